Source: an optimization exercise on an open RTL-to-GDS flow (aim: small area). Production flows keep margins and buffers that such runs may drop. RTL that was checked went through simulation tests only; none was proved equivalent to the original. The runs stand in the order in which they began. Some may have run side by side, so a run need not build on the results above it, and the first need not be the original design. Some runs may be left out. An edit can pass the tests and still lose a function that they never use. The RTL of runs 8 and 9 was laid out without a check of its function. Power and IR drop assume default switching activity.

[flow/config.mk]
export PLATFORM = sky130hd
export DESIGN_NAME = pacman_top
export DESIGN_NICKNAME = pacman_top
export VERILOG_FILES = /design/flow/design.v
export SDC_FILE = /design/flow/constraint.sdc
export NUM_CORES = 8
export LEC_CHECK = 0
export CAP_MARGIN = 20
export CORE_MARGIN = 2
export CORE_UTILIZATION = 40
export SLEW_MARGIN = 20
[flow/run.sh]
#!/bin/bash
# synth_recipe.tcl (not shown) runs the flow's synth.tcl, then flattens the netlist and writes it again
# the make line also repeats each setting of config.mk as NAME=value (left out here)
make -C /OpenROAD-flow-scripts/flow DESIGN_CONFIG=/design/flow/config.mk WORK_HOME=/design/flow/orfs CLKGATE_MAP_FILE= SYNTH_SCRIPT=/design/flow/synth_recipe.tcl finish
[flow/design.v]
`timescale 1ns / 1ps
module vga_controller_640_480(
    input  wire        pixel_clk,
    input  wire        rst,
    output reg         hs,
    output reg         vs,
    output reg  [10:0] hcount,
    output reg  [10:0] vcount,
    output reg         blank
);
    localparam [10:0] HMAX   = 11'd800;
    localparam [10:0] HLINES = 11'd640;
    localparam [10:0] HFP    = 11'd648;
    localparam [10:0] HSP    = 11'd744;
    localparam [10:0] VMAX   = 11'd525;
    localparam [10:0] VLINES = 11'd480;
    localparam [10:0] VFP    = 11'd482;
    localparam [10:0] VSP    = 11'd484;
    localparam [10:0] HLAST = HMAX - 11'd1;
    localparam [10:0] VLAST = VMAX - 11'd1;
    always @(posedge pixel_clk) begin
        if (rst) begin
            hcount <= 11'd0;
        end else if (hcount == HLAST) begin
            hcount <= 11'd0;
        end else begin
            hcount <= hcount + 11'd1;
        end
    end
    always @(posedge pixel_clk) begin
        if (rst) hs <= 1'b1;
        else     hs <= (hcount >= HFP && hcount < HSP) ? 1'b0 : 1'b1;
    end
    always @(posedge pixel_clk) begin
        if (rst) begin
            vcount <= 11'd0;
        end else if (hcount == HLAST) begin
            if (vcount == VLAST) vcount <= 11'd0;
            else                 vcount <= vcount + 11'd1;
        end
    end
    always @(posedge pixel_clk) begin
        if (rst) begin
            vs <= 1'b1;
        end else if (hcount == HLAST) begin
            vs <= (vcount >= VFP && vcount < VSP) ? 1'b0 : 1'b1;
        end
    end
    always @(posedge pixel_clk) begin
        blank <= ((hcount < HLINES) && (vcount < VLINES)) ? 1'b0 : 1'b1;
    end
endmodule
`timescale 1ns/1ps
module move_control #(
    parameter [10:0] STEP_SIZE = 11'd4,
    parameter [10:0] START_X   = 11'd320,
    parameter [10:0] START_Y   = 11'd240,
    parameter [10:0] MIN_X     = 11'd30,
    parameter [10:0] MAX_X     = 11'd610,
    parameter [10:0] MIN_Y     = 11'd30,
    parameter [10:0] MAX_Y     = 11'd450
)(
    input  wire       pixel_clk,
    input  wire       rst,
    input  wire       vs,
    input  wire       btn_up,
    input  wire       btn_down,
    input  wire       btn_left,
    input  wire       btn_right,
    output reg [10:0] cx,
    output reg [10:0] cy
);
    reg up_d1, up_d2;
    reg dn_d1, dn_d2;
    reg lf_d1, lf_d2;
    reg rt_d1, rt_d2;
    always @(posedge pixel_clk) begin
        up_d1 <= btn_up;    up_d2 <= up_d1;
        dn_d1 <= btn_down;  dn_d2 <= dn_d1;
        lf_d1 <= btn_left;  lf_d2 <= lf_d1;
        rt_d1 <= btn_right; rt_d2 <= rt_d1;
    end
    wire up    = up_d2;
    wire down  = dn_d2;
    wire left  = lf_d2;
    wire right = rt_d2;
    reg vs_d;
    always @(posedge pixel_clk) begin
        if (rst) vs_d <= 1'b1;
        else     vs_d <= vs;
    end
    wire vs_rise = vs & ~vs_d;
    always @(posedge pixel_clk) begin
        if (rst) begin
            cx <= START_X;
            cy <= START_Y;
        end else if (vs_rise) begin
            if (up) begin
                if (cy >= (MIN_Y + STEP_SIZE)) cy <= cy - STEP_SIZE;
                else                           cy <= MIN_Y;
            end
            if (down) begin
                if ((cy + STEP_SIZE) <= MAX_Y) cy <= cy + STEP_SIZE;
                else                           cy <= MAX_Y;
            end
            if (left) begin
                if (cx >= (MIN_X + STEP_SIZE)) cx <= cx - STEP_SIZE;
                else                           cx <= MIN_X;
            end
            if (right) begin
                if ((cx + STEP_SIZE) <= MAX_X) cx <= cx + STEP_SIZE;
                else                           cx <= MAX_X;
            end
        end
    end
endmodule
`timescale 1ns / 1ps
module pacman_top (
    input  wire        clk,
    input  wire        rst,
    input  wire        btn_up,
    input  wire        btn_down,
    input  wire        btn_left,
    input  wire        btn_right,
    output wire        hs,
    output wire        vs,
    output reg  [11:0] rgb
);
    localparam BALL_RADIUS    = 10;
    localparam PELLET_RADIUS  = 4;
    localparam ENEMY_RADIUS   = 10;
    localparam WALL_THICKNESS = 20;
    localparam SCREEN_W       = 640;
    localparam SCREEN_H       = 480;
    wire pixel_clk = clk;
    wire [10:0] hcount, vcount;
    wire        blank;
    vga_controller_640_480 vga_ctrl (
        .pixel_clk (pixel_clk),
        .rst       (rst),
        .hs        (hs),
        .vs        (vs),
        .hcount    (hcount),
        .vcount    (vcount),
        .blank     (blank)
    );
    reg vs_d;
    always @(posedge pixel_clk) begin
        if (rst) vs_d <= 1'b1;
        else     vs_d <= vs;
    end
    wire vs_rise = vs & ~vs_d;
    wire [10:0] mover_cx, mover_cy;
    wire game_reset;
    move_control #(4) mover (
        .pixel_clk (pixel_clk),
        .rst       (game_reset),
        .vs        (vs),
        .btn_up    (btn_up),
        .btn_down  (btn_down),
        .btn_left  (btn_left),
        .btn_right (btn_right),
        .cx        (mover_cx),
        .cy        (mover_cy)
    );
    reg [10:0] cx, cy;
    reg        pacman_reset;
    reg [164:0] pellet_bits;
    reg [10:0] ex0, ey0;  reg dir0_h;
    reg [10:0] ex1, ey1;  reg dir1_h;
    reg [10:0] ex2, ey2;  reg dir2_h;
    reg [10:0] ex3, ey3;  reg dir3_h;
    reg [10:0] ex4, ey4;  reg dir4_h;
    reg [10:0] ex5, ey5;  reg dir5_h;
    reg [10:0] ex6, ey6;  reg dir6_h;
    reg [10:0] ex7, ey7;  reg dir7_h;
    reg [10:0] ex8, ey8;  reg dir8_h;
    reg [10:0] ex9, ey9;  reg dir9_h;
    reg [10:0] ex10, ey10;  reg dir10_v;
    reg [10:0] ex11, ey11;  reg dir11_v;
    reg [10:0] ex12, ey12;  reg dir12_v;
    reg [10:0] ex13, ey13;  reg dir13_v;
    reg [10:0] ex14, ey14;  reg dir14_v;
    reg [10:0] ex15, ey15;  reg dir15_v;
    reg [10:0] ex16, ey16;  reg dir16_v;
    reg [10:0] ex17, ey17;  reg dir17_v;
    reg [10:0] ex18, ey18;  reg dir18_v;
    reg [10:0] ex19, ey19;  reg dir19_v;
    reg  [4:0]  check_idx;
    reg  [10:0] target_ex, target_ey;
    reg         collide_latch;
    always @(*) begin
        case (check_idx)
            5'd0:  begin target_ex = ex0;  target_ey = ey0;  end
            5'd1:  begin target_ex = ex1;  target_ey = ey1;  end
            5'd2:  begin target_ex = ex2;  target_ey = ey2;  end
            5'd3:  begin target_ex = ex3;  target_ey = ey3;  end
            5'd4:  begin target_ex = ex4;  target_ey = ey4;  end
            5'd5:  begin target_ex = ex5;  target_ey = ey5;  end
            5'd6:  begin target_ex = ex6;  target_ey = ey6;  end
            5'd7:  begin target_ex = ex7;  target_ey = ey7;  end
            5'd8:  begin target_ex = ex8;  target_ey = ey8;  end
            5'd9:  begin target_ex = ex9;  target_ey = ey9;  end
            5'd10: begin target_ex = ex10; target_ey = ey10; end
            5'd11: begin target_ex = ex11; target_ey = ey11; end
            5'd12: begin target_ex = ex12; target_ey = ey12; end
            5'd13: begin target_ex = ex13; target_ey = ey13; end
            5'd14: begin target_ex = ex14; target_ey = ey14; end
            5'd15: begin target_ex = ex15; target_ey = ey15; end
            5'd16: begin target_ex = ex16; target_ey = ey16; end
            5'd17: begin target_ex = ex17; target_ey = ey17; end
            5'd18: begin target_ex = ex18; target_ey = ey18; end
            5'd19: begin target_ex = ex19; target_ey = ey19; end
            default: begin target_ex = ex0; target_ey = ey0; end
        endcase
    end
    wire [10:0] t_dx = (cx > target_ex) ? (cx - target_ex) : (target_ex - cx);
    wire [10:0] t_dy = (cy > target_ey) ? (cy - target_ey) : (target_ey - cy);
    wire [21:0] t_dist_sq = (t_dx * t_dx) + (t_dy * t_dy);
    wire [21:0] hit_enemy_sq = (BALL_RADIUS + ENEMY_RADIUS) * (BALL_RADIUS + ENEMY_RADIUS);
    wire        current_hit  = (t_dist_sq < hit_enemy_sq);
    always @(posedge pixel_clk) begin
        if (rst) begin
            check_idx     <= 0;
            collide_latch <= 1'b0;
        end else begin
            check_idx <= (check_idx == 5'd19) ? 5'd0 : (check_idx + 5'd1);
            if (vs_rise) begin
                collide_latch <= 1'b0;
            end else if (current_hit) begin
                collide_latch <= 1'b1;
            end
        end
    end
    reg collide_d;
    always @(posedge pixel_clk) begin
        if (rst) collide_d <= 1'b0;
        else     collide_d <= collide_latch;
    end
    wire collide_pulse = collide_latch & ~collide_d;
    assign game_reset = rst | collide_pulse;
    wire [10:0] pm_rel_x = (cx >= WALL_THICKNESS) ? (cx - WALL_THICKNESS) : 11'd0;
    wire [10:0] pm_rel_y = (cy >= WALL_THICKNESS) ? (cy - WALL_THICKNESS) : 11'd0;
    wire [3:0] pm_grid_x = pm_rel_x / 40;   
    wire [3:0] pm_grid_y = pm_rel_y / 40;   
    wire [7:0] pm_idx = (pm_grid_y * 8'd15) + pm_grid_x;
    wire [10:0] pellet_cx = 11'd40 + (pm_grid_x * 11'd40);
    wire [10:0] pellet_cy = 11'd40 + (pm_grid_y * 11'd40);
    wire [10:0] pm_dx = (cx > pellet_cx) ? (cx - pellet_cx) : (pellet_cx - cx);
    wire [10:0] pm_dy = (cy > pellet_cy) ? (cy - pellet_cy) : (pellet_cy - cy);
    wire [21:0] pm_dist_sq = (pm_dx * pm_dx) + (pm_dy * pm_dy);
    wire [21:0] eat_sq = (BALL_RADIUS + PELLET_RADIUS) * (BALL_RADIUS + PELLET_RADIUS);
    wire eat_signal =
        (pm_grid_x < 4'd15) && (pm_grid_y < 4'd11) &&
        (pellet_bits[pm_idx] == 1'b1) &&
        (pm_dist_sq < eat_sq);
    always @(posedge pixel_clk) begin
        if (game_reset) begin
            pellet_bits   <= {165{1'b1}};
            cx            <= 320;
            cy            <= 240;
            pacman_reset  <= 1'b1;
            ex0  <=  40;  ey0  <=  80;  dir0_h  <= 1'b1;
            ex1  <= 120;  ey1  <= 120;  dir1_h  <= 1'b0;
            ex2  <= 200;  ey2  <= 160;  dir2_h  <= 1'b1;
            ex3  <= 280;  ey3  <= 200;  dir3_h  <= 1'b0;
            ex4  <= 360;  ey4  <= 240;  dir4_h  <= 1'b1;
            ex5  <=  80;  ey5  <= 280;  dir5_h  <= 1'b0;
            ex6  <= 160;  ey6  <= 320;  dir6_h  <= 1'b1;
            ex7  <= 240;  ey7  <= 360;  dir7_h  <= 1'b0;
            ex8  <= 320;  ey8  <= 400;  dir8_h  <= 1'b1;
            ex9  <= 400;  ey9  <= 440;  dir9_h  <= 1'b0;
            ex10 <=  60;  ey10 <=  60;  dir10_v <= 1'b1;
            ex11 <= 140;  ey11 <= 140;  dir11_v <= 1'b0;
            ex12 <= 220;  ey12 <= 220;  dir12_v <= 1'b1;
            ex13 <= 300;  ey13 <= 300;  dir13_v <= 1'b0;
            ex14 <= 380;  ey14 <= 380;  dir14_v <= 1'b1;
            ex15 <=  60;  ey15 <= 440;  dir15_v <= 1'b0;
            ex16 <= 220;  ey16 <=  60;  dir16_v <= 1'b1;
            ex17 <= 380;  ey17 <= 140;  dir17_v <= 1'b0;
            ex18 <=  60;  ey18 <= 220;  dir18_v <= 1'b1;
            ex19 <= 140;  ey19 <= 300;  dir19_v <= 1'b0;
        end else if (vs_rise) begin
            if (eat_signal) pellet_bits[pm_idx] <= 1'b0;
            if (pacman_reset) begin
                cx <= 320;
                cy <= 240;
                if (btn_up || btn_down || btn_left || btn_right)
                    pacman_reset <= 1'b0;
            end else begin
                cx <= mover_cx;
                cy <= mover_cy;
            end
            if (dir0_h)  begin if (ex0  + 2 <= SCREEN_W - WALL_THICKNESS - ENEMY_RADIUS) ex0  <= ex0  + 2; else begin ex0  <= SCREEN_W - WALL_THICKNESS - ENEMY_RADIUS; dir0_h  <= 1'b0; end end
            else         begin if (ex0  >= WALL_THICKNESS + ENEMY_RADIUS + 2)           ex0  <= ex0  - 2; else begin ex0  <= WALL_THICKNESS + ENEMY_RADIUS;           dir0_h  <= 1'b1; end end
            if (dir1_h)  begin if (ex1  + 2 <= SCREEN_W - WALL_THICKNESS - ENEMY_RADIUS) ex1  <= ex1  + 2; else begin ex1  <= SCREEN_W - WALL_THICKNESS - ENEMY_RADIUS; dir1_h  <= 1'b0; end end
            else         begin if (ex1  >= WALL_THICKNESS + ENEMY_RADIUS + 2)           ex1  <= ex1  - 2; else begin ex1  <= WALL_THICKNESS + ENEMY_RADIUS;           dir1_h  <= 1'b1; end end
            if (dir2_h)  begin if (ex2  + 2 <= SCREEN_W - WALL_THICKNESS - ENEMY_RADIUS) ex2  <= ex2  + 2; else begin ex2  <= SCREEN_W - WALL_THICKNESS - ENEMY_RADIUS; dir2_h  <= 1'b0; end end
            else         begin if (ex2  >= WALL_THICKNESS + ENEMY_RADIUS + 2)           ex2  <= ex2  - 2; else begin ex2  <= WALL_THICKNESS + ENEMY_RADIUS;           dir2_h  <= 1'b1; end end
            if (dir3_h)  begin if (ex3  + 2 <= SCREEN_W - WALL_THICKNESS - ENEMY_RADIUS) ex3  <= ex3  + 2; else begin ex3  <= SCREEN_W - WALL_THICKNESS - ENEMY_RADIUS; dir3_h  <= 1'b0; end end
            else         begin if (ex3  >= WALL_THICKNESS + ENEMY_RADIUS + 2)           ex3  <= ex3  - 2; else begin ex3  <= WALL_THICKNESS + ENEMY_RADIUS;           dir3_h  <= 1'b1; end end
            if (dir4_h)  begin if (ex4  + 2 <= SCREEN_W - WALL_THICKNESS - ENEMY_RADIUS) ex4  <= ex4  + 2; else begin ex4  <= SCREEN_W - WALL_THICKNESS - ENEMY_RADIUS; dir4_h  <= 1'b0; end end
            else         begin if (ex4  >= WALL_THICKNESS + ENEMY_RADIUS + 2)           ex4  <= ex4  - 2; else begin ex4  <= WALL_THICKNESS + ENEMY_RADIUS;           dir4_h  <= 1'b1; end end
            if (dir5_h)  begin if (ex5  + 2 <= SCREEN_W - WALL_THICKNESS - ENEMY_RADIUS) ex5  <= ex5  + 2; else begin ex5  <= SCREEN_W - WALL_THICKNESS - ENEMY_RADIUS; dir5_h  <= 1'b0; end end
            else         begin if (ex5  >= WALL_THICKNESS + ENEMY_RADIUS + 2)           ex5  <= ex5  - 2; else begin ex5  <= WALL_THICKNESS + ENEMY_RADIUS;           dir5_h  <= 1'b1; end end
            if (dir6_h)  begin if (ex6  + 2 <= SCREEN_W - WALL_THICKNESS - ENEMY_RADIUS) ex6  <= ex6  + 2; else begin ex6  <= SCREEN_W - WALL_THICKNESS - ENEMY_RADIUS; dir6_h  <= 1'b0; end end
            else         begin if (ex6  >= WALL_THICKNESS + ENEMY_RADIUS + 2)           ex6  <= ex6  - 2; else begin ex6  <= WALL_THICKNESS + ENEMY_RADIUS;           dir6_h  <= 1'b1; end end
            if (dir7_h)  begin if (ex7  + 2 <= SCREEN_W - WALL_THICKNESS - ENEMY_RADIUS) ex7  <= ex7  + 2; else begin ex7  <= SCREEN_W - WALL_THICKNESS - ENEMY_RADIUS; dir7_h  <= 1'b0; end end
            else         begin if (ex7  >= WALL_THICKNESS + ENEMY_RADIUS + 2)           ex7  <= ex7  - 2; else begin ex7  <= WALL_THICKNESS + ENEMY_RADIUS;           dir7_h  <= 1'b1; end end
            if (dir8_h)  begin if (ex8  + 2 <= SCREEN_W - WALL_THICKNESS - ENEMY_RADIUS) ex8  <= ex8  + 2; else begin ex8  <= SCREEN_W - WALL_THICKNESS - ENEMY_RADIUS; dir8_h  <= 1'b0; end end
            else         begin if (ex8  >= WALL_THICKNESS + ENEMY_RADIUS + 2)           ex8  <= ex8  - 2; else begin ex8  <= WALL_THICKNESS + ENEMY_RADIUS;           dir8_h  <= 1'b1; end end
            if (dir9_h)  begin if (ex9  + 2 <= SCREEN_W - WALL_THICKNESS - ENEMY_RADIUS) ex9  <= ex9  + 2; else begin ex9  <= SCREEN_W - WALL_THICKNESS - ENEMY_RADIUS; dir9_h  <= 1'b0; end end
            else         begin if (ex9  >= WALL_THICKNESS + ENEMY_RADIUS + 2)           ex9  <= ex9  - 2; else begin ex9  <= WALL_THICKNESS + ENEMY_RADIUS;           dir9_h  <= 1'b1; end end
            if (dir10_v) begin if (ey10 + 2 <= SCREEN_H - WALL_THICKNESS - ENEMY_RADIUS) ey10 <= ey10 + 2; else begin ey10 <= SCREEN_H - WALL_THICKNESS - ENEMY_RADIUS; dir10_v <= 1'b0; end end
            else         begin if (ey10 >= WALL_THICKNESS + ENEMY_RADIUS + 2)           ey10 <= ey10 - 2; else begin ey10 <= WALL_THICKNESS + ENEMY_RADIUS;           dir10_v <= 1'b1; end end
            if (dir11_v) begin if (ey11 + 2 <= SCREEN_H - WALL_THICKNESS - ENEMY_RADIUS) ey11 <= ey11 + 2; else begin ey11 <= SCREEN_H - WALL_THICKNESS - ENEMY_RADIUS; dir11_v <= 1'b0; end end
            else         begin if (ey11 >= WALL_THICKNESS + ENEMY_RADIUS + 2)           ey11 <= ey11 - 2; else begin ey11 <= WALL_THICKNESS + ENEMY_RADIUS;           dir11_v <= 1'b1; end end
            if (dir12_v) begin if (ey12 + 2 <= SCREEN_H - WALL_THICKNESS - ENEMY_RADIUS) ey12 <= ey12 + 2; else begin ey12 <= SCREEN_H - WALL_THICKNESS - ENEMY_RADIUS; dir12_v <= 1'b0; end end
            else         begin if (ey12 >= WALL_THICKNESS + ENEMY_RADIUS + 2)           ey12 <= ey12 - 2; else begin ey12 <= WALL_THICKNESS + ENEMY_RADIUS;           dir12_v <= 1'b1; end end
            if (dir13_v) begin if (ey13 + 2 <= SCREEN_H - WALL_THICKNESS - ENEMY_RADIUS) ey13 <= ey13 + 2; else begin ey13 <= SCREEN_H - WALL_THICKNESS - ENEMY_RADIUS; dir13_v <= 1'b0; end end
            else         begin if (ey13 >= WALL_THICKNESS + ENEMY_RADIUS + 2)           ey13 <= ey13 - 2; else begin ey13 <= WALL_THICKNESS + ENEMY_RADIUS;           dir13_v <= 1'b1; end end
            if (dir14_v) begin if (ey14 + 2 <= SCREEN_H - WALL_THICKNESS - ENEMY_RADIUS) ey14 <= ey14 + 2; else begin ey14 <= SCREEN_H - WALL_THICKNESS - ENEMY_RADIUS; dir14_v <= 1'b0; end end
            else         begin if (ey14 >= WALL_THICKNESS + ENEMY_RADIUS + 2)           ey14 <= ey14 - 2; else begin ey14 <= WALL_THICKNESS + ENEMY_RADIUS;           dir14_v <= 1'b1; end end
            if (dir15_v) begin if (ey15 + 2 <= SCREEN_H - WALL_THICKNESS - ENEMY_RADIUS) ey15 <= ey15 + 2; else begin ey15 <= SCREEN_H - WALL_THICKNESS - ENEMY_RADIUS; dir15_v <= 1'b0; end end
            else         begin if (ey15 >= WALL_THICKNESS + ENEMY_RADIUS + 2)           ey15 <= ey15 - 2; else begin ey15 <= WALL_THICKNESS + ENEMY_RADIUS;           dir15_v <= 1'b1; end end
            if (dir16_v) begin if (ey16 + 2 <= SCREEN_H - WALL_THICKNESS - ENEMY_RADIUS) ey16 <= ey16 + 2; else begin ey16 <= SCREEN_H - WALL_THICKNESS - ENEMY_RADIUS; dir16_v <= 1'b0; end end
            else         begin if (ey16 >= WALL_THICKNESS + ENEMY_RADIUS + 2)           ey16 <= ey16 - 2; else begin ey16 <= WALL_THICKNESS + ENEMY_RADIUS;           dir16_v <= 1'b1; end end
            if (dir17_v) begin if (ey17 + 2 <= SCREEN_H - WALL_THICKNESS - ENEMY_RADIUS) ey17 <= ey17 + 2; else begin ey17 <= SCREEN_H - WALL_THICKNESS - ENEMY_RADIUS; dir17_v <= 1'b0; end end
            else         begin if (ey17 >= WALL_THICKNESS + ENEMY_RADIUS + 2)           ey17 <= ey17 - 2; else begin ey17 <= WALL_THICKNESS + ENEMY_RADIUS;           dir17_v <= 1'b1; end end
            if (dir18_v) begin if (ey18 + 2 <= SCREEN_H - WALL_THICKNESS - ENEMY_RADIUS) ey18 <= ey18 + 2; else begin ey18 <= SCREEN_H - WALL_THICKNESS - ENEMY_RADIUS; dir18_v <= 1'b0; end end
            else         begin if (ey18 >= WALL_THICKNESS + ENEMY_RADIUS + 2)           ey18 <= ey18 - 2; else begin ey18 <= WALL_THICKNESS + ENEMY_RADIUS;           dir18_v <= 1'b1; end end
            if (dir19_v) begin if (ey19 + 2 <= SCREEN_H - WALL_THICKNESS - ENEMY_RADIUS) ey19 <= ey19 + 2; else begin ey19 <= SCREEN_H - WALL_THICKNESS - ENEMY_RADIUS; dir19_v <= 1'b0; end end
            else         begin if (ey19 >= WALL_THICKNESS + ENEMY_RADIUS + 2)           ey19 <= ey19 - 2; else begin ey19 <= WALL_THICKNESS + ENEMY_RADIUS;           dir19_v <= 1'b1; end end
        end
    end
    function [21:0] dist_sq;
        input [10:0] x1, y1, x2, y2;
        reg   [10:0] dx, dy;
        begin
            dx = (x1 > x2) ? (x1 - x2) : (x2 - x1);
            dy = (y1 > y2) ? (y1 - y2) : (y2 - y1);
            dist_sq = (dx * dx) + (dy * dy);
        end
    endfunction
    wire [21:0] enemy_r_sq = ENEMY_RADIUS * ENEMY_RADIUS;
    wire [21:0] ball_r_sq  = BALL_RADIUS  * BALL_RADIUS;
    wire [21:0] pellet_r_sq = PELLET_RADIUS * PELLET_RADIUS;
    wire [10:0] rr_x = (hcount >= WALL_THICKNESS) ? (hcount - WALL_THICKNESS) : 11'd0;
    wire [10:0] rr_y = (vcount >= WALL_THICKNESS) ? (vcount - WALL_THICKNESS) : 11'd0;
    wire [3:0] rg_x = rr_x / 40;
    wire [3:0] rg_y = rr_y / 40;
    wire [7:0] render_idx = (rg_y * 8'd15) + rg_x;
    wire [10:0] p_cx = 11'd40 + (rg_x * 11'd40);
    wire [10:0] p_cy = 11'd40 + (rg_y * 11'd40);
    wire is_pellet_pixel =
        (hcount >= WALL_THICKNESS) && (vcount >= WALL_THICKNESS) &&
        (rg_x < 4'd15) && (rg_y < 4'd11) &&
        (pellet_bits[render_idx] == 1'b1) &&
        (dist_sq(hcount, vcount, p_cx, p_cy) < pellet_r_sq);
    always @(*) begin
        if (blank) begin
            rgb = 12'h000;
        end else if ((hcount < WALL_THICKNESS) ||
                     (hcount >= SCREEN_W - WALL_THICKNESS) ||
                     (vcount < WALL_THICKNESS) ||
                     (vcount >= SCREEN_H - WALL_THICKNESS)) begin
            rgb = 12'h00F;
        end else if (is_pellet_pixel) begin
            rgb = 12'hFFF;
        end else begin
            if      (dist_sq(hcount, vcount, ex0,  ey0)  < enemy_r_sq) rgb = 12'hF00;
            else if (dist_sq(hcount, vcount, ex1,  ey1)  < enemy_r_sq) rgb = 12'h0F0;
            else if (dist_sq(hcount, vcount, ex2,  ey2)  < enemy_r_sq) rgb = 12'h00F;
            else if (dist_sq(hcount, vcount, ex3,  ey3)  < enemy_r_sq) rgb = 12'h0FF;
            else if (dist_sq(hcount, vcount, ex4,  ey4)  < enemy_r_sq) rgb = 12'hF0F;
            else if (dist_sq(hcount, vcount, ex5,  ey5)  < enemy_r_sq) rgb = 12'hFF0;
            else if (dist_sq(hcount, vcount, ex6,  ey6)  < enemy_r_sq) rgb = 12'hF80;
            else if (dist_sq(hcount, vcount, ex7,  ey7)  < enemy_r_sq) rgb = 12'hF8F;
            else if (dist_sq(hcount, vcount, ex8,  ey8)  < enemy_r_sq) rgb = 12'h08F;
            else if (dist_sq(hcount, vcount, ex9,  ey9)  < enemy_r_sq) rgb = 12'h8F0;
            else if (dist_sq(hcount, vcount, ex10, ey10) < enemy_r_sq) rgb = 12'hF44;
            else if (dist_sq(hcount, vcount, ex11, ey11) < enemy_r_sq) rgb = 12'h4F4;
            else if (dist_sq(hcount, vcount, ex12, ey12) < enemy_r_sq) rgb = 12'h44F;
            else if (dist_sq(hcount, vcount, ex13, ey13) < enemy_r_sq) rgb = 12'hA50;
            else if (dist_sq(hcount, vcount, ex14, ey14) < enemy_r_sq) rgb = 12'hA0A;
            else if (dist_sq(hcount, vcount, ex15, ey15) < enemy_r_sq) rgb = 12'h0AF;
            else if (dist_sq(hcount, vcount, ex16, ey16) < enemy_r_sq) rgb = 12'h8A0;
            else if (dist_sq(hcount, vcount, ex17, ey17) < enemy_r_sq) rgb = 12'h00A;
            else if (dist_sq(hcount, vcount, ex18, ey18) < enemy_r_sq) rgb = 12'hA00;
            else if (dist_sq(hcount, vcount, ex19, ey19) < enemy_r_sq) rgb = 12'h888;
            else if (dist_sq(hcount, vcount, cx,   cy)   < ball_r_sq)  rgb = 12'hFF0;
            else rgb = 12'h000;
        end
    end
endmodule
[flow/constraint.sdc]
create_clock -name core_clock -period 40.0 [get_ports {clk}]
set_input_delay 8.0000 -clock core_clock [delete_from_list [all_inputs] [get_ports {clk}]]
set_output_delay 8.0000 -clock core_clock [all_outputs]
set_load 0.01 [all_outputs]
==> results of run 1 <==
## worst paths after layout
check                         end  slack, ns          startpoint  depth (start not counted)
setup reg to reg  pellet_bits[15]      19.46               cy[0]                         74
hold reg to reg       mover.lf_d2       0.33         mover.lf_d1                          0
hold / removal        mover.lf_d2       0.33         mover.lf_d1                          0
setup / recovery           rgb[4]      10.98  vga_ctrl.hcount[3]                         64
## layout by cell type (no fill, tap or decap), types with 71 or more instances in the layout
cell type,instances
sky130_fd_sc_hd__o21a_1,143
sky130_fd_sc_hd__o31ai_1,133
sky130_fd_sc_hd__a22oi_1,94
sky130_fd_sc_hd__o22ai_1,79
sky130_fd_sc_hd__buf_4,501
sky130_fd_sc_hd__nand3_1,339
sky130_fd_sc_hd__a21o_1,355
sky130_fd_sc_hd__nor2_1,2734
sky130_fd_sc_hd__a221oi_1,74
sky130_fd_sc_hd__o211ai_1,99
sky130_fd_sc_hd__xor2_1,242
sky130_fd_sc_hd__mux2_2,84
sky130_fd_sc_hd__or2_2,255
sky130_fd_sc_hd__mux2i_1,223
sky130_fd_sc_hd__fa_1,3524
sky130_fd_sc_hd__a211oi_1,120
sky130_fd_sc_hd__and2_1,71
sky130_fd_sc_hd__a31oi_1,208
sky130_fd_sc_hd__o21bai_1,121
sky130_fd_sc_hd__mux4_2,99
sky130_fd_sc_hd__xnor2_1,755
sky130_fd_sc_hd__a21boi_0,73
sky130_fd_sc_hd__nor2b_1,160
sky130_fd_sc_hd__or3_1,96
sky130_fd_sc_hd__nor4_1,115
sky130_fd_sc_hd__and3_1,120
sky130_fd_sc_hd__a21oi_1,1205
sky130_fd_sc_hd__nand4_1,147
sky130_fd_sc_hd__ha_1,2782
sky130_fd_sc_hd__nor3_1,320
sky130_fd_sc_hd__o21ai_0,957
sky130_fd_sc_hd__nand2b_1,300
sky130_fd_sc_hd__inv_1,5273
sky130_fd_sc_hd__dfxtp_1,447
sky130_fd_sc_hd__nand2_1,1486
## per-layer routing
| layer | track usage, % | vias up | wire (µm) |
|---|---|---|---|
| met3 | 4.04 | 1134 | 47700 |
| li1 | - | 80226 | - |
| met4 | 9.53 | 10 | 30200 |
| met2 | 40.5 | 5609 | 300000 |
| met5 | 0 | - | 70 |
| met1 | 34.1 | 86108 | 289000 |
## metrics by stage
step,cells,total power [mW],area [µm²]
finish,31886,15.7,222000
global route,31871,18.0,222000
CTS,31866,15.8,222000
detailed placement,31751,15.0,219000
global placement,31751,14.9,219000
floorplan,25073,11.8,209000
## layout make-up
type	count	share of cell area [%]
clock inverters	24	0.190
clock buffers	91	0.833
flip-flops and latches	469	4.26
diodes	17	0.0192
well taps	6942	3.92
inverters	5361	9.08
multi-input cells	18457	79.9
repair buffers	525	1.84
## cell usage after synthesis (255+ instances only)
cell type,count,area share (%)
sky130_fd_sc_hd__dfxtp_1,469,4.5
sky130_fd_sc_hd__clkbuf_1,713,1.3
sky130_fd_sc_hd__a21o_1,355,1.3
sky130_fd_sc_hd__nor2_1,2736,4.9
sky130_fd_sc_hd__nor3_1,326,0.78
sky130_fd_sc_hd__xnor2_1,781,3.3
sky130_fd_sc_hd__nand2b_1,302,0.90
sky130_fd_sc_hd__inv_1,5283,9.5
sky130_fd_sc_hd__a21oi_1,1208,2.9
sky130_fd_sc_hd__fa_1,3525,34
sky130_fd_sc_hd__or2_2,255,0.76
sky130_fd_sc_hd__ha_1,2787,17
sky130_fd_sc_hd__nand2_1,1486,2.7
sky130_fd_sc_hd__o21ai_0,963,2.3
sky130_fd_sc_hd__nand3_1,339,0.81
## power groups by stage
stage / Sequential [mW] / Combinational, mW / Clock [mW]
after CTS: 0.472 / 14.7 / 0.651
after detailed placement: 0.482 / 14.6 / 0
after global routing: 0.472 / 16.8 / 0.668
after floorplan: 0.480 / 11.4 / 0
after global placement: 0.482 / 14.4 / 0
final: 0.472 / 14.6 / 0.644
## flip-flops by register name, indices dropped and copies added (netlist names), 11 cells and up
| signal | flops |
|---|---|
| pellet_bits | 165 |
| vga_ctrl.vcount | 11 |
| vga_ctrl.hcount | 11 |
| cy | 11 |
## critical path: cells and delay by family, from the launching register on
kind | cells | cell delay [ns]
xor+xnor | 1 | 0.75
compound gates | 15 | 4.29
mux | 1 | 0.28
simple gates | 19 | 5.85
flops | 1 | 0.31
buf+inv | 14 | 3.03
fa+ha+maj | 14 | 5.68
## cells by family after synthesis
logic type / share of synthesized area, %
AOI/OAI and AO/OA: 13.2
adders and majority gates: 50.4
muxes: 2.61
xor gates and xnor gates: 4.39
other: 0.00359
buffers and inverters: 11.1
and+or+nand+nor: 13.8
DFF: 4.49
==> key figures, run 1 <==
Final layout
  – Filler cells: about 52k
  – Proportion of layout cells with a drive suffix above 1: between 5 and 6%
  – Area of combinational cells with multiple inputs: between 150000 and 200000 µm²
  – Nets: 31.2k
  – Area growth from synthesis to layout: 6.06%
  – Area occupied by registers: roughly 9400 µm²
  – Final core utilization: between 40% and 50%

Placement
  – Worst slack after detailed placement: 11.95 ns
  – Detailed placer's ending HPWL: 557000 µm
  – Number of input and output port buffers inserted: 19
  – Final RePlAce weighted congestion: between 1 and 1.5

Pwr
  – Relative contribution of combinational cells to total power: between 90 and 100%
  – Sequential cell fraction of total power: 3.0%
  – Proportion of total power due to net switching: 55.8%
  – LEAKAGE: between 100 and 150 nW
  – Power density of the placed cells: about 71 nW/µm²
  – Peak VDD IR: 0.000891 V
  – Total net switching power: a little under 9 mW
  – Internal cell power: between 6 and 7 mW
  – Power share of the clock group: 4.1%

Die
  – Die footprint: ~530000 µm²
  – Total I/O pin count: 20
  – Horiz. Die Dim: approximately 730 µm
  – Cell Rows: 265
  – Core region area: between 500000 and 600000 µm²
  – Die Span Y: a little over 700 µm
  – Initial core utilization: ~40%

Synth
  – Total of warnings raised by yosys: 3
  – Avg Inst Size Synth: about 8.4 µm²
  – Post-synthesis sequential element count: 469
  – Library cells used by synthesis: between 100 and 150
  – Flip-flop cell with the highest count after synthesis: sky130_fd_sc_hd__dfxtp_1
  – Portion of the post-synthesis area used by sequential elements: 4.49%
  – Post-synth EDFFs: 0
  – Post-synthesis instance total: 25.0k
  – Fraction of registers with async set or reset after synthesis: 0%
  – Post-synthesis instance area: between 200000 and 250000 µm²

STA
  – Crit share post-route: between 70% and 80%
  – Highest achievable clock rate: around 34 MHz
  – Fin crit period: between 20 and 30 ns
  – Transition time at the pin with the least slew margin: ~1.2 ns
  – Worst hold slack after final layout: about 0.33 ns
  – Hold Vio Cnt, Final: 0
  – Final setup viols: 0
  – Number of slew-limit violations in the final report: 0
  – RSZ-0062 raised after global routing: false
  – Slew HR: approximately 19%
  – Worst setup slack after layout: about 11 ns
  – Sum Neg Setup Slack: 0 ns
  – Worst clock skew: around 0.087 ns

Critical path
  – Classification of the worst setup path: reg -> out
  – Dominant cell type by count on the critical path: sky130_fd_sc_hd__inv_1
  – Crit path required time: 32.00 ns
  – Arr. time, crit path: around 21 ns
  – Library cell contributing the largest single delay on the critical path: sky130_fd_sc_hd__xnor2_1
  – Kind of start point of the critical path: register
  – Max FO, Critical Path: 19
  – Delay of the slowest cell on the worst path: about 0.75 ns
  – Element type at the critical path end: output port

Drt
  – Vias/cell: approximately 5.4
  – Via total after detailed routing: around 170k
  – Number of detailed-route iterations in the first pass: 9
  – Iteration-0 DRC Markers: about 14k
  – Detailed-route DRC error count: 0
  – Final wirelength: about 670000 µm
  – Post-route antenna net violation count: 0
  – Routed wirelength normalized by instance count: 20.9 µm

Clocking
  – Maximum root-to-sink buffer count: 3
  – CTS tree: done
  – CTS HTree Levels: 3
  – Quantity of hold-fixing buffers added after cts: 0
  – Clk sink count: roughly 470
  – Latest clock arrival within the worst-skew pair: between 0.7 and 0.8 ns
  – Number of cells upsized or downsized after cts: 0
  – Number of buffers created by CTS: between 60 and 70
  – Clock slew seen by the registers of the worst setup and hold paths: around 0.060 ns
  – Cell chosen for the clock root: sky130_fd_sc_hd__clkbuf_16
  – Number of buffers inserted by post-CTS setup repair: 0

Min path
  – Path type of the worst min-delay path: reg -> reg

Global route
  – GRT overflow: 0
  – Antenna violations before repair: 28
  – First-pass GRT wire length: around 1000000 µm
  – Vias in the first global route: 177k
  – Largest net degree at the start of global routing: 95
  – Global-route usage over all layers: roughly 25%

Flow run
  – Max capacitance violation total: 0

Run status
  – Outcome: finished clean
==> run 2: changes to the inputs <==
==> flow/design.v (replaced) <==
`timescale 1ns / 1ps
module pacman_top (
    input  wire        clk,
    input  wire        rst,
    input  wire        btn_up,
    input  wire        btn_down,
    input  wire        btn_left,
    input  wire        btn_right,
    output wire        hs,
    output wire        vs,
    output reg  [11:0] rgb
);
    function [10:0] add11;
        input [10:0] a, b;
        input        ci;
        reg c;
        integer i;
        begin
            c = ci;
            for (i = 0; i < 11; i = i + 1) begin
                add11[i] = a[i] ^ b[i] ^ c;
                c = (a[i] & b[i]) | (a[i] & c) | (b[i] & c);
            end
        end
    endfunction
    function [9:0] inc10;
        input [9:0] a;
        reg c;
        integer i;
        begin
            c = 1'b1;
            for (i = 0; i < 10; i = i + 1) begin
                inc10[i] = a[i] ^ c;
                c = c & a[i];
            end
        end
    endfunction
    function [8:0] dec9;
        input [8:0] a;
        reg b;
        integer i;
        begin
            b = 1'b1;
            for (i = 0; i < 9; i = i + 1) begin
                dec9[i] = a[i] ^ b;
                b = b & ~a[i];
            end
        end
    endfunction
    function [3:0] dstep;
        input [2:0] r;
        input       b;
        begin
            case ({r, b})
                4'd0: dstep = 4'b0_000;  4'd1: dstep = 4'b0_001;
                4'd2: dstep = 4'b0_010;  4'd3: dstep = 4'b0_011;
                4'd4: dstep = 4'b0_100;  4'd5: dstep = 4'b1_000;
                4'd6: dstep = 4'b1_001;  4'd7: dstep = 4'b1_010;
                4'd8: dstep = 4'b1_011;  4'd9: dstep = 4'b1_100;
                default: dstep = 4'bxxxx;
            endcase
        end
    endfunction
    function [7:0] dm5;
        input [6:0] x;
        reg [2:0] r;
        reg [6:0] q;
        reg [3:0] t;
        integer i;
        begin
            r = 3'd0;
            for (i = 6; i >= 0; i = i - 1) begin
                t = dstep(r, x[i]);
                q[i] = t[3];
                r = t[2:0];
            end
            dm5 = {q[4:0], r};
        end
    endfunction
    function [2:0] wcode;
        input [4:0] a;
        begin
            case (a)
                5'd0, 5'd1, 5'd2, 5'd3, 5'd4: wcode = 3'd5;
                5'd5:       wcode = 3'd4;
                5'd6, 5'd7: wcode = 3'd3;
                5'd8:       wcode = 3'd2;
                5'd9:       wcode = 3'd1;
                default:    wcode = 3'd0;
            endcase
        end
    endfunction
    function covers;
        input [2:0] c;
        input [4:0] a;
        begin
            case (c)
                3'd1: covers = (a <= 5'd4);
                3'd2: covers = (a <= 5'd5);
                3'd3: covers = (a <= 5'd7);
                3'd4: covers = (a <= 5'd8);
                3'd5: covers = (a <= 5'd9);
                default: covers = 1'b0;
            endcase
        end
    endfunction
    function [4:0] abs5;
        input [9:0] d;
        reg [4:0] n;
        reg c;
        integer i;
        begin
            c = 1'b1;
            for (i = 0; i < 5; i = i + 1) begin
                n[i] = ~d[i] ^ c;
                c = c & ~d[i];
            end
            if (d[9:5] == 5'b00000)                   abs5 = d[4:0];
            else if ((d[9:5] == 5'b11111) & ~c)       abs5 = n;
            else                                      abs5 = 5'd31;
        end
    endfunction
    function [4:0] ad20;
        input [5:0] a;
        begin
            ad20 = (a >= 6'd20) ? (a - 6'd20) : (6'd20 - a);
        end
    endfunction
    reg  [9:0] hb;             
    reg  [9:0] vb;             
    reg        blank;
    wire       hend = hb[9] & hb[8] & hb[5] & hb[4] & hb[1] & hb[0];    
    wire       vend = vb[9] & vb[5];                                    
    always @(posedge clk) begin
        if (rst) begin
            hb <= 10'd20;
            vb <= 10'd20;
        end else begin
            hb <= hend ? 10'd20 : inc10(hb);
            if (hend) vb <= vend ? 10'd20 : inc10(vb);
        end
    end
    always @(posedge clk)
        blank <= ~((hb < 10'd660) & (vb < 10'd500));
    assign hs = ~((hb >= 10'd669) & (hb <= 10'd764));
    assign vs = ~((vb == 10'd503) | (vb == 10'd504));
    wire pretick = hend & (vb == 10'd504);            
    wire tick    = (hb == 10'd20) & (vb == 10'd505);  
    wire colmode = (vb == 10'd506);                   
    wire line0e  = hend & (vb == 10'd20);
    reg  [3:0] d1;             
    reg  [3:0] step;           
    reg  [8:0] Rx;             
    reg  [7:0] Ry;
    reg        PR;             
    reg        T;              
    reg  [9:0] P;              
    reg  [8:0] Q;              
    reg        F;              
    reg        eatp;           
    wire       C320 = PR | T;
    wire [8:0] CXe  = C320 ? 9'd170 : Rx;
    wire [7:0] CYe  = C320 ? 8'd130 : Ry;
    wire       collide;
    wire       greset = rst | collide;
    wire [3:0] smv = PR ? d1 : (T ? 4'd0 : step);
    wire       anyb = btn_up | btn_down | btn_left | btn_right;
    wire [8:0] Rxp = {inc10({2'b0, Rx[8:1]}), Rx[0]};
    wire [8:0] Rxm = {dec9({1'b0, Rx[8:1]}), Rx[0]};
    wire [7:0] Ryp = {inc10({3'b0, Ry[7:1]}), Ry[0]};
    wire [7:0] Rym = {dec9({2'b0, Ry[7:1]}), Ry[0]};
    always @(posedge clk) d1 <= {btn_up, btn_down, btn_left, btn_right};
    always @(posedge clk) begin
        if (greset) begin
            Rx <= 9'd170;
            Ry <= 8'd130;
            PR <= 1'b1;
            T  <= 1'b0;
            P  <= 10'd0;
            Q  <= 9'd0;
        end else begin
            if (pretick) begin
                step <= d1;
                if (smv[2])      Ry <= (Ry <= 8'd233) ? Ryp : 8'd235;
                else if (smv[3]) Ry <= (Ry >= 8'd27)  ? Rym : 8'd25;
                if (smv[0])      Rx <= (Rx <= 9'd313) ? Rxp : 9'd315;
                else if (smv[1]) Rx <= (Rx >= 9'd27)  ? Rxm : 9'd25;
            end
            if (tick) begin
                T  <= PR & anyb;
                PR <= PR & ~anyb;
                P  <= (P == 10'd581) ? 10'd0 : inc10(P);
                Q  <= (Q == 9'd421)  ? 9'd0  : inc10({1'b0, Q});
            end
        end
    end
    wire [9:0] vbe = colmode ? {1'b0, CYe, 1'b0} : vb;
    wire [7:0] hdm = dm5(hb[9:3]);
    wire [7:0] vdm = dm5(vbe[9:3]);
    wire [4:0] hq  = hdm[7:3];
    wire [5:0] hr  = {hdm[2:0], hb[2:0]};
    wire [4:0] vq  = vdm[7:3];
    wire [5:0] vr  = {vdm[2:0], vbe[2:0]};
    wire op_slot = (hq[4:1] <= 4'd4) & ~hq[0] & (hr >= 6'd20) & (hr <= 6'd22);
    wire op_pdy  = (hq == 5'd0) & (hr == 6'd23);
    wire op_hx   = (hq == 5'd0) & (hr == 6'd24);
    wire [2:0] cj = hq[3:1];
    wire [1:0] cs = hr[1:0];           
    wire [3:0] hk = vq[3:0] - 4'd2;    
    reg  [9:0] off;
    reg        slot_ok;
    always @(*) begin
        off = 10'd0;
        slot_ok = 1'b0;
        if (op_hx) begin
            case (hk)
                4'd0: off = 10'd5;
                4'd1: off = 10'd536;
                4'd2: off = 10'd85;
                4'd3: off = 10'd456;
                4'd4: off = 10'd165;
                4'd5: off = 10'd556;
                4'd6: off = 10'd65;
                4'd7: off = 10'd476;
                4'd8: off = 10'd145;
                4'd9: off = 10'd396;
                default: off = 10'd0;
            endcase
        end else begin
            case ({cj, cs})
                {3'd0, 2'd0}: begin off = 10'd15; slot_ok = 1'b1; end
                {3'd0, 2'd1}: begin off = 10'd216; slot_ok = 1'b1; end
                {3'd0, 2'd2}: begin off = 10'd95; slot_ok = 1'b1; end
                {3'd1, 2'd0}: begin off = 10'd366; slot_ok = 1'b1; end
                {3'd1, 2'd1}: begin off = 10'd286; slot_ok = 1'b1; end
                {3'd2, 2'd0}: begin off = 10'd95; slot_ok = 1'b1; end
                {3'd2, 2'd1}: begin off = 10'd15; slot_ok = 1'b1; end
                {3'd3, 2'd0}: begin off = 10'd286; slot_ok = 1'b1; end
                {3'd4, 2'd0}: begin off = 10'd175; slot_ok = 1'b1; end
                {3'd4, 2'd1}: begin off = 10'd366; slot_ok = 1'b1; end
                default: ;
            endcase
        end
    end
    wire        isH = op_hx;
    wire [10:0] t   = add11(isH ? {1'b0, P} : {2'b0, Q}, {1'b0, off}, 1'b0);
    wire c1 = isH ? (t >= 11'd291) : (t >= 11'd211);
    wire c2 = isH ? (t >= 11'd582) : (t >= 11'd422);
    wire c3 = isH ? (t >= 11'd873) : (t >= 11'd633);
    wire neg = c1 ^ c2 ^ c3;
    reg [10:0] K;
    always @(*) begin
        case ({isH, c2, c3, c1})
            4'b1000: K = 11'd25;
            4'b1001: K = 11'd607;
            4'b1100: K = 11'd1491;
            4'b1101: K = 11'd1491;
            4'b1110: K = 11'd1189;
            4'b1111: K = 11'd1189;
            4'b0000: K = 11'd25;
            4'b0001: K = 11'd447;
            4'b0100: K = 11'd1651;
            4'b0101: K = 11'd1651;
            4'b0110: K = 11'd869;
            4'b0111: K = 11'd869;
            default: K = 11'd0;
        endcase
    end
    wire [10:0] tx   = add11(t ^ {11{neg}}, K, 1'b0);
    wire [8:0]  E    = tx[8:0];
    wire [8:0]  Ysel = op_pdy ? {1'b0, CYe} : E;
    wire [10:0] Dx   = add11({1'b0, vbe}, {1'b1, ~Ysel, 1'b1}, 1'b1);
    wire [9:0]  D    = Dx[9:0];
    wire [4:0]  Da   = abs5(D);
    wire [4:0]  Dah  = colmode ? {1'b0, Da[4:1]} : Da;
    wire [2:0]  Dw   = wcode(Dah);
    reg  [8:0] HX;
    reg  [2:0] PYw;
    reg        PYc;
    reg  [2:0] sl0, sl1, sl2;
    always @(posedge clk) begin
        if (op_hx)  HX <= E;
        if (op_pdy) begin PYw <= Dw; PYc <= (D == 10'd0); end
        if (op_slot & (cs == 2'd0)) sl0 <= slot_ok ? Dw : 3'd0;
        if (op_slot & (cs == 2'd1)) sl1 <= slot_ok ? Dw : 3'd0;
        if (op_slot & (cs == 2'd2)) sl2 <= slot_ok ? Dw : 3'd0;
    end
    wire [10:0] dxpx = add11({1'b0, hb}, {1'b1, ~CXe, 1'b1}, 1'b1);
    wire [10:0] dxhx = add11({1'b0, hb}, {1'b1, ~HX, 1'b1}, 1'b1);
    wire [9:0] dxp  = dxpx[9:0];
    wire [9:0] dxh  = dxhx[9:0];
    wire [4:0] axp  = abs5(dxp);
    wire [4:0] axh  = abs5(dxh);
    wire [4:0] axhh = colmode ? {1'b0, axh[4:1]} : axh;
    wire [4:0] ayr  = ad20(vr);
    wire [4:0] ayrh = colmode ? {1'b0, ayr[4:1]} : ayr;
    wire       hrow = (vq >= 5'd2) & (vq <= 5'd11);
    wire       hen  = hrow & covers(wcode(ayrh), axhh);
    wire       cwin = (hq >= 5'd1) & (hq <= 5'd10) & (hq[0] ? (hr >= 6'd20) : (hr <= 6'd19));
    wire [4:0] axc  = (hr <= 6'd19) ? hr[4:0] : (5'd8 - hr[4:0]);    
    wire [4:0] axch = colmode ? {1'b0, axc[4:1]} : axc;
    wire [2:0] wj   = hq[3:1] - {2'b0, ~hq[0]};                    
    wire       v0   = cwin & covers(sl0, axch);
    wire       v1   = cwin & covers(sl1, axch);
    wire       v2   = cwin & covers(sl2, axch);
    wire       ven  = v0 | v1 | v2;
    wire       ply  = covers(PYw, axp);
    assign collide = colmode & (dxp == 10'd0) & (hen | ven);
    reg  [199:0] ring;
    reg          cur;
    wire         load = (hr == {1'b0, vq});
    wire [1:0]   grp  = (hq <= 5'd5) ? 2'd0 : (hq <= 5'd10) ? 2'd1 : 2'd2;
    wire         tap  = (grp == 2'd0) ? ring[199] : (grp == 2'd1) ? ring[188] : ring[177];
    wire         cellm = (dxp[9:5] == 5'b11111) | (dxp[9:3] == 7'd0);
    wire         clr  = eatp & load & cellm & (vr >= 6'd23) & (vr <= 6'd39);
    wire         clr0 = clr & (grp == 2'd0);
    wire         clr1 = clr & (grp == 2'd1);
    wire         clr2 = clr & (grp == 2'd2);
    reg        ein;
    always @(*) begin
        case (ayr)
            5'd0, 5'd2, 5'd4, 5'd6: ein = (axp <= 5'd13);
            5'd8:                   ein = (axp <= 5'd11);
            5'd10:                  ein = (axp <= 5'd9);
            5'd12:                  ein = (axp <= 5'd7);
            default:                ein = 1'b0;
        endcase
    end
    wire eset = ~colmode & PYc & (hr == 6'd20) & ein;
    always @(posedge clk) begin
        ring <= {ring[198:189], ring[188] & ~clr1, ring[187:178], ring[177] & ~clr2,
                 ring[176:0], F | (ring[199] & ~clr0)};
        if (load) cur <= tap;
    end
    always @(posedge clk) begin
        if (greset) begin
            F    <= 1'b1;
            eatp <= 1'b0;
        end else begin
            if (line0e) F <= 1'b0;
            if (eset) eatp <= 1'b1;
            else if (clr) eatp <= 1'b0;
        end
    end
    wire [4:0] pax = ad20(hr);
    wire       pel = cur & ((ayr <= 5'd2) ? (pax <= 5'd3) : (ayr == 5'd3) ? (pax <= 5'd2) : 1'b0);
    wire wall = (hq == 5'd0) | (hq >= 5'd16) | (vq == 5'd0) | (vq >= 5'd12);
    reg [11:0] hcol, vcol;
    always @(*) begin
        case (hk)
            4'd0: hcol = 12'hF00;
            4'd1: hcol = 12'h0F0;
            4'd2: hcol = 12'h00F;
            4'd3: hcol = 12'h0FF;
            4'd4: hcol = 12'hF0F;
            4'd5: hcol = 12'hFF0;
            4'd6: hcol = 12'hF80;
            4'd7: hcol = 12'hF8F;
            4'd8: hcol = 12'h08F;
            4'd9: hcol = 12'h8F0;
            default: hcol = 12'h000;
        endcase
        vcol = 12'h000;
        case ({wj, v0 ? 2'd0 : v1 ? 2'd1 : 2'd2})
            {3'd0, 2'd0}: vcol = 12'hF44;
            {3'd0, 2'd1}: vcol = 12'h0AF;
            {3'd0, 2'd2}: vcol = 12'hA00;
            {3'd1, 2'd0}: vcol = 12'h4F4;
            {3'd1, 2'd1}: vcol = 12'h888;
            {3'd2, 2'd0}: vcol = 12'h44F;
            {3'd2, 2'd1}: vcol = 12'h8A0;
            {3'd3, 2'd0}: vcol = 12'hA50;
            {3'd4, 2'd0}: vcol = 12'hA0A;
            {3'd4, 2'd1}: vcol = 12'h00A;
            default: ;
        endcase
    end
    always @(*) begin
        if (blank)      rgb = 12'h000;
        else if (wall)  rgb = 12'h00F;
        else if (pel)   rgb = 12'hFFF;
        else if (hen)   rgb = hcol;
        else if (ven)   rgb = vcol;
        else if (ply)   rgb = 12'hFF0;
        else            rgb = 12'h000;
    end
endmodule
==> flow/flow/run.sh (new file) <==
#!/bin/bash
# Layout flow: the standard synthesis, then its combinational logic mapped
# again by ABC for area (registers untouched), then the standard layout.
set -eo pipefail
R=orfs/results/$FLOW_PLATFORM/pacman_top/base
LIB=$FLOW_HOME/platforms/$FLOW_PLATFORM/lib/sky130_fd_sc_hd__tt_025C_1v80.lib
PCFG=$FLOW_HOME/platforms/$FLOW_PLATFORM/config.mk
if [ -z "$YOSYS_EXE" ]; then
  if command -v yosys > /dev/null; then export YOSYS_EXE=$(command -v yosys);
  else export YOSYS_EXE=$FLOW_HOME/../tools/install/yosys/bin/yosys; fi
fi
bash standard.sh synth > std_synth.log 2>&1
cp $R/1_2_yosys.v synth_std.v
mkdir -p reopt
python3 flow/reopt.py $LIB $PCFG synth_std.v reopt/reopt.v reopt > reopt.log 2>&1
cp reopt/reopt.v $R/1_2_yosys.v
touch $R/1_2_yosys.v
bash standard.sh > std_layout.log 2>&1
==> flow/flow/mkcells.py (new file) <==
#!/usr/bin/env python3
"""Write Verilog models of the combinational sky130hd cells from the liberty file."""
import re, sys
lib = open(sys.argv[1]).read()
out = []
# split into cells
for m in re.finditer(r'\n\s*cell\s*\(\s*"?(\w+)"?\s*\)\s*\{', lib):
    name = m.group(1)
    start = m.end()
    depth = 1; i = start
    while depth:
        c = lib[i]
        if c == '{': depth += 1
        elif c == '}': depth -= 1
        i += 1
    body = lib[start:i]
    if re.search(r'\b(ff|latch|statetable)\s*\(', body):
        continue
    pins = []
    for pm in re.finditer(r'\n\s*pin\s*\(\s*"?(\w+)"?\s*\)\s*\{', body):
        pn = pm.group(1)
        s = pm.end(); d = 1; j = s
        while d:
            c = body[j]
            if c == '{': d += 1
            elif c == '}': d -= 1
            j += 1
        pb = body[s:j]
        dirm = re.search(r'direction\s*:\s*"?(\w+)"?', pb)
        fm = re.search(r'\n\s*function\s*:\s*"([^"]*)"', pb)
        pins.append((pn, dirm.group(1) if dirm else None, fm.group(1) if fm else None))
    ins = [p for p in pins if p[1] == 'input']
    outs = [p for p in pins if p[1] == 'output']
    if not outs or any(f is None for _, _, f in outs):
        continue
    def conv(f):
        f = f.replace('!', '~').replace('+', '|').replace('*', '&')
        # implicit AND by space between operands: "A B" -> "A & B"
        f = re.sub(r'(?<=[\w\)])\s+(?=[\w\(~])', ' & ', f)
        return f
    ports = [p[0] for p in ins] + [p[0] for p in outs]
    s = "module %s(%s);\n" % (name, ", ".join(ports))
    for p in ins: s += "  input %s;\n" % p[0]
    for p in outs: s += "  output %s;\n  assign %s = %s;\n" % (p[0], p[0], conv(p[2]))
    s += "endmodule\n"
    out.append(s)
print("".join(out))
==> flow/flow/reopt.py (new file) <==
#!/usr/bin/env python3
"""Maps the combinational logic of the standard synthesis netlist again with
ABC for area.  Registers (and their names and cell types) are left as they are.

usage: reopt.py LIB PLATFORM_CONFIG IN.v OUT.v WORKDIR
"""
import os, re, subprocess, sys

lib, pcfg, vin, vout, wd = sys.argv[1:6]
here = os.path.dirname(os.path.abspath(__file__))
yosys = os.environ.get("YOSYS_EXE") or "yosys"

# dont-use cells of the platform
cfg = open(pcfg).read()
m = re.search(r"DONT_USE_CELLS\s*\+?=((?:[^\n]*\\\n)*[^\n]*)", cfg)
du = re.findall(r"sky130_fd_sc_hd__\w+", m.group(1)) if m else []
duargs = " ".join("-dont_use " + c for c in du)

cells = os.path.join(wd, "cells.v")
with open(cells, "w") as f:
    subprocess.run([sys.executable, os.path.join(here, "mkcells.py"), lib], stdout=f, check=True)

abc = os.path.join(wd, "area.abc")
open(abc, "w").write(
    "strash; &get -n; &fraig -x; &put; dc2; strash; &get -n; &deepsyn -T 30; "
    "&dch -f; &nf -R 1000 -F 10 -A 10 -E 100; &put\n")

ys = os.path.join(wd, "reopt.ys")
open(ys, "w").write(f"""
read_verilog {cells}
read_liberty -lib -ignore_redef {lib}
read_verilog {vin}
hierarchy -top {os.environ.get('FLOW_TOP', 'pacman_top')}
flatten
opt -purge
techmap
opt -purge
abc -liberty {lib} {duargs} -script {abc}
opt_clean -purge
read_liberty -lib -ignore_redef {lib}
hilomap -singleton -hicell sky130_fd_sc_hd__conb_1 HI -locell sky130_fd_sc_hd__conb_1 LO
insbuf -buf sky130_fd_sc_hd__buf_4 A X
opt_clean -purge
tee -o {os.path.join(wd, 'reopt_stat.txt')} stat -liberty {lib}
check -assert -mapped
write_verilog -noattr -nohex -nodec {vout}
""")
subprocess.run([yosys, "-q", "-l", os.path.join(wd, "reopt_yosys.log"), ys], check=True)

# registers must be the same instances, names and cell types
def regs(path):
    txt = open(path).read()
    return sorted(re.findall(r"^\s*(sky130_fd_sc_hd__\w*df\w*)\s+(\S+)\s*\(", txt, re.M))
a, b = regs(vin), regs(vout)
if a != b:
    sys.exit("register mismatch: %d vs %d" % (len(a), len(b)))
print("registers kept:", len(a))
==> flow/standard.sh (new file) <==
#!/bin/bash
# synth_recipe.tcl (not shown) runs the flow's synth.tcl, then flattens the netlist and writes it again
# the make line also repeats each setting of config.mk as NAME=value (left out here)
make -C /OpenROAD-flow-scripts/flow DESIGN_CONFIG=/design/flow/config.mk WORK_HOME=/design/flow/orfs CLKGATE_MAP_FILE= SYNTH_SCRIPT=/design/flow/synth_recipe.tcl "${@:-finish}"
removed: flow/run.sh
==> run 2 against run 1 <==
Net effect:
- cell count down 95%
- count of clock-buffer cells in the layout down 47
- register-to-register slack better by 5.8 ns
- critical path depth down 33
- critical endpoint is now rgb[5]
- highest routed layer is now met4
==> key figures, run 2 <==
Critical path
  – Arr. time, crit path: 8.34 ns
  – Dominant cell type by count on the critical path: sky130_fd_sc_hd__nor2_1
  – Max FO, Critical Path: 11
  – Kind of start point of the critical path: register
  – Element type at the critical path end: output port
  – Delay of the slowest cell on the worst path: 0.59 ns
  – Critical register-to-register path endpoint: sl0[1]
  – Critical register-to-register path startpoint: vb[9]
  – Library cell contributing the largest single delay on the critical path: sky130_fd_sc_hd__clkdlybuf4s50_1
  – Number of cell instances on the worst register-to-register path: 63
  – Classification of the worst setup path: reg -> out
  – Reg2reg setup slack: roughly 25 ns
  – Crit path required time: between 30 and 40 ns

Drt
  – Number of detailed-route iterations in the first pass: 5
  – Iteration-0 DRC Markers: 642
  – Met3 wirelength from detailed routing: around 1700 µm
  – Routed metal-1 wirelength: ~13000 µm
  – Via total after detailed routing: 9343
  – Post-route antenna net violation count: 0
  – Highest metal used: met4
  – Final wirelength: 28900 µm
  – Length of routed met2 wiring: about 13000 µm
  – Detailed-route DRC error count: 0
  – Routed wirelength normalized by instance count: 16.8 µm
  – Vias/cell: about 5.4

STA
  – Final setup viols: 0
  – Fin crit period: 16.34 ns
  – Transition time at the pin with the least slew margin: approximately 0.91 ns
  – Worst hold slack after final layout: around 0.3 ns
  – Sum Neg Setup Slack: 0 ns
  – RSZ-0062 raised after global routing: false
  – Crit share post-route: between 40% and 50%
  – Number of slew-limit violations in the final report: 0
  – Hold Vio Cnt, Final: 0
  – Worst clock skew: between 0.02 and 0.03 ns
  – Slew HR: about two fifths
  – Highest achievable clock rate: around 60 MHz

Die
  – Initial core utilization: 40.6%
  – Total I/O pin count: 20
  – Horiz. Die Dim: 174 µm
  – Core region area: between 20000 and 30000 µm²
  – Die footprint: about 30000 µm²
  – Die Span Y: around 170 µm
  – Cell Rows: between 60 and 70

Clocking
  – Number of buffers created by CTS: 29
  – Clock slew seen by the registers of the worst setup and hold paths: 0.07 ns
  – Latest clock arrival within the worst-skew pair: roughly 0.57 ns
  – Clk sink count: about 300
  – CTS HTree Levels: 1
  – Number of cells upsized or downsized after cts: 0
  – Number of buffers inserted by post-CTS setup repair: 0
  – Quantity of hold-fixing buffers added after cts: 0
  – Maximum root-to-sink buffer count: 3
  – CTS tree: done
  – Cell chosen for the clock root: sky130_fd_sc_hd__clkbuf_16

Final layout
  – Proportion of layout cells with a drive suffix above 1: roughly 4.5%
  – Final Instance Area: 13400 µm²
  – Inserted Diodes: 0
  – Number of flip-flops in the largest register: 200
  – Nets: 1319
  – Leading cell types in the layout, fill and taps excluded: 265 x sky130_fd_sc_hd__dfxtp_1, 137 x sky130_fd_sc_hd__nor2_1, 132 x sky130_fd_sc_hd__nand2_1
  – Most common cell after layout, fill and taps aside: sky130_fd_sc_hd__dfxtp_1
  – Non-filler instance count after layout: around 1.7k
  – Register with the most flip-flops: ring
  – Area growth from synthesis to layout: 15.4%

Global route
  – Largest net degree at the start of global routing: 27
  – Vias in the first global route: between 8k and 9k
  – First-pass GRT wire length: between 40000 and 50000 µm
  – GRT overflow: 0
  – Global-route usage over all layers: between 10% and 20%
  – Antenna violations before repair: 0

Synth
  – Post-synthesis instance area: 11600 µm²
  – Avg Inst Size Synth: a little over 9 µm²
  – Total of warnings raised by yosys: 1
  – Post-synthesis instance total: roughly 1.3k

Min path
  – Min-Delay Path Depth: 0
  – Path type of the worst min-delay path: reg -> reg
  – Hold path endpoint: ring[188]
  – Hold Path Origin: ring[187]

Pwr
  – Peak VDD IR: ~0.000035 V
  – Final Total Pwr: ~0.67 mW
  – Total net switching power: between 0.15 and 0.2 mW
  – Relative contribution of combinational cells to total power: a little over an eighth
  – Power density of the placed cells: about 50 nW/µm²
  – Proportion of total power due to net switching: between 20% and 30%
  – Sequential cell fraction of total power: 44.6%
  – Power share of the clock group: 41.6%
  – LEAKAGE: slightly below 5 nW
  – Internal cell power: approximately 0.5 mW

Flow run
  – Max capacitance violation total: 0

Run status
  – Outcome: finished clean

Placement
  – Detailed placer's ending HPWL: between 20000 and 25000 µm
  – Number of cells after detailed placement: ~1.7k
  – Final RePlAce weighted congestion: just over 0.9
  – Cell area after placement: 12400 µm²
  – Number of input and output port buffers inserted: 19
## run 2: layer usage
layer | track usage [%] | up-vias
met4 | 6.55 | 0
met5 | 0 | -
met1 | 25.9 | 4377
met2 | 30.6 | 303
li1 | - | 4591
met3 | 3.22 | 72
## run 2: worst max path at each step
stage	from	slack, ns	endpoint	cells past startpoint
floorplan	vb[9]	26.09	rgb[5]	30
CTS	vb[9]	23.81	rgb[5]	31
detailed placement	vb[9]	24.46	rgb[5]	31
global placement	vb[9]	24.46	rgb[11]	32
global route	vb[9]	22.99	rgb[5]	31
finish	vb[9]	23.66	rgb[5]	31
## run 2: metrics by stage
| stage | util [%] | setup WS, ns |
|---|---|---|
| after floorplan | - | 26.09 |
| after global placement | 43.3 | 24.46 |
| after detailed placement | 43.3 | 24.46 |
| after CTS | 46.8 | 23.81 |
| after global routing | 46.8 | 22.99 |
| final | 46.8 | 23.66 |
## run 2: layout make-up
| type | instances | area [µm²] |
|---|---|---|
| clock buffers | 44 | 896 |
| clock inverters | 9 | 116 |
| fillers | 2727 | 15200 |
| inverters | 38 | 143 |
| multi-input cells | 921 | 5360 |
| flip-flops and latches | 292 | 6120 |
| well taps | 384 | 480 |
| repair buffers | 31 | 280 |
## run 2: critical path: cells and delay by family (launching register included)
kind,cells,cell delay [ns]
and+or+nand+nor,13,2.44
DFF,1,0.45
buffers and inverters,5,1.15
AOI/OAI and AO/OA,13,3.74
## run 2: power groups by stage
stage	sequential, mW	clock, mW	combinational, mW
after detailed placement	0.307	0	0.0906
after CTS	0.300	0.288	0.0911
after global placement	0.307	0	0.0896
after floorplan	0.306	0	0.0685
final	0.300	0.280	0.0923
after global routing	0.300	0.298	0.102
==> run 3: changes to the inputs <==
==> flow/run.sh (new file) <==
#!/bin/bash
# synth_recipe.tcl (not shown) runs the flow's synth.tcl, then flattens the netlist and writes it again
# the make line also repeats each setting of config.mk as NAME=value (left out here)
make -C /OpenROAD-flow-scripts/flow DESIGN_CONFIG=/design/flow/config.mk WORK_HOME=/design/flow/orfs CLKGATE_MAP_FILE= SYNTH_SCRIPT=/design/flow/synth_recipe.tcl finish
--- a/flow/config.mk
+++ b/flow/config.mk
@@ -10,2 +10,3 @@
 export CORE_UTILIZATION = 40
+export CTS_BUF_LIST = sky130_fd_sc_hd__clkbuf_2 sky130_fd_sc_hd__clkbuf_4
 export SLEW_MARGIN = 20
removed: flow/flow/run.sh
removed: flow/flow/mkcells.py
removed: flow/flow/reopt.py
removed: flow/standard.sh
==> run 3 against run 2 <==
Net effect:
- power fell by 8.5%
- critical endpoint is now rgb[9]
- cell count up 25%
- area after synthesis rose by 28%
- worst setup slack worse by 0.41 ns
- utilization is 1.8 points lower
- die area increased by 27%
- still clean
==> key figures, run 3 <==
Min path
  – Min-Delay Path Depth: 0
  – Path type of the worst min-delay path: reg -> reg
  – Hold path endpoint: ring[185]
  – Hold Path Origin: ring[184]

Critical path
  – Classification of the worst setup path: reg -> out
  – Critical register-to-register path startpoint: vb[0]
  – Reg2reg setup slack: between 20 and 25 ns
  – Max FO, Critical Path: 13
  – Delay of the slowest cell on the worst path: 0.63 ns
  – Number of cell instances on the worst register-to-register path: 54
  – CP Cell Sequence: inv_1, ha_1, inv_1, fa_1, fa_1, fa_1, fa_1, fa_1, fa_1, fa_1, xnor2_1, xnor2_1, or4b_2, o31ai_1, o21ai_0, or3_1, nand4_1, o211ai_1, a2111oi_2, nor3_1, or2_4, o311a_4, a221oi_1, clkdlybuf4s50_1
  – Kind of start point of the critical path: register
  – Critical register-to-register path endpoint: sl2[1]
  – Element type at the critical path end: output port
  – Arr. time, crit path: about 9 ns
  – Dominant cell type by count on the critical path: sky130_fd_sc_hd__fa_1
  – Crit path required time: around 32 ns
  – Library cell contributing the largest single delay on the critical path: sky130_fd_sc_hd__or4b_2

STA
  – Slew HR: around 25%
  – Fin crit period: between 15 and 20 ns
  – Sum Neg Setup Slack: 0 ns
  – Crit share post-route: a little over two fifths
  – Number of slew-limit violations in the final report: 0
  – Worst clock skew: between 0.06 and 0.07 ns
  – Final setup viols: 0
  – Transition time at the pin with the least slew margin: between 1 and 1.5 ns
  – Hold Vio Cnt, Final: 0
  – Highest achievable clock rate: 59.7 MHz
  – RSZ-0062 raised after global routing: false

Clocking
  – Maximum root-to-sink buffer count: 3
  – CTS HTree Levels: 3
  – Clock slew seen by the registers of the worst setup and hold paths: approximately 0.080 ns
  – Number of cells upsized or downsized after cts: 0
  – Cell chosen for the clock root: sky130_fd_sc_hd__clkbuf_4
  – Quantity of hold-fixing buffers added after cts: 0
  – CTS tree: done
  – Latest clock arrival within the worst-skew pair: a little over 0.7 ns
  – Number of buffers created by CTS: 74
  – Number of buffers inserted by post-CTS setup repair: 0
  – Clk sink count: approximately 290

Run status
  – Outcome: finished clean

Synth
  – Cell with the most instances after synthesis: sky130_fd_sc_hd__dfxtp_1
  – Post-synthesis instance total: between 1.5k and 2k
  – Portion of the post-synthesis area used by sequential elements: around two fifths
  – Library cells used by synthesis: between 100 and 150
  – Library cell occupying the most area in the post-synthesis netlist: sky130_fd_sc_hd__dfxtp_1
  – Flip-flop cell with the highest count after synthesis: sky130_fd_sc_hd__dfxtp_1
  – Fraction of registers with async set or reset after synthesis: 0%
  – Total of warnings raised by yosys: 1
  – Post-synthesis instance area: between 10000 and 15000 µm²
  – Avg Inst Size Synth: 9.39 µm²
  – Share of the synthesized area in the top cell type: a little over a third
  – Post-synthesis sequential element count: between 200 and 300
  – Cell types occupying the most area after synthesis: sky130_fd_sc_hd__dfxtp_1 36%, sky130_fd_sc_hd__ha_1 9.0%, sky130_fd_sc_hd__edfxtp_1 5.5%, sky130_fd_sc_hd__fa_1 4.8%, sky130_fd_sc_hd__a21oi_1 3.6%
  – Synth top cells by count: 265 x sky130_fd_sc_hd__dfxtp_1, 125 x sky130_fd_sc_hd__nand2_1, 108 x sky130_fd_sc_hd__nor2_1
  – Post-synth EDFFs: 27

Placement
  – Detailed placer's ending HPWL: roughly 26000 µm
  – Number of cells after detailed placement: around 2.0k
  – Cell area after placement: 15500 µm²
  – Number of input and output port buffers inserted: 19
  – Final RePlAce weighted congestion: ~0.92

Final layout
  – Final Instance Area: around 16000 µm²
  – Leading cell types in the layout, fill and taps excluded: 264 x sky130_fd_sc_hd__dfxtp_1, 125 x sky130_fd_sc_hd__nand2_1, 109 x sky130_fd_sc_hd__clkbuf_4
  – Number of flip-flops in the largest register: 200
  – Proportion of layout cells with a drive suffix above 1: 11.4%
  – Register with the most flip-flops: ring
  – Filler cells: about 3.6k
  – Non-filler instance count after layout: about 2.1k
  – Most common cell after layout, fill and taps aside: sky130_fd_sc_hd__dfxtp_1
  – Area growth from synthesis to layout: 10.7%
  – Nets: 1773

Die
  – Cell Rows: 70
  – Initial core utilization: 40.6%
  – Core region area: ~37000 µm²
  – Die Span Y: between 150 and 200 µm
  – Die footprint: 38700 µm²
  – Horiz. Die Dim: between 150 and 200 µm
  – Total I/O pin count: 20

Drt
  – Routed wirelength normalized by instance count: approximately 17 µm
  – Number of detailed-route iterations in the first pass: 5
  – Final wirelength: between 30000 and 40000 µm
  – Detailed-route DRC error count: 0
  – Via total after detailed routing: 12.0k
  – Vias/cell: roughly 5.6
  – Iteration-0 DRC Markers: 824
  – Post-route antenna net violation count: 0

Pwr
  – Final Total Pwr: about 0.62 mW
  – Peak VDD IR: approximately 0.000038 V
  – Power density of the placed cells: between 30 and 40 nW/µm²
  – LEAKAGE: approximately 6.5 nW

Global route
  – First-pass GRT wire length: between 60000 and 70000 µm
  – Global-route usage over all layers: between 10% and 20%
  – Antenna violations before repair: 2
  – Vias in the first global route: ~12k
  – Largest net degree at the start of global routing: 39
  – GRT overflow: 0

Flow run
  – Max capacitance violation total: 0
-- run 3: final cells by class --
cell class / instances / area [µm²] / area share (%)
inverters: 102 / 389 / 2.37
flip-flops and latches: 292 / 6120 / 37.2
well taps: 468 / 586 / 3.56
diodes: 1 / 2.50 / 0.0152
clock inverters: 23 / 145 / 0.882
repair buffers: 36 / 318 / 1.93
clock buffers: 109 / 818 / 4.97
multi-input cells: 1118 / 8080 / 49.1
-- run 3: worst max-delay path by stage --
stage              to  slack, ns  cells past startpoint  startpoint
3_3_place_gp   rgb[7]      24.06                     24       hb[1]
3_5_place_dp   sl0[1]      23.71                     54       vb[0]
5_1_grt        sl1[0]      22.38                     54       vb[0]
6_report       rgb[9]      23.25                     24       hb[1]
4_1_cts        rgb[9]      23.26                     24       hb[1]
2_1_floorplan  rgb[7]      25.19                     24       hb[1]
-- run 3: report_power, final --
part	switching (mW)	total [mW]	internal [mW]	leakage, nW
sequential	0.00206	0.300	0.297	2.38
clock	0.120	0.253	0.133	0.556
combinational	0.0383	0.0631	0.0248	3.59
-- run 3: kinds of logic (layout without fill, tap and decap cells) --
logic type	Yosys count	in the layout	synth area share, %
other	1	2	0.0252
adder cells (fa/ha/maj)	146	146	14.1
buffers and inverters	173	270	4.65
AND/OR/NAND/NOR	494	494	17.0
multiplexers	21	21	1.50
AO/OA/AOI/OAI	422	422	19.6
flip-flops	292	292	41.1
XOR/XNOR	34	34	2.00
-- run 3: metal layers --
metal  up-vias  global-route usage, %  part of all wire (%)
met1      5709                   26.4                    46
li1       5813                      -                     -
met3        74                   4.35                   6.7
met2       355                   30.2                    44
met5         -                      0                 0.035
met4         2                   6.63                   2.5
-- run 3: stage by stage --
step | worst slack [ns] | utilization [%] | hold slack, ns
CTS | 23.26 | 44.9 | 0.283
floorplan | 25.19 | - | 0.310
global placement | 24.06 | 42.3 | 0.310
global route | 22.38 | 44.9 | 0.288
detailed placement | 23.71 | 42.3 | 0.312
finish | 23.25 | 44.9 | 0.291
-- run 3: worst max-delay path: cells and delay by family, from the launching register on --
kind	cells	cell delay (ns)
buf+inv	3	1.04
xor+xnor	2	0.66
compound gates	6	1.35
flops	1	0.47
fa+ha+maj	8	2.99
simple gates	5	1.54
==> run 4: changes to the inputs <==
==> flow/flow/run.sh (new file) <==
#!/bin/bash
# Layout flow: the standard synthesis, then its combinational logic mapped
# again by ABC for area (registers untouched), then the standard layout.
set -eo pipefail
R=orfs/results/$FLOW_PLATFORM/pacman_top/base
LIB=$FLOW_HOME/platforms/$FLOW_PLATFORM/lib/sky130_fd_sc_hd__tt_025C_1v80.lib
PCFG=$FLOW_HOME/platforms/$FLOW_PLATFORM/config.mk
if [ -z "$YOSYS_EXE" ]; then
  if command -v yosys > /dev/null; then export YOSYS_EXE=$(command -v yosys);
  else export YOSYS_EXE=$FLOW_HOME/../tools/install/yosys/bin/yosys; fi
fi
bash standard.sh synth > std_synth.log 2>&1
cp $R/1_2_yosys.v synth_std.v
mkdir -p reopt
python3 flow/reopt.py $LIB $PCFG synth_std.v reopt/reopt.v reopt > reopt.log 2>&1
cp reopt/reopt.v $R/1_2_yosys.v
touch $R/1_2_yosys.v
bash standard.sh > std_layout.log 2>&1
==> flow/flow/mkcells.py (new file) <==
#!/usr/bin/env python3
"""Write Verilog models of the combinational sky130hd cells from the liberty file."""
import re, sys
lib = open(sys.argv[1]).read()
out = []
# split into cells
for m in re.finditer(r'\n\s*cell\s*\(\s*"?(\w+)"?\s*\)\s*\{', lib):
    name = m.group(1)
    start = m.end()
    depth = 1; i = start
    while depth:
        c = lib[i]
        if c == '{': depth += 1
        elif c == '}': depth -= 1
        i += 1
    body = lib[start:i]
    if re.search(r'\b(ff|latch|statetable)\s*\(', body):
        continue
    pins = []
    for pm in re.finditer(r'\n\s*pin\s*\(\s*"?(\w+)"?\s*\)\s*\{', body):
        pn = pm.group(1)
        s = pm.end(); d = 1; j = s
        while d:
            c = body[j]
            if c == '{': d += 1
            elif c == '}': d -= 1
            j += 1
        pb = body[s:j]
        dirm = re.search(r'direction\s*:\s*"?(\w+)"?', pb)
        fm = re.search(r'\n\s*function\s*:\s*"([^"]*)"', pb)
        pins.append((pn, dirm.group(1) if dirm else None, fm.group(1) if fm else None))
    ins = [p for p in pins if p[1] == 'input']
    outs = [p for p in pins if p[1] == 'output']
    if not outs or any(f is None for _, _, f in outs):
        continue
    def conv(f):
        f = f.replace('!', '~').replace('+', '|').replace('*', '&')
        # implicit AND by space between operands: "A B" -> "A & B"
        f = re.sub(r'(?<=[\w\)])\s+(?=[\w\(~])', ' & ', f)
        return f
    ports = [p[0] for p in ins] + [p[0] for p in outs]
    s = "module %s(%s);\n" % (name, ", ".join(ports))
    for p in ins: s += "  input %s;\n" % p[0]
    for p in outs: s += "  output %s;\n  assign %s = %s;\n" % (p[0], p[0], conv(p[2]))
    s += "endmodule\n"
    out.append(s)
print("".join(out))
==> flow/flow/reopt.py (new file) <==
#!/usr/bin/env python3
"""Maps the combinational logic of the standard synthesis netlist again with
ABC for area.  Registers (and their names and cell types) are left as they are.

usage: reopt.py LIB PLATFORM_CONFIG IN.v OUT.v WORKDIR
"""
import os, re, subprocess, sys

lib, pcfg, vin, vout, wd = sys.argv[1:6]
here = os.path.dirname(os.path.abspath(__file__))
yosys = os.environ.get("YOSYS_EXE") or "yosys"

# dont-use cells of the platform
cfg = open(pcfg).read()
m = re.search(r"DONT_USE_CELLS\s*\+?=((?:[^\n]*\\\n)*[^\n]*)", cfg)
du = re.findall(r"sky130_fd_sc_hd__\w+", m.group(1)) if m else []
duargs = " ".join("-dont_use " + c for c in du)

cells = os.path.join(wd, "cells.v")
with open(cells, "w") as f:
    subprocess.run([sys.executable, os.path.join(here, "mkcells.py"), lib], stdout=f, check=True)

abc = os.path.join(wd, "area.abc")
open(abc, "w").write(
    "strash; &get -n; &fraig -x; &put; dc2; strash; &get -n; &deepsyn -T 30; "
    "&dch -f; &nf -R 1000 -F 10 -A 10 -E 100; &put\n")

ys = os.path.join(wd, "reopt.ys")
open(ys, "w").write(f"""
read_verilog {cells}
read_liberty -lib -ignore_redef {lib}
read_verilog {vin}
hierarchy -top {os.environ.get('FLOW_TOP', 'pacman_top')}
flatten
opt -purge
techmap
opt -purge
abc -liberty {lib} {duargs} -script {abc}
opt_clean -purge
read_liberty -lib -ignore_redef {lib}
hilomap -singleton -hicell sky130_fd_sc_hd__conb_1 HI -locell sky130_fd_sc_hd__conb_1 LO
insbuf -buf sky130_fd_sc_hd__buf_4 A X
opt_clean -purge
tee -o {os.path.join(wd, 'reopt_stat.txt')} stat -liberty {lib}
check -assert -mapped
write_verilog -noattr -nohex -nodec {vout}
""")
subprocess.run([yosys, "-q", "-l", os.path.join(wd, "reopt_yosys.log"), ys], check=True)

# registers must be the same instances, names and cell types
def regs(path):
    txt = open(path).read()
    return sorted(re.findall(r"^\s*(sky130_fd_sc_hd__\w*df\w*)\s+(\S+)\s*\(", txt, re.M))
a, b = regs(vin), regs(vout)
if a != b:
    sys.exit("register mismatch: %d vs %d" % (len(a), len(b)))
print("registers kept:", len(a))
==> flow/standard.sh (new file) <==
#!/bin/bash
# synth_recipe.tcl (not shown) runs the flow's synth.tcl, then flattens the netlist and writes it again
# the make line also repeats each setting of config.mk as NAME=value (left out here)
make -C /OpenROAD-flow-scripts/flow DESIGN_CONFIG=/design/flow/config.mk WORK_HOME=/design/flow/orfs CLKGATE_MAP_FILE= SYNTH_SCRIPT=/design/flow/synth_recipe.tcl "${@:-finish}"
--- a/flow/config.mk
+++ b/flow/config.mk
@@ -9,4 +9,6 @@
 export CORE_MARGIN = 2
-export CORE_UTILIZATION = 40
-export CTS_BUF_LIST = sky130_fd_sc_hd__clkbuf_2 sky130_fd_sc_hd__clkbuf_4
+export CORE_UTILIZATION = 60
+export CTS_BUF_LIST = sky130_fd_sc_hd__clkbuf_4 sky130_fd_sc_hd__clkbuf_8
+export CTS_CLUSTER_DIAMETER = 80
+export CTS_CLUSTER_SIZE = 20
 export SLEW_MARGIN = 20
removed: flow/run.sh
==> run 4 against run 3 <==
Net effect:
- worst setup slack better by 0.50 ns
- non-clock buffer count fell by 6
- clock skew decreased by 0.028 ns
- hold slack improved by 0.016 ns
- area after synthesis shrank 22%
==> key figures, run 4 <==
Critical path
  – Element type at the critical path end: output port
  – Kind of start point of the critical path: register
  – Delay of the slowest cell on the worst path: between 0.9 and 1 ns
  – Max FO, Critical Path: 11
  – Crit path required time: around 32 ns
  – Classification of the worst setup path: reg -> out
  – Arr. time, crit path: approximately 8.3 ns
  – Critical Path Start: vb[9]
  – Library cell contributing the largest single delay on the critical path: sky130_fd_sc_hd__o31ai_1
  – Critical register-to-register path startpoint: vb[9]

Placement
  – Number of input and output port buffers inserted: 19
  – Final RePlAce weighted congestion: 0.996
  – Number of cells after detailed placement: 1541
  – Detailed placer's ending HPWL: a little under 20000 µm
  – Cell area after placement: between 10000 and 15000 µm²

STA
  – Transition time at the pin with the least slew margin: 1.11 ns
  – Worst hold slack after final layout: roughly 0.31 ns
  – Fin crit period: about 16 ns
  – Worst clock skew: roughly 0.033 ns
  – Number of slew-limit violations in the final report: 0
  – Highest achievable clock rate: 61.5 MHz
  – Crit share post-route: 40.6%
  – Final setup viols: 0
  – Hold Vio Cnt, Final: 0
  – Slew HR: between 20% and 30%
  – RSZ-0062 raised after global routing: false
  – Sum Neg Setup Slack: 0 ns

Global route
  – Global-route usage over all layers: approximately a quarter
  – First-pass GRT wire length: between 40000 and 50000 µm
  – Vias in the first global route: approximately 8.4k
  – GRT overflow: 0
  – Largest net degree at the start of global routing: 26
  – Antenna violations before repair: 0

Die
  – Die footprint: slightly above 20000 µm²
  – Core region area: roughly 19000 µm²
  – Horiz. Die Dim: 143 µm
  – Total I/O pin count: 20
  – Initial core utilization: about three fifths
  – Die Span Y: approximately 140 µm
  – Cell Rows: 50

Final layout
  – Final core utilization: about two thirds
  – Number of flip-flops in the largest register: 200
  – Inserted Diodes: 0
  – Proportion of layout cells with a drive suffix above 1: under 10%
  – Area growth from synthesis to layout: 8.23%
  – Leading cell types in the layout, fill and taps excluded: 265 x sky130_fd_sc_hd__dfxtp_1, 137 x sky130_fd_sc_hd__nor2_1, 132 x sky130_fd_sc_hd__nand2_1
  – Non-filler instance count after layout: ~1.6k
  – Most common cell after layout, fill and taps aside: sky130_fd_sc_hd__dfxtp_1
  – Nets: roughly 1.3k
  – Filler cells: 1560
  – Final Instance Area: roughly 13000 µm²
  – Register with the most flip-flops: ring

Flow run
  – Max capacitance violation total: 0

Pwr
  – Relative contribution of combinational cells to total power: 17.2%
  – Internal cell power: slightly below 0.4 mW
  – Power share of the clock group: 26.5%
  – Sequential cell fraction of total power: a little under three fifths
  – Power density of the placed cells: between 40 and 50 nW/µm²
  – Total net switching power: ~0.15 mW
  – LEAKAGE: between 4 and 5 nW
  – Peak VDD IR: about 0.000043 V
  – Proportion of total power due to net switching: 27.7%

Synth
  – Post-synthesis instance area: 11600 µm²
  – Avg Inst Size Synth: between 9 and 10 µm²
  – Total of warnings raised by yosys: 1
  – Post-synthesis instance total: ~1.3k

Clocking
  – Number of buffers created by CTS: 19
  – Number of buffers inserted by post-CTS setup repair: 0
  – Latest clock arrival within the worst-skew pair: ~0.56 ns
  – CTS tree: done
  – Clk sink count: ~290
  – Cell chosen for the clock root: sky130_fd_sc_hd__clkbuf_8
  – Number of cells upsized or downsized after cts: 0
  – Maximum root-to-sink buffer count: 3
  – Quantity of hold-fixing buffers added after cts: 0
  – CTS HTree Levels: 1
  – Clock slew seen by the registers of the worst setup and hold paths: 0.12 ns

Drt
  – Number of detailed-route iterations in the first pass: 6
  – Detailed-route DRC error count: 0
  – Post-route antenna net violation count: 0
  – Final wirelength: between 20000 and 30000 µm
  – Iteration-0 DRC Markers: 669
  – Vias/cell: 5.91
  – Routed wirelength normalized by instance count: approximately 17 µm
  – Via total after detailed routing: ~9.3k

Min path
  – Path type of the worst min-delay path: reg -> reg
  – Hold Path Origin: ring[173]

Run status
  – Outcome: finished clean
run 4: worst max-delay path, delay by kind of cell (launching register included):
family / cells / cell delay (ns)
buffers and inverters: 4 / 0.91
DFF: 1 / 0.45
muxes: 1 / 0.39
AOI/OAI and AO/OA: 12 / 3.58
and+or+nand+nor: 14 / 2.37
run 4: area by class of cell:
class | count | area [µm²] | share of cell area [%]
Tap cell | 260 | 325 | 2.59
Clock inverter | 5 | 70.1 | 0.558
Sequential cell | 292 | 6120 | 48.7
Clock buffer | 21 | 277 | 2.20
Timing Repair Buffer | 30 | 273 | 2.17
Inverter | 38 | 143 | 1.14
Multi-Input combinational cell | 921 | 5360 | 42.7
run 4: per-stage QoR:
step	power, mW	setup slack [ns]
after global routing	0.557	22.91
after detailed placement	0.395	24.62
after CTS	0.535	23.93
final	0.533	23.75
after floorplan	0.375	26.09
after global placement	0.393	25.00
run 4: worst paths after layout:
| check | endpoint | slack, ns | depth (start not counted) |
|---|---|---|---|
| min reg2reg | ring[174] | 0.31 | 0 |
| min | ring[174] | 0.31 | 0 |
| max reg2reg | sl2[1] | 24.48 | 60 |
| max | rgb[5] | 23.75 | 31 |
run 4: power groups by stage:
stage / clock network, mW / registers (mW) / logic, mW
2_1_floorplan: 0 / 0.306 / 0.0685
3_5_place_dp: 0 / 0.307 / 0.0884
5_1_grt: 0.156 / 0.300 / 0.101
3_3_place_gp: 0 / 0.306 / 0.0869
6_report: 0.141 / 0.300 / 0.0918
4_1_cts: 0.146 / 0.300 / 0.0893
run 4: per-layer routing:
| metal | vias up | global-route usage, % | wire length [µm] |
|---|---|---|---|
| met3 | 78 | 4.56 | 1680 |
| li1 | 4553 | - | - |
| met1 | 4329 | 36.5 | 12100 |
| met2 | 301 | 42.5 | 12100 |
| met4 | 0 | 10.2 | 1060 |
| met5 | - | 0 | 0 |
==> run 5: changes to the inputs <==
--- a/flow/flow/run.sh
+++ b/flow/flow/run.sh
@@ -17,2 +17,2 @@
 touch $R/1_2_yosys.v
-bash standard.sh > std_layout.log 2>&1
+bash standard.sh "BUFFER_PORTS_ARGS=-buffer_cell sky130_fd_sc_hd__buf_1" finish > std_layout.log 2>&1
--- a/flow/config.mk
+++ b/flow/config.mk
@@ -10,5 +10,5 @@
 export CORE_UTILIZATION = 60
-export CTS_BUF_LIST = sky130_fd_sc_hd__clkbuf_4 sky130_fd_sc_hd__clkbuf_8
-export CTS_CLUSTER_DIAMETER = 80
-export CTS_CLUSTER_SIZE = 20
+export CTS_BUF_LIST = sky130_fd_sc_hd__clkbuf_16
+export CTS_CLUSTER_DIAMETER = 60
+export CTS_CLUSTER_SIZE = 25
 export SLEW_MARGIN = 20
==> run 5 against run 4 <==
Net effect:
- critical path depth fell by 1
- largest power group unchanged
- critical path type unchanged
- area after synthesis unchanged
- synthesized cell count is the same
- cell count is 0.19% higher
- maximum frequency up 1.7%
- clock skew shrank 0.015 ns
==> key figures, run 5 <==
Pwr
  – Peak VDD IR: 0.0000377 V
  – LEAKAGE: around 4.6 nW
  – Final Total Pwr: 0.594 mW
  – Power density of the placed cells: ~47 nW/µm²

Critical path
  – Crit-path leading delay family: compound AO/OA/AOI/OAI gates
  – Dominant cell type by count on the critical path: sky130_fd_sc_hd__nor2_1
  – Crit path required time: roughly 32 ns
  – Kind of start point of the critical path: register
  – Arr. time, crit path: ~8 ns
  – Max FO, Critical Path: 11
  – Delay of the slowest cell on the worst path: between 0.9 and 1 ns
  – Count of buffering cells on the critical path with inverters included: 4
  – Classification of the worst setup path: reg -> out
  – Library cell contributing the largest single delay on the critical path: sky130_fd_sc_hd__o31ai_1
  – Element type at the critical path end: output port

Clocking
  – Clock slew seen by the registers of the worst setup and hold paths: 0.09 ns
  – Latest clock arrival within the worst-skew pair: 0.52 ns
  – Number of cells upsized or downsized after cts: 0
  – Number of buffers created by CTS: 19
  – Clk sink count: about 290
  – CTS HTree Levels: 1
  – CTS tree: done
  – Number of buffers inserted by post-CTS setup repair: 0
  – Maximum root-to-sink buffer count: 3
  – Cell chosen for the clock root: sky130_fd_sc_hd__clkbuf_16
  – Quantity of hold-fixing buffers added after cts: 0

STA
  – Number of slew-limit violations in the final report: 0
  – RSZ-0062 raised after global routing: false
  – Slew HR: a little over a quarter
  – Hold Vio Cnt, Final: 0
  – Crit share post-route: between 30% and 40%
  – Worst clock skew: between 0.015 and 0.02 ns
  – Fin crit period: ~16 ns
  – Transition time at the pin with the least slew margin: 1.08 ns
  – Highest achievable clock rate: between 60 and 70 MHz
  – Sum Neg Setup Slack: 0 ns
  – Final setup viols: 0

Placement
  – Cell area after placement: 12100 µm²
  – Final RePlAce weighted congestion: about 1
  – Detailed placer's ending HPWL: 19400 µm
  – Number of input and output port buffers inserted: 19

Drt
  – Via total after detailed routing: slightly above 9k
  – Number of detailed-route iterations in the first pass: 7
  – Routed wirelength normalized by instance count: ~17 µm
  – Iteration-0 DRC Markers: 688
  – Final wirelength: roughly 27000 µm
  – Detailed-route DRC error count: 0
  – Post-route antenna net violation count: 0
  – Vias/cell: slightly below 6

Final layout
  – Most common cell after layout, fill and taps aside: sky130_fd_sc_hd__dfxtp_1
  – Area growth from synthesis to layout: 9.53%
  – Number of flip-flops in the largest register: 200
  – Filler cells: 1541
  – Leading cell types in the layout, fill and taps excluded: 265 x sky130_fd_sc_hd__dfxtp_1, 137 x sky130_fd_sc_hd__nor2_1, 132 x sky130_fd_sc_hd__nand2_1
  – Register with the most flip-flops: ring
  – Inserted Diodes: 0
  – Final Instance Area: ~13000 µm²
  – Nets: approximately 1.3k
  – Proportion of layout cells with a drive suffix above 1: under 10%
  – Final core utilization: between 60 and 70%

Die
  – Die footprint: roughly 20000 µm²
  – Initial core utilization: about three fifths
  – Die Span Y: roughly 140 µm
  – Cell Rows: 50
  – Horiz. Die Dim: 143 µm
  – Core region area: between 15000 and 20000 µm²
  – Total I/O pin count: 20

Global route
  – GRT overflow: 0
  – Global-route usage over all layers: between 20% and 30%
  – Antenna violations before repair: 0
  – Vias in the first global route: between 8k and 9k
  – Largest net degree at the start of global routing: 27
  – First-pass GRT wire length: about 43000 µm

Run status
  – Outcome: finished clean

Flow run
  – Max capacitance violation total: 0

Synth
  – Post-synthesis instance area: 11600 µm²
  – Total of warnings raised by yosys: 1
  – Post-synthesis instance total: between 1k and 1.5k
  – Avg Inst Size Synth: slightly above 9 µm²

Min path
  – Path type of the worst min-delay path: reg -> reg
[run 5: cell type report]
cell class / instances / area, µm² / area share (%)
multi-input combinational: 921 / 5360 / 42.2
timing repair buffer: 29 / 146 / 1.15
tap: 260 / 325 / 2.56
sequential: 292 / 6120 / 48.1
clock buffer: 19 / 475 / 3.74
clock inverter: 11 / 148 / 1.16
inverter: 38 / 143 / 1.12
[run 5: per-layer routing]
layer | vias to the layer above | wire, µm | global-route usage (%)
li1 | 4564 | - | -
met1 | 4310 | 12500 | 37.4
met2 | 311 | 11900 | 41.0
met3 | 59 | 1880 | 4.93
met4 | 0 | 721 | 7.97
met5 | - | 0 | 0
[run 5: worst paths after layout]
| kind | start | end | slack (ns) | cells after the start |
|---|---|---|---|---|
| min | ring[141] | ring[142] | 0.33 | 0 |
| min reg2reg | ring[141] | ring[142] | 0.33 | 0 |
| max reg2reg | vb[9] | sl2[1] | 25.07 | 61 |
| max | vb[9] | rgb[5] | 24.03 | 30 |
[run 5: report_power, final]
| part | internal (mW) | leakage (nW) | switching, mW |
|---|---|---|---|
| clock network | 0.0940 | 0.307 | 0.108 |
| logic | 0.0332 | 1.88 | 0.0592 |
| registers | 0.298 | 2.40 | 0.00175 |
| total | 0.425 | 4.59 | 0.169 |
[run 5: stage by stage]
stage	worst slack [ns]	hold slack [ns]	cells
2_1_floorplan	26.09	0.310	1251
3_3_place_gp	24.97	0.310	1540
4_1_cts	24.21	0.329	1570
5_1_grt	23.12	0.333	1570
6_report	24.03	0.326	1570
3_5_place_dp	24.85	0.312	1540
==> run 6: changes to the inputs <==
--- a/flow/config.mk
+++ b/flow/config.mk
@@ -10,5 +10,5 @@
 export CORE_UTILIZATION = 60
-export CTS_BUF_LIST = sky130_fd_sc_hd__clkbuf_16
-export CTS_CLUSTER_DIAMETER = 60
-export CTS_CLUSTER_SIZE = 25
+export CTS_BUF_LIST = sky130_fd_sc_hd__clkbuf_4
+export CTS_CLUSTER_DIAMETER = 40
+export CTS_CLUSTER_SIZE = 10
 export SLEW_MARGIN = 20
==> run 6 against run 5 <==
Net effect:
- area after synthesis unchanged
- critical path depth unchanged
- utilization down 0.91 points
- critical path type unchanged
- largest power group unchanged
==> key figures, run 6 <==
Die
  – Die Span Y: about 140 µm
  – Total I/O pin count: 20
  – Die footprint: approximately 20000 µm²
  – Core region area: between 15000 and 20000 µm²
  – Horiz. Die Dim: between 100 and 150 µm
  – Initial core utilization: between 60% and 70%
  – Cell Rows: 50

Pwr
  – LEAKAGE: about 4.5 nW
  – Peak VDD IR: 0.0000413 V
  – Power density of the placed cells: 43.9 nW/µm²

Critical path
  – Arr. time, crit path: 8.04 ns
  – Critical register-to-register path endpoint: sl0[1]
  – Library cell contributing the largest single delay on the critical path: sky130_fd_sc_hd__o31ai_1
  – Classification of the worst setup path: reg -> out
  – Number of cell instances on the worst register-to-register path: 61
  – Reg2reg setup slack: roughly 25 ns
  – Kind of start point of the critical path: register
  – Critical Path Start: vb[9]
  – Dominant cell type by count on the critical path: sky130_fd_sc_hd__nor2_1
  – Delay of the slowest cell on the worst path: about 0.96 ns
  – Max FO, Critical Path: 11
  – Timing endpoint of the critical path: rgb[5]
  – Element type at the critical path end: output port
  – Critical register-to-register path startpoint: vb[9]
  – Crit path required time: between 30 and 40 ns

STA
  – Slew HR: around 27%
  – Number of slew-limit violations in the final report: 0
  – Fin crit period: ~16 ns
  – Highest achievable clock rate: 62.3 MHz
  – Hold Vio Cnt, Final: 0
  – Crit share post-route: approximately two fifths
  – Worst setup slack after layout: around 24 ns
  – Sum Neg Setup Slack: 0 ns
  – Transition time at the pin with the least slew margin: between 1 and 1.5 ns
  – Worst hold slack after final layout: about 0.32 ns
  – Final setup viols: 0
  – RSZ-0062 raised after global routing: false
  – Worst clock skew: 0.0302 ns

Clocking
  – CTS tree: done
  – CTS HTree Levels: 2
  – Maximum root-to-sink buffer count: 3
  – Latest clock arrival within the worst-skew pair: 0.66 ns
  – Quantity of hold-fixing buffers added after cts: 0
  – Clock slew seen by the registers of the worst setup and hold paths: around 0.10 ns
  – Number of cells upsized or downsized after cts: 0
  – Number of buffers inserted by post-CTS setup repair: 0
  – Cell chosen for the clock root: sky130_fd_sc_hd__clkbuf_4
  – Clk sink count: roughly 290
  – Number of buffers created by CTS: 39

Placement
  – Number of input and output port buffers inserted: 19
  – Worst slack after detailed placement: between 20 and 25 ns
  – Final RePlAce weighted congestion: approximately 1
  – Detailed placer's ending HPWL: 19400 µm
  – Number of cells after detailed placement: about 1.5k

Synth
  – Avg Inst Size Synth: a little over 9 µm²
  – Total of warnings raised by yosys: 1
  – Post-synthesis instance total: 1251
  – Post-synthesis instance area: roughly 12000 µm²

Drt
  – Via total after detailed routing: between 9k and 10k
  – Vias/cell: 5.82
  – Number of detailed-route iterations in the first pass: 5
  – Routed wirelength normalized by instance count: roughly 17 µm
  – Post-route antenna net violation count: 0
  – Detailed-route DRC error count: 0
  – Iteration-0 DRC Markers: ~740
  – Final wirelength: around 27000 µm

Global route
  – Vias in the first global route: 8452
  – First-pass GRT wire length: roughly 43000 µm
  – Largest net degree at the start of global routing: 27
  – Global-route usage over all layers: 26.4%
  – GRT overflow: 0
  – Antenna violations before repair: 1

Final layout
  – Number of flip-flops in the largest register: 200
  – Nets: 1327
  – Area occupied by registers: slightly above 6000 µm²
  – Leading cell types in the layout, fill and taps excluded: 265 x sky130_fd_sc_hd__dfxtp_1, 137 x sky130_fd_sc_hd__nor2_1, 132 x sky130_fd_sc_hd__nand2_1
  – Area of combinational cells with multiple inputs: about 5400 µm²
  – Register with the most flip-flops: ring
  – Area growth from synthesis to layout: 8.05%
  – Non-filler instance count after layout: approximately 1.6k
  – Filler cells: about 1.6k
  – Proportion of layout cells with a drive suffix above 1: between 4 and 5%
  – Most common cell after layout, fill and taps aside: sky130_fd_sc_hd__dfxtp_1

Run status
  – Outcome: finished clean

Min path
  – Path type of the worst min-delay path: reg -> reg

Flow run
  – Max capacitance violation total: 0
==> run 6: cell count changes in the layout (fill, tap and decap cells not counted), moves of 2 or more <==
cell,change
sky130_fd_sc_hd__inv_12,-3
sky130_fd_sc_hd__clkinvlp_4,+5
sky130_fd_sc_hd__clkbuf_4,+43
sky130_fd_sc_hd__bufinv_16,+2
sky130_fd_sc_hd__clkinv_1,+3
sky130_fd_sc_hd__clkbuf_16,-19
==> run 6: worst max-delay path: cells and delay by family (launching register included) <==
| kind | cells | cell delay [ns] |
|---|---|---|
| flip-flops | 1 | 0.45 |
| AND/OR/NAND/NOR | 13 | 2.31 |
| AO/OA/AOI/OAI | 13 | 4.12 |
| buffers and inverters | 4 | 0.52 |
==> run 6: how the worst min path moves through the flow <==
stage                    from   endpoint  slack, ns  cells past startpoint
finish              ring[114]  ring[115]       0.32                      0
global route         ring[91]   ring[92]       0.33                      0
CTS                 ring[184]  ring[185]       0.32                      0
detailed placement  ring[148]  ring[149]       0.31                      0
global placement    ring[120]  ring[121]       0.31                      0
floorplan            ring[99]  ring[100]       0.31                      0
==> run 6: power by group <==
part	leakage, nW	internal, mW	total [mW]	switching (mW)
combinational	1.88	0.0332	0.0924	0.0593
sequential	2.40	0.298	0.300	0.00174
clock	0.241	0.0655	0.159	0.0937
total	4.52	0.397	0.551	0.155
==> run 6: per-stage QoR <==
stage / instance area [µm²] / util, % / total power, mW
floorplan: 11600 / - / 0.375
detailed placement: 12100 / 64.2 / 0.396
global placement: 12100 / 64.2 / 0.395
finish: 12500 / 66.6 / 0.551
CTS: 12500 / 66.6 / 0.554
global route: 12500 / 66.6 / 0.578
==> run 6: cell type report <==
type                       count  share of cell area [%]
tap                          260                    2.59
inverter                      38                    1.14
clock inverter                12                    1.01
antenna                        1                  0.0200
clock buffer                  43                    2.57
multi-input combinational    921                    42.7
sequential                   292                    48.8
timing repair buffer          29                    1.17
==> run 6: layer usage <==
metal | share of wire (%) | track usage, %
met5 | 0 | 0
met4 | 2.8 | 10.1
met3 | 6.8 | 5.13
met2 | 44 | 40.2
met1 | 46 | 37.1
==> run 7: changes to the inputs <==
--- a/flow/config.mk
+++ b/flow/config.mk
@@ -10,5 +10,5 @@
 export CORE_UTILIZATION = 60
-export CTS_BUF_LIST = sky130_fd_sc_hd__clkbuf_4
-export CTS_CLUSTER_DIAMETER = 40
-export CTS_CLUSTER_SIZE = 10
+export CTS_BUF_LIST = sky130_fd_sc_hd__clkbuf_8
+export CTS_CLUSTER_DIAMETER = 50
+export CTS_CLUSTER_SIZE = 15
 export SLEW_MARGIN = 20
==> run 7 against run 6 <==
Net effect:
- count of clock-buffer cells in the layout decreased by 17
- global-route usage decreased by 0.20 points
- non-clock buffer count stayed put
- cell count is 1.2% lower
- combinational power about the same
- still clean
- flip-flop and latch count unchanged
- critical path type unchanged
- area after synthesis did not move
- register-to-register slack about the same
- routed wire length shrank 0.35%
- clock power up 4%
==> key figures, run 7 <==
Run status
  – Outcome: finished clean

Critical path
  – Critical Path Start: vb[9]
  – Library cell contributing the largest single delay on the critical path: sky130_fd_sc_hd__o31ai_1
  – Kind of start point of the critical path: register
  – Element type at the critical path end: output port
  – Critical register-to-register path startpoint: vb[9]
  – Dominant cell type by count on the critical path: sky130_fd_sc_hd__nor2_1
  – Count of buffering cells on the critical path with inverters included: 4
  – Crit-path leading delay family: compound AO/OA/AOI/OAI gates
  – Delay of the slowest cell on the worst path: between 0.9 and 1 ns
  – Crit path required time: 32.00 ns
  – Arr. time, crit path: between 7 and 8 ns
  – Classification of the worst setup path: reg -> out
  – Max FO, Critical Path: 11

STA
  – Hold Vio Cnt, Final: 0
  – Slew HR: between 20% and 30%
  – Final setup viols: 0
  – Fin crit period: 15.99 ns
  – RSZ-0062 raised after global routing: false
  – Transition time at the pin with the least slew margin: 1.05 ns
  – Crit share post-route: between 30% and 40%
  – Sum Neg Setup Slack: 0 ns
  – Highest achievable clock rate: ~63 MHz
  – Worst hold slack after final layout: 0.324 ns
  – Worst setup slack after layout: around 24 ns
  – Worst clock skew: between 0.02 and 0.025 ns
  – Number of slew-limit violations in the final report: 0

Final layout
  – Nets: around 1.3k
  – Leading cell types in the layout, fill and taps excluded: 265 x sky130_fd_sc_hd__dfxtp_1, 137 x sky130_fd_sc_hd__nor2_1, 132 x sky130_fd_sc_hd__nand2_1
  – Most common cell after layout, fill and taps aside: sky130_fd_sc_hd__dfxtp_1
  – Non-filler instance count after layout: between 1.5k and 2k
  – Number of flip-flops in the largest register: 200
  – Inserted Diodes: 0
  – Final Instance Area: 12600 µm²
  – Final core utilization: around two thirds
  – Register with the most flip-flops: ring
  – Filler cells: ~1.6k
  – Area growth from synthesis to layout: 8.26%
  – Proportion of layout cells with a drive suffix above 1: 3.57%

Pwr
  – Final Total Pwr: roughly 0.56 mW
  – Relative contribution of combinational cells to total power: about 17%
  – Internal cell power: about 0.4 mW
  – Sequential cell fraction of total power: a little over half
  – Total net switching power: about 0.16 mW
  – Power density of the placed cells: ~44 nW/µm²
  – LEAKAGE: about 4.5 nW
  – Power share of the clock group: between 20% and 30%
  – Peak VDD IR: about 0.000044 V
  – Proportion of total power due to net switching: between 20% and 30%

Global route
  – Global-route usage over all layers: between 20% and 30%
  – First-pass GRT wire length: around 43000 µm
  – Vias in the first global route: approximately 8.4k
  – Largest net degree at the start of global routing: 27
  – Antenna violations before repair: 0
  – GRT overflow: 0

Drt
  – Routed wirelength normalized by instance count: between 15 and 20 µm
  – Detailed-route DRC error count: 0
  – Final wirelength: 26700 µm
  – Vias/cell: about 5.8
  – Iteration-0 DRC Markers: ~640
  – Post-route antenna net violation count: 0
  – Number of detailed-route iterations in the first pass: 7
  – Via total after detailed routing: 9197

Clocking
  – Latest clock arrival within the worst-skew pair: between 0.5 and 0.6 ns
  – Quantity of hold-fixing buffers added after cts: 0
  – CTS tree: done
  – Number of buffers created by CTS: 26
  – CTS HTree Levels: 1
  – Clk sink count: roughly 290
  – Number of cells upsized or downsized after cts: 0
  – Maximum root-to-sink buffer count: 3
  – Number of buffers inserted by post-CTS setup repair: 0
  – Cell chosen for the clock root: sky130_fd_sc_hd__clkbuf_8
  – Clock slew seen by the registers of the worst setup and hold paths: roughly 0.090 ns

Synth
  – Avg Inst Size Synth: just over 9 µm²
  – Post-synthesis instance total: 1251
  – Post-synthesis instance area: between 10000 and 15000 µm²
  – Total of warnings raised by yosys: 1

Flow run
  – Max capacitance violation total: 0

Placement
  – Worst slack after detailed placement: about 25 ns
  – Number of input and output port buffers inserted: 19
  – Number of cells after detailed placement: around 1.5k
  – Cell area after placement: between 10000 and 15000 µm²
  – Detailed placer's ending HPWL: a little under 20000 µm
  – Final RePlAce weighted congestion: ~0.99

Min path
  – Hold Path Origin: ring[91]
  – Path type of the worst min-delay path: reg -> reg

Die
  – Horiz. Die Dim: about 140 µm
  – Initial core utilization: between 60% and 70%
  – Total I/O pin count: 20
  – Core region area: approximately 19000 µm²
  – Die footprint: between 20000 and 25000 µm²
  – Die Span Y: between 100 and 150 µm
  – Cell Rows: 50
run 7: path summary, 6_finish.rpt:
| path | endpoint | slack (ns) | cells after the start |
|---|---|---|---|
| setup reg to reg | sl0[1] | 25.04 | 61 |
| hold reg to reg | ring[92] | 0.32 | 0 |
| hold / removal | ring[92] | 0.32 | 0 |
| setup / recovery | rgb[5] | 24.01 | 30 |
run 7: final cells by class:
cell class | instances | area, µm² | share of cell area (%)
repair buffers | 29 | 146 | 1.16
clock inverters | 11 | 118 | 0.936
inverters | 38 | 143 | 1.14
flip-flops and latches | 292 | 6120 | 48.7
clock buffers | 26 | 358 | 2.85
well taps | 260 | 325 | 2.59
multi-input cells | 921 | 5360 | 42.7
run 7: power by group through the flow:
stage	logic, mW	clock network (mW)	registers (mW)
2_1_floorplan	0.0685	0	0.306
3_3_place_gp	0.0885	0	0.306
3_5_place_dp	0.0894	0	0.306
4_1_cts	0.0900	0.169	0.300
5_1_grt	0.101	0.181	0.300
6_report	0.0925	0.165	0.300
run 7: routing by layer:
metal | GRT usage (%) | wire (µm) | share of wire, %
met1 | 37.1 | 12400 | 46
met2 | 39.9 | 11500 | 43
met3 | 5.43 | 1950 | 7.3
met4 | 8.91 | 839 | 3.1
met5 | 0 | 0 | 0
==> run 8: changes to the inputs <==
--- a/flow/design.v
+++ b/flow/design.v
@@ -308,12 +308,59 @@
     assign collide = colmode & (dxp == 10'd0) & (hen | ven);
-    reg  [199:0] ring;
+    reg  [174:0] ring;
     reg          cur;
-    wire         load = (hr == {1'b0, vq});
     wire [1:0]   grp  = (hq <= 5'd5) ? 2'd0 : (hq <= 5'd10) ? 2'd1 : 2'd2;
-    wire         tap  = (grp == 2'd0) ? ring[199] : (grp == 2'd1) ? ring[188] : ring[177];
+    reg  [3:0]   ldo;
+    always @(*) begin
+        case ({vq[3:0], grp})
+            {4'd1, 2'd0}: ldo = 4'd0;
+            {4'd1, 2'd1}: ldo = 4'd0;
+            {4'd1, 2'd2}: ldo = 4'd0;
+            {4'd2, 2'd0}: ldo = 4'd0;
+            {4'd2, 2'd1}: ldo = 4'd1;
+            {4'd2, 2'd2}: ldo = 4'd1;
+            {4'd3, 2'd0}: ldo = 4'd0;
+            {4'd3, 2'd1}: ldo = 4'd1;
+            {4'd3, 2'd2}: ldo = 4'd2;
+            {4'd4, 2'd0}: ldo = 4'd0;
+            {4'd4, 2'd1}: ldo = 4'd1;
+            {4'd4, 2'd2}: ldo = 4'd2;
+            {4'd5, 2'd0}: ldo = 4'd0;
+            {4'd5, 2'd1}: ldo = 4'd1;
+            {4'd5, 2'd2}: ldo = 4'd2;
+            {4'd6, 2'd0}: ldo = 4'd1;
+            {4'd6, 2'd1}: ldo = 4'd1;
+            {4'd6, 2'd2}: ldo = 4'd2;
+            {4'd7, 2'd0}: ldo = 4'd2;
+            {4'd7, 2'd1}: ldo = 4'd2;
+            {4'd7, 2'd2}: ldo = 4'd2;
+            {4'd8, 2'd0}: ldo = 4'd3;
+            {4'd8, 2'd1}: ldo = 4'd3;
+            {4'd8, 2'd2}: ldo = 4'd3;
+            {4'd9, 2'd0}: ldo = 4'd3;
+            {4'd9, 2'd1}: ldo = 4'd4;
+            {4'd9, 2'd2}: ldo = 4'd4;
+            {4'd10, 2'd0}: ldo = 4'd3;
+            {4'd10, 2'd1}: ldo = 4'd4;
+            {4'd10, 2'd2}: ldo = 4'd9;
+            {4'd11, 2'd0}: ldo = 4'd3;
+            {4'd11, 2'd1}: ldo = 4'd9;
+            {4'd11, 2'd2}: ldo = 4'd9;
+            default: ldo = 4'd0;
+        endcase
+    end
+    wire         load = (hr == {2'b00, ldo});
+    reg          tap;
+    always @(*) begin
+        case (vr[2:0])    
+            3'd1: tap = ring[0];
+            3'd2: tap = ring[100];
+            3'd3: tap = ring[25];
+            3'd4: tap = ring[125];
+            3'd5: tap = ring[50];
+            3'd6: tap = ring[150];
+            default: tap = ring[75];
+        endcase
+    end
     wire         cellm = (dxp[9:5] == 5'b11111) | (dxp[9:3] == 7'd0);
-    wire         clr  = eatp & load & cellm & (vr >= 6'd23) & (vr <= 6'd39);
-    wire         clr0 = clr & (grp == 2'd0);
-    wire         clr1 = clr & (grp == 2'd1);
-    wire         clr2 = clr & (grp == 2'd2);
+    wire         clr  = eatp & load & cellm & ((vr == 6'd23) | (vr == 6'd30) | (vr == 6'd37));
     reg        ein;
@@ -330,4 +377,3 @@
     always @(posedge clk) begin
-        ring <= {ring[198:189], ring[188] & ~clr1, ring[187:178], ring[177] & ~clr2,
-                 ring[176:0], F | (ring[199] & ~clr0)};
+        ring <= {ring[173:76], ring[75] & ~clr, ring[74:0], F | ring[174]};
         if (load) cur <= tap;
==> run 8 against run 7 <==
Net effect:
- still clean on timing, DRC and antenna
- register-to-register slack got worse by 1.0 ns
- cell count about the same
- flip-flop and latch count decreased by 25
- maximum frequency decreased by 4.2%
- die area decreased by 1.6%
- hold slack improved by 0.0038 ns
- sequential share of layout area decreased by 3.2 points
- first-iteration DRC count increased by 38%
- power increased by 2.1%
- synthesized cell count increased by 1.8%
- largest power group unchanged
==> key figures, run 8 <==
Synth
  – Post-synthesis instance area: 11400 µm²
  – Avg Inst Size Synth: between 8 and 9 µm²
  – Post-synthesis instance total: between 1k and 1.5k
  – Total of warnings raised by yosys: 1

Die
  – Initial core utilization: 61.0%
  – Die Span Y: roughly 140 µm
  – Die footprint: slightly above 20000 µm²
  – Cell Rows: 50
  – Total I/O pin count: 20
  – Horiz. Die Dim: ~140 µm
  – Core region area: 18700 µm²

STA
  – Crit share post-route: between 40% and 50%
  – Slew HR: 33.4%
  – Fin crit period: 16.68 ns
  – Worst setup slack after layout: approximately 23 ns
  – Hold Vio Cnt, Final: 0
  – Transition time at the pin with the least slew margin: slightly below 1 ns
  – Highest achievable clock rate: between 50 and 60 MHz
  – Sum Neg Setup Slack: 0 ns
  – Final setup viols: 0
  – Number of slew-limit violations in the final report: 0
  – Worst clock skew: ~0.018 ns
  – RSZ-0062 raised after global routing: false

Final layout
  – Most common cell after layout, fill and taps aside: sky130_fd_sc_hd__dfxtp_1
  – Number of flip-flops in the largest register: around 180
  – Filler cells: 1578
  – Final core utilization: between 60 and 70%
  – Area growth from synthesis to layout: 8.17%
  – Nets: 1335
  – Inserted Diodes: 0
  – Proportion of layout cells with a drive suffix above 1: under 10%
  – Leading cell types in the layout, fill and taps excluded: 240 x sky130_fd_sc_hd__dfxtp_1, 162 x sky130_fd_sc_hd__nor2_1, 111 x sky130_fd_sc_hd__nand2_1
  – Area of combinational cells with multiple inputs: roughly 5600 µm²
  – Area occupied by registers: approximately 5600 µm²
  – Register with the most flip-flops: ring

Clocking
  – CTS tree: done
  – Quantity of hold-fixing buffers added after cts: 0
  – Number of buffers inserted by post-CTS setup repair: 0
  – Maximum root-to-sink buffer count: 3
  – Cell chosen for the clock root: sky130_fd_sc_hd__clkbuf_8
  – CTS HTree Levels: 1
  – Latest clock arrival within the worst-skew pair: around 0.57 ns
  – Clock slew seen by the registers of the worst setup and hold paths: 0.09 ns
  – Clk sink count: roughly 270
  – Number of buffers created by CTS: 25
  – Number of cells upsized or downsized after cts: 0

Critical path
  – Element type at the critical path end: output port
  – Kind of start point of the critical path: register
  – Number of cell instances on the worst register-to-register path: 59
  – Reg2reg setup slack: around 24 ns
  – Critical register-to-register path startpoint: vb[5]
  – Dominant cell type by count on the critical path: sky130_fd_sc_hd__nor2_1
  – Library cell contributing the largest single delay on the critical path: sky130_fd_sc_hd__o21ai_0
  – Critical Path Start: vb[5]
  – Critical register-to-register path endpoint: sl0[2]
  – Delay of the slowest cell on the worst path: between 0.7 and 0.8 ns
  – Max FO, Critical Path: 18
  – Arr. time, crit path: between 8 and 9 ns
  – Classification of the worst setup path: reg -> out
  – Crit path required time: ~32 ns
  – Timing endpoint of the critical path: rgb[11]

Pwr
  – LEAKAGE: between 4 and 5 nW
  – Power density of the placed cells: around 46 nW/µm²
  – Peak VDD IR: approximately 0.000038 V

Drt
  – Via total after detailed routing: ~9.5k
  – Iteration-0 DRC Markers: 877
  – Detailed-route DRC error count: 0
  – Routed wirelength normalized by instance count: 17.5 µm
  – Post-route antenna net violation count: 0
  – Number of detailed-route iterations in the first pass: 8
  – Final wirelength: 27600 µm
  – Vias/cell: approximately 6

Global route
  – GRT overflow: 0
  – First-pass GRT wire length: about 44000 µm
  – Antenna violations before repair: 0
  – Largest net degree at the start of global routing: 33
  – Global-route usage over all layers: between 20% and 30%
  – Vias in the first global route: about 8.7k

Run status
  – Outcome: finished clean

Flow run
  – Max capacitance violation total: 0

Placement
  – Detailed placer's ending HPWL: slightly above 20000 µm
  – Number of input and output port buffers inserted: 19
  – Final RePlAce weighted congestion: approximately 0.95
  – Worst slack after detailed placement: ~23 ns

Min path
  – Path type of the worst min-delay path: reg -> reg
## run 8: changes by cell type in the layout (fill, tap and decap cells not counted), moves of 7 or more
cell	delta
sky130_fd_sc_hd__and3_1	+14
sky130_fd_sc_hd__o21ai_0	-9
sky130_fd_sc_hd__o22ai_1	+8
sky130_fd_sc_hd__dfxtp_1	-25
sky130_fd_sc_hd__nor3_1	+18
sky130_fd_sc_hd__nor2_1	+25
sky130_fd_sc_hd__nand2_1	-21
sky130_fd_sc_hd__a31oi_1	+9
sky130_fd_sc_hd__and2_0	+8
sky130_fd_sc_hd__a21oi_1	-14
sky130_fd_sc_hd__clkinv_1	+7
## run 8: where the power goes
part | total, mW | switching (mW) | internal [mW]
combinational | 0.127 | 0.0813 | 0.0459
clock | 0.160 | 0.0913 | 0.0691
sequential | 0.282 | 0.00316 | 0.278
total | 0.569 | 0.176 | 0.393
## run 8: worst min-delay path by stage
stage                     startpoint         to  cells after the start  slack (ns)
after floorplan             ring[99]  ring[100]                      0        0.31
after detailed placement   ring[154]  ring[155]                      0        0.31
final                       ring[13]   ring[14]                      0        0.33
after CTS                   ring[13]   ring[14]                      0        0.33
after global routing       ring[146]  ring[147]                      0        0.33
after global placement     ring[130]  ring[131]                      0        0.31
## run 8: metrics by stage
step	hold slack [ns]	power, mW	instances	area [µm²]
floorplan	0.310	0.385	1273	11400
global placement	0.310	0.410	1535	11900
detailed placement	0.312	0.412	1535	11900
CTS	0.328	0.569	1575	12300
global route	0.332	0.594	1576	12300
finish	0.327	0.569	1576	12300
## run 8: area by class of cell
class | count | area share [%]
Clock buffer | 26 | 2.90
Clock inverter | 14 | 1.03
Inverter | 45 | 1.37
Multi-Input combinational cell | 961 | 45.7
Sequential cell | 267 | 45.5
Tap cell | 234 | 2.37
Timing Repair Buffer | 29 | 1.17
## run 8: routing by layer
| layer | wire, µm | track usage, % |
|---|---|---|
| met5 | 0 | 0 |
| met1 | 12700 | 37.5 |
| met2 | 12400 | 44.9 |
| met3 | 1710 | 4.37 |
| met4 | 764 | 8.53 |
## run 8: worst max-delay path: cells and delay by family (launching register included)
| family | cells | cell delay (ns) |
|---|---|---|
| xor+xnor | 2 | 0.33 |
| flops | 1 | 0.45 |
| simple gates | 11 | 2.32 |
| buf+inv | 2 | 0.24 |
| compound gates | 18 | 4.80 |
==> run 9: changes to the inputs <==
--- a/flow/flow/run.sh
+++ b/flow/flow/run.sh
@@ -1,4 +1,5 @@
 #!/bin/bash
-# Layout flow: the standard synthesis, then its combinational logic mapped
-# again by ABC for area (registers untouched), then the standard layout.
+# Layout flow: the standard synthesis (for reference), then an area-oriented
+# synthesis that keeps the same registers (flow/resynth.py), then the
+# standard layout steps with smaller port buffers.
 set -eo pipefail
@@ -13,5 +14,5 @@
 cp $R/1_2_yosys.v synth_std.v
-mkdir -p reopt
-python3 flow/reopt.py $LIB $PCFG synth_std.v reopt/reopt.v reopt > reopt.log 2>&1
-cp reopt/reopt.v $R/1_2_yosys.v
+mkdir -p resynth
+python3 flow/resynth.py $LIB $PCFG design.v synth_std.v resynth/out.v resynth > resynth.log 2>&1
+cp resynth/out.v $R/1_2_yosys.v
 touch $R/1_2_yosys.v
==> flow/flow/resynth.py (new file) <==
#!/usr/bin/env python3
"""Area-oriented logic synthesis for the layout, keeping the registers of the
standard synthesis (same count, names and cell types).

Two candidates are made, and the smaller one whose registers match is kept:
  own:   the design synthesized again from the RTL (same front end, register
         naming and -nofsm -noshare as the standard synthesis), mapped by ABC
         with an area script;
  remap: the standard synthesis netlist with its combinational cells mapped
         again by ABC (registers kept as they are).

usage: resynth.py LIB PLATFORM_CONFIG DESIGN.v STD.v OUT.v WORKDIR
"""
import os, re, subprocess, sys

lib, pcfg, design, std, vout, wd = sys.argv[1:7]
here = os.path.dirname(os.path.abspath(__file__))
yosys = os.environ.get("YOSYS_EXE") or "yosys"
top = os.environ.get("FLOW_TOP", "pacman_top")
T = int(os.environ.get("DEEPSYN_T", "300"))

cfg = open(pcfg).read()
m = re.search(r"DONT_USE_CELLS\s*\+?=((?:[^\n]*\\\n)*[^\n]*)", cfg)
du = re.findall(r"sky130_fd_sc_hd__\w+", m.group(1)) if m else []
duargs = " ".join("-dont_use " + c for c in du)

abc = os.path.join(wd, "area.abc")
open(abc, "w").write(
    "strash; &get -n; &fraig -x; &put; dc2; strash; &get -n; &deepsyn -T %d; "
    "&dch -f; &nf -R 1000 -F 10 -A 10 -E 100; &put\n" % T)

tail = f"""
abc -liberty {lib} {duargs} -script {abc}
opt_clean -purge
read_liberty -lib -ignore_redef {lib}
hilomap -singleton -hicell sky130_fd_sc_hd__conb_1 HI -locell sky130_fd_sc_hd__conb_1 LO
insbuf -buf sky130_fd_sc_hd__buf_4 A X
splitnets
opt_clean -purge
check -assert -mapped
"""

cells = os.path.join(wd, "cells.v")
with open(cells, "w") as f:
    subprocess.run([sys.executable, os.path.join(here, "mkcells.py"), lib], stdout=f, check=True)

scripts = {
    "own": f"""
read_liberty -lib {lib}
read_verilog -defer -sv {design}
hierarchy -check -top {top}
synth -top {top} -flatten -nofsm -noshare
rename -wire
opt -purge
rename -hide w:*$func$*
dfflibmap -liberty {lib} {duargs}
opt
setundef -zero
""" + tail,
    "remap": f"""
read_verilog {cells}
read_liberty -lib -ignore_redef {lib}
read_verilog {std}
hierarchy -top {top}
flatten
opt -purge
techmap
opt -purge
""" + tail,
}

procs = {}
for name, body in scripts.items():
    out = os.path.join(wd, name + ".v")
    ys = os.path.join(wd, name + ".ys")
    open(ys, "w").write(body + f"tee -o {os.path.join(wd, name + '_stat.txt')} stat -liberty {lib}\n"
                        f"write_verilog -noattr -nohex -nodec {out}\n")
    log = open(os.path.join(wd, name + "_yosys.log"), "w")
    procs[name] = subprocess.Popen([yosys, "-q", "-l", os.path.join(wd, name + "_yosys_q.log"), ys],
                                   stdout=log, stderr=subprocess.STDOUT)

def regs(path):
    txt = open(path).read()
    return sorted(re.findall(r"^\s*(sky130_fd_sc_hd__\w*df\w*)\s+(\S+)\s*\(", txt, re.M))

ref = regs(std)
best = None
for name, p in procs.items():
    rc = p.wait()
    out = os.path.join(wd, name + ".v")
    if rc != 0 or not os.path.exists(out):
        print(name, "failed", rc)
        continue
    r = regs(out)
    st = open(os.path.join(wd, name + "_stat.txt")).read()
    area = float(re.search(r"Chip area for module .*?: ([\d.]+)", st).group(1))
    ok = (r == ref)
    print(name, "area", area, "registers", len(r), "match" if ok else "MISMATCH")
    if ok and (best is None or area < best[1]):
        best = (name, area)
if best is None:
    sys.exit("no candidate kept the registers")
print("kept", best[0])
subprocess.run(["cp", os.path.join(wd, best[0] + ".v"), vout], check=True)
removed: flow/flow/reopt.py
==> run 9 against run 8 <==
Net effect:
- area after synthesis down 2.0%
- utilization grew 0.76 points
- cell count decreased by 2.3%
- via count decreased by 3.3%
- clock power up 4%
- largest cell class is now sequential cells
- register-to-register slack better by 1.6 ns
- count of clock-buffer cells in the layout is 1 lower
- sequential power shrank 2%
==> key figures, run 9 <==
Drt
  – Vias/cell: 5.96
  – Highest metal used: met4
  – Met3 wirelength from detailed routing: between 1500 and 2000 µm
  – Routed metal-1 wirelength: approximately 12000 µm
  – Length of routed met2 wiring: 11300 µm
  – Iteration-0 DRC Markers: approximately 800
  – Detailed-route DRC error count: 0
  – Final wirelength: roughly 26000 µm
  – Routed wirelength normalized by instance count: ~17 µm
  – Number of detailed-route iterations in the first pass: 5
  – Post-route antenna net violation count: 0
  – Via total after detailed routing: 9174

STA
  – Sum Neg Setup Slack: 0 ns
  – Transition time at the pin with the least slew margin: between 1 and 1.5 ns
  – Worst setup slack after layout: 23.58 ns
  – Worst hold slack after final layout: ~0.32 ns
  – Highest achievable clock rate: 60.9 MHz
  – Number of slew-limit violations in the final report: 0
  – Slew HR: 32.3%
  – Crit share post-route: between 40 and 50%
  – Fin crit period: between 15 and 20 ns
  – Worst clock skew: 0.0134 ns
  – Final setup viols: 0
  – RSZ-0062 raised after global routing: false
  – Hold Vio Cnt, Final: 0

Die
  – Core region area: roughly 18000 µm²
  – Die footprint: roughly 20000 µm²
  – Cell Rows: about 50
  – Horiz. Die Dim: roughly 140 µm
  – Total I/O pin count: 20
  – Die Span Y: between 100 and 150 µm
  – Initial core utilization: approximately 62%

Synth
  – Post-synthesis instance area: 11200 µm²
  – Post-synthesis instance total: 1243
  – Total of warnings raised by yosys: 1
  – Avg Inst Size Synth: between 8 and 9 µm²

Final layout
  – Leading cell types in the layout, fill and taps excluded: 240 x sky130_fd_sc_hd__dfxtp_1, 141 x sky130_fd_sc_hd__nor2_1, 130 x sky130_fd_sc_hd__nand2_1
  – Register with the most flip-flops: ring
  – Inserted Diodes: 0
  – Area growth from synthesis to layout: 8.31%
  – Number of flip-flops in the largest register: 175
  – Nets: around 1.3k
  – Proportion of layout cells with a drive suffix above 1: under 10%
  – Non-filler instance count after layout: between 1.5k and 2k
  – Most common cell after layout, fill and taps aside: sky130_fd_sc_hd__dfxtp_1

Clocking
  – CTS HTree Levels: 1
  – Maximum root-to-sink buffer count: 3
  – Number of buffers created by CTS: 25
  – Clock slew seen by the registers of the worst setup and hold paths: 0.09 ns
  – Number of buffers inserted by post-CTS setup repair: 0
  – Cell chosen for the clock root: sky130_fd_sc_hd__clkbuf_8
  – CTS tree: done
  – Number of cells upsized or downsized after cts: 0
  – Quantity of hold-fixing buffers added after cts: 0
  – Clk sink count: 267
  – Latest clock arrival within the worst-skew pair: around 0.57 ns

Placement
  – Number of cells after detailed placement: between 1.5k and 2k
  – Final RePlAce weighted congestion: around 0.92
  – Worst slack after detailed placement: between 20 and 25 ns
  – Detailed placer's ending HPWL: 18900 µm
  – Number of input and output port buffers inserted: 19

Min path
  – Min-Delay Path Depth: 0
  – Path type of the worst min-delay path: reg -> reg

Critical path
  – Classification of the worst setup path: reg -> out
  – Crit path required time: around 32 ns
  – Count of buffering cells on the critical path with inverters included: 3
  – Depth of the critical timing path with buffers and inverters included: 29
  – Delay of the slowest cell on the worst path: between 0.9 and 1 ns
  – Max FO, Critical Path: 25
  – Element type at the critical path end: output port
  – Library cell contributing the largest single delay on the critical path: sky130_fd_sc_hd__o21ai_0
  – Kind of start point of the critical path: register
  – Number of cell instances on the worst register-to-register path: between 50 and 60
  – Crit-path leading delay family: compound AO/OA/AOI/OAI gates
  – Arr. time, crit path: between 8 and 9 ns

Pwr
  – Power density of the placed cells: around 41 nW/µm²
  – Final Total Pwr: slightly below 0.5 mW
  – LEAKAGE: 4.51 nW
  – Peak VDD IR: between 0.00005 and 0.00006 V

Global route
  – GRT overflow: 0
  – Largest net degree at the start of global routing: 35
  – Antenna violations before repair: 0
  – Vias in the first global route: 8318
  – Global-route usage over all layers: 26.4%
  – First-pass GRT wire length: about 43000 µm

Flow run
  – Max capacitance violation total: 0

Run status
  – Outcome: finished clean
[run 9: through the flow]
stage / utilization, % / area, µm²
2_1_floorplan: - / 11200
5_1_grt: 66.8 / 12100
4_1_cts: 66.8 / 12100
3_5_place_dp: 64.1 / 11600
3_3_place_gp: 64.1 / 11600
6_report: 66.8 / 12100
[run 9: worst paths after layout]
kind | startpoint | slack [ns] | endpoint
worst max register to register | vb[9] | 25.57 | sl2[1]
worst max-delay path | vb[9] | 23.58 | rgb[3]
worst min register to register | ring[115] | 0.32 | ring[116]
worst min-delay path | ring[115] | 0.32 | ring[116]
[run 9: area by class of cell]
| class | instances | area (µm²) |
|---|---|---|
| clock inverter | 13 | 146 |
| multi-input combinational | 937 | 5430 |
| sequential | 267 | 5620 |
| tap | 229 | 287 |
| timing repair buffer | 29 | 146 |
| fill | 1537 | 6030 |
| clock buffer | 25 | 344 |
| inverter | 39 | 146 |
[run 9: where the power goes]
group          switching [mW]  internal, mW  leakage [nW]
Sequential            0.00234         0.273          2.19
Clock                  0.0915        0.0741         0.264
Combinational          0.0335        0.0208          2.06
Total                   0.127         0.368          4.51
[run 9: per-layer routing]
| layer | track usage, % | vias up |
|---|---|---|
| met3 | 3.25 | 43 |
| met4 | 6.58 | 0 |
| met1 | 39.4 | 4265 |
| met5 | 0 | - |
| met2 | 41.2 | 313 |
| li1 | - | 4553 |
[run 9: worst register-to-register path, delay by kind of cell, from the launching register on]
family	cells	cell delay, ns
and+or+nand+nor	26	5.76
AOI/OAI and AO/OA	23	5.56
adders and majority gates	3	1.25
xor gates and xnor gates	5	1.07
DFF	1	0.43
buffers and inverters	1	0.16
==> run 10: changes to the inputs <==
--- a/flow/design.v
+++ b/flow/design.v
@@ -101,3 +101,3 @@
                 3'd4: covers = (a <= 5'd8);
-                3'd5: covers = (a <= 5'd9);
+                3'd5, 3'd6: covers = (a <= 5'd9);
                 default: covers = 1'b0;
@@ -216,12 +216,12 @@
             case (hk)
-                4'd0: off = 10'd5;
-                4'd1: off = 10'd536;
-                4'd2: off = 10'd85;
-                4'd3: off = 10'd456;
-                4'd4: off = 10'd165;
-                4'd5: off = 10'd556;
-                4'd6: off = 10'd65;
-                4'd7: off = 10'd476;
-                4'd8: off = 10'd145;
-                4'd9: off = 10'd396;
+                4'd0: off = 10'd447;
+                4'd1: off = 10'd978;
+                4'd2: off = 10'd527;
+                4'd3: off = 10'd898;
+                4'd4: off = 10'd607;
+                4'd5: off = 10'd998;
+                4'd6: off = 10'd507;
+                4'd7: off = 10'd918;
+                4'd8: off = 10'd587;
+                4'd9: off = 10'd838;
                 default: off = 10'd0;
@@ -230,12 +230,12 @@
             case ({cj, cs})
-                {3'd0, 2'd0}: begin off = 10'd15; slot_ok = 1'b1; end
-                {3'd0, 2'd1}: begin off = 10'd216; slot_ok = 1'b1; end
-                {3'd0, 2'd2}: begin off = 10'd95; slot_ok = 1'b1; end
-                {3'd1, 2'd0}: begin off = 10'd366; slot_ok = 1'b1; end
-                {3'd1, 2'd1}: begin off = 10'd286; slot_ok = 1'b1; end
-                {3'd2, 2'd0}: begin off = 10'd95; slot_ok = 1'b1; end
-                {3'd2, 2'd1}: begin off = 10'd15; slot_ok = 1'b1; end
-                {3'd3, 2'd0}: begin off = 10'd286; slot_ok = 1'b1; end
-                {3'd4, 2'd0}: begin off = 10'd175; slot_ok = 1'b1; end
-                {3'd4, 2'd1}: begin off = 10'd366; slot_ok = 1'b1; end
+                {3'd0, 2'd0}: begin off = 10'd617; slot_ok = 1'b1; end
+                {3'd0, 2'd1}: begin off = 10'd818; slot_ok = 1'b1; end
+                {3'd0, 2'd2}: begin off = 10'd697; slot_ok = 1'b1; end
+                {3'd1, 2'd0}: begin off = 10'd968; slot_ok = 1'b1; end
+                {3'd1, 2'd1}: begin off = 10'd888; slot_ok = 1'b1; end
+                {3'd2, 2'd0}: begin off = 10'd697; slot_ok = 1'b1; end
+                {3'd2, 2'd1}: begin off = 10'd617; slot_ok = 1'b1; end
+                {3'd3, 2'd0}: begin off = 10'd888; slot_ok = 1'b1; end
+                {3'd4, 2'd0}: begin off = 10'd777; slot_ok = 1'b1; end
+                {3'd4, 2'd1}: begin off = 10'd968; slot_ok = 1'b1; end
                 default: ;
@@ -245,26 +245,8 @@
     wire        isH = op_hx;
-    wire [10:0] t   = add11(isH ? {1'b0, P} : {2'b0, Q}, {1'b0, off}, 1'b0);
-    wire c1 = isH ? (t >= 11'd291) : (t >= 11'd211);
-    wire c2 = isH ? (t >= 11'd582) : (t >= 11'd422);
-    wire c3 = isH ? (t >= 11'd873) : (t >= 11'd633);
-    wire neg = c1 ^ c2 ^ c3;
-    reg [10:0] K;
-    always @(*) begin
-        case ({isH, c2, c3, c1})
-            4'b1000: K = 11'd25;
-            4'b1001: K = 11'd607;
-            4'b1100: K = 11'd1491;
-            4'b1101: K = 11'd1491;
-            4'b1110: K = 11'd1189;
-            4'b1111: K = 11'd1189;
-            4'b0000: K = 11'd25;
-            4'b0001: K = 11'd447;
-            4'b0100: K = 11'd1651;
-            4'b0101: K = 11'd1651;
-            4'b0110: K = 11'd869;
-            4'b0111: K = 11'd869;
-            default: K = 11'd0;
-        endcase
-    end
-    wire [10:0] tx   = add11(t ^ {11{neg}}, K, 1'b0);
+    wire [10:0] tp  = add11(isH ? {1'b0, P} : {2'b0, Q}, {1'b1, off}, 1'b0);
+    wire lo  = tp[10] & (isH ? (tp[9:0] < 10'd733) : (tp[9:0] < 10'd813));     
+    wire hi  = ~tp[10] & (isH ? (tp[9:0] >= 10'd291) : (tp[9:0] >= 10'd211));  
+    wire neg = (tp[10] & ~lo) | hi;
+    wire [10:0] K = (lo | hi) ? (isH ? 11'd607 : 11'd447) : 11'd25;
+    wire [10:0] tx   = add11(tp ^ {11{neg}}, K, 1'b0);
     wire [8:0]  E    = tx[8:0];
@@ -278,3 +260,2 @@
     reg  [2:0] PYw;
-    reg        PYc;
     reg  [2:0] sl0, sl1, sl2;
@@ -282,3 +263,3 @@
         if (op_hx)  HX <= E;
-        if (op_pdy) begin PYw <= Dw; PYc <= (D == 10'd0); end
+        if (op_pdy) PYw <= (D == 10'd0) ? 3'd6 : Dw;    
         if (op_slot & (cs == 2'd0)) sl0 <= slot_ok ? Dw : 3'd0;
@@ -375,3 +356,3 @@
     end
-    wire eset = ~colmode & PYc & (hr == 6'd20) & ein;
+    wire eset = ~colmode & (PYw == 3'd6) & (hr == 6'd20) & ein;
     always @(posedge clk) begin
--- a/flow/flow/resynth.py
+++ b/flow/flow/resynth.py
@@ -26,8 +26,11 @@
 
-abc = os.path.join(wd, "area.abc")
-open(abc, "w").write(
-    "strash; &get -n; &fraig -x; &put; dc2; strash; &get -n; &deepsyn -T %d; "
-    "&dch -f; &nf -R 1000 -F 10 -A 10 -E 100; &put\n" % T)
+pre = "strash; &get -n; &fraig -x; &put; dc2; strash; &get -n; &deepsyn -T %d; " % T
+mappers = {
+    "nf": pre + "&dch -f; &nf -R 1000 -F 10 -A 10 -E 100; &put\n",
+    "amap": pre + "&put; dch -f; amap -m -F 2 -A 20 -C 1000; topo\n",
+}
+for mname, text in mappers.items():
+    open(os.path.join(wd, mname + ".abc"), "w").write(text)
 
-tail = f"""
+tail = """
 abc -liberty {lib} {duargs} -script {abc}
@@ -46,3 +49,3 @@
 
-scripts = {
+fronts = {
     "own": f"""
@@ -58,3 +61,3 @@
 setundef -zero
-""" + tail,
+""",
     "remap": f"""
@@ -68,4 +71,9 @@
 opt -purge
-""" + tail,
+""",
 }
+scripts = {}
+for fname, ftext in fronts.items():
+    for mname in mappers:
+        scripts[fname + "_" + mname] = ftext + tail.format(
+            lib=lib, duargs=duargs, abc=os.path.join(wd, mname + ".abc"))
 
==> run 10 against run 9 <==
Net effect:
- power is 0.61% lower
- synthesized cell count increased by 8.8%
- worst setup slack gained 0.016 ns
- first-iteration DRC count increased by 28%
- via count rose by 6.9%
- utilization decreased by 0.51 points
- cell count is 7.3% higher
- sequential power is essentially flat
- register-to-register slack worse by 0.50 ns
- maximum frequency is essentially flat
- area after synthesis shrank 2.6%
- count of clock-buffer cells in the layout up 3
- largest cell class unchanged
- highest routed layer unchanged
==> key figures, run 10 <==
Clocking
  – CTS HTree Levels: 1
  – CTS tree: done
  – Latest clock arrival within the worst-skew pair: just over 0.6 ns
  – Number of buffers inserted by post-CTS setup repair: 0
  – Cell chosen for the clock root: sky130_fd_sc_hd__clkbuf_8
  – Maximum root-to-sink buffer count: 3
  – Quantity of hold-fixing buffers added after cts: 0
  – Number of cells upsized or downsized after cts: 0
  – Number of buffers created by CTS: 28
  – Clock slew seen by the registers of the worst setup and hold paths: approximately 0.090 ns
  – Clk sink count: approximately 270

Pwr
  – Final Total Pwr: between 0.4 and 0.5 mW
  – LEAKAGE: around 4.3 nW
  – Peak VDD IR: just under 0.00005 V
  – Power density of the placed cells: 41.5 nW/µm²

Final layout
  – Inserted Diodes: 0
  – Final Instance Area: about 12000 µm²
  – Register with the most flip-flops: ring
  – Proportion of layout cells with a drive suffix above 1: between 3 and 4%
  – Leading cell types in the layout, fill and taps excluded: 279 x sky130_fd_sc_hd__nor2_1, 240 x sky130_fd_sc_hd__dfxtp_1, 169 x sky130_fd_sc_hd__clkinv_1
  – Filler cells: 1567
  – Most common cell after layout, fill and taps aside: sky130_fd_sc_hd__nor2_1
  – Nets: between 1k and 1.5k
  – Number of flip-flops in the largest register: ~180
  – Area growth from synthesis to layout: 8.82%

Drt
  – Vias/cell: approximately 5.9
  – Iteration-0 DRC Markers: slightly above 1k
  – Detailed-route DRC error count: 0
  – Final wirelength: roughly 29000 µm
  – Post-route antenna net violation count: 0
  – Number of detailed-route iterations in the first pass: 6
  – Routed wirelength normalized by instance count: ~18 µm
  – Via total after detailed routing: ~10k

Placement
  – Cell area after placement: 11300 µm²
  – Detailed placer's ending HPWL: 22200 µm
  – Number of input and output port buffers inserted: 19
  – Final RePlAce weighted congestion: between 1 and 1.5

Run status
  – Outcome: finished clean

Critical path
  – Delay of the slowest cell on the worst path: 0.61 ns
  – Library cell contributing the largest single delay on the critical path: sky130_fd_sc_hd__clkinv_1
  – Kind of start point of the critical path: register
  – Number of cell instances on the worst register-to-register path: between 60 and 70
  – Element type at the critical path end: output port
  – Count of buffering cells on the critical path with inverters included: 9
  – Crit-path leading delay family: simple AND/OR/NAND/NOR gates
  – Critical register-to-register path endpoint: sl1[1]
  – Crit path required time: 32.00 ns
  – Classification of the worst setup path: reg -> out
  – Max FO, Critical Path: 18
  – Reg2reg setup slack: roughly 25 ns
  – Critical register-to-register path startpoint: vb[9]
  – Arr. time, crit path: around 8.4 ns

Die
  – Die footprint: slightly below 20000 µm²
  – Initial core utilization: between 60 and 70%
  – Die Span Y: around 140 µm
  – Core region area: roughly 18000 µm²
  – Horiz. Die Dim: roughly 140 µm
  – Cell Rows: 49
  – Total I/O pin count: 20

STA
  – Fin crit period: approximately 16 ns
  – Slew HR: 30.9%
  – Sum Neg Setup Slack: 0 ns
  – Final setup viols: 0
  – Worst hold slack after final layout: 0.322 ns
  – Crit share post-route: 41.0%
  – Highest achievable clock rate: 61.0 MHz
  – Worst clock skew: 0.0480 ns
  – Transition time at the pin with the least slew margin: 1.03 ns
  – RSZ-0062 raised after global routing: false
  – Number of slew-limit violations in the final report: 0
  – Hold Vio Cnt, Final: 0

Synth
  – Post-synthesis instance total: about 1.4k
  – Total of warnings raised by yosys: 1
  – Avg Inst Size Synth: ~8 µm²
  – Post-synthesis instance area: about 11000 µm²

Global route
  – Largest net degree at the start of global routing: 30
  – First-pass GRT wire length: between 40000 and 50000 µm
  – Global-route usage over all layers: approximately 30%
  – Antenna violations before repair: 0
  – GRT overflow: 0
  – Vias in the first global route: approximately 9.0k

Min path
  – Hold path endpoint: ring[69]
  – Hold Path Origin: ring[68]
  – Min-Delay Path Depth: 0
  – Path type of the worst min-delay path: reg -> reg

Flow run
  – Max capacitance violation total: 0
run 10: worst max path at each step:
stage                     start       to  slack (ns)  depth (start not counted)
after global placement    vb[9]   rgb[8]       24.85                         33
after global routing      vb[9]  rgb[10]       22.80                         31
after floorplan           vb[9]   rgb[6]       26.16                         31
final                     vb[9]   rgb[8]       23.59                         33
after CTS                 vb[9]   rgb[8]       23.78                         33
after detailed placement  vb[9]   rgb[8]       24.45                         33
run 10: area by class of cell:
cell class	count	area, µm²	share of cell area (%)
Sequential cell	266	5590	47.1
Inverter	169	634	5.35
Timing Repair Buffer	25	116	0.981
Clock inverter	17	168	1.41
Clock buffer	28	385	3.25
Tap cell	229	287	2.42
Multi-Input combinational cell	918	4690	39.5
run 10: metrics by stage:
step,instances,setup WS [ns],util (%)
floorplan,1353,26.16,-
global placement,1607,24.85,63.2
detailed placement,1607,24.45,63.2
CTS,1652,23.78,66.3
global route,1652,22.80,66.3
finish,1652,23.59,66.3
run 10: metal layers:
layer	global-route usage, %	share of wire, %
met1	42.3	45
met2	45.4	43
met3	5.11	7.7
met4	14.1	4.8
met5	0	0
run 10: worst register-to-register path: cells and delay by family, from the launching register on:
family                 cells  cell delay [ns]
and+or+nand+nor           34             5.43
DFF                        1             0.39
AOI/OAI and AO/OA         23             6.59
buffers and inverters      9             2.25
run 10: power by group:
group	total [mW]	internal [mW]	switching [mW]	leakage, nW
Combinational	0.0477	0.0146	0.0330	1.83
Clock	0.171	0.0708	0.100	0.296
Sequential	0.274	0.272	0.00194	2.17
==> run 11: changes to the inputs <==
--- a/flow/design.v
+++ b/flow/design.v
@@ -178,4 +178,4 @@
             T  <= 1'b0;
-            P  <= 10'd0;
-            Q  <= 9'd0;
+            P  <= 10'd442;
+            Q  <= 9'd90;
         end else begin
@@ -191,4 +191,4 @@
                 PR <= PR & ~anyb;
-                P  <= (P == 10'd581) ? 10'd0 : inc10(P);
-                Q  <= (Q == 9'd421)  ? 9'd0  : inc10({1'b0, Q});
+                P  <= (&P) ? 10'd442 : inc10(P);
+                Q  <= (&Q) ? 9'd90 : inc10({1'b0, Q});
             end
@@ -203,2 +203,3 @@
     wire [5:0] vr  = {vdm[2:0], vbe[2:0]};
+    wire [4:0] pax = ad20(hr);          
     wire op_slot = (hq[4:1] <= 4'd4) & ~hq[0] & (hr >= 6'd20) & (hr <= 6'd22);
@@ -216,12 +217,12 @@
             case (hk)
-                4'd0: off = 10'd447;
-                4'd1: off = 10'd978;
-                4'd2: off = 10'd527;
-                4'd3: off = 10'd898;
-                4'd4: off = 10'd607;
-                4'd5: off = 10'd998;
-                4'd6: off = 10'd507;
-                4'd7: off = 10'd918;
-                4'd8: off = 10'd587;
-                4'd9: off = 10'd838;
+                4'd0: off = 10'd5;
+                4'd1: off = 10'd536;
+                4'd2: off = 10'd85;
+                4'd3: off = 10'd456;
+                4'd4: off = 10'd165;
+                4'd5: off = 10'd556;
+                4'd6: off = 10'd65;
+                4'd7: off = 10'd476;
+                4'd8: off = 10'd145;
+                4'd9: off = 10'd396;
                 default: off = 10'd0;
@@ -230,12 +231,12 @@
             case ({cj, cs})
-                {3'd0, 2'd0}: begin off = 10'd617; slot_ok = 1'b1; end
-                {3'd0, 2'd1}: begin off = 10'd818; slot_ok = 1'b1; end
-                {3'd0, 2'd2}: begin off = 10'd697; slot_ok = 1'b1; end
-                {3'd1, 2'd0}: begin off = 10'd968; slot_ok = 1'b1; end
-                {3'd1, 2'd1}: begin off = 10'd888; slot_ok = 1'b1; end
-                {3'd2, 2'd0}: begin off = 10'd697; slot_ok = 1'b1; end
-                {3'd2, 2'd1}: begin off = 10'd617; slot_ok = 1'b1; end
-                {3'd3, 2'd0}: begin off = 10'd888; slot_ok = 1'b1; end
-                {3'd4, 2'd0}: begin off = 10'd777; slot_ok = 1'b1; end
-                {3'd4, 2'd1}: begin off = 10'd968; slot_ok = 1'b1; end
+                {3'd0, 2'd0}: begin off = 10'd527; slot_ok = 1'b1; end
+                {3'd0, 2'd1}: begin off = 10'd728; slot_ok = 1'b1; end
+                {3'd0, 2'd2}: begin off = 10'd607; slot_ok = 1'b1; end
+                {3'd1, 2'd0}: begin off = 10'd878; slot_ok = 1'b1; end
+                {3'd1, 2'd1}: begin off = 10'd798; slot_ok = 1'b1; end
+                {3'd2, 2'd0}: begin off = 10'd607; slot_ok = 1'b1; end
+                {3'd2, 2'd1}: begin off = 10'd527; slot_ok = 1'b1; end
+                {3'd3, 2'd0}: begin off = 10'd798; slot_ok = 1'b1; end
+                {3'd4, 2'd0}: begin off = 10'd687; slot_ok = 1'b1; end
+                {3'd4, 2'd1}: begin off = 10'd878; slot_ok = 1'b1; end
                 default: ;
@@ -280,3 +281,3 @@
     wire       cwin = (hq >= 5'd1) & (hq <= 5'd10) & (hq[0] ? (hr >= 6'd20) : (hr <= 6'd19));
-    wire [4:0] axc  = (hr <= 6'd19) ? hr[4:0] : (5'd8 - hr[4:0]);    
+    wire [4:0] axc  = 5'd20 - pax;      
     wire [4:0] axch = colmode ? {1'b0, axc[4:1]} : axc;
@@ -349,6 +350,6 @@
         case (ayr)
-            5'd0, 5'd2, 5'd4, 5'd6: ein = (axp <= 5'd13);
-            5'd8:                   ein = (axp <= 5'd11);
-            5'd10:                  ein = (axp <= 5'd9);
-            5'd12:                  ein = (axp <= 5'd7);
+            5'd0, 5'd2, 5'd4, 5'd6: ein = (pax <= 5'd13);
+            5'd8:                   ein = (pax <= 5'd11);
+            5'd10:                  ein = (pax <= 5'd9);
+            5'd12:                  ein = (pax <= 5'd7);
             default:                ein = 1'b0;
@@ -356,3 +357,3 @@
     end
-    wire eset = ~colmode & (PYw == 3'd6) & (hr == 6'd20) & ein;
+    wire eset = ~colmode & (PYw == 3'd6) & (dxp == 10'd0) & ein;    
     always @(posedge clk) begin
@@ -371,3 +372,2 @@
     end
-    wire [4:0] pax = ad20(hr);
     wire       pel = cur & ((ayr <= 5'd2) ? (pax <= 5'd3) : (ayr == 5'd3) ? (pax <= 5'd2) : 1'b0);
--- a/flow/flow/run.sh
+++ b/flow/flow/run.sh
@@ -3,3 +3,4 @@
 # synthesis that keeps the same registers (flow/resynth.py), then the
-# standard layout steps with smaller port buffers.
+# standard layout steps with a smaller clock tree (no dummy loads, small
+# clusters of clkbuf_4) and single-width port buffers.
 set -eo pipefail
@@ -18,2 +19,5 @@
 touch $R/1_2_yosys.v
-bash standard.sh "BUFFER_PORTS_ARGS=-buffer_cell sky130_fd_sc_hd__buf_1" finish > std_layout.log 2>&1
+bash standard.sh \
+  "BUFFER_PORTS_ARGS=-buffer_cell sky130_fd_sc_hd__buf_1" \
+  "CTS_ARGS=-sink_clustering_enable -repair_clock_nets -dont_use_dummy_load -sink_clustering_size 10 -sink_clustering_max_diameter 40 -buf_list sky130_fd_sc_hd__clkbuf_4" \
+  finish > std_layout.log 2>&1
--- a/flow/config.mk
+++ b/flow/config.mk
@@ -10,5 +10,3 @@
 export CORE_UTILIZATION = 60
-export CTS_BUF_LIST = sky130_fd_sc_hd__clkbuf_8
-export CTS_CLUSTER_DIAMETER = 50
-export CTS_CLUSTER_SIZE = 15
+export GPL_TIMING_DRIVEN = 0
 export SLEW_MARGIN = 20
==> run 11 against run 10 <==
Net effect:
- die area barely moved
- largest cell class unchanged
- critical path type unchanged
- still clean
- largest power group unchanged
- power fell by 8.7%
- global-route usage fell by 2.6 points
==> key figures, run 11 <==
Run status
  – Outcome: finished clean

Critical path
  – Classification of the worst setup path: reg -> out
  – Dominant cell type by count on the critical path: sky130_fd_sc_hd__o21ai_0
  – Arr. time, crit path: around 10 ns
  – Element type at the critical path end: output port
  – Reg2reg setup slack: approximately 22 ns
  – Kind of start point of the critical path: register
  – Delay of the slowest cell on the worst path: a little over 0.8 ns
  – Crit path required time: between 30 and 40 ns
  – Library cell contributing the largest single delay on the critical path: sky130_fd_sc_hd__nand4_1
  – Max FO, Critical Path: 19

Drt
  – Detailed-route DRC error count: 0
  – Vias/cell: roughly 6
  – Via total after detailed routing: between 9k and 10k
  – Iteration-0 DRC Markers: roughly 880
  – Final wirelength: 27100 µm
  – Routed wirelength normalized by instance count: ~17 µm
  – Post-route antenna net violation count: 0
  – Number of detailed-route iterations in the first pass: 9

Final layout
  – Final Instance Area: approximately 12000 µm²
  – Most common cell after layout, fill and taps aside: sky130_fd_sc_hd__nor2_1
  – Area growth from synthesis to layout: 6.20%
  – Nets: 1403
  – Leading cell types in the layout, fill and taps excluded: 260 x sky130_fd_sc_hd__nor2_1, 240 x sky130_fd_sc_hd__dfxtp_1, 174 x sky130_fd_sc_hd__clkinv_1
  – Register with the most flip-flops: ring
  – Non-filler instance count after layout: approximately 1.6k
  – Number of flip-flops in the largest register: ~180
  – Proportion of layout cells with a drive suffix above 1: approximately 3.1%
  – Final core utilization: between 60% and 70%

STA
  – Number of slew-limit violations in the final report: 0
  – Sum Neg Setup Slack: 0 ns
  – Final setup viols: 0
  – Crit share post-route: 45.0%
  – Hold Vio Cnt, Final: 0
  – Slew HR: between 20% and 30%
  – Highest achievable clock rate: 55.6 MHz
  – Fin crit period: 18.00 ns
  – Worst clock skew: about 0.09 ns
  – RSZ-0062 raised after global routing: false
  – Transition time at the pin with the least slew margin: between 1 and 1.5 ns

Clocking
  – Maximum root-to-sink buffer count: 3
  – Number of buffers inserted by post-CTS setup repair: 0
  – CTS HTree Levels: 2
  – Cell chosen for the clock root: sky130_fd_sc_hd__clkbuf_4
  – CTS tree: done
  – Number of buffers created by CTS: 38
  – Quantity of hold-fixing buffers added after cts: 0
  – Clock slew seen by the registers of the worst setup and hold paths: around 0.09 ns
  – Latest clock arrival within the worst-skew pair: around 0.65 ns
  – Clk sink count: about 270
  – Number of cells upsized or downsized after cts: 0

Global route
  – GRT overflow: 0
  – Largest net degree at the start of global routing: 20
  – Vias in the first global route: approximately 8.6k
  – Global-route usage over all layers: a little over a quarter
  – First-pass GRT wire length: about 43000 µm
  – Antenna violations before repair: 1

Die
  – Total I/O pin count: 20
  – Horiz. Die Dim: ~140 µm
  – Core region area: roughly 18000 µm²
  – Die Span Y: approximately 140 µm
  – Initial core utilization: about three fifths
  – Die footprint: slightly below 20000 µm²
  – Cell Rows: just under 50

Placement
  – Cell area after placement: approximately 11000 µm²
  – Number of input and output port buffers inserted: 19
  – Detailed placer's ending HPWL: between 20000 and 25000 µm
  – Number of cells after detailed placement: roughly 1.6k
  – Final RePlAce weighted congestion: 0.963

Pwr
  – Peak VDD IR: 0.0000428 V
  – Power density of the placed cells: between 30 and 40 nW/µm²
  – LEAKAGE: 4.07 nW

Flow run
  – Max capacitance violation total: 0

Synth
  – Post-synthesis instance area: around 11000 µm²
  – Post-synthesis instance total: around 1.3k
  – Avg Inst Size Synth: a little over 8 µm²
  – Total of warnings raised by yosys: 1

Min path
  – Path type of the worst min-delay path: reg -> reg
[run 11: layout make-up]
type	instances	area [µm²]
fillers	1593	6330
inverters	174	653
diodes	2	5.00
multi-input cells	896	4670
repair buffers	21	86.3
well taps	229	287
clock buffers	38	285
flip-flops and latches	266	5590
[run 11: metal layers]
layer	track usage, %	up-vias	routed length [µm]
li1	-	4883	-
met5	0	-	0
met4	10.8	0	1000
met2	42.6	420	11500
met3	4.83	78	2230
met1	38.5	4395	12300
[run 11: report_power, final]
part	total [mW]	switching, mW	internal [mW]
Sequential	0.274	0.00187	0.272
Clock	0.123	0.0794	0.0436
Combinational	0.0527	0.0357	0.0169
[run 11: worst max-delay path: cells and delay by family, from the launching register on]
| family | cells | cell delay [ns] |
|---|---|---|
| simple gates | 11 | 3.02 |
| compound gates | 17 | 4.27 |
| buf+inv | 8 | 1.63 |
| flops | 1 | 0.42 |
[run 11: worst paths after layout]
kind         startpoint        end  cells past startpoint
max               vb[2]     rgb[4]                     36
min           ring[162]  ring[163]                      0
max reg2reg       vb[2]     sl1[0]                     74
min reg2reg   ring[162]  ring[163]                      0
[run 11: per-stage QoR]
| step | hold WS [ns] | power [mW] | setup slack [ns] |
|---|---|---|---|
| floorplan | 0.310 | 0.318 | 25.39 |
| global placement | 0.310 | 0.330 | 22.89 |
| detailed placement | 0.312 | 0.331 | 22.90 |
| CTS | 0.279 | 0.452 | 22.28 |
| global route | 0.268 | 0.470 | 20.44 |
| finish | 0.277 | 0.450 | 22.00 |
==> run 12: changes to the inputs <==
--- a/flow/flow/run.sh
+++ b/flow/flow/run.sh
@@ -21,3 +21,3 @@
   "BUFFER_PORTS_ARGS=-buffer_cell sky130_fd_sc_hd__buf_1" \
-  "CTS_ARGS=-sink_clustering_enable -repair_clock_nets -dont_use_dummy_load -sink_clustering_size 10 -sink_clustering_max_diameter 40 -buf_list sky130_fd_sc_hd__clkbuf_4" \
+  "CTS_ARGS=-sink_clustering_enable -repair_clock_nets -dont_use_dummy_load -sink_clustering_size 11 -sink_clustering_max_diameter 42 -buf_list sky130_fd_sc_hd__clkbuf_4" \
   finish > std_layout.log 2>&1
--- a/flow/flow/resynth.py
+++ b/flow/flow/resynth.py
@@ -19,3 +19,5 @@
 top = os.environ.get("FLOW_TOP", "pacman_top")
-T = int(os.environ.get("DEEPSYN_T", "300"))
+T = int(os.environ.get("DEEPSYN_T", "60"))
+SEEDS = [int(x) for x in os.environ.get("DEEPSYN_SEEDS", "0 1 2 3").split()]
+JOBS = int(os.environ.get("NUM_CORES", "8"))
 
@@ -26,7 +28,11 @@
 
-pre = "strash; &get -n; &fraig -x; &put; dc2; strash; &get -n; &deepsyn -T %d; " % T
-mappers = {
-    "nf": pre + "&dch -f; &nf -R 1000 -F 10 -A 10 -E 100; &put\n",
-    "amap": pre + "&put; dch -f; amap -m -F 2 -A 20 -C 1000; topo\n",
-}
+mappers = {}
+for sd in SEEDS:
+    pre = "strash; &get -n; &fraig -x; &put; dc2; strash; &get -n; &deepsyn -T %d -S %d; " % (T, sd)
+    mappers["nf%d" % sd] = pre + "&dch -f; &nf -R 1000 -F 10 -A 10 -E 100; &put\n"
+    amap = "&put; dch -f; amap -m -F 2 -A 20 -C 1000; topo"
+    mappers["amap%d" % sd] = pre + amap + "\n"
+    # once more from the mapped network
+    mappers["amapi%d" % sd] = (pre + amap + "; strash; &get -n; &deepsyn -T %d -S %d; " % (T, sd + 10)
+                               + amap + "\n")
 for mname, text in mappers.items():
@@ -79,4 +85,5 @@
 
-procs = {}
-for name, body in scripts.items():
+import concurrent.futures
+def run(name):
+    body = scripts[name]
     out = os.path.join(wd, name + ".v")
@@ -85,5 +92,7 @@
                         f"write_verilog -noattr -nohex -nodec {out}\n")
-    log = open(os.path.join(wd, name + "_yosys.log"), "w")
-    procs[name] = subprocess.Popen([yosys, "-q", "-l", os.path.join(wd, name + "_yosys_q.log"), ys],
-                                   stdout=log, stderr=subprocess.STDOUT)
+    with open(os.path.join(wd, name + "_yosys.log"), "w") as log:
+        return subprocess.run([yosys, "-q", "-l", os.path.join(wd, name + "_yosys_q.log"), ys],
+                              stdout=log, stderr=subprocess.STDOUT).returncode
+with concurrent.futures.ThreadPoolExecutor(max_workers=JOBS) as ex:
+    rcs = dict(zip(scripts, ex.map(run, scripts)))
 
@@ -95,4 +104,3 @@
 best = None
-for name, p in procs.items():
-    rc = p.wait()
+for name, rc in rcs.items():
     out = os.path.join(wd, name + ".v")
==> run 12 against run 11 <==
Net effect:
- die area decreased by 0.72%
- register-to-register slack improved by 1.1 ns
- critical path type unchanged
- maximum frequency fell by 5.4%
- still clean
- utilization is 0.39 points lower
- global-route usage shrank 0.46 points
- synthesized cell count shrank 0.22%
- sequential share of layout area up 0.46 points
- routed wire length decreased by 5.2%
- power rose by 4.7%
- final area decreased by 0.94%
==> key figures, run 12 <==
Pwr
  – LEAKAGE: 4.08 nW
  – Power density of the placed cells: 41.1 nW/µm²
  – Peak VDD IR: ~0.000035 V

Flow run
  – Max capacitance violation total: 0

Final layout
  – Leading cell types in the layout, fill and taps excluded: 277 x sky130_fd_sc_hd__nor2_1, 240 x sky130_fd_sc_hd__dfxtp_1, 174 x sky130_fd_sc_hd__clkinv_1
  – Register with the most flip-flops: ring
  – Filler cells: between 1.5k and 2k
  – Final Instance Area: between 10000 and 15000 µm²
  – Proportion of layout cells with a drive suffix above 1: approximately 2.8%
  – Area of combinational cells with multiple inputs: between 4000 and 5000 µm²
  – Nets: around 1.4k
  – Number of flip-flops in the largest register: between 150 and 200
  – Most common cell after layout, fill and taps aside: sky130_fd_sc_hd__nor2_1
  – Area occupied by registers: around 5600 µm²
  – Area growth from synthesis to layout: 5.98%
  – Final core utilization: around 64%

Die
  – Cell Rows: 49
  – Initial core utilization: about three fifths
  – Core region area: 17800 µm²
  – Die Span Y: between 100 and 150 µm
  – Total I/O pin count: 20
  – Die footprint: approximately 19000 µm²
  – Horiz. Die Dim: 138 µm

STA
  – Transition time at the pin with the least slew margin: between 1 and 1.5 ns
  – Hold Vio Cnt, Final: 0
  – Highest achievable clock rate: 52.5 MHz
  – Number of slew-limit violations in the final report: 0
  – Worst setup slack after layout: 20.97 ns
  – Worst clock skew: 0.104 ns
  – Worst hold slack after final layout: 0.267 ns
  – Final setup viols: 0
  – Fin crit period: between 15 and 20 ns
  – RSZ-0062 raised after global routing: false
  – Slew HR: between 30% and 40%
  – Sum Neg Setup Slack: 0 ns
  – Crit share post-route: between 40% and 50%

Global route
  – GRT overflow: 0
  – Vias in the first global route: between 8k and 9k
  – Largest net degree at the start of global routing: 21
  – First-pass GRT wire length: approximately 42000 µm
  – Antenna violations before repair: 2
  – Global-route usage over all layers: a little over a quarter

Critical path
  – Classification of the worst setup path: reg -> out
  – Crit path required time: roughly 32 ns
  – Max FO, Critical Path: 19
  – Timing endpoint of the critical path: rgb[3]
  – Dominant cell type by count on the critical path: sky130_fd_sc_hd__clkinv_1
  – Critical register-to-register path startpoint: vb[9]
  – Kind of start point of the critical path: register
  – Reg2reg setup slack: 23.29 ns
  – Arr. time, crit path: ~11 ns
  – Critical Path Start: vb[9]
  – Number of cell instances on the worst register-to-register path: slightly above 70
  – Library cell contributing the largest single delay on the critical path: sky130_fd_sc_hd__clkinv_1
  – Critical register-to-register path endpoint: sl2[0]
  – Element type at the critical path end: output port
  – Delay of the slowest cell on the worst path: between 0.7 and 0.8 ns

Drt
  – Vias/cell: ~5.8
  – Final wirelength: 25700 µm
  – Detailed-route DRC error count: 0
  – Via total after detailed routing: 9418
  – Post-route antenna net violation count: 0
  – Iteration-0 DRC Markers: 660
  – Routed wirelength normalized by instance count: about 16 µm
  – Number of detailed-route iterations in the first pass: 5

Clocking
  – Quantity of hold-fixing buffers added after cts: 0
  – Maximum root-to-sink buffer count: 3
  – Latest clock arrival within the worst-skew pair: 0.67 ns
  – Cell chosen for the clock root: sky130_fd_sc_hd__clkbuf_4
  – Number of cells upsized or downsized after cts: 0
  – Number of buffers inserted by post-CTS setup repair: 0
  – Clk sink count: 266
  – Number of buffers created by CTS: 34
  – CTS tree: done
  – CTS HTree Levels: 2
  – Clock slew seen by the registers of the worst setup and hold paths: 0.12 ns

Placement
  – Cell area after placement: between 10000 and 15000 µm²
  – Number of input and output port buffers inserted: 19
  – Detailed placer's ending HPWL: slightly below 20000 µm
  – Final RePlAce weighted congestion: 0.985
  – Worst slack after detailed placement: between 20 and 25 ns

Synth
  – Avg Inst Size Synth: 8.12 µm²
  – Post-synthesis instance total: approximately 1.3k
  – Total of warnings raised by yosys: 1
  – Post-synthesis instance area: ~11000 µm²

Run status
  – Outcome: finished clean

Min path
  – Min-Delay Path Depth: 0
  – Path type of the worst min-delay path: reg -> reg
==> run 12: through the flow <==
step           cells  total power, mW
3_5_place_dp    1583            0.357
6_report        1618            0.471
2_1_floorplan   1333            0.340
5_1_grt         1618            0.495
3_3_place_gp    1581            0.355
4_1_cts         1617            0.474
==> run 12: worst max-delay path, delay by kind of cell, from the launching register on <==
kind	cells	cell delay (ns)
flip-flops	1	0.43
AND/OR/NAND/NOR	12	2.98
AO/OA/AOI/OAI	16	4.54
buffers and inverters	9	2.38
==> run 12: routing by layer <==
layer	up-vias	track usage (%)	wire [µm]
met3	53	5.02	1760
li1	4806	-	-
met1	4256	39.0	12300
met5	-	0	0
met4	0	9.08	697
met2	303	41.1	10900
==> run 12: how the worst min path moves through the flow <==
stage                     startpoint        end  slack (ns)
final                       ring[97]   ring[98]        0.27
after global routing        ring[97]   ring[98]        0.27
after CTS                   ring[97]   ring[98]        0.28
after detailed placement    ring[37]   ring[38]        0.31
after global placement      ring[16]   ring[17]        0.31
after floorplan             ring[99]  ring[100]        0.31
==> run 12: report_power, final <==
part | switching [mW] | leakage (nW) | internal, mW
clock network | 0.0785 | 0.156 | 0.0394
registers | 0.00217 | 2.18 | 0.273
logic | 0.0517 | 1.74 | 0.0258
==> run 12: cell type report <==
cell class | count | share of cell area, %
antenna | 1 | 0.0218
tap | 229 | 2.50
timing repair buffer | 21 | 0.786
clock buffer | 34 | 2.23
inverter | 174 | 5.70
multi-input combinational | 893 | 40.1
sequential | 266 | 48.7
==> run 13: changes to the inputs <==
--- a/flow/flow/run.sh
+++ b/flow/flow/run.sh
@@ -21,3 +21,3 @@
   "BUFFER_PORTS_ARGS=-buffer_cell sky130_fd_sc_hd__buf_1" \
-  "CTS_ARGS=-sink_clustering_enable -repair_clock_nets -dont_use_dummy_load -sink_clustering_size 11 -sink_clustering_max_diameter 42 -buf_list sky130_fd_sc_hd__clkbuf_4" \
+  "CTS_ARGS=-sink_clustering_enable -repair_clock_nets -dont_use_dummy_load -sink_clustering_size 10 -sink_clustering_max_diameter 40 -buf_list sky130_fd_sc_hd__clkbuf_4" \
   finish > std_layout.log 2>&1
==> run 13 against run 12 <==
Net effect:
- global-route usage down 0.052 points
- register-to-register slack improved by 0.03 ns
- area after synthesis did not move
- synthesized cell count is the same
- via count grew 0.45%
- utilization rose by 0.15 points
- flip-flop and latch count is the same
- hold slack better by 0.0096 ns
- die area unchanged
- worst setup slack got worse by 0.070 ns
- final area increased by 0.24%
- critical endpoint unchanged
==> key figures, run 13 <==
Run status
  – Outcome: finished clean

Die
  – Die Span Y: between 100 and 150 µm
  – Core region area: around 18000 µm²
  – Horiz. Die Dim: ~140 µm
  – Cell Rows: 49
  – Die footprint: between 15000 and 20000 µm²
  – Total I/O pin count: 20
  – Initial core utilization: around three fifths

Placement
  – Worst slack after detailed placement: between 20 and 25 ns
  – Number of input and output port buffers inserted: 19
  – Detailed placer's ending HPWL: 19500 µm
  – Final RePlAce weighted congestion: about 0.99

Final layout
  – Most common cell after layout, fill and taps aside: sky130_fd_sc_hd__nor2_1
  – Number of flip-flops in the largest register: about 180
  – Nets: between 1k and 1.5k
  – Area growth from synthesis to layout: 6.23%
  – Area of combinational cells with multiple inputs: between 4000 and 5000 µm²
  – Leading cell types in the layout, fill and taps excluded: 277 x sky130_fd_sc_hd__nor2_1, 240 x sky130_fd_sc_hd__dfxtp_1, 174 x sky130_fd_sc_hd__clkinv_1
  – Proportion of layout cells with a drive suffix above 1: around 3.0%
  – Register with the most flip-flops: ring
  – Area occupied by registers: between 5000 and 6000 µm²
  – Filler cells: 1527

Drt
  – Final wirelength: ~26000 µm
  – Routed wirelength normalized by instance count: approximately 16 µm
  – Vias/cell: about 5.8
  – Iteration-0 DRC Markers: a little under 700
  – Post-route antenna net violation count: 0
  – Number of detailed-route iterations in the first pass: 5
  – Via total after detailed routing: 9460
  – Detailed-route DRC error count: 0

Clocking
  – Quantity of hold-fixing buffers added after cts: 0
  – Clock slew seen by the registers of the worst setup and hold paths: roughly 0.11 ns
  – CTS HTree Levels: 2
  – Number of cells upsized or downsized after cts: 0
  – Maximum root-to-sink buffer count: 3
  – Number of buffers created by CTS: 37
  – Number of buffers inserted by post-CTS setup repair: 0
  – Clk sink count: 266
  – Cell chosen for the clock root: sky130_fd_sc_hd__clkbuf_4
  – CTS tree: done
  – Latest clock arrival within the worst-skew pair: around 0.66 ns

STA
  – Worst setup slack after layout: approximately 21 ns
  – Number of slew-limit violations in the final report: 0
  – Hold Vio Cnt, Final: 0
  – Sum Neg Setup Slack: 0 ns
  – Crit share post-route: 47.8%
  – Final setup viols: 0
  – Slew HR: a little under a third
  – Fin crit period: around 19 ns
  – Highest achievable clock rate: 52.4 MHz
  – Worst clock skew: 0.117 ns
  – RSZ-0062 raised after global routing: false
  – Transition time at the pin with the least slew margin: 1.02 ns

Flow run
  – Max capacitance violation total: 0

Global route
  – Largest net degree at the start of global routing: 21
  – Global-route usage over all layers: a little over a quarter
  – GRT overflow: 0
  – Antenna violations before repair: 2
  – First-pass GRT wire length: 42200 µm
  – Vias in the first global route: roughly 8.5k

Critical path
  – Classification of the worst setup path: reg -> out
  – Dominant cell type by count on the critical path: sky130_fd_sc_hd__clkinv_1
  – Library cell contributing the largest single delay on the critical path: sky130_fd_sc_hd__clkinv_1
  – Max FO, Critical Path: 19
  – Arr. time, crit path: roughly 11 ns
  – Crit path required time: between 30 and 40 ns
  – Delay of the slowest cell on the worst path: 0.75 ns
  – Crit-path leading delay family: compound AO/OA/AOI/OAI gates
  – Element type at the critical path end: output port
  – Kind of start point of the critical path: register
  – Count of buffering cells on the critical path with inverters included: 9

Synth
  – Total of warnings raised by yosys: 1
  – Post-synthesis instance area: roughly 11000 µm²
  – Avg Inst Size Synth: 8.12 µm²
  – Post-synthesis instance total: roughly 1.3k

Min path
  – Path type of the worst min-delay path: reg -> reg

Pwr
  – Peak VDD IR: 0.0000374 V
  – Power density of the placed cells: slightly above 40 nW/µm²
  – LEAKAGE: about 4 nW
==> run 13: layer usage <==
layer,vias to the layer above,global-route usage (%),part of all wire (%)
li1,4813,-,-
met1,4249,38.7,48
met2,331,40.7,42
met3,67,5.33,7.2
met4,0,9.56,3.1
met5,-,0,0
==> run 13: report_power, final <==
group | total [mW] | internal [mW] | switching [mW]
Sequential | 0.275 | 0.273 | 0.00220
Clock | 0.121 | 0.0427 | 0.0784
Combinational | 0.0773 | 0.0258 | 0.0515
Total | 0.474 | 0.342 | 0.132
==> run 13: stage by stage <==
stage / std cells / total power, mW / util, % / hold slack (ns) / instance area, µm²
finish: 1623 / 0.474 / 64.4 / 0.276 / 11500
floorplan: 1333 / 0.340 / - / 0.310 / 10800
CTS: 1620 / 0.477 / 64.4 / 0.285 / 11500
detailed placement: 1583 / 0.357 / 62.8 / 0.312 / 11200
global route: 1622 / 0.499 / 64.4 / 0.269 / 11500
global placement: 1581 / 0.355 / 62.6 / 0.310 / 11200
==> run 13: final timing paths <==
| path | from | end | slack [ns] | cells after the start |
|---|---|---|---|---|
| worst max-delay path | vb[9] | rgb[3] | 20.90 | 37 |
| worst min-delay path | ring[97] | ring[98] | 0.28 | 0 |
| worst max register to register | vb[9] | sl1[1] | 23.32 | 69 |
| worst min register to register | ring[97] | ring[98] | 0.28 | 0 |
==> run 13: layout make-up <==
class / instances / area share [%]
inverters: 174 / 5.68
multi-input cells: 893 / 40.0
clock buffers: 37 / 2.42
repair buffers: 21 / 0.784
well taps: 229 / 2.49
flip-flops and latches: 266 / 48.6
diodes: 3 / 0.0653
==> run 13: worst reg2reg max path: cells and delay by family, from the launching register on <==
family / cells / cell delay, ns
simple gates: 28 / 5.07
flops: 1 / 0.42
compound gates: 32 / 8.90
buf+inv: 9 / 2.03

[separate check: timing with driven ports]
Ports are ideal in the flow. The routed layouts listed here were re-timed in OpenROAD.
Step 1 sets driving cells, clkbuf_16 on the clock port and buf_2 on the other inputs (assumed; they add their load-dependent delay and slew).
Step 2 also shifts input and output timing later by t, the mid clock arrival at the registers, as if the neighbouring blocks saw the same clock.
a / b / c = no drivers / after step 1 / after step 2; a / b = the first two.
| run | t, ns | setup WS [ns] | hold WS [ns] | worst setup path after step 2 |
|---|---|---|---|---|
| run 1 | 0.804 | 10.977 / 10.880 / 11.685 | 0.326 / 0.326 / 0.326 | register to output |
| run 2 | 0.601 | 23.658 / 23.610 / 24.211 | 0.301 / 0.301 / 0.301 | register to output |
| run 3 | 0.730 | 23.249 / 23.204 / 23.531 | 0.291 / 0.291 / 0.291 | register to register |
| run 4 | 0.584 | 23.749 / 23.709 / 24.293 | 0.307 / 0.307 / 0.307 | register to output |
| run 5 | 0.559 | 24.026 / 23.983 / 24.542 | 0.326 / 0.326 / 0.326 | register to output |
| run 6 | 0.682 | 23.957 / 23.917 / 24.599 | 0.322 / 0.322 / 0.322 | register to output |
| run 7 | 0.609 | 24.014 / 23.973 / 24.583 | 0.324 / 0.324 / 0.324 | register to output |
| run 8 | 0.599 | 23.317 / 23.274 / 23.873 | 0.327 / 0.327 / 0.327 | register to output |
| run 9 | 0.600 | 23.578 / 23.537 / 24.137 | 0.324 / 0.324 / 0.324 | register to output |
| run 10 | 0.629 | 23.594 / 23.549 / 24.178 | 0.322 / 0.322 / 0.322 | register to output |
| run 11 | 0.638 | 21.999 / 21.960 / 22.166 | 0.277 / 0.277 / 0.277 | register to register |
| run 12 | 0.653 | 20.969 / 20.932 / 21.585 | 0.267 / 0.267 / 0.267 | register to output |
| run 13 | 0.638 | 20.899 / 20.860 / 21.499 | 0.276 / 0.276 / 0.276 | register to output |
After both steps every run listed still meets setup and hold.
